Background: an optimization exercise with open tools, aiming at small area. Do not read the settings as production practice. RTL that was checked went through simulation tests only; none was proved equivalent to the original. Runs are listed by start time; runs that overlapped did not see each other's results, and the first one shown may already differ from the original design. Not every run is shown, and edits may drop behaviour that the tests do not exercise. The RTL of runs 3, 4 and 8 was laid out without a check of its function. No driver is modelled on the clock port, so clocking that relies on it looks cheaper here than on a real chip. Power is estimated from default activity; no workload was simulated.

**design/flow/config.mk**
```make
export PLATFORM = sky130hd
export DESIGN_NAME = simon_top
export DESIGN_NICKNAME = simon_top
export VERILOG_FILES = /design/flow/design.v
export SDC_FILE = /design/flow/constraint.sdc
export NUM_CORES = 4
export LEC_CHECK = 0
export CAP_MARGIN = 20
export CORE_MARGIN = 2
export CORE_UTILIZATION = 40
export SLEW_MARGIN = 20
```
**design/flow/constraint.sdc**
```tcl
create_clock -name core_clock -period 10.0 [get_ports {CLOCK_50}]
set_input_delay 2.0000 -clock core_clock [delete_from_list [all_inputs] [get_ports {CLOCK_50}]]
set_output_delay 2.0000 -clock core_clock [all_outputs]
set_load 0.01 [all_outputs]
```
**design/flow/design.v**
```verilog
module clock_divider (
    input  wire clk,
    input  wire rst_n,
    output wire tick
);
    reg [5:0] counter_reg;
    assign tick = counter_reg[5] & counter_reg[4] & ~counter_reg[3] & counter_reg[0];
    always @(posedge clk or negedge rst_n) begin
        if (!rst_n)
            counter_reg <= 6'd63;
        else if (tick)
            counter_reg <= 6'd0;
        else
            counter_reg <= counter_reg + 6'd1;
    end
endmodule
module debounce_sampler (
    input  wire clk,
    input  wire rst_n,
    output wire sample
);
    reg [2:0] johnson;
    assign sample = johnson[2] & ~johnson[1];
    always @(posedge clk or negedge rst_n) begin
        if (!rst_n)
            johnson <= 3'b000;
        else
            johnson <= {johnson[1:0], ~johnson[2]};
    end
endmodule
module button_debouncer (
    input  wire clk,
    input  wire rst_n,
    input  wire btn_in,
    input  wire sample,
    input  wire tick,
    output reg  btn_evt
);
    reg [1:0] sync_ff;           
    reg debounced_level;
    reg last_debounced_level;
    wire both_hi = sync_ff[1] & sync_ff[0];
    wire both_lo = ~(sync_ff[1] | sync_ff[0]);
    wire press   = sample & both_hi & ~last_debounced_level;
    always @(posedge clk)
        sync_ff <= {sync_ff[0], btn_in};
    always @(posedge clk or negedge rst_n) begin
        if (!rst_n) begin
            debounced_level      <= 1'b0;
            last_debounced_level <= 1'b0;
            btn_evt              <= 1'b0;
        end else begin
            if (sample) begin
                last_debounced_level <= debounced_level;
                if (both_hi)
                    debounced_level <= 1'b1;
                else if (both_lo)
                    debounced_level <= 1'b0;
            end
            btn_evt <= (btn_evt & ~tick) | press;
        end
    end
endmodule
module lfsr (
    input wire clk,
    input wire rst_n,
    input wire tick,
    output wire [7:0] data_out
);
    reg [7:0] lfsr_reg;
    wire feedback_bit;
    assign feedback_bit = lfsr_reg[7] ^ lfsr_reg[5] ^ lfsr_reg[4] ^ lfsr_reg[3];
    always @(posedge clk or negedge rst_n) begin
        if (!rst_n) begin
            lfsr_reg <= 8'hA1;
        end else if (tick) begin
            lfsr_reg <= {feedback_bit, lfsr_reg[7:1]};
        end
    end
    assign data_out = lfsr_reg;
endmodule
module pattern_memory (
    input  wire       clk,
    input  wire       write_en,
    input  wire [5:0] wr_addr,
    input  wire [1:0] data_in,
    input  wire [5:0] rd_addr,
    output reg  [1:0] rd_data
);
    reg [127:0] ring;
    reg [4:0]   pos;
    wire [3:0] head   = ring[3:0];
    wire       wr_hit = write_en & (pos == wr_addr[5:1]);
    wire [3:0] feed   = {(wr_hit &  wr_addr[0]) ? data_in : head[3:2],
                         (wr_hit & ~wr_addr[0]) ? data_in : head[1:0]};
    always @(posedge clk) begin
        ring <= {feed, ring[127:4]};
        pos  <= pos + 5'd1;
        if (pos == rd_addr[5:1])
            rd_data <= rd_addr[0] ? head[3:2] : head[1:0];
    end
endmodule
module game_fsm (
    input  wire       clk,
    input  wire       rst_n,
    input  wire       tick,
    input  wire [3:0] btn_evt,
    input  wire [1:0] lfsr_data,
    output wire       mem_write_en,
    output wire [5:0] mem_wr_addr,
    output wire [1:0] mem_data_in,
    output wire [5:0] mem_rd_addr,
    input  wire [1:0] mem_data_out,
    output wire [3:0] game_leds,
    output wire       led_success,
    output wire       led_fail,
    output wire [3:0] score_out
);
    localparam S_IDLE       = 4'd0;
    localparam S_IDLE_F     = 4'd1;
    localparam S_LVL_FIRST  = 4'd2;
    localparam S_LVL_NEXT   = 4'd3;
    localparam S_SHOW_DELAY = 4'd4;
    localparam S_LED_ON     = 4'd5;
    localparam S_LED_OFF    = 4'd6;
    localparam S_WAIT       = 4'd7;
    localparam S_CHECK_OK   = 4'd8;
    localparam S_CHECK_BAD  = 4'd9;
    localparam S_SUCCESS    = 4'd10;
    localparam S_FAIL       = 4'd11;
    localparam S_FAIL_WAIT  = 4'd12;
    reg [3:0] state;
    reg [6:0] timer;             
    reg [5:0] index;             
    reg [5:0] won;
    wire done = timer[6] & timer[5] & timer[4] & timer[1] & timer[0];
    wire last = (index == won) & ~(&won);
    wire any_btn = |btn_evt;
    reg [3:0] colour_leds;
    always @(*) begin
        case (mem_data_out)
            2'b00: colour_leds = 4'b0001;
            2'b01: colour_leds = 4'b0010;
            2'b10: colour_leds = 4'b0100;
            default: colour_leds = 4'b1000;
        endcase
    end
    wire bad = |(btn_evt & ~colour_leds);
    assign game_leds   = (state == S_LED_OFF) ? colour_leds :
                         {4{(state == S_FAIL_WAIT) & timer[3]}};
    assign led_success = (state == S_LVL_NEXT);
    assign led_fail    = (state == S_FAIL_WAIT) | (state == S_IDLE_F);
    assign score_out   = won[3:0];
    assign mem_write_en = (state == S_LVL_FIRST) | (state == S_LVL_NEXT);
    assign mem_wr_addr  = won;
    assign mem_data_in  = lfsr_data;
    assign mem_rd_addr  = index;
    always @(posedge clk) begin
        if (tick) begin
            case (state)
                S_SHOW_DELAY, S_LED_OFF, S_FAIL_WAIT: timer <= timer + 7'd1;
                S_FAIL:  timer <= 7'd15;
                default: timer <= 7'd65;
            endcase
            case (state)
                S_LVL_FIRST, S_LVL_NEXT: index <= 6'd0;
                S_LED_OFF:  if (done) index <= last ? 6'd0 : index + 6'd1;
                S_CHECK_OK: index <= index + 6'd1;
                default: ;
            endcase
        end
    end
    always @(posedge clk or negedge rst_n) begin
        if (!rst_n) begin
            state <= S_IDLE;
            won   <= 6'd0;
        end else if (tick) begin
            case (state)
                S_IDLE, S_IDLE_F:
                    state <= any_btn ? S_LVL_FIRST : S_IDLE;
                S_LVL_FIRST, S_LVL_NEXT:
                    state <= S_SHOW_DELAY;
                S_SHOW_DELAY:
                    if (done) state <= S_LED_ON;
                S_LED_ON:
                    state <= S_LED_OFF;
                S_LED_OFF:
                    if (done) state <= last ? S_WAIT : S_LED_ON;
                S_WAIT:
                    if (any_btn) state <= bad ? S_CHECK_BAD : S_CHECK_OK;
                S_CHECK_OK:
                    state <= last ? S_SUCCESS : S_WAIT;
                S_CHECK_BAD:
                    state <= S_FAIL;
                S_SUCCESS: begin
                    won   <= won + 6'd1;
                    state <= S_LVL_NEXT;
                end
                S_FAIL: begin
                    won   <= 6'd0;
                    state <= S_FAIL_WAIT;
                end
                S_FAIL_WAIT:
                    if (done) state <= S_IDLE_F;
                default:
                    state <= S_IDLE;
            endcase
        end
    end
endmodule
module seven_seg (
    input wire [3:0] num_in,
    output reg [6:0] seg_out
);
    always @(*) begin
        case (num_in)
            4'h0: seg_out = 7'b1000000;  
            4'h1: seg_out = 7'b1111001;  
            4'h2: seg_out = 7'b0100100;  
            4'h3: seg_out = 7'b0110000;  
            4'h4: seg_out = 7'b0011001;  
            4'h5: seg_out = 7'b0010010;  
            4'h6: seg_out = 7'b0000010;  
            4'h7: seg_out = 7'b1111000;  
            4'h8: seg_out = 7'b0000000;  
            4'h9: seg_out = 7'b0010000;  
            4'hA: seg_out = 7'b0001000;  
            4'hB: seg_out = 7'b0000011;  
            4'hC: seg_out = 7'b1000110;  
            4'hD: seg_out = 7'b0100001;  
            4'hE: seg_out = 7'b0000110;  
            4'hF: seg_out = 7'b0001110;  
            default: seg_out = 7'b1111111;
        endcase
    end
endmodule
module simon_top (
    input wire CLOCK_50,
    input wire [0:0] KEY,     
    input wire [3:0] SW,      
    output wire [9:0] LEDR,
    output wire [6:0] HEX0    
);
    wire rst_n = KEY[0];
    wire tick;
    wire sample;
    wire [3:0] btn_evt;
    wire [7:0] lfsr_out;
    wire mem_write_en;
    wire [5:0] mem_wr_addr;
    wire [5:0] mem_rd_addr;
    wire [1:0] mem_data_in;
    wire [1:0] mem_data_out;
    wire [3:0] game_leds_out;
    wire led_success_out;
    wire led_fail_out;
    wire [3:0] score_out_fsm;
    clock_divider fsm_ticker (
        .clk(CLOCK_50),
        .rst_n(rst_n),
        .tick(tick)
    );
    debounce_sampler sampler (
        .clk(CLOCK_50),
        .rst_n(rst_n),
        .sample(sample)
    );
    button_debouncer debouncer_0 (.clk(CLOCK_50), .rst_n(rst_n), .btn_in(SW[0]), .sample(sample), .tick(tick), .btn_evt(btn_evt[0]));
    button_debouncer debouncer_1 (.clk(CLOCK_50), .rst_n(rst_n), .btn_in(SW[1]), .sample(sample), .tick(tick), .btn_evt(btn_evt[1]));
    button_debouncer debouncer_2 (.clk(CLOCK_50), .rst_n(rst_n), .btn_in(SW[2]), .sample(sample), .tick(tick), .btn_evt(btn_evt[2]));
    button_debouncer debouncer_3 (.clk(CLOCK_50), .rst_n(rst_n), .btn_in(SW[3]), .sample(sample), .tick(tick), .btn_evt(btn_evt[3]));
    lfsr lfsr_inst (
        .clk(CLOCK_50),
        .rst_n(rst_n),
        .tick(tick),
        .data_out(lfsr_out)
    );
    pattern_memory mem_inst (
        .clk(CLOCK_50),
        .write_en(mem_write_en),
        .wr_addr(mem_wr_addr),
        .data_in(mem_data_in),
        .rd_addr(mem_rd_addr),
        .rd_data(mem_data_out)
    );
    game_fsm the_game (
        .clk(CLOCK_50),
        .rst_n(rst_n),
        .tick(tick),
        .btn_evt(btn_evt),
        .lfsr_data(lfsr_out[1:0]),
        .mem_write_en(mem_write_en),
        .mem_wr_addr(mem_wr_addr),
        .mem_data_in(mem_data_in),
        .mem_rd_addr(mem_rd_addr),
        .mem_data_out(mem_data_out),
        .game_leds(game_leds_out),
        .led_success(led_success_out),
        .led_fail(led_fail_out),
        .score_out(score_out_fsm)
    );
    seven_seg score_display (
        .num_in(score_out_fsm),
        .seg_out(HEX0)
    );
    assign LEDR[3:0] = game_leds_out;    
    assign LEDR[8]   = led_success_out;  
    assign LEDR[9]   = led_fail_out;     
    assign LEDR[7:4] = 4'b0000;
endmodule
```
**design/flow/run.sh**
```bash
#!/bin/bash
# synth_recipe.tcl (not shown) runs the flow's synth.tcl, then flattens the netlist and writes it again
# the make line also repeats each setting of config.mk as NAME=value (left out here)
make -C /OpenROAD-flow-scripts/flow DESIGN_CONFIG=/design/flow/config.mk WORK_HOME=/design/flow/orfs CLKGATE_MAP_FILE= SYNTH_SCRIPT=/design/flow/synth_recipe.tcl finish
```
==> results.toml, run 1 <==
[power]
cellInternalPower_mw = 1.16
power_density_nw_per_um2 = 209
power.share.clock_pct = 44.7
power_frac_comb_pct = 0.8
p_switching_uw = 307
netSwitchingFraction_pct = 20.9
sequentialPowerShare_pct = 54.5
finalPower_mw = 1.47
peakVddDrop_v = 0.000106
static-leakage-power_nw = 2.87

[route]
route.vias.total = 3275
initialDrtViolationCount = 140
dr_wl_met3_um = 247
highest_layer = "met4"
drt-total-wl_um = 8800
routed-wl-met2_um = 3870
detail-route-antenna-nets = 0
via_per_inst = 4.64
routed_length_on_met1_um = 4560
drtPass1Iterations = 4
drt_drc_violations_left = 0
routed_wire_length_per_instance_um = 12.5

[timing]
slew_headroom_pct = 41.2
fin_tns_setup_ps = 0
holdWs_ps = 322
timing.final.hold_violations = 0
worst_clock_skew_ps = 8.67
maxClockFrequency_mhz = 217
setup_viol = 0
post-route-min-period_ps = 4610
worstMarginPinSlew_ps = 882
final-max-slew-violation-count = 0
grt_setup_unrepaired = "no"
min_period_over_period_pct = 46.1

[floorplanning]
die_area_um2 = 16400
die_y_um = 128
chipWidth_um = 128
core_region_area_um2 = 15100
fp-row-count = 45
boundaryPins = 23
initial_core_util_pct = 40.7

[global_routing]
wire_length_of_the_first_global_routing_pass_um = 15400
remaining_overflow_grt = 0
grt_max_degree = 40
first_global_vias = 3185
grtUsageTotal_pct = 12.2
antenna_found_initial = 0

[setup_path]
worst_ep_arrival_time_ps = 2610
startpoint_to_endpoint_class_of_the_critical_path = "reg -> out"
critical_path.endpoint = "LEDR[0]"
critical_path.startpoint_type = "flop"
crit_required_ps = 8000
crit_path_end_kind = "output pin"
setup.reg_to_reg.worst_slack_ps = 7280
crit_fanout = 18
r2r_end = "the_game.won[4]"
worst-r2r-cell-count = 6
reg_to_reg_critical_path_startpoint = "fsm_ticker.counter_reg[0]"
critical_path.startpoint = "the_game.state[1]"

[synth]
most_used_flip_flop_cell_after_synthesis = "sky130_fd_sc_hd__dfxtp_1"
synth_async_sr_flop_share_pct = 20.0
seq_area_frac_synth_pct = 69.4
avgSynthCellArea_um2 = 12.6
netlist.top_cell.by_area = "sky130_fd_sc_hd__dfxtp_1"
yosys_warnings = 7
synth_top_cell_area_share_pct = 46.0
synthMostInstantiatedCell = "sky130_fd_sc_hd__dfxtp_1"
synth.area.top_cells = "sky130_fd_sc_hd__dfxtp_1, sky130_fd_sc_hd__dfrtp_1, sky130_fd_sc_hd__edfxtp_1"
synth_enable_flop_cells = 15
ys_seq_elements = 195
netlist_top_cells_count = "sky130_fd_sc_hd__dfxtp_1, sky130_fd_sc_hd__nand2_1, sky130_fd_sc_hd__nor2_1"
syn_area_um2 = 6140
synth_cells = 489
synth_cell_type_count = 53

[placed_design]
place_inst = 674
dp_hpwl_um = 5780
routabilityCongestion = 0.812
portBuffers = 18

[cts]
post_cts.resized_instances = 0
htree_levels = 4
number_of_clock_buffers_inserted_by_tritoncts = 17
clk_transition_reported_paths_ps = 70
cts_hold_buffers = 0
cts_num_sinks = 195
cts_max_path_buffers = 2
root_buffer = "sky130_fd_sc_hd__clkbuf_16"
cts.repair_timing.setup_buffer_count = 0
worstSkewPairLatency_ps = 420
tritoncts = "built"

[hold_path]
hold_path.class = "reg -> reg"

[layout]
filler_cell_count = 1363
diodes = 0
area_delta_synth_final_pct = 14.2
layoutNonFillerInstCount = 706
nets = 525
max_ffs_per_register = 128
drive_gt1_share_pct = 11.2
final_core_util_pct = 46.5

[status]
status = "timing/DRC/antenna clean"

[job]
drv_cap = 0
-- how the worst min path moves through the flow --
stage	end	slack, ps	start	cells after the start
4_1_cts	mem_inst.ring[47]	330	mem_inst.ring[51]	0
5_1_grt	mem_inst.ring[35]	330	mem_inst.ring[39]	0
2_1_floorplan	mem_inst.ring[0]	310	mem_inst.ring[4]	0
3_5_place_dp	mem_inst.ring[108]	310	mem_inst.ring[112]	0
6_report	mem_inst.ring[47]	320	mem_inst.ring[51]	0
3_3_place_gp	mem_inst.ring[5]	310	mem_inst.ring[9]	0
-- power groups by stage --
stage	sequential [mW]	combinational [mW]	clock (mW)
global route	0.798	0.0139	0.708
finish	0.798	0.0117	0.656
CTS	0.798	0.0123	0.676
detailed placement	0.815	0.0121	0
global placement	0.815	0.0116	0
floorplan	0.814	0.00710	0
-- critical path: stages (launching register included) --
cell and delay (ps):
sky130_fd_sc_hd__dfrtp_1 640, sky130_fd_sc_hd__nor2b_1 380, sky130_fd_sc_hd__nand2_1 160, sky130_fd_sc_hd__nor2_1 230
sky130_fd_sc_hd__nand2_1 80, sky130_fd_sc_hd__o21ai_0 150, sky130_fd_sc_hd__clkdlybuf4s50_1 550
-- layer usage --
metal  vias to the layer above  global-route usage (%)
li1                       1660                       -
met1                      1562                    16.7
met2                        43                    17.0
met3                        10                    3.88
met4                         0                    6.59
met5                         -                       0
-- placed cells by master (no fill, tap or decap), types with 6 or more instances in the layout --
master,n
sky130_fd_sc_hd__ha_1,14
sky130_fd_sc_hd__xnor2_1,18
sky130_fd_sc_hd__mux2i_1,6
sky130_fd_sc_hd__clkbuf_16,17
sky130_fd_sc_hd__dfrtp_1,30
sky130_fd_sc_hd__clkdlybuf4s50_1,17
sky130_fd_sc_hd__a21oi_1,7
sky130_fd_sc_hd__nand3_1,17
sky130_fd_sc_hd__xor2_1,18
sky130_fd_sc_hd__edfxtp_1,15
sky130_fd_sc_hd__nor2_1,38
sky130_fd_sc_hd__o21ai_0,17
sky130_fd_sc_hd__inv_1,16
sky130_fd_sc_hd__dfxtp_1,141
sky130_fd_sc_hd__nand2_1,47
sky130_fd_sc_hd__dfstp_2,9
sky130_fd_sc_hd__mux2_2,9
sky130_fd_sc_hd__a32o_1,6
-- final cells by class --
cell class	count	area (um^2)	share of cell area (%)
clock buffers	19	443	6.32
multi-input cells	256	1690	24.1
inverters	17	63.8	0.910
repair buffers	18	175	2.50
well taps	188	235	3.35
clock inverters	13	144	2.05
flip-flops and latches	195	4260	60.8
-- logic make-up (layout without fill, tap and decap cells) --
kind of cell,count (synthesis),in the layout,synth area share [%]
AO/OA/AOI/OAI,49,49,5.44
XOR/XNOR,38,38,5.66
adder cells (fa/ha/maj),14,14,2.85
buffers and inverters,41,67,3.28
flip-flops,195,195,69.4
multiplexers,18,18,3.36
other,1,4,0.0611
AND/OR/NAND/NOR,133,133,9.96
-- per-stage QoR --
step | setup WS [ps] | area [um^2]
6_report | 5390 | 7010
5_1_grt | 5190 | 7010
4_1_cts | 5360 | 7010
3_5_place_dp | 5830 | 6420
3_3_place_gp | 5920 | 6420
2_1_floorplan | 6550 | 6150
==> run 2: changes to the inputs <==
--- a/design/flow/config.mk
+++ b/design/flow/config.mk
@@ -5,6 +5,7 @@
 export SDC_FILE = /design/flow/constraint.sdc
 export NUM_CORES = 4
 export LEC_CHECK = 0
+export ABC_AREA = 1
 export CAP_MARGIN = 20
 export CORE_MARGIN = 2
 export CORE_UTILIZATION = 40
==> results.toml, run 2 <==
[status]
status = "timing/DRC/antenna clean"

[global_routing]
first_global_vias = 3344
antenna_found_initial = 0
remaining_overflow_grt = 0
grt_max_degree = 40
wire_length_of_the_first_global_routing_pass_um = 15700
grt_busiest_layer = "met2"
global_route.usage.met1_pct = 16.4
grt_met2_usage_pct = 18.1
grtUsageTotal_pct = 12.4
groute.layer.met3.usage_pct = 4.16

[synth]
synth_top_cell_area_share_pct = 45.6
netlist_top_cells_count = "sky130_fd_sc_hd__dfxtp_1, sky130_fd_sc_hd__nand2_1, sky130_fd_sc_hd__inv_1"
most_used_flip_flop_cell_after_synthesis = "sky130_fd_sc_hd__dfxtp_1"
synth_cells = 568
netlist.top_cell.by_area = "sky130_fd_sc_hd__dfxtp_1"
synth_async_sr_flop_share_pct = 20.0
synth_enable_flop_cells = 15
syn_area_um2 = 6190
yosys_warnings = 7
ys_seq_elements = 195
avgSynthCellArea_um2 = 10.9
synthMostInstantiatedCell = "sky130_fd_sc_hd__dfxtp_1"
synth_cell_type_count = 39
synth.area.top_cells = "sky130_fd_sc_hd__dfxtp_1, sky130_fd_sc_hd__dfrtp_1, sky130_fd_sc_hd__nand2_1"
seq_area_frac_synth_pct = 68.9

[timing]
worstMarginPinSlew_ps = 913
final.setup.worst_slack_ps = 5700
post-route-min-period_ps = 4300
min_period_over_period_pct = 43.0
final-max-slew-violation-count = 0
maxClockFrequency_mhz = 232
grt_setup_unrepaired = "no"
fin_tns_setup_ps = 0
setup_viol = 0
timing.final.hold_violations = 0
worst_clock_skew_ps = 11.8
slew_headroom_pct = 39.1
holdWs_ps = 320

[layout]
nets = 614
layout_common_cells = "sky130_fd_sc_hd__dfxtp_1, sky130_fd_sc_hd__nand2_1, sky130_fd_sc_hd__inv_1, sky130_fd_sc_hd__nor2_1, sky130_fd_sc_hd__o21ai_0"
multi_input_area_um2 = 1620
mostFrequentLayoutCell = "sky130_fd_sc_hd__dfxtp_1"
final_core_util_pct = 47.0
filler_cell_count = 1378
drive_gt1_share_pct = 11.2
max_ffs_per_register = 128
area_delta_synth_final_pct = 15.0
diodes = 0
register_area_um2 = 4260
layoutNonFillerInstCount = 795

[setup_path]
reg_to_reg_critical_path_startpoint = "the_game.state[1]"
crit_fanout = 8
critical_path.startpoint_type = "flop"
critical_path.endpoint = "HEX0[3]"
r2r_end = "the_game.index[0]"
critical_path.startpoint = "the_game.won[1]"
worst_ep_arrival_time_ps = 2300
startpoint_to_endpoint_class_of_the_critical_path = "reg -> out"
worst-r2r-cell-count = 5
crit_required_ps = 8000
setup.reg_to_reg.worst_slack_ps = 8040
crit_path_end_kind = "output pin"

[power]
peakVddDrop_v = 0.000153
power_density_nw_per_um2 = 209
static-leakage-power_nw = 3.11

[route]
via_per_inst = 4.56
drt-total-wl_um = 9270
route.vias.total = 3625
detail-route-antenna-nets = 0
drt_drc_violations_left = 0
initialDrtViolationCount = 246
drtPass1Iterations = 5
routed_wire_length_per_instance_um = 11.7

[cts]
cts.repair_timing.setup_buffer_count = 0
cts_max_path_buffers = 2
htree_levels = 4
cts_num_sinks = 195
tritoncts = "built"
worstSkewPairLatency_ps = 420
root_buffer = "sky130_fd_sc_hd__clkbuf_16"
post_cts.resized_instances = 0
cts_hold_buffers = 0
clk_transition_reported_paths_ps = 70
number_of_clock_buffers_inserted_by_tritoncts = 17

[floorplanning]
die_y_um = 128
die_area_um2 = 16500
core_region_area_um2 = 15100
chipWidth_um = 128
fp-row-count = 45
boundaryPins = 23
initial_core_util_pct = 40.8

[placed_design]
dp_worst_setup_slack_ps = 6130
portBuffers = 18
routabilityCongestion = 0.858
dp_hpwl_um = 6040
place_inst = 763

[hold_path]
hold_path.class = "reg -> reg"

[job]
drv_cap = 0
[run 2: cell count changes in the layout (fill, tap and decap cells not counted), moves of 5 or more]
cell                      previous run  this run
sky130_fd_sc_hd__nand3_1            17        24
sky130_fd_sc_hd__mux2_2              9         0
sky130_fd_sc_hd__inv_2               1         7
sky130_fd_sc_hd__a21oi_1             7        12
sky130_fd_sc_hd__nand2_1            47       123
sky130_fd_sc_hd__mux2i_1             6         0
sky130_fd_sc_hd__o21ai_0            17        36
sky130_fd_sc_hd__a32o_1              6         0
sky130_fd_sc_hd__xnor2_1            18         6
sky130_fd_sc_hd__inv_1              16        50
sky130_fd_sc_hd__xor2_1             18        13
[run 2: kinds of logic (layout without fill, tap and decap cells)]
group	Yosys count	in the layout	synth area share (%)
AND/OR/NAND/NOR	206	206	14.7
flip-flops	195	195	68.9
buffers and inverters	71	107	5.10
AO/OA/AOI/OAI	62	62	5.79
XOR/XNOR	19	19	2.69
adder cells (fa/ha/maj)	14	14	2.83
other	1	4	0.0606
[run 2: area by class of cell]
class | count | share of cell area (%)
clock buffers | 18 | 6.17
clock inverters | 14 | 2.39
inverters | 57 | 3.01
multi-input cells | 305 | 22.8
flip-flops and latches | 195 | 59.9
well taps | 188 | 3.31
repair buffers | 18 | 2.46
[run 2: worst min path at each step]
| stage | start | end | depth (start not counted) |
|---|---|---|---|
| 3_3_place_gp | mem_inst.ring[23] | mem_inst.ring[19] | 0 |
| 6_report | mem_inst.ring[59] | mem_inst.ring[55] | 0 |
| 2_1_floorplan | mem_inst.ring[4] | mem_inst.ring[0] | 0 |
| 5_1_grt | mem_inst.ring[105] | mem_inst.ring[101] | 0 |
| 3_5_place_dp | mem_inst.ring[17] | mem_inst.ring[13] | 0 |
| 4_1_cts | mem_inst.ring[59] | mem_inst.ring[55] | 0 |
[run 2: per-stage QoR]
step	cell area, um^2	total power [mW]
5_1_grt	7120	1.55
4_1_cts	7120	1.51
3_5_place_dp	6510	0.826
2_1_floorplan	6200	0.820
3_3_place_gp	6510	0.826
6_report	7120	1.49
[run 2: layer usage]
layer,vias up,wire (um)
met5,-,0
met4,0,156
met3,9,496
met2,83,4060
met1,1684,4560
li1,1849,-
[run 2: critical path, cell delays in order, from the launching register on]
cell	delay (ps)
sky130_fd_sc_hd__dfrtp_1	480
sky130_fd_sc_hd__inv_1	180
sky130_fd_sc_hd__ha_1	350
sky130_fd_sc_hd__o21ai_0	190
sky130_fd_sc_hd__nand2_1	60
sky130_fd_sc_hd__o21ai_0	70
sky130_fd_sc_hd__clkdlybuf4s50_1	560
[run 2: power by group]
| part | internal, mW | switching [mW] |
|---|---|---|
| combinational | 0.00408 | 0.00721 |
| sequential | 0.794 | 0.00355 |
| clock | 0.383 | 0.296 |
==> run 3: changes to the inputs <==
--- a/design/flow/design.v
+++ b/design/flow/design.v
@@ -82,22 +82,22 @@
 module pattern_memory (
     input  wire       clk,
     input  wire       write_en,
-    input  wire [5:0] wr_addr,
+    input  wire [5:0] addr,
     input  wire [1:0] data_in,
-    input  wire [5:0] rd_addr,
     output reg  [1:0] rd_data
 );
     reg [127:0] ring;
     reg [4:0]   pos;
     wire [3:0] head   = ring[3:0];
-    wire       wr_hit = write_en & (pos == wr_addr[5:1]);
-    wire [3:0] feed   = {(wr_hit &  wr_addr[0]) ? data_in : head[3:2],
-                         (wr_hit & ~wr_addr[0]) ? data_in : head[1:0]};
+    wire       hit    = (pos == addr[5:1]);
+    wire       wr_hit = write_en & hit;
+    wire [3:0] feed   = {(wr_hit &  addr[0]) ? data_in : head[3:2],
+                         (wr_hit & ~addr[0]) ? data_in : head[1:0]};
     always @(posedge clk) begin
         ring <= {feed, ring[127:4]};
         pos  <= pos + 5'd1;
-        if (pos == rd_addr[5:1])
-            rd_data <= rd_addr[0] ? head[3:2] : head[1:0];
+        if (hit)
+            rd_data <= addr[0] ? head[3:2] : head[1:0];
     end
 endmodule
 module game_fsm (
@@ -107,9 +107,8 @@
     input  wire [3:0] btn_evt,
     input  wire [1:0] lfsr_data,
     output wire       mem_write_en,
-    output wire [5:0] mem_wr_addr,
+    output wire [5:0] mem_addr,
     output wire [1:0] mem_data_in,
-    output wire [5:0] mem_rd_addr,
     input  wire [1:0] mem_data_out,
     output wire [3:0] game_leds,
     output wire       led_success,
@@ -152,9 +151,8 @@
     assign led_fail    = (state == S_FAIL_WAIT) | (state == S_IDLE_F);
     assign score_out   = won[3:0];
     assign mem_write_en = (state == S_LVL_FIRST) | (state == S_LVL_NEXT);
-    assign mem_wr_addr  = won;
+    assign mem_addr     = index;
     assign mem_data_in  = lfsr_data;
-    assign mem_rd_addr  = index;
     always @(posedge clk) begin
         if (tick) begin
             case (state)
@@ -163,7 +161,8 @@
                 default: timer <= 7'd65;
             endcase
             case (state)
-                S_LVL_FIRST, S_LVL_NEXT: index <= 6'd0;
+                S_IDLE, S_IDLE_F, S_LVL_FIRST, S_LVL_NEXT:
+                    index <= 6'd0;
                 S_LED_OFF:  if (done) index <= last ? 6'd0 : index + 6'd1;
                 S_CHECK_OK: index <= index + 6'd1;
                 default: ;
@@ -247,8 +246,7 @@
     wire [3:0] btn_evt;
     wire [7:0] lfsr_out;
     wire mem_write_en;
-    wire [5:0] mem_wr_addr;
-    wire [5:0] mem_rd_addr;
+    wire [5:0] mem_addr;
     wire [1:0] mem_data_in;
     wire [1:0] mem_data_out;
     wire [3:0] game_leds_out;
@@ -278,9 +276,8 @@
     pattern_memory mem_inst (
         .clk(CLOCK_50),
         .write_en(mem_write_en),
-        .wr_addr(mem_wr_addr),
+        .addr(mem_addr),
         .data_in(mem_data_in),
-        .rd_addr(mem_rd_addr),
         .rd_data(mem_data_out)
     );
     game_fsm the_game (
@@ -290,9 +287,8 @@
         .btn_evt(btn_evt),
         .lfsr_data(lfsr_out[1:0]),
         .mem_write_en(mem_write_en),
-        .mem_wr_addr(mem_wr_addr),
+        .mem_addr(mem_addr),
         .mem_data_in(mem_data_in),
-        .mem_rd_addr(mem_rd_addr),
         .mem_data_out(mem_data_out),
         .game_leds(game_leds_out),
         .led_success(led_success_out),
==> design/flow/flow/run.sh (new file) <==
#!/bin/bash
# The standard layout, with CTS told not to add dummy loads and to use
# small clock buffers, and buf_1 as the port buffers. Make's whole output goes
# to flow_make.log; ORFS keeps each step's log under orfs/logs/.
set -euo pipefail
CTS="-sink_clustering_enable -repair_clock_nets -dont_use_dummy_load -sink_clustering_size 30 -sink_clustering_max_diameter 100 -buf_list {sky130_fd_sc_hd__clkbuf_4 sky130_fd_sc_hd__clkbuf_8}"
bash standard.sh "CTS_ARGS=$CTS" "BUFFER_PORTS_ARGS=-buffer_cell sky130_fd_sc_hd__buf_1" finish > flow_make.log 2>&1
==> design/flow/standard.sh (new file) <==
#!/bin/bash
# synth_recipe.tcl (not shown) runs the flow's synth.tcl, then flattens the netlist and writes it again
# the make line also repeats each setting of config.mk as NAME=value (left out here)
make -C /OpenROAD-flow-scripts/flow DESIGN_CONFIG=/design/flow/config.mk WORK_HOME=/design/flow/orfs CLKGATE_MAP_FILE= SYNTH_SCRIPT=/design/flow/synth_recipe.tcl "${@:-finish}"
--- a/design/flow/config.mk
+++ b/design/flow/config.mk
@@ -5,7 +5,6 @@
 export SDC_FILE = /design/flow/constraint.sdc
 export NUM_CORES = 4
 export LEC_CHECK = 0
-export ABC_AREA = 1
 export CAP_MARGIN = 20
 export CORE_MARGIN = 2
 export CORE_UTILIZATION = 40
removed: design/flow/run.sh
==> results.toml, run 3 <==
[status]
status = "timing/DRC/antenna clean"

[timing]
post-route-min-period_ps = 4100
slew_headroom_pct = 40.3
worstMarginPinSlew_ps = 895
min_period_over_period_pct = 41.0
maxClockFrequency_mhz = 244
grt_setup_unrepaired = "no"
timing.final.hold_violations = 0
fin_tns_setup_ps = 0
worst_clock_skew_ps = 26.9
holdWs_ps = 311
setup_viol = 0
final-max-slew-violation-count = 0

[global_routing]
grtUsageTotal_pct = 11.5
antenna_found_initial = 0
remaining_overflow_grt = 0
first_global_vias = 3118
grt_max_degree = 40
wire_length_of_the_first_global_routing_pass_um = 14800

[cts]
cts.repair_timing.setup_buffer_count = 0
cts_max_path_buffers = 2
cts_num_sinks = 195
htree_levels = 4
worstSkewPairLatency_ps = 450
root_buffer = "sky130_fd_sc_hd__clkbuf_8"
cts_hold_buffers = 0
number_of_clock_buffers_inserted_by_tritoncts = 17
clk_transition_reported_paths_ps = 90
post_cts.resized_instances = 0
tritoncts = "built"

[synth]
compound_cell_area_share_of_the_yosys_netlist_pct = 6.27
avgSynthCellArea_um2 = 12.6
post_synth_xor_area_fraction_pct = 4.61
netlist_top_cells_count = "sky130_fd_sc_hd__dfxtp_1, sky130_fd_sc_hd__nand2_1, sky130_fd_sc_hd__nor2_1"
synth_enable_flop_cells = 15
synth_cells = 481
synth_async_sr_flop_share_pct = 20.0
synth_top_cell_area_share_pct = 46.4
synth_cell_type_count = 59
synthMostInstantiatedCell = "sky130_fd_sc_hd__dfxtp_1"
adder_and_majority_gate_portion_of_the_synthesized_area_pct = 2.88
seq_area_frac_synth_pct = 70.0
largest_family_of_logic_cells_by_synthesized_area = "simple AND/OR/NAND/NOR gates"
synth-simple-area-share_pct = 10.5
syn_area_um2 = 6080
most_used_flip_flop_cell_after_synthesis = "sky130_fd_sc_hd__dfxtp_1"
ys_seq_elements = 195
post_synth_mux_area_share_pct = 2.53
netlist.top_cell.by_area = "sky130_fd_sc_hd__dfxtp_1"
synth.area.top_cells = "sky130_fd_sc_hd__dfxtp_1, sky130_fd_sc_hd__dfrtp_1, sky130_fd_sc_hd__edfxtp_1"
yosys_warnings = 7

[setup_path]
timing.critical_path.cells = "nand2b_2 -> nor3b_1 -> nand2_1 -> o21ai_0 -> buf_1"
timing.critical_path.buf_inv = 1
timing.critical_path.slowest_stage_cell = "sky130_fd_sc_hd__dfrtp_1"
worst-path-stages = 5
crit_path_end_kind = "output pin"
startpoint_to_endpoint_class_of_the_critical_path = "reg -> out"
critical_path.startpoint_type = "flop"
crit_path_max_incr_delay_ps = 560
crit_required_ps = 8000
worst-r2r-cell-count = 6
worst_ep_arrival_time_ps = 2100
crit_fanout = 17
critical_path.top_delay_family = "simple AND/OR/NAND/NOR gates"

[placed_design]
place_inst = 667
routabilityCongestion = 0.770
portBuffers = 18
dp_hpwl_um = 5490

[route]
routed-wl-met2_um = 3590
routed_length_on_met1_um = 4440
routed_wire_length_per_instance_um = 12.5
drt-total-wl_um = 8530
via_per_inst = 4.69
route.vias.total = 3208
highest_layer = "met4"
dr_wl_met3_um = 284
drtPass1Iterations = 4
detail-route-antenna-nets = 0
initialDrtViolationCount = 184
drt_drc_violations_left = 0

[layout]
layout_common_cells = "sky130_fd_sc_hd__dfxtp_1, sky130_fd_sc_hd__nand2_1, sky130_fd_sc_hd__nor2_1, sky130_fd_sc_hd__dfrtp_1, sky130_fd_sc_hd__xnor2_1"
max_ffs_per_register = 128
area_delta_synth_final_pct = 6.66
nets = 518
multi_input_area_um2 = 1640
register_area_um2 = 4260
filler_cell_count = 1401
layoutNonFillerInstCount = 684
mostFrequentLayoutCell = "sky130_fd_sc_hd__dfxtp_1"
final_core_util_pct = 43.2
diodes = 0
drive_gt1_share_pct = 9.27

[hold_path]
worstHoldPathCells = 0
hold_path.class = "reg -> reg"

[power]
static-leakage-power_nw = 2.55
peakVddDrop_v = 0.0000832
finalPower_mw = 1.18
power_density_nw_per_um2 = 181

[floorplanning]
die_area_um2 = 16200
core_region_area_um2 = 15000
chipWidth_um = 127
boundaryPins = 23
initial_core_util_pct = 40.5
die_y_um = 127
fp-row-count = 45

[job]
drv_cap = 0
## run 3: cell type report
cell class	count	area share (%)
Clock buffer	17	3.61
Inverter	13	0.752
Multi-Input combinational cell	253	25.3
Sequential cell	195	65.6
Tap cell	188	3.62
Timing Repair Buffer	18	1.06
## run 3: per-layer routing
| layer | up-vias | GRT usage, % |
|---|---|---|
| met5 | - | 0 |
| met4 | 0 | 5.95 |
| met3 | 19 | 3.56 |
| met2 | 53 | 16.3 |
| met1 | 1525 | 16.0 |
| li1 | 1611 | - |
## run 3: cells by family (layout without fill, tap and decap cells)
family	count (synthesis)	in the layout
buffers and inverters	36	48
other	1	4
multiplexers	14	14
flip-flops	195	195
XOR/XNOR	32	32
adder cells (fa/ha/maj)	14	14
AND/OR/NAND/NOR	134	134
AO/OA/AOI/OAI	55	55
## run 3: through the flow
stage,setup slack [ps],area [um^2]
6_report,5900,6490
2_1_floorplan,6570,6100
5_1_grt,5660,6490
3_5_place_dp,6350,6260
3_3_place_gp,6420,6260
4_1_cts,5860,6490
## run 3: path summary, 6_finish.rpt
| path | from | endpoint | slack [ps] |
|---|---|---|---|
| min in group asynchronous | KEY[0] | sampler.johnson[1] | 1700 |
| max in group asynchronous | KEY[0] | the_game.won[5] | 7740 |
| worst min-delay path | mem_inst.ring[9] | mem_inst.ring[5] | 310 |
| worst min register to register | mem_inst.ring[9] | mem_inst.ring[5] | 310 |
| worst max register to register | fsm_ticker.counter_reg[0] | the_game.state[2] | 7540 |
| worst max-delay path | the_game.state[3] | LEDR[3] | 5900 |
## run 3: power breakdown
group,switching (mW),internal (mW),leakage [nW]
clock network,0.216,0.151,0.122
registers,0.00403,0.794,1.74
logic,0.00672,0.00400,0.686
==> run 4: changes to the inputs <==
==> design/flow/flow/run.sh (replaced) <==
#!/bin/bash
# The standard layout, with CTS told not to add dummy loads and to use
# small clock buffers. Make's whole output goes to flow_make.log; ORFS keeps
# each step's log under orfs/logs/.
set -euo pipefail
CTS="-sink_clustering_enable -repair_clock_nets -dont_use_dummy_load -sink_clustering_size 20 -sink_clustering_max_diameter 100 -buf_list {sky130_fd_sc_hd__clkbuf_4 sky130_fd_sc_hd__clkbuf_8}"
bash standard.sh "CTS_ARGS=$CTS" finish > flow_make.log 2>&1
==> results.toml, run 4 <==
[status]
status = "timing/DRC/antenna clean"

[synth]
synthMostInstantiatedCell = "sky130_fd_sc_hd__dfxtp_1"
synth-simple-area-share_pct = 10.5
netlist_top_cells_count = "sky130_fd_sc_hd__dfxtp_1, sky130_fd_sc_hd__nand2_1, sky130_fd_sc_hd__nor2_1"
synth_cell_type_count = 59
compound_cell_area_share_of_the_yosys_netlist_pct = 6.27
syn_area_um2 = 6080
post_synth_mux_area_share_pct = 2.53
adder_and_majority_gate_portion_of_the_synthesized_area_pct = 2.88
avgSynthCellArea_um2 = 12.6
synth_enable_flop_cells = 15
largest_family_of_logic_cells_by_synthesized_area = "simple AND/OR/NAND/NOR gates"
netlist.top_cell.by_area = "sky130_fd_sc_hd__dfxtp_1"
synth_cells = 481
most_used_flip_flop_cell_after_synthesis = "sky130_fd_sc_hd__dfxtp_1"
synth.area.top_cells = "sky130_fd_sc_hd__dfxtp_1, sky130_fd_sc_hd__dfrtp_1, sky130_fd_sc_hd__edfxtp_1"
synth_async_sr_flop_share_pct = 20.0
synth_top_cell_area_share_pct = 46.4
seq_area_frac_synth_pct = 70.0
ys_seq_elements = 195
yosys_warnings = 7
post_synth_xor_area_fraction_pct = 4.61

[cts]
post_cts.resized_instances = 0
number_of_clock_buffers_inserted_by_tritoncts = 17
cts_num_sinks = 195
tritoncts = "built"
root_buffer = "sky130_fd_sc_hd__clkbuf_8"
worstSkewPairLatency_ps = 440
cts.repair_timing.setup_buffer_count = 0
cts_max_path_buffers = 2
cts_hold_buffers = 0
clk_transition_reported_paths_ps = 90
htree_levels = 4

[timing]
post-route-min-period_ps = 4500
timing.final.hold_violations = 0
worst_clock_skew_ps = 27.8
maxClockFrequency_mhz = 222
min_period_over_period_pct = 45.0
worstMarginPinSlew_ps = 851
holdWs_ps = 310
grt_setup_unrepaired = "no"
slew_headroom_pct = 43.3
fin_tns_setup_ps = 0
setup_viol = 0
final-max-slew-violation-count = 0

[setup_path]
timing.critical_path.slowest_stage_cell = "sky130_fd_sc_hd__dfrtp_1"
crit_fanout = 17
worst_ep_arrival_time_ps = 2500
crit_path_max_incr_delay_ps = 560
crit_required_ps = 8000
critical_path.top_delay_family = "simple AND/OR/NAND/NOR gates"
critical_path.startpoint_type = "flop"
startpoint_to_endpoint_class_of_the_critical_path = "reg -> out"
timing.critical_path.cells = "nand2b_2 -> nor3b_1 -> nand2_1 -> o21ai_0 -> clkdlybuf4s50_1"
crit_path_end_kind = "output pin"
timing.critical_path.buf_inv = 1

[floorplanning]
fp-row-count = 45
chipWidth_um = 127
boundaryPins = 23
die_area_um2 = 16200
core_region_area_um2 = 15000
die_y_um = 127
initial_core_util_pct = 40.5

[layout]
drive_gt1_share_pct = 9.27
final_core_util_pct = 43.9
mostFrequentLayoutCell = "sky130_fd_sc_hd__dfxtp_1"
max_ffs_per_register = 128
area_delta_synth_final_pct = 8.41
diodes = 0
layout_common_cells = "sky130_fd_sc_hd__dfxtp_1, sky130_fd_sc_hd__nand2_1, sky130_fd_sc_hd__nor2_1, sky130_fd_sc_hd__dfrtp_1, sky130_fd_sc_hd__xnor2_1"
nets = 518
postLayoutCellArea_um2 = 6600
filler_cell_count = 1358

[power]
static-leakage-power_nw = 2.59
power.share.clock_pct = 31.1
sequentialPowerShare_pct = 67.9
power_density_nw_per_um2 = 178
peakVddDrop_v = 0.000115
netSwitchingFraction_pct = 19.2
p_switching_uw = 226
finalPower_mw = 1.18
cellInternalPower_uw = 950
power_frac_comb_pct = 1.0

[placed_design]
dp_hpwl_um = 5540
routabilityCongestion = 0.784
cell_area_after_placement_um2 = 6360
portBuffers = 18

[route]
route.vias.total = 3248
drt-total-wl_um = 8560
via_per_inst = 4.75
initialDrtViolationCount = 159
routed_wire_length_per_instance_um = 12.5
drtPass1Iterations = 4
drt_drc_violations_left = 0
detail-route-antenna-nets = 0

[global_routing]
first_global_vias = 3143
remaining_overflow_grt = 0
grt_max_degree = 40
wire_length_of_the_first_global_routing_pass_um = 14700
grtUsageTotal_pct = 11.5
antenna_found_initial = 0

[job]
drv_cap = 0

[hold_path]
hold_path.class = "reg -> reg"
[run 4: cell counts after synthesis]
Identical to the previous run, type by type.
[run 4: path summary, 6_finish.rpt]
| check | end | depth (start not counted) | startpoint | slack, ps |
|---|---|---|---|---|
| min in group asynchronous | debouncer_0.last_debounced_level | 1 | KEY[0] | 1670 |
| min reg2reg | mem_inst.ring[115] | 0 | mem_inst.ring[119] | 310 |
| min | mem_inst.ring[115] | 0 | mem_inst.ring[119] | 310 |
| max | LEDR[0] | 5 | the_game.state[3] | 5500 |
| max reg2reg | the_game.state[2] | 6 | fsm_ticker.counter_reg[0] | 7510 |
| max in group asynchronous | debouncer_0.debounced_level | 1 | KEY[0] | 7780 |
[run 4: through the flow]
step           setup WS [ps]  instances
2_1_floorplan           6570        484
3_3_place_gp            6030        667
3_5_place_dp            5960        667
4_1_cts                 5470        684
5_1_grt                 5250        684
6_report                5500        684
[run 4: power groups by stage]
| stage | combinational, mW | sequential, mW | clock, mW |
|---|---|---|---|
| finish | 0.0116 | 0.798 | 0.366 |
| global route | 0.0135 | 0.799 | 0.412 |
| CTS | 0.0121 | 0.798 | 0.383 |
| detailed placement | 0.0119 | 0.815 | 0 |
| global placement | 0.0115 | 0.815 | 0 |
| floorplan | 0.00711 | 0.814 | 0 |
[run 4: metal layers]
metal  routed length (um)  part of all wire, %  GRT usage, %  up-vias
met3                  341                  4.0          3.60       17
met2                 3700                   43          16.9       59
met4                  182                  2.1          5.95        0
met1                 4340                   51          15.4     1559
li1                     -                    -             -     1613
met5                    0                    0             0        -
[run 4: area by class of cell]
cell class                 instances  area, um^2  area share, %
tap                              188         235           3.57
sequential                       195        4260           64.6
inverter                          13        48.8          0.740
clock buffer                      17         234           3.55
timing repair buffer              18         175           2.66
multi-input combinational        253        1640           24.9
[run 4: worst register-to-register path: cells and delay by family, from the launching register on]
family	cells	cell delay, ps
flops	1	600
buf+inv	1	520
simple gates	1	390
compound gates	4	860
[run 4: cells by family after synthesis]
group / after synthesis
AO/OA/AOI/OAI: 55
XOR/XNOR: 32
adder cells (fa/ha/maj): 14
buffers and inverters: 36
flip-flops: 195
multiplexers: 14
other: 1
AND/OR/NAND/NOR: 134
==> run 5: changes to the inputs <==
--- a/design/flow/design.v
+++ b/design/flow/design.v
@@ -95,7 +95,7 @@
                          (wr_hit & ~addr[0]) ? data_in : head[1:0]};
     always @(posedge clk) begin
         ring <= {feed, ring[127:4]};
-        pos  <= pos + 5'd1;
+        pos  <= {pos[3:0], pos[4] ^ pos[2] ^ ~|pos[3:0]};
         if (hit)
             rd_data <= addr[0] ? head[3:2] : head[1:0];
     end
==> design/flow/flow/run.sh (replaced) <==
#!/bin/bash
# The standard layout, with CTS told not to add dummy loads and to use
# small clock buffers, and buf_1 as the port buffers. Make's whole output goes
# to flow_make.log; ORFS keeps each step's log under orfs/logs/.
set -euo pipefail
CTS="-sink_clustering_enable -repair_clock_nets -dont_use_dummy_load -sink_clustering_size 12 -sink_clustering_max_diameter 50 -buf_list {sky130_fd_sc_hd__clkbuf_4 sky130_fd_sc_hd__clkbuf_8} -sink_clustering_buffer sky130_fd_sc_hd__clkbuf_4 -root_buf sky130_fd_sc_hd__clkbuf_8"
bash standard.sh "CTS_ARGS=$CTS" "BUFFER_PORTS_ARGS=-buffer_cell sky130_fd_sc_hd__buf_1" finish > flow_make.log 2>&1
==> results.toml, run 5 <==
[layout]
register_area_um2 = 4260
nets = 516
max_ffs_per_register = 128
drive_gt1_share_pct = 9.49
mostFrequentLayoutCell = "sky130_fd_sc_hd__dfxtp_1"
area_delta_synth_final_pct = 7.14
diodes = 0
filler_cell_count = 1357
layout_common_cells = "sky130_fd_sc_hd__dfxtp_1, sky130_fd_sc_hd__nand2_1, sky130_fd_sc_hd__nor2_1, sky130_fd_sc_hd__dfrtp_1"
multi_input_area_um2 = 1640

[synth]
synth_async_sr_flop_share_pct = 20.0
netlist_top_cells_count = "sky130_fd_sc_hd__dfxtp_1, sky130_fd_sc_hd__nand2_1, sky130_fd_sc_hd__nor2_1"
synth_enable_flop_cells = 15
avgSynthCellArea_um2 = 12.7
netlist.top_cell.by_area = "sky130_fd_sc_hd__dfxtp_1"
seq_area_frac_synth_pct = 70.4
most_used_flip_flop_cell_after_synthesis = "sky130_fd_sc_hd__dfxtp_1"
syn_area_um2 = 6050
yosys_warnings = 7
synth.area.top_cells = "sky130_fd_sc_hd__dfxtp_1, sky130_fd_sc_hd__dfrtp_1, sky130_fd_sc_hd__edfxtp_1"
synthMostInstantiatedCell = "sky130_fd_sc_hd__dfxtp_1"
ys_seq_elements = 195
synth_top_cell_area_share_pct = 46.7
synth_cells = 477
synth_cell_type_count = 53

[power]
netSwitchingFraction_pct = 19.2
p_switching_uw = 225
power_frac_comb_pct = 0.9
peakVddDrop_v = 0.000115
static-leakage-power_nw = 2.53
sequentialPowerShare_pct = 68.0
power_density_nw_per_um2 = 181
power.share.clock_pct = 31.1
cellInternalPower_uw = 949

[global_routing]
grt_max_degree = 40
first_global_vias = 3097
remaining_overflow_grt = 0
wire_length_of_the_first_global_routing_pass_um = 14900
grtUsageTotal_pct = 11.7
antenna_found_initial = 0

[route]
via_per_inst = 4.68
routed_wire_length_per_instance_um = 12.6
detail-route-antenna-nets = 0
initialDrtViolationCount = 209
drtPass1Iterations = 4
route.vias.total = 3180
drt-total-wl_um = 8580
drt_drc_violations_left = 0

[setup_path]
critical_path.startpoint_type = "flop"
timing.critical_path.slowest_stage_cell = "sky130_fd_sc_hd__dfrtp_1"
crit_fanout = 15
timing.critical_path.cells = "nor2b_1 -> nand2_1 -> nor2_1 -> nand2_1 -> o21ai_0 -> buf_1"
worst_ep_arrival_time_ps = 2160
cpMostUsedCell = "sky130_fd_sc_hd__nand2_1"
crit_path_max_incr_delay_ps = 610
crit_path_end_kind = "output pin"
critical_path.top_delay_family = "simple AND/OR/NAND/NOR gates"
crit_required_ps = 8000
startpoint_to_endpoint_class_of_the_critical_path = "reg -> out"
timing.critical_path.buf_inv = 1

[job]
drv_cap = 0

[cts]
number_of_clock_buffers_inserted_by_tritoncts = 17
clk_transition_reported_paths_ps = 90
cts.repair_timing.setup_buffer_count = 0
worstSkewPairLatency_ps = 430
tritoncts = "built"
root_buffer = "sky130_fd_sc_hd__clkbuf_8"
cts_hold_buffers = 0
cts_num_sinks = 195
cts_max_path_buffers = 2
htree_levels = 4
post_cts.resized_instances = 0

[timing]
worst_clock_skew_ps = 27.4
setup_viol = 0
timing.final.hold_violations = 0
grt_setup_unrepaired = "no"
min_period_over_period_pct = 41.6
worstMarginPinSlew_ps = 875
maxClockFrequency_mhz = 240
post-route-min-period_ps = 4160
slew_headroom_pct = 41.7
final.setup.worst_slack_ps = 5840
fin_tns_setup_ps = 0
final-max-slew-violation-count = 0

[floorplanning]
core_region_area_um2 = 14600
fp-row-count = 44
initial_core_util_pct = 41.3
die_y_um = 127
boundaryPins = 23
die_area_um2 = 16100
chipWidth_um = 127

[status]
status = "timing/DRC/antenna clean"

[placed_design]
routabilityCongestion = 0.826
dp_hpwl_um = 5540
dp_worst_setup_slack_ps = 6330
portBuffers = 18

[hold_path]
hold_path.class = "reg -> reg"
-- run 5: changes by cell type after synthesis, sizes merged, moves of 3 or more --
cell   previous run  this run
nor2b             6         3
nor2             32        43
xor2             11        14
xnor2            21        16
a21oi            11         8
and3              3         0
-- run 5: final cells by class --
class | instances | area share [%]
Sequential cell | 195 | 65.7
Clock buffer | 17 | 3.61
Timing Repair Buffer | 18 | 1.06
Tap cell | 184 | 3.55
Inverter | 14 | 0.811
Multi-Input combinational cell | 251 | 25.2
-- run 5: power groups by stage --
| stage | sequential, mW | clock, mW | combinational [mW] |
|---|---|---|---|
| 2_1_floorplan | 0.814 | 0 | 0.00702 |
| 3_3_place_gp | 0.815 | 0 | 0.0103 |
| 3_5_place_dp | 0.816 | 0 | 0.0109 |
| 4_1_cts | 0.798 | 0.382 | 0.0110 |
| 5_1_grt | 0.799 | 0.416 | 0.0129 |
| 6_report | 0.798 | 0.365 | 0.0106 |
-- run 5: final timing paths --
| kind | cells past startpoint | start | to | slack (ps) |
|---|---|---|---|---|
| max in group asynchronous | 1 | KEY[0] | lfsr_inst.lfsr_reg[6] | 7740 |
| max | 6 | the_game.state[2] | LEDR[2] | 5840 |
| min | 0 | mem_inst.ring[82] | mem_inst.ring[78] | 300 |
| min in group asynchronous | 1 | KEY[0] | the_game.state[1] | 1680 |
| max reg2reg | 6 | fsm_ticker.counter_reg[0] | the_game.won[5] | 7660 |
| min reg2reg | 0 | mem_inst.ring[82] | mem_inst.ring[78] | 300 |
-- run 5: routing by layer --
metal | wire length [um] | GRT usage (%)
met1 | 4460 | 16.1
met2 | 3590 | 16.9
met5 | 0 | 0
met4 | 135 | 4.52
met3 | 399 | 4.06
-- run 5: logic make-up after synthesis --
kind of cell	count (synthesis)	share of synthesized area, %
AND/OR/NAND/NOR	137	10.9
XOR/XNOR	30	4.47
multiplexers	17	3.27
other	1	0.0620
AO/OA/AOI/OAI	50	5.46
buffers and inverters	34	2.73
flip-flops	195	70.4
adder cells (fa/ha/maj)	13	2.69
-- run 5: through the flow --
stage	hold slack, ps	util, %	instance area (um^2)	total power, mW	cells
floorplan	310	-	6060	0.821	480
global placement	311	42.7	6250	0.826	662
detailed placement	312	42.7	6250	0.827	662
CTS	310	44.3	6480	1.19	679
global route	307	44.3	6480	1.23	679
finish	304	44.3	6480	1.17	679
==> run 6: changes to the inputs <==
==> design/flow/flow/run.sh (replaced) <==
#!/bin/bash
# Own layout flow: the standard flow (standard.sh) with three changes.
#  1. After the standard synthesis, the combinational logic is mapped again
#     by ABC for area (remap.tcl); the flip-flops are kept as they are, by
#     instance name and cell type.
#  2. CTS adds no dummy loads and uses clkbuf_8 buffers; after CTS each leaf
#     clock buffer is shrunk to the smallest clkbuf whose flip-flop clock-pin
#     slew stays low (post_cts.tcl).
#  3. Ports are buffered with buf_1.
# Every tool's full output goes to a log of its own in this folder; ORFS also
# keeps each step's log under orfs/logs/.
set -euo pipefail
W=$(pwd)
RES=$W/orfs/results/sky130hd/simon_top/base

bash standard.sh "$RES/1_2_yosys.v" > make_synth.log 2>&1
cp "$RES/1_2_yosys.v" "$W/standard_1_2_yosys.v"

DONT_USE=$(sed -n '/DONT_USE_CELLS/,/^$/p' "$FLOW_HOME/platforms/sky130hd/config.mk" \
           | grep -oE 'sky130_fd_sc_hd__[a-z0-9_]+' | tr '\n' ' ')
LIB="$FLOW_HOME/platforms/sky130hd/lib/sky130_fd_sc_hd__tt_025C_1v80.lib"
REMAP_IN="$W/standard_1_2_yosys.v" REMAP_OUT="$W/remapped.v" REMAP_LIB="$LIB" \
REMAP_DONT_USE="$DONT_USE" yosys -c "$W/flow/remap.tcl" > remap.log 2>&1
cp "$W/remapped.v" "$RES/1_2_yosys.v"

CTS="-sink_clustering_enable -repair_clock_nets -dont_use_dummy_load -buf_list {sky130_fd_sc_hd__clkbuf_8}"
bash standard.sh "CTS_ARGS=$CTS" "BUFFER_PORTS_ARGS=-buffer_cell sky130_fd_sc_hd__buf_1" \
    "POST_CTS_TCL=$W/flow/post_cts.tcl" finish > make_finish.log 2>&1
==> design/flow/flow/post_cts.tcl (new file) <==
# Shrink each leaf clock buffer (one that drives only flip-flop clock pins)
# to the smallest clkbuf that keeps the clock-pin slew at or below 105 ps,
# with placement-estimated parasitics. Smaller cells keep their origin, so
# the placement stays legal.
set limit 0.105
estimate_parasitics -placement
foreach inst [get_cells clkbuf_*] {
  set orig [get_property $inst ref_name]
  set out [get_pins -of_objects $inst -filter "direction == output"]
  set loads [get_pins -of_objects [get_nets -of_objects $out] -filter "direction == input"]
  set leaf 1
  foreach l $loads {
    if {![string match */CLK [get_full_name $l]]} { set leaf 0 }
  }
  if {!$leaf} { continue }
  set chosen ""
  foreach cand {sky130_fd_sc_hd__clkbuf_1 sky130_fd_sc_hd__clkbuf_2 sky130_fd_sc_hd__clkbuf_4} {
    replace_cell $inst $cand
    estimate_parasitics -placement
    set worst 0
    foreach l $loads {
      foreach p {slew_max_rise slew_max_fall} {
        set s [get_property $l $p]
        if {$s > $worst} { set worst $s }
      }
    }
    if {$worst <= $limit} { set chosen $cand; break }
  }
  if {$chosen eq ""} {
    replace_cell $inst $orig
    set chosen $orig
  }
  puts "post_cts: [get_full_name $inst] $orig -> $chosen"
}
estimate_parasitics -placement
==> design/flow/flow/remap.tcl (new file) <==
# Map the standard synthesis's combinational logic again, for area. The
# flip-flop cells are kept as instances (keep_hierarchy), so every register
# keeps its instance name and cell type.
yosys -import
set lib $::env(REMAP_LIB)
set du {}
foreach c $::env(REMAP_DONT_USE) { lappend du -dont_use $c }
read_liberty -ignore_miss_func $lib
read_verilog $::env(REMAP_IN)
hierarchy -top simon_top
setattr -mod -set keep_hierarchy 1 sky130_fd_sc_hd__df* sky130_fd_sc_hd__edf*
flatten
opt -purge
abc -liberty $lib {*}$du -script "+strash;dch,-f;amap"
splitnets
opt_clean -purge
hilomap -singleton -hicell sky130_fd_sc_hd__conb_1 HI -locell sky130_fd_sc_hd__conb_1 LO
opt_clean -purge
select simon_top
stat -liberty $lib
write_verilog -noattr -nohex -nodec -selected $::env(REMAP_OUT)
==> results.toml, run 6 <==
[global_routing]
antenna_found_initial = 0
grtUsageTotal_pct = 13.0
remaining_overflow_grt = 0
first_global_vias = 3233
grt_max_degree = 40
wire_length_of_the_first_global_routing_pass_um = 14900

[timing]
fin_tns_setup_ps = 0
maxClockFrequency_mhz = 242
holdWs_ps = 316
final.setup.worst_slack_ps = 5860
post-route-min-period_ps = 4140
min_period_over_period_pct = 41.4
final-max-slew-violation-count = 0
grt_setup_unrepaired = "no"
worst_clock_skew_ps = 35.2
setup_viol = 0
worstMarginPinSlew_ps = 860
slew_headroom_pct = 42.6
timing.final.hold_violations = 0

[placed_design]
cell_area_after_placement_um2 = 5910
dp_worst_setup_slack_ps = 6320
portBuffers = 18
routabilityCongestion = 0.783
dp_hpwl_um = 5750

[synth]
yosys_warnings = 7
syn_area_um2 = 5590
synth_cells = 464
avgSynthCellArea_um2 = 12.1

[floorplanning]
fp-row-count = 43
core_region_area_um2 = 13800
die_y_um = 122
die_area_um2 = 14900
boundaryPins = 23
chipWidth_um = 122
initial_core_util_pct = 40.6

[route]
highest_layer = "met4"
initialDrtViolationCount = 321
routed_length_on_met1_um = 4070
drt-total-wl_um = 8700
dr_wl_met3_um = 507
detail-route-antenna-nets = 0
route.vias.total = 3358
via_per_inst = 4.92
routed-wl-met2_um = 3950
drt_drc_violations_left = 0
drtPass1Iterations = 4
routed_wire_length_per_instance_um = 12.7

[power]
static-leakage-power_nw = 2.28
power_density_nw_per_um2 = 188
sequentialPowerShare_pct = 69.3
power.share.clock_pct = 29.9
netSwitchingFraction_pct = 19.2
peakVddDrop_v = 0.000103
cellInternalPower_uw = 931
power_frac_comb_pct = 0.9
p_switching_uw = 220

[setup_path]
critical_path.startpoint_type = "flop"
startpoint_to_endpoint_class_of_the_critical_path = "reg -> out"
crit_path_end_kind = "output pin"
cpMostUsedCell = "sky130_fd_sc_hd__clkinv_1"
crit_required_ps = 8000
timing.critical_path.cells = "clkinv_1 -> nor2_1 -> clkinv_1 -> nor3_1 -> nand2_1 -> o21ai_0 -> buf_1"
worst_ep_arrival_time_ps = 2140
crit_fanout = 7
crit_path_max_incr_delay_ps = 460
timing.critical_path.slowest_stage_cell = "sky130_fd_sc_hd__dfrtp_1"

[layout]
nets = 511
final_core_util_pct = 44.4
area_delta_synth_final_pct = 9.33
mostFrequentLayoutCell = "sky130_fd_sc_hd__dfxtp_1"
postLayoutCellArea_um2 = 6120
diodes = 0
drive_gt1_share_pct = 5.57
max_ffs_per_register = 128
layout_common_cells = "sky130_fd_sc_hd__dfxtp_1, sky130_fd_sc_hd__nor2_1, sky130_fd_sc_hd__clkinv_1, sky130_fd_sc_hd__dfrtp_1, sky130_fd_sc_hd__o21ai_0"

[job]
drv_cap = 0

[status]
status = "timing/DRC/antenna clean"

[cts]
cts_num_sinks = 195
clk_transition_reported_paths_ps = 80
tritoncts = "built"
worstSkewPairLatency_ps = 440

[hold_path]
hold_path.class = "reg -> reg"
-- run 6: cell types whose count changed in the layout (fill, tap and decap cells not counted), moves of 10 or more --
cell / delta
sky130_fd_sc_hd__ha_1: -13
sky130_fd_sc_hd__xnor2_1: -15
sky130_fd_sc_hd__a21oi_1: +10
sky130_fd_sc_hd__nor2_1: +14
sky130_fd_sc_hd__mux2_2: -12
sky130_fd_sc_hd__clkinv_1: +53
sky130_fd_sc_hd__nor3_1: +14
sky130_fd_sc_hd__nand2_1: -24
sky130_fd_sc_hd__xor2_1: -14
sky130_fd_sc_hd__o22ai_1: +12
sky130_fd_sc_hd__o21ai_0: +10
sky130_fd_sc_hd__inv_1: -14
sky130_fd_sc_hd__o22a_1: +10
-- run 6: critical path, delay by kind of cell (launching register included) --
kind	cells	cell delay, ps
buf+inv	3	500
compound gates	1	150
simple gates	3	610
flops	1	460
-- run 6: cell type report --
| cell class | count | area [um^2] |
|---|---|---|
| Fill cell | 1304 | 7660 |
| Clock buffer | 17 | 209 |
| Tap cell | 180 | 225 |
| Multi-Input combinational cell | 219 | 1150 |
| Inverter | 53 | 199 |
| Sequential cell | 195 | 4260 |
| Timing Repair Buffer | 19 | 76.3 |
-- run 6: path summary, 6_finish.rpt --
path / from / endpoint / slack, ps / cells after the start
setup / recovery: the_game.state[2] / LEDR[3] / 5860 / 7
hold / removal: mem_inst.ring[43] / mem_inst.ring[39] / 320 / 0
setup reg to reg: fsm_ticker.counter_reg[4] / the_game.won[5] / 7050 / 10
hold reg to reg: mem_inst.ring[43] / mem_inst.ring[39] / 320 / 0
max in group asynchronous: KEY[0] / debouncer_2.last_debounced_level / 7770 / 1
min in group asynchronous: KEY[0] / debouncer_1.last_debounced_level / 1670 / 1
-- run 6: metal layers --
metal	track usage, %	vias to the layer above
met2	19.4	96
met5	0	-
met1	16.7	1574
li1	-	1671
met4	6.68	0
met3	4.51	17
-- run 6: power by group through the flow --
| stage | Clock (mW) | Combinational [mW] | Sequential (mW) |
|---|---|---|---|
| floorplan | 0 | 0.00535 | 0.814 |
| global placement | 0 | 0.00989 | 0.815 |
| detailed placement | 0 | 0.0103 | 0.815 |
| global route | 0.391 | 0.0118 | 0.798 |
| finish | 0.344 | 0.00988 | 0.797 |
-- run 6: per-stage QoR --
| step | total power, mW | cells |
|---|---|---|
| 2_1_floorplan | 0.819 | 467 |
| 3_3_place_gp | 0.824 | 666 |
| 3_5_place_dp | 0.825 | 666 |
| 5_1_grt | 1.20 | 683 |
| 6_report | 1.15 | 683 |
==> run 7: changes to the inputs <==
--- a/design/flow/flow/post_cts.tcl
+++ b/design/flow/flow/post_cts.tcl
@@ -1,8 +1,4 @@
-# Shrink each leaf clock buffer (one that drives only flip-flop clock pins)
-# to the smallest clkbuf that keeps the clock-pin slew at or below 105 ps,
-# with placement-estimated parasitics. Smaller cells keep their origin, so
-# the placement stays legal.
-set limit 0.105
+set limit 0.112
 estimate_parasitics -placement
 foreach inst [get_cells clkbuf_*] {
   set orig [get_property $inst ref_name]
==> results.toml, run 7 <==
[status]
status = "timing/DRC/antenna clean"

[setup_path]
setup.reg_to_reg.worst_slack_ps = 6990
timing.critical_path.cells = "clkinv_1 -> nor2_1 -> clkinv_1 -> nor3_1 -> nand2_1 -> o21ai_0 -> buf_1"
crit_fanout = 7
startpoint_to_endpoint_class_of_the_critical_path = "reg -> out"
crit_path_max_incr_delay_ps = 460
r2r_end = "the_game.won[5]"
crit_path_end_kind = "output pin"
worst-r2r-cell-count = 10
crit_required_ps = 8000
worst_ep_arrival_time_ps = 2140
cpMostUsedCell = "sky130_fd_sc_hd__clkinv_1"
reg_to_reg_critical_path_startpoint = "fsm_ticker.counter_reg[4]"
timing.critical_path.slowest_stage_cell = "sky130_fd_sc_hd__dfrtp_1"
critical_path.startpoint_type = "flop"

[timing]
fin_tns_setup_ps = 0
post-route-min-period_ps = 4140
holdWs_ps = 315
worstMarginPinSlew_ps = 862
maxClockFrequency_mhz = 241
min_period_over_period_pct = 41.4
timing.final.hold_violations = 0
final-max-slew-violation-count = 0
final.setup.worst_slack_ps = 5860
slew_headroom_pct = 42.6
worst_clock_skew_ps = 33.0
setup_viol = 0
grt_setup_unrepaired = "no"

[route]
initialDrtViolationCount = 311
detail-route-antenna-nets = 0
drt-total-wl_um = 8740
drt_drc_violations_left = 0
routed_wire_length_per_instance_um = 12.8
via_per_inst = 4.94
route.vias.total = 3374
drtPass1Iterations = 5

[hold_path]
worstHoldPathCells = 0
min_delay_worst_endpoint = "mem_inst.ring[59]"
hold_path.class = "reg -> reg"
origin_of_the_worst_min_delay_path = "mem_inst.ring[63]"

[cts]
clk_transition_reported_paths_ps = 100
cts_num_sinks = 195
tritoncts = "built"
worstSkewPairLatency_ps = 440

[global_routing]
antenna_found_initial = 0
wire_length_of_the_first_global_routing_pass_um = 14900
grtUsageTotal_pct = 13.0
remaining_overflow_grt = 0
grt_max_degree = 40
first_global_vias = 3233

[floorplanning]
initial_core_util_pct = 40.6
boundaryPins = 23
core_region_area_um2 = 13800
chipWidth_um = 122
die_area_um2 = 14900
die_y_um = 122
fp-row-count = 43

[layout]
layout_common_cells = "sky130_fd_sc_hd__dfxtp_1, sky130_fd_sc_hd__nor2_1, sky130_fd_sc_hd__clkinv_1, sky130_fd_sc_hd__dfrtp_1, sky130_fd_sc_hd__o21ai_0"
mostFrequentLayoutCell = "sky130_fd_sc_hd__dfxtp_1"
drive_gt1_share_pct = 5.57
diodes = 0
nets = 511
max_ffs_per_register = 128
area_delta_synth_final_pct = 9.21
layoutNonFillerInstCount = 683

[placed_design]
dp_hpwl_um = 5750
portBuffers = 18
dp_worst_setup_slack_ps = 6320
place_inst = 666
routabilityCongestion = 0.783

[power]
finalPower_mw = 1.15
static-leakage-power_nw = 2.28
power_density_nw_per_um2 = 188
peakVddDrop_v = 0.000103

[synth]
yosys_warnings = 7
avgSynthCellArea_um2 = 12.1
synth_cells = 464
syn_area_um2 = 5590

[job]
drv_cap = 0
## run 7: how the worst max path moves through the flow
stage                            startpoint       to  slack [ps]
after floorplan           the_game.state[2]  LEDR[2]        6530
after global placement    the_game.state[2]  LEDR[2]        6340
after detailed placement  the_game.state[2]  LEDR[3]        6320
after global routing      the_game.state[2]  LEDR[3]        5580
final                     the_game.state[2]  LEDR[3]        5860
## run 7: metrics by stage
step	util [%]	instance area, um^2
after global placement	42.9	5910
final	44.4	6110
after global routing	44.4	6110
after floorplan	-	5610
after detailed placement	42.9	5910
## run 7: layout make-up
| class | instances | area [um^2] |
|---|---|---|
| timing repair buffer | 19 | 76.3 |
| fill | 1306 | 7660 |
| clock buffer | 17 | 203 |
| multi-input combinational | 219 | 1150 |
| tap | 180 | 225 |
| sequential | 195 | 4260 |
| inverter | 53 | 199 |
## run 7: per-layer routing
metal / share of wire, % / global-route usage (%) / routed length (um) / vias to the layer above
met5: 0 / 0 / 0 / -
met3: 5.4 / 4.51 / 476 / 17
met1: 48 / 16.7 / 4160 / 1579
met4: 2.0 / 6.68 / 174 / 0
met2: 45 / 19.4 / 3920 / 107
li1: - / - / - / 1671
## run 7: critical path: cells and delay by family (launching register included)
family | cells | cell delay, ps
and+or+nand+nor | 3 | 610
DFF | 1 | 460
AOI/OAI and AO/OA | 1 | 150
buffers and inverters | 3 | 500
## run 7: report_power, final
part           total (mW)  leakage (nW)  switching (mW)  internal [mW]
Sequential          0.797          1.74         0.00375          0.794
Clock               0.340         0.109           0.210          0.130
Combinational     0.00989         0.430         0.00705        0.00284
==> run 8: changes to the inputs <==
--- a/design/flow/design.v
+++ b/design/flow/design.v
@@ -4,14 +4,14 @@
     output wire tick
 );
     reg [5:0] counter_reg;
-    assign tick = counter_reg[5] & counter_reg[4] & ~counter_reg[3] & counter_reg[0];
+    assign tick = counter_reg[5] & counter_reg[2] & counter_reg[1] & counter_reg[0];
     always @(posedge clk or negedge rst_n) begin
         if (!rst_n)
-            counter_reg <= 6'd63;
-        else if (tick)
             counter_reg <= 6'd0;
+        else if (tick)
+            counter_reg <= 6'd1;
         else
-            counter_reg <= counter_reg + 6'd1;
+            counter_reg <= {counter_reg[4:0], ~(counter_reg[5] ^ counter_reg[0])};
     end
 endmodule
 module debounce_sampler (
@@ -132,7 +132,7 @@
     reg [6:0] timer;             
     reg [5:0] index;             
     reg [5:0] won;
-    wire done = timer[6] & timer[5] & timer[4] & timer[1] & timer[0];
+    wire done = ~(timer[6] | timer[5] | timer[4] | timer[3] | timer[1]);
     wire last = (index == won) & ~(&won);
     wire any_btn = |btn_evt;
     reg [3:0] colour_leds;
@@ -146,7 +146,7 @@
     end
     wire bad = |(btn_evt & ~colour_leds);
     assign game_leds   = (state == S_LED_OFF) ? colour_leds :
-                         {4{(state == S_FAIL_WAIT) & timer[3]}};
+                         {4{(state == S_FAIL_WAIT) & index[3]}};
     assign led_success = (state == S_LVL_NEXT);
     assign led_fail    = (state == S_FAIL_WAIT) | (state == S_IDLE_F);
     assign score_out   = won[3:0];
@@ -156,15 +156,17 @@
     always @(posedge clk) begin
         if (tick) begin
             case (state)
-                S_SHOW_DELAY, S_LED_OFF, S_FAIL_WAIT: timer <= timer + 7'd1;
-                S_FAIL:  timer <= 7'd15;
-                default: timer <= 7'd65;
+                S_SHOW_DELAY, S_LED_OFF, S_FAIL_WAIT:
+                    timer <= {timer[5:0], timer[6] ^ timer[5]};
+                S_FAIL:  timer <= 7'd72;
+                default: timer <= 7'd45;
             endcase
             case (state)
                 S_IDLE, S_IDLE_F, S_LVL_FIRST, S_LVL_NEXT:
                     index <= 6'd0;
                 S_LED_OFF:  if (done) index <= last ? 6'd0 : index + 6'd1;
-                S_CHECK_OK: index <= index + 6'd1;
+                S_CHECK_OK, S_FAIL_WAIT: index <= index + 6'd1;
+                S_FAIL:     index <= 6'd63;
                 default: ;
             endcase
         end
--- a/design/flow/flow/run.sh
+++ b/design/flow/flow/run.sh
@@ -1,11 +1,11 @@
 #!/bin/bash
 # Own layout flow: the standard flow (standard.sh) with three changes.
 #  1. After the standard synthesis, the combinational logic is mapped again
-#     by ABC for area (remap.tcl); the flip-flops are kept as they are, by
+#     by ABC for area (remap.tcl, with a 30 s &deepsyn run); the flip-flops are kept as they are, by
 #     instance name and cell type.
 #  2. CTS adds no dummy loads and uses clkbuf_8 buffers; after CTS each leaf
 #     clock buffer is shrunk to the smallest clkbuf whose flip-flop clock-pin
-#     slew stays low (post_cts.tcl).
+#     slew stays low (post_cts.tcl); buf_6 is tried before keeping clkbuf_8.
 #  3. Ports are buffered with buf_1.
 # Every tool's full output goes to a log of its own in this folder; ORFS also
 # keeps each step's log under orfs/logs/.
--- a/design/flow/flow/post_cts.tcl
+++ b/design/flow/flow/post_cts.tcl
@@ -10,7 +10,7 @@
   }
   if {!$leaf} { continue }
   set chosen ""
-  foreach cand {sky130_fd_sc_hd__clkbuf_1 sky130_fd_sc_hd__clkbuf_2 sky130_fd_sc_hd__clkbuf_4} {
+  foreach cand {sky130_fd_sc_hd__clkbuf_1 sky130_fd_sc_hd__clkbuf_2 sky130_fd_sc_hd__clkbuf_4 sky130_fd_sc_hd__buf_6} {
     replace_cell $inst $cand
     estimate_parasitics -placement
     set worst 0
--- a/design/flow/flow/remap.tcl
+++ b/design/flow/flow/remap.tcl
@@ -11,7 +11,7 @@
 setattr -mod -set keep_hierarchy 1 sky130_fd_sc_hd__df* sky130_fd_sc_hd__edf*
 flatten
 opt -purge
-abc -liberty $lib {*}$du -script "+strash;dch,-f;amap"
+abc -liberty $lib {*}$du -script "+strash;&get,-n;&deepsyn,-T,30;&put;dch,-f;amap"
 splitnets
 opt_clean -purge
 hilomap -singleton -hicell sky130_fd_sc_hd__conb_1 HI -locell sky130_fd_sc_hd__conb_1 LO
==> results.toml, run 8 <==
[power]
netSwitchingFraction_pct = 19.8
power.share.clock_pct = 28.6
peakVddDrop_v = 0.0000816
static-leakage-power_nw = 2.25
power_density_nw_per_um2 = 191
finalPower_mw = 1.13
p_switching_uw = 224
power_frac_comb_pct = 0.9
sequentialPowerShare_pct = 70.5
cellInternalPower_uw = 909

[global_routing]
remaining_overflow_grt = 0
first_global_vias = 3007
antenna_found_initial = 0
grt_max_degree = 40
wire_length_of_the_first_global_routing_pass_um = 14000
grtUsageTotal_pct = 12.4

[route]
drt_drc_violations_left = 0
initialDrtViolationCount = 202
drtPass1Iterations = 5
via_per_inst = 4.69
routed_wire_length_per_instance_um = 12.5
drt-total-wl_um = 8100
detail-route-antenna-nets = 0
route.vias.total = 3042

[cts]
worstSkewPairLatency_ps = 460
cts_num_sinks = 195
clk_transition_reported_paths_ps = 100
tritoncts = "built"

[timing]
min_period_over_period_pct = 40.1
maxClockFrequency_mhz = 250
setup_viol = 0
grt_setup_unrepaired = "no"
fin_tns_setup_ps = 0
worst_clock_skew_ps = 70.0
post-route-min-period_ps = 4010
holdWs_ps = 266
slew_headroom_pct = 34.6
timing.final.hold_violations = 0
final-max-slew-violation-count = 0
worstMarginPinSlew_ps = 981

[layout]
drive_gt1_share_pct = 4.45
mostFrequentLayoutCell = "sky130_fd_sc_hd__dfxtp_1"
register_area_um2 = 4250
filler_cell_count = 1216
max_ffs_per_register = 128
layout_common_cells = "sky130_fd_sc_hd__dfxtp_1, sky130_fd_sc_hd__clkinv_1, sky130_fd_sc_hd__nor2_1, sky130_fd_sc_hd__dfrtp_1, sky130_fd_sc_hd__o21ai_0"
nets = 480
multi_input_area_um2 = 1040
area_delta_synth_final_pct = 8.60
diodes = 0
layoutNonFillerInstCount = 648

[placed_design]
place_inst = 631
portBuffers = 18
dp_hpwl_um = 5270
routabilityCongestion = 0.940

[status]
status = "timing/DRC/antenna clean"

[floorplanning]
initial_core_util_pct = 41.1
fp-row-count = 42
die_y_um = 121
core_region_area_um2 = 13300
boundaryPins = 23
die_area_um2 = 14600
chipWidth_um = 121

[setup_path]
crit_fanout = 6
critical_path.top_delay_family = "simple AND/OR/NAND/NOR gates"
critical_path.startpoint_type = "flop"
timing.critical_path.cells = "clkinv_1 -> nor2_1 -> clkinv_1 -> nor2_1 -> a31oi_1 -> nor2_1 -> a31oi_1 -> clkinv_1 -> o21ai_0 -> buf_1"
crit_path_max_incr_delay_ps = 400
crit_required_ps = 8000
timing.critical_path.buf_inv = 4
worst_ep_arrival_time_ps = 2010
critical_path.startpoint = "the_game.won[0]"
crit_path_end_kind = "output pin"
reg_to_reg_critical_path_startpoint = "fsm_ticker.counter_reg[0]"
timing.critical_path.slowest_stage_cell = "sky130_fd_sc_hd__dfrtp_1"
startpoint_to_endpoint_class_of_the_critical_path = "reg -> out"

[job]
drv_cap = 0

[synth]
syn_area_um2 = 5460
yosys_warnings = 7
avgSynthCellArea_um2 = 12.6
synth_cells = 434

[hold_path]
hold_path.class = "reg -> reg"
origin_of_the_worst_min_delay_path = "mem_inst.ring[26]"
[run 8: power by group through the flow]
stage	Combinational (mW)	Sequential [mW]	Clock (mW)
2_1_floorplan	0.00559	0.814	0
3_3_place_gp	0.00999	0.815	0
3_5_place_dp	0.0106	0.815	0
5_1_grt	0.0122	0.799	0.371
6_report	0.0100	0.798	0.324
[run 8: stage by stage]
step           instance area [um^2]  setup WS [ps]  utilization [%]
6_report                       5930           5990             44.6
2_1_floorplan                  5470           6640                -
5_1_grt                        5930           5680             44.6
3_3_place_gp                   5760           6540             43.3
3_5_place_dp                   5760           6460             43.3
[run 8: per-layer routing]
| metal | vias up | track usage [%] | part of all wire [%] |
|---|---|---|---|
| met3 | 20 | 4.58 | 4.7 |
| met4 | 0 | 6.90 | 2.9 |
| li1 | 1539 | - | - |
| met5 | - | 0 | 0 |
| met1 | 1408 | 16.8 | 52 |
| met2 | 75 | 17.2 | 40 |
[run 8: worst paths after layout]
kind                                                     to  slack (ps)  cells past startpoint
max                                                 HEX0[1]        5990                     10
min                                       mem_inst.ring[22]         270                      0
max reg2reg                                 the_game.won[5]        6680                     14
min reg2reg                               mem_inst.ring[22]         270                      0
max in group asynchronous                 the_game.state[2]        7650                      1
min in group asynchronous  debouncer_1.last_debounced_level        1690                      1
[run 8: final cells by class]
type | instances | area share [%]
clock buffer | 17 | 2.85
inverter | 47 | 2.98
multi-input combinational | 195 | 17.5
sequential | 195 | 71.8
tap | 176 | 3.72
timing repair buffer | 18 | 1.16
==> run 9: changes to the inputs <==
--- a/design/flow/design.v
+++ b/design/flow/design.v
@@ -153,6 +153,27 @@
     assign mem_write_en = (state == S_LVL_FIRST) | (state == S_LVL_NEXT);
     assign mem_addr     = index;
     assign mem_data_in  = lfsr_data;
+    reg idx_clear, idx_inc, idx_set;
+    always @(*) begin
+        idx_clear = 1'b0;
+        idx_inc   = 1'b0;
+        idx_set   = 1'b0;
+        if (tick) begin
+            case (state)
+                S_IDLE, S_IDLE_F, S_LVL_FIRST, S_LVL_NEXT:
+                    idx_clear = 1'b1;
+                S_LED_OFF: begin
+                    idx_clear = done & last;
+                    idx_inc   = done & ~last;
+                end
+                S_CHECK_OK, S_FAIL_WAIT:
+                    idx_inc = 1'b1;
+                S_FAIL:
+                    idx_set = 1'b1;
+                default: ;
+            endcase
+        end
+    end
     always @(posedge clk) begin
         if (tick) begin
             case (state)
@@ -161,15 +182,8 @@
                 S_FAIL:  timer <= 7'd72;
                 default: timer <= 7'd45;
             endcase
-            case (state)
-                S_IDLE, S_IDLE_F, S_LVL_FIRST, S_LVL_NEXT:
-                    index <= 6'd0;
-                S_LED_OFF:  if (done) index <= last ? 6'd0 : index + 6'd1;
-                S_CHECK_OK, S_FAIL_WAIT: index <= index + 6'd1;
-                S_FAIL:     index <= 6'd63;
-                default: ;
-            endcase
         end
+        index <= ((index & {6{~idx_clear}}) + {5'd0, idx_inc}) | {6{idx_set}};
     end
     always @(posedge clk or negedge rst_n) begin
         if (!rst_n) begin
--- a/design/flow/flow/run.sh
+++ b/design/flow/flow/run.sh
@@ -1,7 +1,7 @@
 #!/bin/bash
 # Own layout flow: the standard flow (standard.sh) with three changes.
 #  1. After the standard synthesis, the combinational logic is mapped again
-#     by ABC for area (remap.tcl, with a 30 s &deepsyn run); the flip-flops are kept as they are, by
+#     by ABC for area (remap.tcl, with a 120 s &deepsyn run); the flip-flops are kept as they are, by
 #     instance name and cell type.
 #  2. CTS adds no dummy loads and uses clkbuf_8 buffers; after CTS each leaf
 #     clock buffer is shrunk to the smallest clkbuf whose flip-flop clock-pin
--- a/design/flow/flow/remap.tcl
+++ b/design/flow/flow/remap.tcl
@@ -11,7 +11,7 @@
 setattr -mod -set keep_hierarchy 1 sky130_fd_sc_hd__df* sky130_fd_sc_hd__edf*
 flatten
 opt -purge
-abc -liberty $lib {*}$du -script "+strash;&get,-n;&deepsyn,-T,30;&put;dch,-f;amap"
+abc -liberty $lib {*}$du -script "+strash;&get,-n;&deepsyn,-T,120;&put;dch,-f;amap"
 splitnets
 opt_clean -purge
 hilomap -singleton -hicell sky130_fd_sc_hd__conb_1 HI -locell sky130_fd_sc_hd__conb_1 LO
==> results.toml, run 9 <==
[status]
status = "timing/DRC/antenna clean"

[timing]
min_period_over_period_pct = 41.7
slew_headroom_pct = 40.7
post-route-min-period_ps = 4170
worst_clock_skew_ps = 63.2
worstMarginPinSlew_ps = 890
setup_viol = 0
fin_tns_setup_ps = 0
grt_setup_unrepaired = "no"
maxClockFrequency_mhz = 240
final-max-slew-violation-count = 0
timing.final.hold_violations = 0

[layout]
area_delta_synth_final_pct = 8.92
layoutNonFillerInstCount = 648
diodes = 0
layout_common_cells = "sky130_fd_sc_hd__dfxtp_1, sky130_fd_sc_hd__clkinv_1, sky130_fd_sc_hd__nor2_1, sky130_fd_sc_hd__dfrtp_1, sky130_fd_sc_hd__nand2_1"
nets = 480
drive_gt1_share_pct = 4.66
filler_cell_count = 1211
mostFrequentLayoutCell = "sky130_fd_sc_hd__dfxtp_1"
max_ffs_per_register = 128

[job]
drv_cap = 0

[floorplanning]
die_area_um2 = 14400
initial_core_util_pct = 40.9
boundaryPins = 23
chipWidth_um = 120
core_region_area_um2 = 13200
die_y_um = 120
fp-row-count = 42

[global_routing]
grt_max_degree = 40
remaining_overflow_grt = 0
wire_length_of_the_first_global_routing_pass_um = 13800
first_global_vias = 2919
antenna_found_initial = 0
grtUsageTotal_pct = 12.3

[synth]
synth_cells = 433
syn_area_um2 = 5400
yosys_warnings = 7
avgSynthCellArea_um2 = 12.5

[setup_path]
crit_required_ps = 8000
crit_path_max_incr_delay_ps = 410
crit_path_end_kind = "output pin"
startpoint_to_endpoint_class_of_the_critical_path = "reg -> out"
timing.critical_path.cells = "clkinv_1 -> nor2_1 -> clkinv_1 -> o21ai_0 -> or2_0 -> nand2_1 -> o21ai_0 -> o21a_1 -> buf_1"
worst_ep_arrival_time_ps = 2170
critical_path.startpoint_type = "flop"
timing.critical_path.slowest_stage_cell = "sky130_fd_sc_hd__dfrtp_1"
crit_fanout = 5

[placed_design]
place_inst = 631
portBuffers = 18
routabilityCongestion = 0.876
dp_hpwl_um = 5230

[hold_path]
hold_path.class = "reg -> reg"

[route]
initialDrtViolationCount = 205
routed_length_on_met1_um = 4110
routed-wl-met2_um = 3370
drtPass1Iterations = 4
drt_drc_violations_left = 0
dr_wl_met3_um = 310
route.vias.total = 3072
drt-total-wl_um = 7990
routed_wire_length_per_instance_um = 12.3
detail-route-antenna-nets = 0
highest_layer = "met4"
via_per_inst = 4.74

[cts]
tritoncts = "built"
cts_num_sinks = 195
worstSkewPairLatency_ps = 430
clk_transition_reported_paths_ps = 100

[power]
static-leakage-power_nw = 2.27
power_density_nw_per_um2 = 193
peakVddDrop_v = 0.000125
## run 9: cell types whose count changed in the layout (fill, tap and decap cells not counted), moves of 3 or more
cell | previous run | this run
sky130_fd_sc_hd__edfxtp_1 | 15 | 9
sky130_fd_sc_hd__nor2_1 | 43 | 38
sky130_fd_sc_hd__nor4_1 | 1 | 6
sky130_fd_sc_hd__nand2_1 | 23 | 26
sky130_fd_sc_hd__dfxtp_1 | 141 | 147
sky130_fd_sc_hd__o21ai_0 | 29 | 24
sky130_fd_sc_hd__nor3_1 | 7 | 10
sky130_fd_sc_hd__nand3_1 | 7 | 11
## run 9: where the power goes
| part | switching (mW) | internal, mW | total, mW |
|---|---|---|---|
| logic | 0.00682 | 0.00348 | 0.0103 |
| clock network | 0.211 | 0.115 | 0.326 |
| registers | 0.00458 | 0.791 | 0.796 |
## run 9: worst max-delay path, delay by kind of cell (launching register included)
kind / cells / cell delay, ps
AO/OA/AOI/OAI: 3 / 490
buffers and inverters: 3 / 420
flip-flops: 1 / 410
AND/OR/NAND/NOR: 3 / 440
## run 9: metrics by stage
| step | hold slack, ps | cell area [um^2] | power, mW | utilization (%) | worst slack [ps] |
|---|---|---|---|---|---|
| 2_1_floorplan | 310 | 5410 | 0.817 | - | 6430 |
| 3_3_place_gp | 311 | 5710 | 0.823 | 43.3 | 6430 |
| 3_5_place_dp | 312 | 5710 | 0.823 | 43.3 | 6300 |
| 5_1_grt | 266 | 5880 | 1.19 | 44.6 | 5560 |
| 6_report | 276 | 5880 | 1.13 | 44.6 | 5830 |
## run 9: cell type report
type	count	area (um^2)	area share, %
Multi-Input combinational cell	196	1050	17.8
Clock buffer	17	174	2.96
Tap cell	176	220	3.75
Inverter	45	169	2.87
Timing Repair Buffer	19	76.3	1.30
Sequential cell	195	4190	71.3
## run 9: path summary, 6_finish.rpt
kind | start | endpoint | slack, ps | cells after the start
min in group asynchronous | KEY[0] | the_game.won[2] | 1670 | 1
max reg2reg | the_game.won[2] | the_game.index[5] | 6150 | 18
min | mem_inst.ring[11] | mem_inst.ring[7] | 280 | 0
max | the_game.won[2] | HEX0[5] | 5830 | 9
max in group asynchronous | KEY[0] | the_game.won[4] | 7700 | 1
min reg2reg | mem_inst.ring[11] | mem_inst.ring[7] | 280 | 0
## run 9: metal layers
layer	vias to the layer above	GRT usage, %
met4	0	7.28
met3	18	3.75
met2	66	17.0
met5	-	0
li1	1547	-
met1	1441	16.9
==> run 10: changes to the inputs <==
--- a/design/flow/design.v
+++ b/design/flow/design.v
@@ -132,7 +132,7 @@
     reg [6:0] timer;             
     reg [5:0] index;             
     reg [5:0] won;
-    wire done = ~(timer[6] | timer[5] | timer[4] | timer[3] | timer[1]);
+    wire done = timer[6] & timer[5] & timer[4] & timer[1] & timer[0];
     wire last = (index == won) & ~(&won);
     wire any_btn = |btn_evt;
     reg [3:0] colour_leds;
@@ -174,15 +174,11 @@
             endcase
         end
     end
+    wire timing     = (state == S_SHOW_DELAY) | (state == S_LED_OFF) | (state == S_FAIL_WAIT);
+    wire timer_load = tick & ~timing;
     always @(posedge clk) begin
-        if (tick) begin
-            case (state)
-                S_SHOW_DELAY, S_LED_OFF, S_FAIL_WAIT:
-                    timer <= {timer[5:0], timer[6] ^ timer[5]};
-                S_FAIL:  timer <= 7'd72;
-                default: timer <= 7'd45;
-            endcase
-        end
+        timer <= timer_load ? ((state == S_FAIL) ? 7'd15 : 7'd65)
+                            : timer + {6'd0, tick};
         index <= ((index & {6{~idx_clear}}) + {5'd0, idx_inc}) | {6{idx_set}};
     end
     always @(posedge clk or negedge rst_n) begin
==> results.toml, run 10 <==
[cts]
worstSkewPairLatency_ps = 450
clk_transition_reported_paths_ps = 110
cts_num_sinks = 195
tritoncts = "built"

[hold_path]
hold_path.class = "reg -> reg"

[floorplanning]
fp-row-count = 42
die_y_um = 120
boundaryPins = 23
initial_core_util_pct = 40.8
chipWidth_um = 120
core_region_area_um2 = 13200
die_area_um2 = 14500

[setup_path]
worst_ep_arrival_time_ps = 2420
startpoint_to_endpoint_class_of_the_critical_path = "reg -> out"
crit_required_ps = 8000
timing.critical_path.cells = "clkinv_1 -> nor2_1 -> clkinv_1 -> o22ai_1 -> nand2b_1 -> o22ai_1 -> or2_0 -> o21a_1 -> buf_1"
crit_path_max_incr_delay_ps = 420
setup.reg_to_reg.worst_slack_ps = 6860
crit_path_end_kind = "output pin"
critical_path.startpoint_type = "flop"
timing.critical_path.slowest_stage_cell = "sky130_fd_sc_hd__dfrtp_1"
crit_fanout = 8

[synth]
yosys_warnings = 7
synth_cells = 457
syn_area_um2 = 5410
avgSynthCellArea_um2 = 11.8

[global_routing]
grtUsageTotal_pct = 12.2
antenna_found_initial = 0
first_global_vias = 3089
remaining_overflow_grt = 0
grt_max_degree = 40
wire_length_of_the_first_global_routing_pass_um = 14100

[timing]
final-max-slew-violation-count = 0
maxClockFrequency_mhz = 226
setup_viol = 0
post-route-min-period_ps = 4420
min_period_over_period_pct = 44.2
slew_headroom_pct = 45.6
fin_tns_setup_ps = 0
worstMarginPinSlew_ps = 805
timing.final.hold_violations = 0
grt_setup_unrepaired = "no"
final.setup.worst_slack_ps = 5580
holdWs_ps = 272
worst_clock_skew_ps = 64.1

[route]
drt_drc_violations_left = 0
drt-total-wl_um = 8060
initialDrtViolationCount = 218
routed_wire_length_per_instance_um = 12.0
detail-route-antenna-nets = 0
route.vias.total = 3176
drtPass1Iterations = 4
via_per_inst = 4.73

[power]
peakVddDrop_v = 0.000135
static-leakage-power_nw = 2.29
cellInternalPower_uw = 911
power_density_nw_per_um2 = 192
p_switching_uw = 221
finalPower_mw = 1.13
netSwitchingFraction_pct = 19.5
power_frac_comb_pct = 1.0
sequentialPowerShare_pct = 69.9
power.share.clock_pct = 29.1

[layout]
layout_common_cells = "sky130_fd_sc_hd__dfxtp_1, sky130_fd_sc_hd__nor2_1, sky130_fd_sc_hd__clkinv_1, sky130_fd_sc_hd__dfrtp_1, sky130_fd_sc_hd__nand2_1"
max_ffs_per_register = 128
nets = 504
filler_cell_count = 1246
mostFrequentLayoutCell = "sky130_fd_sc_hd__dfxtp_1"
drive_gt1_share_pct = 4.44
area_delta_synth_final_pct = 9.23
layoutNonFillerInstCount = 672
diodes = 0

[status]
status = "timing/DRC/antenna clean"

[job]
drv_cap = 0

[placed_design]
dp_hpwl_um = 5340
routabilityCongestion = 0.901
dp_worst_setup_slack_ps = 6110
place_inst = 654
portBuffers = 18
## run 10: critical path: cells and delay by family (launching register included)
family | cells | cell delay (ps)
flops | 1 | 420
simple gates | 3 | 520
compound gates | 3 | 580
buf+inv | 3 | 480
## run 10: final timing paths
check / from / endpoint / depth (start not counted)
min reg2reg: mem_inst.ring[8] / mem_inst.ring[4] / 0
max reg2reg: fsm_ticker.counter_reg[0] / the_game.index[5] / 15
min: mem_inst.ring[8] / mem_inst.ring[4] / 0
min in group asynchronous: KEY[0] / the_game.state[0] / 1
max: the_game.won[0] / HEX0[5] / 9
max in group asynchronous: KEY[0] / lfsr_inst.lfsr_reg[5] / 2
## run 10: final cells by class
cell class              instances  area (um^2)  area share (%)
multi-input cells             212         1100            18.6
flip-flops and latches        195         4120            69.8
clock buffers                  17          179            3.03
repair buffers                 19         88.8            1.50
well taps                     176          220            3.73
inverters                      53          199            3.37
## run 10: layer usage
metal / wire length (um) / GRT usage [%]
met5: 0 / 0
met4: 107 / 5.01
met3: 360 / 4.29
met2: 3500 / 17.9
met1: 4090 / 16.6
## run 10: through the flow
stage                     area (um^2)  utilization (%)
final                            5910             44.6
after global routing             5910             44.6
after detailed placement         5710             43.1
after global placement           5710             43.1
after floorplan                  5420                -
## run 10: power groups by stage
stage          Sequential, mW  Combinational [mW]  Clock [mW]
2_1_floorplan           0.807             0.00560           0
3_3_place_gp            0.808              0.0102           0
3_5_place_dp            0.808              0.0104           0
5_1_grt                 0.792              0.0135       0.380
6_report                0.791              0.0111       0.329
==> run 11: changes to the inputs <==
--- a/design/flow/flow/run.sh
+++ b/design/flow/flow/run.sh
@@ -1,7 +1,7 @@
 #!/bin/bash
 # Own layout flow: the standard flow (standard.sh) with three changes.
 #  1. After the standard synthesis, the combinational logic is mapped again
-#     by ABC for area (remap.tcl, with a 120 s &deepsyn run); the flip-flops are kept as they are, by
+#     by ABC for area (remap.tcl, with a 30 s &deepsyn run); the flip-flops are kept as they are, by
 #     instance name and cell type.
 #  2. CTS adds no dummy loads and uses clkbuf_8 buffers; after CTS each leaf
 #     clock buffer is shrunk to the smallest clkbuf whose flip-flop clock-pin
--- a/design/flow/flow/remap.tcl
+++ b/design/flow/flow/remap.tcl
@@ -11,7 +11,7 @@
 setattr -mod -set keep_hierarchy 1 sky130_fd_sc_hd__df* sky130_fd_sc_hd__edf*
 flatten
 opt -purge
-abc -liberty $lib {*}$du -script "+strash;&get,-n;&deepsyn,-T,120;&put;dch,-f;amap"
+abc -liberty $lib {*}$du -script "+strash;&get,-n;&deepsyn,-T,30;&put;dch,-f;amap"
 splitnets
 opt_clean -purge
 hilomap -singleton -hicell sky130_fd_sc_hd__conb_1 HI -locell sky130_fd_sc_hd__conb_1 LO
--- a/design/flow/config.mk
+++ b/design/flow/config.mk
@@ -7,5 +7,5 @@
 export LEC_CHECK = 0
 export CAP_MARGIN = 20
 export CORE_MARGIN = 2
-export CORE_UTILIZATION = 40
+export CORE_UTILIZATION = 55
 export SLEW_MARGIN = 20
==> results.toml, run 11 <==
[status]
status = "timing/DRC/antenna clean"

[synth]
syn_area_um2 = 5380
avgSynthCellArea_um2 = 12.3
yosys_warnings = 7
synth_cells = 438

[setup_path]
startpoint_to_endpoint_class_of_the_critical_path = "reg -> out"
crit_path_end_kind = "output pin"
crit_required_ps = 8000
critical_path.startpoint_type = "flop"
crit_fanout = 6
worst_ep_arrival_time_ps = 2340

[hold_path]
hold_path.class = "reg -> reg"

[timing]
maxClockFrequency_mhz = 230
min_period_over_period_pct = 43.4
post-route-min-period_ps = 4340
fin_tns_setup_ps = 0
slew_headroom_pct = 32.1
setup_viol = 0
worstMarginPinSlew_ps = 993
worst_clock_skew_ps = 61.5
grt_setup_unrepaired = "no"
final-max-slew-violation-count = 0
timing.final.hold_violations = 0

[cts]
worstSkewPairLatency_ps = 440
cts_num_sinks = 195
tritoncts = "built"
clk_transition_reported_paths_ps = 100

[floorplanning]
chipWidth_um = 103
die_area_um2 = 10600
core_region_area_um2 = 9640
boundaryPins = 23
die_y_um = 103
initial_core_util_pct = 55.9
fp-row-count = 36

[placed_design]
dp_hpwl_um = 5100
portBuffers = 18
cell_area_after_placement_um2 = 5630
routabilityCongestion = 0.919

[layout]
multi_input_area_um2 = 1120
max_ffs_per_register = 128
drive_gt1_share_pct = 4.41
register_area_um2 = 4120
layout_common_cells = "sky130_fd_sc_hd__dfxtp_1, sky130_fd_sc_hd__nor2_1, sky130_fd_sc_hd__clkinv_1, sky130_fd_sc_hd__dfrtp_1, sky130_fd_sc_hd__o21ai_0"
filler_cell_count = 839
area_delta_synth_final_pct = 7.76
mostFrequentLayoutCell = "sky130_fd_sc_hd__dfxtp_1"
nets = 484
diodes = 0
postLayoutCellArea_um2 = 5800

[route]
drt_drc_violations_left = 0
initialDrtViolationCount = 141
drt-total-wl_um = 8020
drtPass1Iterations = 5
route.vias.total = 3163
via_per_inst = 5.19
detail-route-antenna-nets = 0
routed_wire_length_per_instance_um = 13.2

[global_routing]
wire_length_of_the_first_global_routing_pass_um = 13400
grt_max_degree = 40
antenna_found_initial = 0
first_global_vias = 2942
remaining_overflow_grt = 0
grtUsageTotal_pct = 16.8

[power]
peakVddDrop_v = 0.000117
static-leakage-power_nw = 2.26
power_density_nw_per_um2 = 194

[job]
drv_cap = 0
==> run 11: final timing paths <==
kind / endpoint / from / slack, ps / cells past startpoint
min in group asynchronous: debouncer_2.last_debounced_level / KEY[0] / 1660 / 1
hold reg to reg: mem_inst.ring[91] / mem_inst.ring[95] / 280 / 0
setup reg to reg: the_game.won[5] / fsm_ticker.counter_reg[0] / 6450 / 8
setup / recovery: HEX0[0] / the_game.won[1] / 5660 / 8
hold / removal: mem_inst.ring[91] / mem_inst.ring[95] / 280 / 0
max in group asynchronous: lfsr_inst.lfsr_reg[3] / KEY[0] / 7720 / 1
==> run 11: area by class of cell <==
class | count | share of cell area (%)
clock buffers | 17 | 2.95
repair buffers | 18 | 1.19
well taps | 133 | 2.87
inverters | 41 | 2.65
multi-input cells | 205 | 19.3
flip-flops and latches | 195 | 71.1
==> run 11: metal layers <==
layer / routed length, um / part of all wire, % / GRT usage (%) / up-vias
met5: 0 / 0 / 0 / -
met4: 132 / 1.6 / 8.60 / 0
met3: 357 / 4.4 / 5.69 / 10
met2: 3610 / 45 / 25.0 / 79
li1: - / - / - / 1569
met1: 3920 / 49 / 22.1 / 1505
==> run 11: worst max-delay path: stages (launching register included) <==
cell and delay [ps]:
sky130_fd_sc_hd__dfrtp_1 460, sky130_fd_sc_hd__clkinv_1 180, sky130_fd_sc_hd__o21ai_0 280, sky130_fd_sc_hd__o22a_1 200, sky130_fd_sc_hd__a211oi_1 60, sky130_fd_sc_hd__nor2_1 230, sky130_fd_sc_hd__nor3_1 90, sky130_fd_sc_hd__a211o_1 270
sky130_fd_sc_hd__buf_1 130
==> run 11: per-stage QoR <==
step | util (%) | total power, mW | cells | setup slack [ps] | hold WS [ps]
after floorplan | - | 0.813 | 441 | 6410 | 310
after global placement | 58.4 | 0.819 | 592 | 6290 | 310
after detailed placement | 58.4 | 0.820 | 592 | 6200 | 312
after global routing | 60.2 | 1.18 | 609 | 5460 | 283
final | 60.2 | 1.13 | 609 | 5660 | 283
==> run 11: where the power goes <==
| part | total (mW) | switching [mW] | leakage [nW] | internal (mW) |
|---|---|---|---|---|
| combinational | 0.0107 | 0.00723 | 0.430 | 0.00350 |
| sequential | 0.791 | 0.00423 | 1.73 | 0.787 |
| clock | 0.326 | 0.212 | 0.0953 | 0.113 |
==> run 12: changes to the inputs <==
--- a/design/flow/config.mk
+++ b/design/flow/config.mk
@@ -7,5 +7,5 @@
 export LEC_CHECK = 0
 export CAP_MARGIN = 20
 export CORE_MARGIN = 2
-export CORE_UTILIZATION = 55
+export CORE_UTILIZATION = 40
 export SLEW_MARGIN = 20
==> results.toml, run 12 <==
[layout]
max_ffs_per_register = 128
final_core_util_pct = 44.4
nets = 484
layout_common_cells = "sky130_fd_sc_hd__dfxtp_1, sky130_fd_sc_hd__nor2_1, sky130_fd_sc_hd__clkinv_1, sky130_fd_sc_hd__dfrtp_1, sky130_fd_sc_hd__o21ai_0"
filler_cell_count = 1237
postLayoutCellArea_um2 = 5860
diodes = 0
mostFrequentLayoutCell = "sky130_fd_sc_hd__dfxtp_1"
area_delta_synth_final_pct = 8.83
drive_gt1_share_pct = 4.41

[route]
route.vias.total = 3116
via_per_inst = 4.78
drtPass1Iterations = 4
routed_wire_length_per_instance_um = 12.2
drt_drc_violations_left = 0
detail-route-antenna-nets = 0
drt-total-wl_um = 7930
initialDrtViolationCount = 181

[placed_design]
dp_hpwl_um = 5120
portBuffers = 18
dp_worst_setup_slack_ps = 6150
routabilityCongestion = 0.903
cell_area_after_placement_um2 = 5680

[cts]
cts_num_sinks = 195
worstSkewPairLatency_ps = 440
tritoncts = "built"
clk_transition_reported_paths_ps = 100

[timing]
post-route-min-period_ps = 4380
maxClockFrequency_mhz = 229
final.setup.worst_slack_ps = 5620
worstMarginPinSlew_ps = 959
grt_setup_unrepaired = "no"
setup_viol = 0
min_period_over_period_pct = 43.8
timing.final.hold_violations = 0
worst_clock_skew_ps = 58.3
final-max-slew-violation-count = 0
fin_tns_setup_ps = 0
slew_headroom_pct = 34.4

[global_routing]
wire_length_of_the_first_global_routing_pass_um = 13700
remaining_overflow_grt = 0
grtUsageTotal_pct = 12.2
first_global_vias = 2901
grt_max_degree = 40
antenna_found_initial = 0

[power]
power_density_nw_per_um2 = 192
peakVddDrop_v = 0.000119
static-leakage-power_nw = 2.26

[floorplanning]
die_area_um2 = 14400
boundaryPins = 23
core_region_area_um2 = 13200
initial_core_util_pct = 40.8
die_y_um = 120
fp-row-count = 42
chipWidth_um = 120

[setup_path]
worst_ep_arrival_time_ps = 2380
critical_path.startpoint_type = "flop"
crit_path_max_incr_delay_ps = 450
timing.critical_path.slowest_stage_cell = "sky130_fd_sc_hd__dfrtp_1"
crit_required_ps = 8000
startpoint_to_endpoint_class_of_the_critical_path = "reg -> out"
crit_fanout = 6
crit_path_end_kind = "output pin"
timing.critical_path.cells = "clkinv_1 -> o21ai_0 -> o22a_1 -> a211oi_1 -> nor2_1 -> nor3_1 -> a211o_1 -> buf_1"

[hold_path]
hold_path.class = "reg -> reg"

[synth]
yosys_warnings = 7
avgSynthCellArea_um2 = 12.3
syn_area_um2 = 5380
synth_cells = 438

[status]
status = "timing/DRC/antenna clean"

[job]
drv_cap = 0
-- run 12: final timing paths --
kind,start,to,slack (ps),depth (start not counted)
worst max register to register,fsm_ticker.counter_reg[5],the_game.won[5],6590,8
worst min register to register,mem_inst.ring[32],mem_inst.ring[28],280,0
worst max-delay path,the_game.won[1],HEX0[0],5620,8
min in group asynchronous,KEY[0],the_game.won[2],1670,1
worst min-delay path,mem_inst.ring[32],mem_inst.ring[28],280,0
max in group asynchronous,KEY[0],debouncer_0.last_debounced_level,7710,1
-- run 12: cell type report --
cell class	instances	area, um^2	share of cell area [%]
flip-flops and latches	195	4120	70.4
multi-input cells	205	1120	19.1
repair buffers	18	68.8	1.17
inverters	41	154	2.63
clock buffers	17	175	2.99
well taps	176	220	3.76
-- run 12: metrics by stage --
| stage | instances | total power [mW] | hold slack (ps) |
|---|---|---|---|
| 6_report | 652 | 1.13 | 279 |
| 5_1_grt | 652 | 1.18 | 282 |
| 3_5_place_dp | 635 | 0.820 | 312 |
| 3_3_place_gp | 635 | 0.819 | 312 |
| 2_1_floorplan | 441 | 0.813 | 310 |
-- run 12: power breakdown --
part / total (mW) / leakage (nW) / internal, mW / switching, mW
Combinational: 0.0108 / 0.430 / 0.00350 / 0.00729
Sequential: 0.792 / 1.73 / 0.787 / 0.00424
Clock: 0.325 / 0.0967 / 0.116 / 0.209
Total: 1.13 / 2.26 / 0.907 / 0.221
-- run 12: per-layer routing --
metal	track usage, %	wire length (um)	vias to the layer above	share of wire, %
met5	0	0	-	0
met4	5.81	137	0	1.7
met1	17.4	4060	1464	51
met2	16.7	3410	60	43
met3	3.71	323	16	4.1
li1	-	-	1576	-
-- run 12: critical path, delay by kind of cell, from the launching register on --
kind                   cells  cell delay [ps]
and+or+nand+nor            2              360
DFF                        1              450
AOI/OAI and AO/OA          4              830
buffers and inverters      2              290
==> run 13: changes to the inputs <==
==> design/flow/flow/run.sh (replaced) <==
#!/bin/bash
# Own layout flow: the standard flow (standard.sh) with three changes.
#  1. After the standard synthesis, the combinational logic is mapped again
#     by ABC for area (remap.tcl: &deepsyn, then dch and amap). &deepsyn is
#     randomised, so it runs with several seeds, in two rounds (the second
#     starts from the first round's smallest netlist), and the smallest
#     netlist is kept. The flip-flops are kept as they are, by instance name
#     and cell type.
#  2. CTS adds no dummy loads and uses clkbuf_8 buffers; after CTS each leaf
#     clock buffer is shrunk to the smallest buffer whose flip-flop clock-pin
#     slew stays low (post_cts.tcl).
#  3. Ports are buffered with buf_1.
# Every tool's full output goes to a log of its own in this folder; ORFS also
# keeps each step's log under orfs/logs/.
set -euo pipefail
W=$(pwd)
RES=$W/orfs/results/sky130hd/simon_top/base

bash standard.sh "$RES/1_2_yosys.v" > make_synth.log 2>&1
cp "$RES/1_2_yosys.v" "$W/standard_1_2_yosys.v"

DONT_USE=$(sed -n '/DONT_USE_CELLS/,/^$/p' "$FLOW_HOME/platforms/sky130hd/config.mk" \
           | grep -oE 'sky130_fd_sc_hd__[a-z0-9_]+' | tr '\n' ' ')
LIB="$FLOW_HOME/platforms/sky130hd/lib/sky130_fd_sc_hd__tt_025C_1v80.lib"

area() { grep "Chip area for module" "$1.stat" | awk '{print $NF}'; }

best="$W/standard_1_2_yosys.v"
for round in 1 2; do
  for s in 1 2 3 4; do
    seed=$(( (round - 1) * 4 + s ))
    REMAP_IN="$best" REMAP_OUT="$W/remap_$seed.v" REMAP_LIB="$LIB" REMAP_T=100 \
    REMAP_SEED=$seed REMAP_DONT_USE="$DONT_USE" \
      yosys -c "$W/flow/remap.tcl" > "remap_$seed.log" 2>&1 &
  done
  wait
  for s in 1 2 3 4; do
    seed=$(( (round - 1) * 4 + s ))
    a=$(area "$W/remap_$seed.v")
    echo "round $round seed $seed area $a" >> remap_summary.log
    if [[ "$best" == "$W/standard_1_2_yosys.v" ]] || \
       awk -v a="$a" -v b="$best_area" 'BEGIN { exit !(a < b) }'; then
      best="$W/remap_$seed.v"; best_area=$a
    fi
  done
done
echo "kept $best ($best_area)" >> remap_summary.log
cp "$best" "$RES/1_2_yosys.v"

CTS="-sink_clustering_enable -repair_clock_nets -dont_use_dummy_load -buf_list {sky130_fd_sc_hd__clkbuf_8}"
bash standard.sh "CTS_ARGS=$CTS" "BUFFER_PORTS_ARGS=-buffer_cell sky130_fd_sc_hd__buf_1" \
    "POST_CTS_TCL=$W/flow/post_cts.tcl" finish > make_finish.log 2>&1
--- a/design/flow/flow/remap.tcl
+++ b/design/flow/flow/remap.tcl
@@ -11,11 +11,11 @@
 setattr -mod -set keep_hierarchy 1 sky130_fd_sc_hd__df* sky130_fd_sc_hd__edf*
 flatten
 opt -purge
-abc -liberty $lib {*}$du -script "+strash;&get,-n;&deepsyn,-T,30;&put;dch,-f;amap"
+abc -liberty $lib {*}$du -script "+strash;&get,-n;&deepsyn,-T,$::env(REMAP_T),-S,$::env(REMAP_SEED);&put;dch,-f;amap"
 splitnets
 opt_clean -purge
 hilomap -singleton -hicell sky130_fd_sc_hd__conb_1 HI -locell sky130_fd_sc_hd__conb_1 LO
 opt_clean -purge
 select simon_top
-stat -liberty $lib
+tee -o $::env(REMAP_OUT).stat stat -liberty $lib
 write_verilog -noattr -nohex -nodec -selected $::env(REMAP_OUT)
==> results.toml, run 13 <==
[global_routing]
antenna_found_initial = 0
first_global_vias = 3066
remaining_overflow_grt = 0
grtUsageTotal_pct = 12.3
wire_length_of_the_first_global_routing_pass_um = 13900
grt_max_degree = 40

[timing]
worst_clock_skew_ps = 63.3
min_period_over_period_pct = 45.4
worstMarginPinSlew_ps = 899
maxClockFrequency_mhz = 220
slew_headroom_pct = 38.5
setup_viol = 0
grt_setup_unrepaired = "no"
fin_tns_setup_ps = 0
post-route-min-period_ps = 4540
final-max-slew-violation-count = 0
timing.final.hold_violations = 0

[setup_path]
critical_path.startpoint_type = "flop"
reg_to_reg_critical_path_startpoint = "fsm_ticker.counter_reg[0]"
setup.reg_to_reg.worst_slack_ps = 6570
r2r_end = "the_game.index[5]"
critical_path.top_delay_family = "simple AND/OR/NAND/NOR gates"
worst_ep_arrival_time_ps = 2540
crit_fanout = 9
crit_path_max_incr_delay_ps = 410
timing.critical_path.buf_inv = 2
timing.critical_path.slowest_stage_cell = "sky130_fd_sc_hd__dfrtp_1"
crit_path_end_kind = "output pin"
crit_required_ps = 8000
timing.critical_path.cells = "clkinv_1 -> nor3_1 -> a21oi_1 -> o21ai_0 -> o21ai_0 -> nor3_1 -> o21bai_1 -> buf_1"
worst-r2r-cell-count = 15
critical_path.startpoint = "the_game.won[0]"
startpoint_to_endpoint_class_of_the_critical_path = "reg -> out"

[cts]
tritoncts = "built"
worstSkewPairLatency_ps = 440
clk_transition_reported_paths_ps = 100
cts_num_sinks = 195

[layout]
nets = 492
area_delta_synth_final_pct = 8.75
max_ffs_per_register = 128
layout_common_cells = "sky130_fd_sc_hd__dfxtp_1, sky130_fd_sc_hd__nor2_1, sky130_fd_sc_hd__clkinv_1, sky130_fd_sc_hd__dfrtp_1, sky130_fd_sc_hd__a21oi_1"
diodes = 0
final_core_util_pct = 44.4
drive_gt1_share_pct = 4.34
mostFrequentLayoutCell = "sky130_fd_sc_hd__dfxtp_1"
postLayoutCellArea_um2 = 5860

[power]
static-leakage-power_nw = 2.24
peakVddDrop_v = 0.000113
power_density_nw_per_um2 = 193

[route]
drtPass1Iterations = 6
dr_wl_met3_um = 305
drt_drc_violations_left = 0
via_per_inst = 4.71
routed_length_on_met1_um = 4170
highest_layer = "met4"
initialDrtViolationCount = 231
routed-wl-met2_um = 3530
routed_wire_length_per_instance_um = 12.3
route.vias.total = 3109
drt-total-wl_um = 8090
detail-route-antenna-nets = 0

[hold_path]
hold_path.class = "reg -> reg"
min_delay_worst_endpoint = "mem_inst.ring[29]"
worstHoldPathCells = 0
origin_of_the_worst_min_delay_path = "mem_inst.ring[33]"

[synth]
synth_cells = 446
avgSynthCellArea_um2 = 12.1
yosys_warnings = 7
syn_area_um2 = 5390

[floorplanning]
boundaryPins = 23
die_area_um2 = 14400
core_region_area_um2 = 13200
die_y_um = 120
initial_core_util_pct = 40.9
chipWidth_um = 120
fp-row-count = 42

[placed_design]
cell_area_after_placement_um2 = 5690
portBuffers = 18
routabilityCongestion = 0.818
dp_hpwl_um = 5220

[status]
status = "timing/DRC/antenna clean"

[job]
drv_cap = 0
-- run 13: cell count changes in the layout (fill, tap and decap cells not counted), moves of 3 or more --
cell | previous run | this run
sky130_fd_sc_hd__a21oi_1 | 16 | 22
sky130_fd_sc_hd__o22ai_1 | 10 | 15
sky130_fd_sc_hd__nor3_1 | 16 | 11
sky130_fd_sc_hd__nand3_1 | 5 | 14
sky130_fd_sc_hd__clkinv_1 | 41 | 50
sky130_fd_sc_hd__nand4_1 | 5 | 2
sky130_fd_sc_hd__o21ai_0 | 21 | 16
-- run 13: worst max path at each step --
stage / cells past startpoint / endpoint
final: 8 / HEX0[5]
after detailed placement: 9 / HEX0[2]
after global placement: 9 / HEX0[5]
after floorplan: 8 / HEX0[5]
after global routing: 9 / HEX0[5]
-- run 13: worst register-to-register path, stage by stage, from the launching register on --
cell	delay, ps
sky130_fd_sc_hd__dfrtp_1	370
sky130_fd_sc_hd__clkinv_1	90
sky130_fd_sc_hd__nor3_1	240
sky130_fd_sc_hd__nand2_1	340
sky130_fd_sc_hd__nor2b_1	350
sky130_fd_sc_hd__nand2_1	110
sky130_fd_sc_hd__nor3_1	360
sky130_fd_sc_hd__nand3_1	130
sky130_fd_sc_hd__o22a_1	260
sky130_fd_sc_hd__nor2_1	190
sky130_fd_sc_hd__nand2_1	100
sky130_fd_sc_hd__nor2_1	170
sky130_fd_sc_hd__nand2_1	100
sky130_fd_sc_hd__nor2_1	190
sky130_fd_sc_hd__a211oi_1	100
sky130_fd_sc_hd__or2_0	220
-- run 13: cell type report --
cell class / count / area [um^2]
Fill cell: 1227 / 7330
Sequential cell: 195 / 4120
Multi-Input combinational cell: 204 / 1090
Tap cell: 176 / 220
Inverter: 50 / 188
Clock buffer: 17 / 171
Timing Repair Buffer: 18 / 68.8
-- run 13: per-layer routing --
layer / GRT usage, % / vias up
met5: 0 / -
met4: 4.19 / 0
met3: 5.09 / 9
met2: 18.4 / 55
met1: 16.2 / 1467
li1: - / 1578
-- run 13: metrics by stage --
step / power (mW) / cells / worst slack (ps) / hold slack, ps
after floorplan: 0.813 / 449 / 6130 / 310
after global placement: 0.819 / 643 / 6250 / 310
after detailed placement: 0.820 / 643 / 6000 / 312
after global routing: 1.18 / 660 / 5240 / 278
final: 1.13 / 660 / 5460 / 269
-- run 13: where the power goes --
| part | switching (mW) | total, mW | internal (mW) | leakage [nW] |
|---|---|---|---|---|
| sequential | 0.00388 | 0.791 | 0.787 | 1.73 |
| clock | 0.216 | 0.329 | 0.114 | 0.0953 |
| combinational | 0.00765 | 0.0111 | 0.00341 | 0.412 |
==> run 14: changes to the inputs <==
--- a/design/flow/design.v
+++ b/design/flow/design.v
@@ -146,18 +146,17 @@
     end
     wire bad = |(btn_evt & ~colour_leds);
     assign game_leds   = (state == S_LED_OFF) ? colour_leds :
-                         {4{(state == S_FAIL_WAIT) & index[3]}};
+                         {4{(state == S_FAIL_WAIT) & timer[3]}};
     assign led_success = (state == S_LVL_NEXT);
     assign led_fail    = (state == S_FAIL_WAIT) | (state == S_IDLE_F);
     assign score_out   = won[3:0];
     assign mem_write_en = (state == S_LVL_FIRST) | (state == S_LVL_NEXT);
     assign mem_addr     = index;
     assign mem_data_in  = lfsr_data;
-    reg idx_clear, idx_inc, idx_set;
+    reg idx_clear, idx_inc;
     always @(*) begin
         idx_clear = 1'b0;
         idx_inc   = 1'b0;
-        idx_set   = 1'b0;
         if (tick) begin
             case (state)
                 S_IDLE, S_IDLE_F, S_LVL_FIRST, S_LVL_NEXT:
@@ -166,10 +165,8 @@
                     idx_clear = done & last;
                     idx_inc   = done & ~last;
                 end
-                S_CHECK_OK, S_FAIL_WAIT:
+                S_CHECK_OK:
                     idx_inc = 1'b1;
-                S_FAIL:
-                    idx_set = 1'b1;
                 default: ;
             endcase
         end
@@ -179,7 +176,7 @@
     always @(posedge clk) begin
         timer <= timer_load ? ((state == S_FAIL) ? 7'd15 : 7'd65)
                             : timer + {6'd0, tick};
-        index <= ((index & {6{~idx_clear}}) + {5'd0, idx_inc}) | {6{idx_set}};
+        index <= (index & {6{~idx_clear}}) + {5'd0, idx_inc};
     end
     always @(posedge clk or negedge rst_n) begin
         if (!rst_n) begin
--- a/design/flow/flow/run.sh
+++ b/design/flow/flow/run.sh
@@ -2,9 +2,8 @@
 # Own layout flow: the standard flow (standard.sh) with three changes.
 #  1. After the standard synthesis, the combinational logic is mapped again
 #     by ABC for area (remap.tcl: &deepsyn, then dch and amap). &deepsyn is
-#     randomised, so it runs with several seeds, in two rounds (the second
-#     starts from the first round's smallest netlist), and the smallest
-#     netlist is kept. The flip-flops are kept as they are, by instance name
+#     randomised, so it runs with eight seeds (four at a time) on the
+#     standard netlist, and the smallest netlist is kept. The flip-flops are kept as they are, by instance name
 #     and cell type.
 #  2. CTS adds no dummy loads and uses clkbuf_8 buffers; after CTS each leaf
 #     clock buffer is shrunk to the smallest buffer whose flip-flop clock-pin
@@ -25,11 +24,12 @@
 
 area() { grep "Chip area for module" "$1.stat" | awk '{print $NF}'; }
 
-best="$W/standard_1_2_yosys.v"
+best=""
+best_area=""
 for round in 1 2; do
   for s in 1 2 3 4; do
     seed=$(( (round - 1) * 4 + s ))
-    REMAP_IN="$best" REMAP_OUT="$W/remap_$seed.v" REMAP_LIB="$LIB" REMAP_T=100 \
+    REMAP_IN="$W/standard_1_2_yosys.v" REMAP_OUT="$W/remap_$seed.v" REMAP_LIB="$LIB" REMAP_T=60 \
     REMAP_SEED=$seed REMAP_DONT_USE="$DONT_USE" \
       yosys -c "$W/flow/remap.tcl" > "remap_$seed.log" 2>&1 &
   done
@@ -38,7 +38,7 @@
     seed=$(( (round - 1) * 4 + s ))
     a=$(area "$W/remap_$seed.v")
     echo "round $round seed $seed area $a" >> remap_summary.log
-    if [[ "$best" == "$W/standard_1_2_yosys.v" ]] || \
+    if [[ -z "$best_area" ]] || \
        awk -v a="$a" -v b="$best_area" 'BEGIN { exit !(a < b) }'; then
       best="$W/remap_$seed.v"; best_area=$a
     fi
==> results.toml, run 14 <==
[route]
drt-total-wl_um = 8050
detail-route-antenna-nets = 0
via_per_inst = 4.70
drt_drc_violations_left = 0
initialDrtViolationCount = 301
routed_wire_length_per_instance_um = 12.3
drtPass1Iterations = 5
route.vias.total = 3074

[timing]
post-route-min-period_ps = 4120
worst_clock_skew_ps = 58.1
maxClockFrequency_mhz = 243
setup_viol = 0
min_period_over_period_pct = 41.2
slew_headroom_pct = 41.4
fin_tns_setup_ps = 0
grt_setup_unrepaired = "no"
timing.final.hold_violations = 0
final-max-slew-violation-count = 0
worstMarginPinSlew_ps = 879

[setup_path]
cpMostUsedCell = "sky130_fd_sc_hd__nor2_1"
timing.critical_path.buf_inv = 2
crit_path_end_kind = "output pin"
critical_path.startpoint = "the_game.state[1]"
r2r_end = "the_game.index[5]"
setup.reg_to_reg.worst_slack_ps = 6830
crit_path_max_incr_delay_ps = 450
worst-path-stages = 7
crit_required_ps = 8000
crit_fanout = 6
timing.critical_path.slowest_stage_cell = "sky130_fd_sc_hd__dfrtp_1"
critical_path.endpoint = "LEDR[0]"
worst-r2r-cell-count = 16
startpoint_to_endpoint_class_of_the_critical_path = "reg -> out"
timing.critical_path.cells = "clkinv_1 -> nor2_1 -> nor2_1 -> nor2_1 -> nand4b_1 -> o21ai_0 -> buf_1"
critical_path.startpoint_type = "flop"
worst_ep_arrival_time_ps = 2120
reg_to_reg_critical_path_startpoint = "fsm_ticker.counter_reg[5]"
critical_path.top_delay_family = "simple AND/OR/NAND/NOR gates"

[power]
cellInternalPower_uw = 907
netSwitchingFraction_pct = 20.0
finalPower_mw = 1.13
static-leakage-power_nw = 2.27
peakVddDrop_v = 0.000104
power_frac_comb_pct = 0.9
p_switching_uw = 227
power_density_nw_per_um2 = 195
power.share.clock_pct = 29.3
sequentialPowerShare_pct = 69.8

[global_routing]
grtUsageTotal_pct = 12.4
first_global_vias = 2903
remaining_overflow_grt = 0
wire_length_of_the_first_global_routing_pass_um = 13700
antenna_found_initial = 0
grt_max_degree = 40

[job]
drv_cap = 0

[layout]
layoutNonFillerInstCount = 654
mostFrequentLayoutCell = "sky130_fd_sc_hd__dfxtp_1"
nets = 486
area_delta_synth_final_pct = 9.06
diodes = 0
drive_gt1_share_pct = 4.60
layout_common_cells = "sky130_fd_sc_hd__dfxtp_1, sky130_fd_sc_hd__nor2_1, sky130_fd_sc_hd__clkinv_1, sky130_fd_sc_hd__dfrtp_1, sky130_fd_sc_hd__nand2_1"
final_core_util_pct = 44.3
max_ffs_per_register = 128

[cts]
cts_num_sinks = 195
clk_transition_reported_paths_ps = 90
tritoncts = "built"
worstSkewPairLatency_ps = 450

[status]
status = "timing/DRC/antenna clean"

[floorplanning]
die_area_um2 = 14300
fp-row-count = 42
die_y_um = 119
initial_core_util_pct = 40.6
boundaryPins = 23
chipWidth_um = 119
core_region_area_um2 = 13100

[placed_design]
portBuffers = 18
routabilityCongestion = 0.911
place_inst = 637
dp_hpwl_um = 5190

[synth]
syn_area_um2 = 5330
synth_cells = 439
avgSynthCellArea_um2 = 12.1
yosys_warnings = 7

[hold_path]
hold_path.class = "reg -> reg"
worstHoldPathCells = 0
run 14: cell type report:
type	count	area [um^2]
clock buffer	17	175
timing repair buffer	19	76.3
tap	176	220
multi-input combinational	209	1080
sequential	195	4120
inverter	38	143
fill	1211	7320
run 14: power groups by stage:
stage	logic, mW	registers [mW]	clock network, mW
final	0.0107	0.791	0.332
after global routing	0.0131	0.792	0.380
after detailed placement	0.0110	0.808	0
after global placement	0.0102	0.808	0
after floorplan	0.00593	0.807	0
run 14: through the flow:
stage	cell area [um^2]	hold WS [ps]	setup WS [ps]
finish	5810	281	5880
global route	5810	278	5620
detailed placement	5640	312	6350
global placement	5640	311	6500
floorplan	5340	310	6610
run 14: worst min-delay path by stage:
stage,from,end,slack (ps)
2_1_floorplan,mem_inst.ring[4],mem_inst.ring[0],310
3_3_place_gp,mem_inst.ring[6],mem_inst.ring[2],310
3_5_place_dp,mem_inst.ring[112],mem_inst.ring[108],310
5_1_grt,mem_inst.ring[10],mem_inst.ring[6],280
6_report,mem_inst.ring[10],mem_inst.ring[6],280
run 14: metal layers:
layer	vias up	GRT usage, %	share of wire, %
li1	1561	-	-
met1	1442	16.7	50
met3	13	4.45	3.9
met4	0	6.03	1.3
met2	58	17.8	44
met5	-	0	0
run 14: worst reg2reg max path, cell delays in order, from the launching register on:
cell and delay, ps:
sky130_fd_sc_hd__dfrtp_1 360, sky130_fd_sc_hd__clkinv_1 80, sky130_fd_sc_hd__nor3_1 240, sky130_fd_sc_hd__nand2_1 450, sky130_fd_sc_hd__nor2b_1 340, sky130_fd_sc_hd__nand2_1 130
sky130_fd_sc_hd__nor2_1 230, sky130_fd_sc_hd__nand2_1 110, sky130_fd_sc_hd__nor2_1 110, sky130_fd_sc_hd__a21oi_1 70, sky130_fd_sc_hd__nor2_1 230, sky130_fd_sc_hd__nand2_1 110
sky130_fd_sc_hd__nor2_1 190, sky130_fd_sc_hd__nand2_1 110, sky130_fd_sc_hd__nor2_1 170, sky130_fd_sc_hd__o21ai_0 100, sky130_fd_sc_hd__a21oi_1 110
==> run 15: changes to the inputs <==
--- a/design/flow/flow/run.sh
+++ b/design/flow/flow/run.sh
@@ -6,7 +6,7 @@
 #     standard netlist, and the smallest netlist is kept. The flip-flops are kept as they are, by instance name
 #     and cell type.
 #  2. CTS adds no dummy loads and uses clkbuf_8 buffers; after CTS each leaf
-#     clock buffer is shrunk to the smallest buffer whose flip-flop clock-pin
+#     clock buffer, then the root, is shrunk to the smallest buffer whose flip-flop clock-pin
 #     slew stays low (post_cts.tcl).
 #  3. Ports are buffered with buf_1.
 # Every tool's full output goes to a log of its own in this folder; ORFS also
==> design/flow/flow/post_cts.tcl (replaced) <==
set limit 0.120
set cands {sky130_fd_sc_hd__clkbuf_1 sky130_fd_sc_hd__clkbuf_2 sky130_fd_sc_hd__clkbuf_4
           sky130_fd_sc_hd__buf_6}
set clkpins [get_pins -hierarchical */CLK]

proc worst_slew {pins} {
  set worst 0
  foreach l $pins {
    foreach p {slew_max_rise slew_max_fall} {
      set s [get_property $l $p]
      if {$s > $worst} { set worst $s }
    }
  }
  return $worst
}

proc shrink {inst pins} {
  global cands limit
  set orig [get_property $inst ref_name]
  set chosen $orig
  foreach cand $cands {
    replace_cell $inst $cand
    estimate_parasitics -placement
    if {[worst_slew $pins] <= $limit} { set chosen $cand; break }
  }
  if {$chosen eq $orig} {
    replace_cell $inst $orig
    estimate_parasitics -placement
  }
  puts "post_cts: [get_full_name $inst] $orig -> $chosen"
}

estimate_parasitics -placement
set upper {}
foreach inst [get_cells clkbuf_*] {
  set out [get_pins -of_objects $inst -filter "direction == output"]
  set loads [get_pins -of_objects [get_nets -of_objects $out] -filter "direction == input"]
  set leaf 1
  foreach l $loads {
    if {![string match */CLK [get_full_name $l]]} { set leaf 0 }
  }
  if {$leaf} { shrink $inst $loads } else { lappend upper $inst }
}
foreach inst $upper { shrink $inst $clkpins }
estimate_parasitics -placement
puts "post_cts: worst clock-pin slew [worst_slew $clkpins]"
==> results.toml, run 15 <==
[status]
status = "aborted with a tool error"
flow.stopped_at = "clock tree synthesis (4_1_cts)"
firstError = "Error: cts.tcl, 90 can't read \"cands\": no such variable"

[placed_design]
routabilityCongestion = 0.911
dp_hpwl_um = 5190
dp_worst_setup_slack_ps = 6350
portBuffers = 18
place_inst = 637

[synth]
synth_cells = 439
yosys_warnings = 7
avgSynthCellArea_um2 = 12.1
syn_area_um2 = 5330

[floorplanning]
chipWidth_um = 119
boundaryPins = 23
fp-row-count = 42
initial_core_util_pct = 40.6
die_y_um = 119
-- run 15: worst max path at each step --
stage | start | to | slack (ps) | cells past startpoint
global placement | the_game.state[1] | LEDR[1] | 6500 | 7
detailed placement | the_game.state[1] | LEDR[0] | 6350 | 7
floorplan | the_game.state[1] | LEDR[0] | 6610 | 6
-- run 15: stage by stage --
stage | cell area [um^2] | total power [mW]
global placement | 5640 | 0.818
detailed placement | 5640 | 0.819
floorplan | 5340 | 0.813
-- run 15: power groups by stage --
stage	clock network (mW)	logic (mW)	registers (mW)
floorplan	0	0.00593	0.807
global placement	0	0.0102	0.808
detailed placement	0	0.0110	0.808
==> run 16: changes to the inputs <==
--- a/design/flow/design.v
+++ b/design/flow/design.v
@@ -201,7 +201,7 @@
                 S_CHECK_BAD:
                     state <= S_FAIL;
                 S_SUCCESS: begin
-                    won   <= won + 6'd1;
+                    won   <= index;      
                     state <= S_LVL_NEXT;
                 end
                 S_FAIL: begin
--- a/design/flow/flow/post_cts.tcl
+++ b/design/flow/flow/post_cts.tcl
@@ -1,5 +1,5 @@
-set limit 0.120
-set cands {sky130_fd_sc_hd__clkbuf_1 sky130_fd_sc_hd__clkbuf_2 sky130_fd_sc_hd__clkbuf_4
+set ::post_cts_limit 0.120
+set ::post_cts_cands {sky130_fd_sc_hd__clkbuf_1 sky130_fd_sc_hd__clkbuf_2 sky130_fd_sc_hd__clkbuf_4
            sky130_fd_sc_hd__buf_6}
 set clkpins [get_pins -hierarchical */CLK]
 
@@ -15,13 +15,12 @@
 }
 
 proc shrink {inst pins} {
-  global cands limit
   set orig [get_property $inst ref_name]
   set chosen $orig
-  foreach cand $cands {
+  foreach cand $::post_cts_cands {
     replace_cell $inst $cand
     estimate_parasitics -placement
-    if {[worst_slew $pins] <= $limit} { set chosen $cand; break }
+    if {[worst_slew $pins] <= $::post_cts_limit} { set chosen $cand; break }
   }
   if {$chosen eq $orig} {
     replace_cell $inst $orig
==> results.toml, run 16 <==
[synth]
syn_area_um2 = 5320
yosys_warnings = 7
synth_cells = 431
avgSynthCellArea_um2 = 12.3

[global_routing]
antenna_found_initial = 0
first_global_vias = 2859
grtUsageTotal_pct = 11.8
wire_length_of_the_first_global_routing_pass_um = 13300
remaining_overflow_grt = 0
grt_max_degree = 40

[timing]
final.setup.worst_slack_ps = 5860
worst_clock_skew_ps = 77.6
final-max-slew-violation-count = 0
slew_headroom_pct = 32.2
fin_tns_setup_ps = 0
post-route-min-period_ps = 4140
grt_setup_unrepaired = "no"
worstMarginPinSlew_ps = 1010
setup_viol = 0
maxClockFrequency_mhz = 242
min_period_over_period_pct = 41.4
timing.final.hold_violations = 0

[setup_path]
critical_path.top_delay_family = "simple AND/OR/NAND/NOR gates"
timing.critical_path.buf_inv = 2
crit_path_end_kind = "output pin"
timing.critical_path.cells = "clkinv_1 -> nand2_1 -> o21ai_0 -> nor2_1 -> nor3_1 -> or2_0 -> buf_1"
setup.reg_to_reg.worst_slack_ps = 6590
crit_path_max_incr_delay_ps = 470
crit_fanout = 7
startpoint_to_endpoint_class_of_the_critical_path = "reg -> out"
worst_ep_arrival_time_ps = 2140
timing.critical_path.slowest_stage_cell = "sky130_fd_sc_hd__dfrtp_1"
critical_path.startpoint_type = "flop"
crit_required_ps = 8000

[floorplanning]
initial_core_util_pct = 40.5
chipWidth_um = 119
die_area_um2 = 14200
die_y_um = 119
boundaryPins = 23
core_region_area_um2 = 13100
fp-row-count = 42

[layout]
mostFrequentLayoutCell = "sky130_fd_sc_hd__dfxtp_1"
filler_cell_count = 1247
layoutNonFillerInstCount = 645
max_ffs_per_register = 128
drive_gt1_share_pct = 4.48
nets = 477
final_core_util_pct = 44.0
area_delta_synth_final_pct = 8.61
layout_common_cells = "sky130_fd_sc_hd__dfxtp_1, sky130_fd_sc_hd__clkinv_1, sky130_fd_sc_hd__nor2_1, sky130_fd_sc_hd__dfrtp_1"
diodes = 0

[status]
status = "timing/DRC/antenna clean"

[power]
peakVddDrop_v = 0.000133
power_density_nw_per_um2 = 192
static-leakage-power_nw = 2.27

[route]
via_per_inst = 4.70
initialDrtViolationCount = 145
route.vias.total = 3030
routed_wire_length_per_instance_um = 11.9
drt_drc_violations_left = 0
drt-total-wl_um = 7650
detail-route-antenna-nets = 0
drtPass1Iterations = 5

[placed_design]
dp_worst_setup_slack_ps = 6470
routabilityCongestion = 0.918
dp_hpwl_um = 5040
place_inst = 628
portBuffers = 18

[cts]
cts_num_sinks = 195
clk_transition_reported_paths_ps = 110
worstSkewPairLatency_ps = 550
tritoncts = "built"

[job]
drv_cap = 0

[hold_path]
hold_path.class = "reg -> reg"
## run 16: path summary, 6_finish.rpt
kind,start,endpoint,depth (start not counted)
worst max register to register,fsm_ticker.counter_reg[0],the_game.index[5],15
worst min register to register,mem_inst.ring[82],mem_inst.ring[78],0
max in group asynchronous,KEY[0],debouncer_1.btn_evt,1
min in group asynchronous,KEY[0],lfsr_inst.lfsr_reg[2],1
worst max-delay path,the_game.won[0],HEX0[0],7
worst min-delay path,mem_inst.ring[82],mem_inst.ring[78],0
## run 16: routing by layer
metal | vias up | GRT usage (%) | part of all wire (%)
met5 | - | 0 | 0
met4 | 0 | 4.85 | 1.1
met3 | 9 | 4.45 | 4.4
met2 | 70 | 17.2 | 43
met1 | 1428 | 16.0 | 51
li1 | 1523 | - | -
## run 16: stage by stage
step / hold WS (ps) / area [um^2] / power [mW]
6_report: 256 / 5780 / 1.11
5_1_grt: 244 / 5780 / 1.16
3_5_place_dp: 312 / 5620 / 0.819
3_3_place_gp: 311 / 5620 / 0.818
2_1_floorplan: 310 / 5330 / 0.813
## run 16: power by group
| part | internal [mW] | leakage [nW] | switching [mW] |
|---|---|---|---|
| combinational | 0.00334 | 0.435 | 0.00692 |
| sequential | 0.787 | 1.74 | 0.00381 |
| clock | 0.102 | 0.0898 | 0.206 |
## run 16: cell type report
| cell class | instances | area, um^2 | share of cell area [%] |
|---|---|---|---|
| Clock buffer | 17 | 158 | 2.73 |
| Tap cell | 176 | 220 | 3.81 |
| Multi-Input combinational cell | 193 | 1040 | 17.9 |
| Sequential cell | 195 | 4120 | 71.4 |
| Timing Repair Buffer | 18 | 68.8 | 1.19 |
| Inverter | 46 | 173 | 2.99 |
==> run 17: changes to the inputs <==
--- a/design/flow/flow/run.sh
+++ b/design/flow/flow/run.sh
@@ -2,7 +2,7 @@
 # Own layout flow: the standard flow (standard.sh) with three changes.
 #  1. After the standard synthesis, the combinational logic is mapped again
 #     by ABC for area (remap.tcl: &deepsyn, then dch and amap). &deepsyn is
-#     randomised, so it runs with eight seeds (four at a time) on the
+#     randomised, so it runs with twelve seeds (four at a time) on the
 #     standard netlist, and the smallest netlist is kept. The flip-flops are kept as they are, by instance name
 #     and cell type.
 #  2. CTS adds no dummy loads and uses clkbuf_8 buffers; after CTS each leaf
@@ -26,7 +26,7 @@
 
 best=""
 best_area=""
-for round in 1 2; do
+for round in 1 2 3; do
   for s in 1 2 3 4; do
     seed=$(( (round - 1) * 4 + s ))
     REMAP_IN="$W/standard_1_2_yosys.v" REMAP_OUT="$W/remap_$seed.v" REMAP_LIB="$LIB" REMAP_T=60 \
--- a/design/flow/flow/post_cts.tcl
+++ b/design/flow/flow/post_cts.tcl
@@ -1,4 +1,4 @@
-set ::post_cts_limit 0.120
+set ::post_cts_limit 0.124
 set ::post_cts_cands {sky130_fd_sc_hd__clkbuf_1 sky130_fd_sc_hd__clkbuf_2 sky130_fd_sc_hd__clkbuf_4
            sky130_fd_sc_hd__buf_6}
 set clkpins [get_pins -hierarchical */CLK]
==> results.toml, run 17 <==
[setup_path]
crit_path_end_kind = "output pin"
worst_ep_arrival_time_ps = 1990
startpoint_to_endpoint_class_of_the_critical_path = "reg -> out"
crit_fanout = 7
critical_path.startpoint_type = "flop"
crit_required_ps = 8000

[layout]
drive_gt1_share_pct = 4.48
nets = 477
max_ffs_per_register = 128
area_delta_synth_final_pct = 8.40
mostFrequentLayoutCell = "sky130_fd_sc_hd__dfxtp_1"
layout_common_cells = "sky130_fd_sc_hd__dfxtp_1, sky130_fd_sc_hd__clkinv_1, sky130_fd_sc_hd__nor2_1, sky130_fd_sc_hd__dfrtp_1"
layoutNonFillerInstCount = 645
diodes = 0
filler_cell_count = 1247

[floorplanning]
die_area_um2 = 14200
core_region_area_um2 = 13100
fp-row-count = 42
chipWidth_um = 119
die_y_um = 119
initial_core_util_pct = 40.5
boundaryPins = 23

[power]
power_density_nw_per_um2 = 190
power_frac_comb_pct = 0.9
finalPower_mw = 1.10
sequentialPowerShare_pct = 72.0
static-leakage-power_nw = 2.26
peakVddDrop_v = 0.000133
cellInternalPower_uw = 885
power.share.clock_pct = 27.1
netSwitchingFraction_pct = 19.4
p_switching_uw = 214

[placed_design]
dp_hpwl_um = 5040
place_inst = 628
routabilityCongestion = 0.918
portBuffers = 18

[global_routing]
first_global_vias = 2860
grtUsageTotal_pct = 11.9
grt_max_degree = 40
antenna_found_initial = 0
remaining_overflow_grt = 0
wire_length_of_the_first_global_routing_pass_um = 13300

[status]
status = "timing/DRC/antenna clean"

[timing]
min_period_over_period_pct = 39.9
setup_viol = 0
timing.final.hold_violations = 0
worstMarginPinSlew_ps = 1030
fin_tns_setup_ps = 0
maxClockFrequency_mhz = 251
post-route-min-period_ps = 3990
grt_setup_unrepaired = "no"
final-max-slew-violation-count = 0
worst_clock_skew_ps = 62.3
slew_headroom_pct = 31.0

[cts]
clk_transition_reported_paths_ps = 120
tritoncts = "built"
worstSkewPairLatency_ps = 410
cts_num_sinks = 195

[synth]
avgSynthCellArea_um2 = 12.3
synth_cells = 431
syn_area_um2 = 5320
yosys_warnings = 7

[route]
initialDrtViolationCount = 161
detail-route-antenna-nets = 0
routed_wire_length_per_instance_um = 11.9
drtPass1Iterations = 4
route.vias.total = 3013
via_per_inst = 4.67
drt-total-wl_um = 7650
drt_drc_violations_left = 0

[hold_path]
hold_path.class = "reg -> reg"

[job]
drv_cap = 0
## run 17: layer usage
metal	vias up	GRT usage, %	part of all wire, %
met1	1426	16.1	51
li1	1528	-	-
met2	52	17.2	44
met5	-	0	0
met3	7	4.45	4.2
met4	0	4.85	0.93
## run 17: path summary, 6_finish.rpt
path                                      startpoint  slack [ps]  depth (start not counted)                        end
setup / recovery                     the_game.won[0]        6010                          7                    HEX0[3]
hold / removal                    mem_inst.ring[107]         280                          0         mem_inst.ring[103]
setup reg to reg           fsm_ticker.counter_reg[0]        6580                         15          the_game.index[5]
hold reg to reg                   mem_inst.ring[107]         280                          0         mem_inst.ring[103]
max in group asynchronous                     KEY[0]        7700                          1  fsm_ticker.counter_reg[0]
min in group asynchronous                     KEY[0]        1690                          1          the_game.state[2]
## run 17: metrics by stage
step / setup WS [ps] / instance area, um^2 / hold WS, ps / util, %
final: 6010 / 5770 / 283 / 43.9
after global routing: 5710 / 5770 / 282 / 43.9
after detailed placement: 6470 / 5620 / 312 / 42.8
after global placement: 6600 / 5620 / 311 / 42.8
after floorplan: 6670 / 5330 / 310 / -
## run 17: power groups by stage
stage | clock network (mW) | logic, mW | registers, mW
after floorplan | 0 | 0.00593 | 0.807
after global placement | 0 | 0.0103 | 0.808
after detailed placement | 0 | 0.0107 | 0.808
after global routing | 0.346 | 0.0125 | 0.792
final | 0.298 | 0.0103 | 0.791
## run 17: worst max-delay path, stage by stage, from the launching register on
cell and delay, ps:
sky130_fd_sc_hd__dfrtp_1 460, sky130_fd_sc_hd__clkinv_1 230, sky130_fd_sc_hd__nand2_1 130, sky130_fd_sc_hd__o21ai_0 110
sky130_fd_sc_hd__nor2_1 230, sky130_fd_sc_hd__o21a_1 180, sky130_fd_sc_hd__or2_0 110, sky130_fd_sc_hd__buf_1 150
## run 17: layout make-up
class | instances | area, um^2 | share of cell area, %
clock buffer | 17 | 146 | 2.54
multi-input combinational | 193 | 1040 | 18.0
inverter | 46 | 173 | 2.99
tap | 176 | 220 | 3.82
sequential | 195 | 4120 | 71.5
timing repair buffer | 18 | 68.8 | 1.19
==> run 18: changes to the inputs <==
--- a/design/flow/design.v
+++ b/design/flow/design.v
@@ -128,11 +128,13 @@
     localparam S_SUCCESS    = 4'd10;
     localparam S_FAIL       = 4'd11;
     localparam S_FAIL_WAIT  = 4'd12;
+    localparam S_FAIL_WAIT2 = 4'd13;
     reg [3:0] state;
-    reg [6:0] timer;             
+    reg [5:0] timer;             
     reg [5:0] index;             
     reg [5:0] won;
-    wire done = timer[6] & timer[5] & timer[4] & timer[1] & timer[0];
+    wire done = timer[5] & timer[4] & timer[1] & timer[0];
+    wire top  = &timer;
     wire last = (index == won) & ~(&won);
     wire any_btn = |btn_evt;
     reg [3:0] colour_leds;
@@ -146,9 +148,9 @@
     end
     wire bad = |(btn_evt & ~colour_leds);
     assign game_leds   = (state == S_LED_OFF) ? colour_leds :
-                         {4{(state == S_FAIL_WAIT) & timer[3]}};
+                         {4{((state == S_FAIL_WAIT) | (state == S_FAIL_WAIT2)) & timer[3]}};
     assign led_success = (state == S_LVL_NEXT);
-    assign led_fail    = (state == S_FAIL_WAIT) | (state == S_IDLE_F);
+    assign led_fail    = (state == S_FAIL_WAIT) | (state == S_FAIL_WAIT2) | (state == S_IDLE_F);
     assign score_out   = won[3:0];
     assign mem_write_en = (state == S_LVL_FIRST) | (state == S_LVL_NEXT);
     assign mem_addr     = index;
@@ -171,11 +173,12 @@
             endcase
         end
     end
-    wire timing     = (state == S_SHOW_DELAY) | (state == S_LED_OFF) | (state == S_FAIL_WAIT);
+    wire timing     = (state == S_SHOW_DELAY) | (state == S_LED_OFF) |
+                      (state == S_FAIL_WAIT) | (state == S_FAIL_WAIT2);
     wire timer_load = tick & ~timing;
     always @(posedge clk) begin
-        timer <= timer_load ? ((state == S_FAIL) ? 7'd15 : 7'd65)
-                            : timer + {6'd0, tick};
+        timer <= timer_load ? ((state == S_FAIL) ? 6'd15 : 6'd1)
+                            : timer + {5'd0, tick};
         index <= (index & {6{~idx_clear}}) + {5'd0, idx_inc};
     end
     always @(posedge clk or negedge rst_n) begin
@@ -209,6 +212,8 @@
                     state <= S_FAIL_WAIT;
                 end
                 S_FAIL_WAIT:
+                    if (top) state <= S_FAIL_WAIT2;
+                S_FAIL_WAIT2:
                     if (done) state <= S_IDLE_F;
                 default:
                     state <= S_IDLE;
==> results.toml, run 18 <==
[route]
drtPass1Iterations = 4
drt_drc_violations_left = 0
routed_wire_length_per_instance_um = 11.9
detail-route-antenna-nets = 0
route.vias.total = 3080
initialDrtViolationCount = 223
drt-total-wl_um = 7650
via_per_inst = 4.80

[synth]
syn_area_um2 = 5290
synth_cells = 427
avgSynthCellArea_um2 = 12.4
yosys_warnings = 7

[timing]
slew_headroom_pct = 32.9
final-max-slew-violation-count = 0
worst_clock_skew_ps = 76.5
post-route-min-period_ps = 4390
fin_tns_setup_ps = 0
maxClockFrequency_mhz = 228
worstMarginPinSlew_ps = 999
holdWs_ps = 257
setup_viol = 0
timing.final.hold_violations = 0
grt_setup_unrepaired = "no"
min_period_over_period_pct = 43.9

[cts]
worstSkewPairLatency_ps = 580
cts_num_sinks = 194
tritoncts = "built"
clk_transition_reported_paths_ps = 110

[layout]
area_delta_synth_final_pct = 8.79
drive_gt1_share_pct = 4.72
diodes = 0
mostFrequentLayoutCell = "sky130_fd_sc_hd__dfxtp_1"
max_ffs_per_register = 128
nets = 474
layout_common_cells = "sky130_fd_sc_hd__dfxtp_1, sky130_fd_sc_hd__clkinv_1, sky130_fd_sc_hd__nor2_1, sky130_fd_sc_hd__dfrtp_1"
filler_cell_count = 1219
final_core_util_pct = 44.0

[setup_path]
timing.critical_path.buf_inv = 2
startpoint_to_endpoint_class_of_the_critical_path = "reg -> out"
timing.critical_path.slowest_stage_cell = "sky130_fd_sc_hd__dfrtp_1"
crit_fanout = 6
setup.reg_to_reg.worst_slack_ps = 6490
worst_ep_arrival_time_ps = 2390
crit_required_ps = 8000
timing.critical_path.cells = "clkinv_1 -> o21ai_0 -> nor2_1 -> a21oi_1 -> o21ai_0 -> nor2_1 -> o32ai_1 -> buf_1"
r2r_end = "the_game.state[2]"
worst-r2r-cell-count = 14
critical_path.top_delay_family = "compound AO/OA/AOI/OAI gates"
crit_path_max_incr_delay_ps = 450
crit_path_end_kind = "output pin"
reg_to_reg_critical_path_startpoint = "fsm_ticker.counter_reg[2]"
critical_path.startpoint_type = "flop"

[power]
netSwitchingFraction_pct = 19.8
power_density_nw_per_um2 = 192
power_frac_comb_pct = 1.0
static-leakage-power_nw = 2.23
power.share.clock_pct = 28.0
peakVddDrop_v = 0.000100
p_switching_uw = 219
sequentialPowerShare_pct = 71.0
cellInternalPower_uw = 888

[floorplanning]
boundaryPins = 23
initial_core_util_pct = 40.4
fp-row-count = 42
die_area_um2 = 14200
core_region_area_um2 = 13100
die_y_um = 119
chipWidth_um = 119

[hold_path]
min_delay_worst_endpoint = "mem_inst.ring[61]"
worstHoldPathCells = 0
origin_of_the_worst_min_delay_path = "mem_inst.ring[65]"
hold_path.class = "reg -> reg"

[global_routing]
wire_length_of_the_first_global_routing_pass_um = 13500
grtUsageTotal_pct = 12.2
grt_max_degree = 40
first_global_vias = 2891
antenna_found_initial = 0
remaining_overflow_grt = 0

[placed_design]
portBuffers = 18
dp_hpwl_um = 4880
routabilityCongestion = 0.842

[status]
status = "timing/DRC/antenna clean"

[job]
drv_cap = 0
==> run 18: per-stage QoR <==
| stage | std cells | setup WS (ps) | power, mW | instance area [um^2] |
|---|---|---|---|---|
| floorplan | 430 | 6320 | 0.809 | 5300 |
| global placement | 625 | 6370 | 0.814 | 5600 |
| detailed placement | 625 | 6240 | 0.815 | 5600 |
| global route | 642 | 5390 | 1.16 | 5760 |
| finish | 642 | 5610 | 1.11 | 5760 |
==> run 18: final cells by class <==
class | instances | area (um^2) | share of cell area, %
multi-input combinational | 191 | 1030 | 17.9
timing repair buffer | 19 | 76.3 | 1.33
tap | 176 | 220 | 3.82
clock buffer | 17 | 158 | 2.74
inverter | 45 | 169 | 2.93
sequential | 194 | 4100 | 71.3
==> run 18: worst max path at each step <==
| stage | startpoint | end | slack (ps) | cells past startpoint |
|---|---|---|---|---|
| after detailed placement | the_game.won[0] | HEX0[6] | 6240 | 7 |
| after global routing | the_game.won[0] | HEX0[6] | 5390 | 8 |
| after floorplan | the_game.won[0] | HEX0[6] | 6320 | 6 |
| after global placement | the_game.won[0] | HEX0[6] | 6370 | 7 |
| final | the_game.won[0] | HEX0[6] | 5610 | 8 |
==> run 18: power by group through the flow <==
stage	clock, mW	sequential, mW	combinational (mW)
global placement	0	0.803	0.0108
detailed placement	0	0.804	0.0112
finish	0.310	0.787	0.0108
floorplan	0	0.803	0.00616
global route	0.362	0.787	0.0131
==> run 18: per-layer routing <==
metal / part of all wire, % / track usage (%)
met4: 2.5 / 6.40
met3: 5.5 / 4.89
met1: 51 / 17.1
met2: 41 / 15.9
met5: 0 / 0

[port drivers added, routing unchanged]
The flow's constraints put no driver on any port. The routed layouts listed below were extracted and timed again, unchanged, in two steps.
Step 1 (the two cells are an assumption about what drives the block):
set clk [get_ports {CLOCK_50}]
set_driving_cell -lib_cell sky130_fd_sc_hd__clkbuf_16 $clk
set_driving_cell -lib_cell sky130_fd_sc_hd__buf_2 [delete_from_list [all_inputs] $clk]
Step 2 times the ports against the registers' clock, not the clock port: input delays grow and output delays shrink by t, the midpoint of the rising clock arrivals with the driver on.
a / b / c = no drivers / after step 1 / after step 2; a / b = the first two.
| run | t (ns) | setup WS [ns] | worst hold slack (ns) | clock arrival spread, ns | worst data-port slew with drivers (ns) |
|---|---|---|---|---|---|
| run 1 | 0.459 | 5.386 / 5.347 / 5.806 | 0.322 / 0.322 / 0.322 | 0.010 / 0.010 | 0.03 |
| run 2 | 0.461 | 5.697 / 5.655 / 6.116 | 0.320 / 0.320 / 0.320 | 0.014 / 0.014 | 0.03 |
| run 3 | 0.464 | 5.898 / 5.867 / 6.331 | 0.311 / 0.311 / 0.311 | 0.028 / 0.029 | 0.03 |
| run 4 | 0.462 | 5.501 / 5.470 / 5.932 | 0.310 / 0.310 / 0.310 | 0.035 / 0.034 | 0.03 |
| run 5 | 0.454 | 5.842 / 5.807 / 6.261 | 0.304 / 0.304 / 0.304 | 0.028 / 0.028 | 0.03 |
| run 6 | 0.459 | 5.864 / 5.830 / 6.289 | 0.316 / 0.316 / 0.316 | 0.035 / 0.035 | 0.03 |
| run 7 | 0.458 | 5.857 / 5.823 / 6.281 | 0.315 / 0.315 / 0.315 | 0.034 / 0.034 | 0.03 |
| run 8 | 0.459 | 5.994 / 5.961 / 6.420 | 0.266 / 0.266 / 0.266 | 0.071 / 0.071 | 0.03 |
| run 9 | 0.435 | 5.826 / 5.794 / 6.152 | 0.276 / 0.276 / 0.276 | 0.064 / 0.064 | 0.04 |
| run 10 | 0.444 | 5.580 / 5.549 / 5.992 | 0.272 / 0.272 / 0.272 | 0.067 / 0.067 | 0.03 |
| run 11 | 0.448 | 5.656 / 5.621 / 6.069 | 0.283 / 0.283 / 0.283 | 0.062 / 0.062 | 0.03 |
| run 12 | 0.444 | 5.625 / 5.594 / 6.038 | 0.279 / 0.279 / 0.279 | 0.062 / 0.062 | 0.03 |
| run 13 | 0.442 | 5.464 / 5.433 / 5.874 | 0.269 / 0.269 / 0.269 | 0.065 / 0.065 | 0.03 |
| run 14 | 0.455 | 5.883 / 5.851 / 6.306 | 0.281 / 0.281 / 0.281 | 0.059 / 0.060 | 0.03 |
| run 16 | 0.543 | 5.860 / 5.828 / 6.371 | 0.256 / 0.256 / 0.256 | 0.084 / 0.084 | 0.04 |
| run 17 | 0.414 | 6.015 / 5.981 / 6.395 | 0.283 / 0.283 / 0.283 | 0.063 / 0.063 | 0.04 |
| run 18 | 0.572 | 5.605 / 5.575 / 6.147 | 0.257 / 0.257 / 0.257 | 0.088 / 0.088 | 0.03 |
After both steps every run listed still meets setup and hold.
